From an optimization exercise on the open Yosys and OpenROAD flow, aimed at a short achievable clock period and few clock cycles; shortcuts taken in it are not production practice.
Where RTL was checked, it was by simulation tests only, not by an equivalence proof against the original.
Runs are listed by start time; runs that overlapped did not see each other's results, and the first one shown may already differ from the original design.
The series may have gaps, and a smaller design here may also do less where the tests do not look.
Function not checked in runs 4, 7 to 10 and 12: the RTL went through the layout flow alone.
Power figures rest on the tool's default switching activity, not on a simulated workload.

File: design/flow/design.v
`timescale 1ps/1ps
module adder(input  wire [31:0] a,b,
             output wire [31:0] y);
    assign y = a+b;  
endmodule
module sl2(input  wire [31:0] a,
           output wire [31:0] y);
    assign y = {a[29:0], 2'b00};   
endmodule
module sl16(input  wire [15:0] a,
           output wire [31:0] y);
    assign y = {a, 16'b00};   
endmodule
module signext(input  wire [15:0] inst,
              output wire [31:0] imm);
    assign imm = {{16{inst[15]}}, inst[15:0]};  
endmodule
module equal(input wire [31:0] a, b,
             output wire equal);
    assign equal = (a == b);
endmodule
module flopr #(parameter WIDTH=8)
              (input  wire             clk, reset,
               input  wire [WIDTH-1:0] d,
               output reg [WIDTH-1:0] q);
    reg [WIDTH-1:0] mem;
    always @(posedge clk or posedge reset) begin  
        if(reset) mem <= 0;
        else      mem <= d;
    end
    assign q = mem;
endmodule
module cflopr #(parameter WIDTH=8)
              (input  wire             clk, reset, clr,
               input  wire [WIDTH-1:0] d,
               output reg [WIDTH-1:0] q);
    reg [WIDTH-1:0] mem;
    always @(posedge clk or posedge reset) begin  
        if(reset)    mem <= 0;
        else if(clr) mem <= 0;
        else         mem <= d;
    end
    assign q = mem;
endmodule
module eflopr #(parameter WIDTH=8)
              (input  wire             clk, reset, en,
               input  wire [WIDTH-1:0] d,
               output reg [WIDTH-1:0] q);
    reg [WIDTH-1:0] mem;
    always @(posedge clk or posedge reset) begin  
        if(reset)        mem <= 0;
        else if(en)      mem <= d;
    end
    assign q = mem;
endmodule
module ecflopr #(parameter WIDTH=8)
              (input  wire             clk, reset, en, clr,
               input  wire [WIDTH-1:0] d,
               output reg [WIDTH-1:0] q);
    reg [WIDTH-1:0] mem;
    always @(posedge clk or posedge reset) begin  
        if(reset)        mem <= 0;
        else if(clr)     mem <= 0;
        else if(en)      mem <= d;
    end
    assign q = mem;
endmodule
module mux2 #(parameter WIDTH=8)
             (input  wire [WIDTH-1:0] d0,d1,
              input  wire             s,
              output wire [WIDTH-1:0] y);
    assign y = s ? d1 : d0;   
endmodule
module mux3 #(parameter WIDTH=8)
             (input  wire [WIDTH-1:0] d0,d1, d2,
              input  wire [1:0]       s,
              output wire [WIDTH-1:0] y);
    assign y = s[1] ? d2 : s[0] ? d1 : d0;   
endmodule
`timescale 1ps/1ps
module ALU (input [31:0] InA, InB, input [3:0] ALUControl, output reg [31:0] out, output zero);
  wire less, greater, equal;
  wire [31:0] BB;
  wire [31:0] S;
  wire        cout;
  assign BB = (ALUControl[3]) ? ~InB : InB;
  assign {cout, S} = ALUControl[3] + InA + BB;   
  assign equal = (InA == InB) ? 1'b1 : 1'b0;
  assign less = (InA < InB && equal == 0) ? 1'b1 : 1'b0;
  assign greater = (InA > InB && equal == 0) ? 1'b1 : 1'b0;
  always @ * begin
    case (ALUControl[2:0]) 
      3'b000 : out <= InA & BB;          
      3'b001 : out <= InA | BB;          
      3'b010 : out <= S;                 
      3'b011 : out <= {31'b0, S[31]};    
      3'b100 : out <= InA ^ BB;          
      3'b101 : out <= ~(InA ^ BB);       
      default: out <= 32'h00000000;      
    endcase
  end 
  assign zero = (out == 0);
 endmodule
`timescale 1ps/1ps
module regfile(input  wire         CLK,
               input  wire         RST,
               input  wire         WE3,
               input  wire  [4:0]  A1, A2, A3,
               input  wire  [31:0] WD3,
               output wire  [31:0] RD1,RD2);
    reg [31:0] rf [31:0];
    integer i;
    assign RD1 = (A1 != 0) ? rf[A1] : 32'b0;
    assign RD2 = (A2 != 0) ? rf[A2] : 32'b0;
    always @(negedge CLK or posedge RST)begin
        if(RST) begin
            for(i = 1; i < 32; i = i + 1)begin
                rf[i] <= 32'b0;
            end
        end else begin
            if(WE3) rf[A3] <= WD3;
        end
    end
endmodule
`timescale 1ps/1ps
module multserial(input wire CLK,
                  input wire RST,
                  input wire MST,
                  input wire MSGN,
                  input wire [31:0] SRCA,
                  input wire [31:0] SRCB,
                  output wire [63:0] PROD,
                  output wire PRODV);
    reg [2:0] state;  
    reg msgn;  
  	reg [31:0] A, B;
  	reg [7:0] count;
    reg [63:0] P, T;  
  	reg [31:0] temp_b;  
    reg prodv;
  	assign PRODV = prodv;
  	assign PROD = P;
  	always @(posedge CLK or posedge RST) begin
      	if(RST) begin
          temp_b <= 0;
          msgn <= 0;
          P <= 0;
          T <= 0;
          prodv <= 1;
          A <= 0;
          B <= 0;
          state <= 3;
      	end else begin
          case (state)
              0: begin  
                  P <= 64'b0;
                  prodv <= 1'b0;
                  count <= 0;
                  if(B < A)begin
                      temp_b <= B;
                      T[31:0] <= A;
                      T[63:32] <= 32'b0;
                      if(msgn) begin
                        if(A[31] == 1'b1) begin
                          T[63:32] <= 32'b11111111111111111111111111111111;
                        end else begin
                          T[63:32] <= 32'b0;
                        end
                      end
                  end else begin
                      temp_b <= A;
                      T[31:0] <= B;
                      T[63:32] <= 32'b0;
                      if(msgn) begin
                        if(B[31] == 1'b1) begin
                          T[63:32] <= 32'b11111111111111111111111111111111;
                        end else begin
                          T[63:32] <= 32'b0;
                        end
                      end
                  end
                  state <= 1;
              end
              1: begin  
                    if(temp_b[0] == 1'b1) begin
                        if(count == 31 && msgn) begin  
                              P <= P - T;
                        end else begin
                          P <= P + T;
                        end
                    end else begin  
                          P <= P;
                    end
                    if(temp_b == 0) begin  
                          state <= 2;
                    end else begin  
                          temp_b <= temp_b>>1;  
                          T <= T<<1;  
                          count <= count + 1;
                          state <= 1;
                    end
              end
              2: begin  
                  prodv <= 1'b1;
                  if (MST) begin  
                      state <= 0; 
                      prodv <= 1'b0;
                      msgn <= MSGN;
                      A <= SRCA;
                      B <= SRCB;
                  end else begin  
                      state <= 3;
                  end
              end
              3: begin  
                  if(MST) begin  
                      state <= 0;
                      prodv <= 1'b0;
                      msgn <= MSGN;
                      A <= SRCA;
                      B <= SRCB;
                  end else begin 
                      state <= 3;
                  end
              end
              default: begin
                  if(MST) begin  
                      state <= 0;
                      prodv <= 1'b0;
                      msgn <= MSGN;
                      A <= SRCA;
                      B <= SRCB;
                  end else begin 
                      state <= 3;
                  end
              end
        endcase
      end
    end
endmodule
`timescale 1ps/1ps
module hazard(input regwriteW, regwriteM, memtoregM,
              input [4:0] writeregW, writeregM, writeregE,
              input regwriteE, memtoregE, branchD,
              input [4:0] rsE, rtE, rsD, rtD,
              input jalD, jalE, jalM, mdD, multstartE, prodv, 
              output [1:0] forwardAE, forwardBE,
              output forwardAD, forwardBD, stallD, stallF, flushE);
    wire lwstall, branchstall, jalstall, multstall;
    reg [1:0] forwardAE_temp, forwardBE_temp;
    assign forwardAE = forwardAE_temp;
    assign forwardBE = forwardBE_temp;
    always @ * begin
        if((rsE != 0) & (rsE == writeregM) & regwriteM)
            forwardAE_temp = 2'b10;
        else if ((rsE != 0) & (rsE == writeregW) & regwriteW)
            forwardAE_temp = 2'b01;
        else
            forwardAE_temp = 2'b00;
        if((rtE != 0) & (rtE == writeregM) & regwriteM)
            forwardBE_temp = 2'b10;
        else if ((rtE != 0) & (rtE == writeregW) & regwriteW)
            forwardBE_temp = 2'b01;
        else
            forwardBE_temp = 2'b00; 
    end
    assign forwardAD = (rsD != 0) & (rsD == writeregM) & regwriteM;
    assign forwardBD = (rtD != 0) & (rtD == writeregM) & regwriteM;
    assign lwstall = ((rsD == rtE) | (rtD == rtE)) & memtoregE;
    assign branchstall = (branchD & regwriteE & (writeregE == rsD | writeregE == rtD)) |
                         (branchD & memtoregM & (writeregM == rsD | writeregM == rtD));
    assign jalstall = jalE | jalM;
    assign multstall = mdD & (multstartE | ~prodv);  
    assign flushE = lwstall | branchstall | jalstall | multstall;
    assign stallD = flushE;
    assign stallF = stallD;
endmodule
`timescale 1ps/1ps
module controller(input         clk, rst,
                  input   [5:0] opD, fnD,
                  input         equalD, flushE,
                  output        regwriteW, memtoregW, jalW,
                  output        regwriteM, memtoregM, jalM, memwriteM, aluormultM, lohiM,
                  output        regwriteE, memtoregE, jalE, 
                  output        aluormultE, jalD, 
                  output        multstartE, multsignE,
                  output  [3:0] alucontrolE,
                  output  [1:0] alusrcE, regdstE,
                  output        branchD, jumpD, pcsrcD);
    wire       regwriteD, memwriteD, memtoregD, multstartD, multsignD, aluormultD, lohiD;
    wire [1:0] alusrcD, regdstD;
    wire       bneD;
    wire [2:0] aluopD;
    wire [3:0] alucontrolD;
    wire       lohiE, memwriteE;
    maindec md(opD, regwriteD, memwriteD, branchD, memtoregD, alusrcD, regdstD, jumpD, jalD, bneD, aluopD);
    aludec ad(fnD, aluopD, alucontrolD, multstartD, multsignD, aluormultD, lohiD);
    assign pcsrcD = branchD & (bneD ^ equalD);
    cflopr #(16) regE(clk, rst, flushE,
                    {multstartD, multsignD, regwriteD, 
                    memtoregD, memwriteD, alucontrolD, 
                    alusrcD, regdstD, jalD, aluormultD, lohiD},
                    {multstartE, multsignE, regwriteE, 
                    memtoregE, memwriteE, alucontrolE, 
                    alusrcE, regdstE, jalE, aluormultE, lohiE});
    flopr #(6) regM(clk, rst,
                   {regwriteE, memtoregE, memwriteE, jalE, aluormultE, lohiE},
                   {regwriteM, memtoregM, memwriteM, jalM, aluormultM, lohiM});
    flopr #(3) regW(clk, rst,
                   {regwriteM, memtoregM, jalM},
                   {regwriteW, memtoregW, jalW});
endmodule
module maindec(input  [5:0] op,
               output       regwrite, memwrite,
               output       branch, memtoreg,
               output [1:0] alusrc, regdst,
               output       jump, jal, bne,
               output [2:0] aluop);
    reg [13:0] controls;
    assign {regwrite, regdst, alusrc, branch, memwrite, memtoreg, jump, jal, bne, aluop} = controls;
    always @(op) begin
        case(op)
            6'b000000: controls <= 14'b10100000000010;  
            6'b100011: controls <= 14'b10001001000000;  
            6'b101011: controls <= 14'b00001010000000;  
            6'b000100: controls <= 14'b00000100000001;  
            6'b001000: controls <= 14'b10001000000000;  
            6'b000010: controls <= 14'b00000000100000;  
            6'b001101: controls <= 14'b10001000000011;  
            6'b000101: controls <= 14'b00000100001001;  
            6'b000011: controls <= 14'b11000000110000;  
            6'b001100: controls <= 14'b10001000000100;  
            6'b001110: controls <= 14'b10001000000101;  
            6'b001010: controls <= 14'b10001000000111;  
            6'b001111: controls <= 14'b10010000000000;  
            default:   controls <= 14'b00000000000000;  
        endcase
    end
endmodule
module aludec(input     [5:0]   funct,
              input     [2:0]   aluop,
              output    [3:0]   alucontrol,
              output            multstart,
              output            multsign,
              output            aluormult,
              output            lohi);
    reg [3:0] internal_ctrl;
    reg       int_multstart, int_multsign, int_aluormult, int_lohi;
    always @(funct or aluop) begin
        case(aluop)
            3'b000: begin internal_ctrl <= 3'b010; int_multstart <= 0; int_multsign <= 0; int_aluormult <= 0; int_lohi <= 0; end  
            3'b001: begin internal_ctrl <= 3'b110; int_multstart <= 0; int_multsign <= 0; int_aluormult <= 0; int_lohi <= 0; end  
            3'b010: case(funct)
                        6'b100000: begin internal_ctrl <= 4'b0010; int_multstart <= 0; int_multsign <= 0; int_aluormult <= 0; int_lohi <= 0; end  
                        6'b100010: begin internal_ctrl <= 4'b1010; int_multstart <= 0; int_multsign <= 0; int_aluormult <= 0; int_lohi <= 0; end  
                        6'b100100: begin internal_ctrl <= 4'b0000; int_multstart <= 0; int_multsign <= 0; int_aluormult <= 0; int_lohi <= 0; end  
                        6'b100101: begin internal_ctrl <= 4'b0001; int_multstart <= 0; int_multsign <= 0; int_aluormult <= 0; int_lohi <= 0; end  
                        6'b100110: begin internal_ctrl <= 4'b0100; int_multstart <= 0; int_multsign <= 0; int_aluormult <= 0; int_lohi <= 0; end  
                        6'b101000: begin internal_ctrl <= 4'b0101; int_multstart <= 0; int_multsign <= 0; int_aluormult <= 0; int_lohi <= 0; end  
                        6'b101010: begin internal_ctrl <= 4'b1011; int_multstart <= 0; int_multsign <= 0; int_aluormult <= 0; int_lohi <= 0; end  
                        6'b011000: begin internal_ctrl <= 4'b0000; int_multstart <= 1; int_multsign <= 1; int_aluormult <= 0; int_lohi <= 0; end  
                        6'b011001: begin internal_ctrl <= 4'b0000; int_multstart <= 1; int_multsign <= 0; int_aluormult <= 0; int_lohi <= 0; end  
                        6'b010010: begin internal_ctrl <= 4'b0000; int_multstart <= 0; int_multsign <= 0; int_aluormult <= 1; int_lohi <= 0; end 
                        6'b010000: begin internal_ctrl <= 4'b0000; int_multstart <= 0; int_multsign <= 0; int_aluormult <= 1; int_lohi <= 1; end 
                        default:   begin internal_ctrl <= 4'b0000; int_multstart <= 0; int_multsign <= 0; int_aluormult <= 0; int_lohi <= 0; end  
                    endcase
            3'b011: begin internal_ctrl <= 4'b0001; int_multstart <= 0; int_multsign <= 0; int_aluormult <= 0; int_lohi <= 0; end  
            3'b100: begin internal_ctrl <= 4'b0000; int_multstart <= 0; int_multsign <= 0; int_aluormult <= 0; int_lohi <= 0; end  
            3'b101: begin internal_ctrl <= 4'b0100; int_multstart <= 0; int_multsign <= 0; int_aluormult <= 0; int_lohi <= 0; end  
            3'b111: begin internal_ctrl <= 4'b1011; int_multstart <= 0; int_multsign <= 0; int_aluormult <= 0; int_lohi <= 0; end  
            default: begin internal_ctrl <= 4'b0000; int_multstart <= 0; int_multsign <= 0; int_aluormult <= 0; int_lohi <= 0; end  
        endcase
    end
    assign alucontrol = internal_ctrl;
    assign multstart = int_multstart;
    assign multsign = int_multsign; 
    assign aluormult = int_aluormult; 
    assign lohi = int_lohi;
endmodule
`timescale 1ps/1ps
module datapath(input        clk, rst,
                input  [31:0]instrF,
                input        regwriteW, memtoregW, jalW,
                input        regwriteM, memtoregM, jalM, memwriteM, aluormultM, lohiM,
                input        regwriteE, memtoregE, jalE, 
                input        multstartE, multsignE, aluormultE,
                input  [3:0] alucontrolE,
                input  [1:0] alusrcE, regdstE,
                input        branchD, jumpD, pcsrcD, jalD,
                input  [31:0]readdataM,
                output [31:0]alumultoutM, writedataM, pcF,
                output       flushE, equalD,
                output [5:0] opD, fnD);
    wire forwardAD, forwardBD;
    wire stallF, stallD, flushD, prodVE, mdD;
    wire [1:0] forwardAE, forwardBE;
    wire [4:0] rsD, rtD, rdD, rsE, rtE, rdE, writeregE, writeregM, writeregW;
    wire [31:0] wd3;
    wire [31:0] pcnextF, pcplus4F, pcplus4D, pcplus4E, pcplus4M, pcplus4W, 
                pctempD, pcbranchD, instrD,
                signimmD, signimmE, signimmshD, 
                luiD, luiE, srcAD, srcAE, srcBD, srcBE, writedataE,
                rfread1E, rfread2E, eq1, eq2,
                aluoutE, aluoutM, alumultoutW,
                readdataW, resultW, prodM1;
    wire [63:0] prodE, prodM;
    mux2 #(32) pcbrmux(pcplus4F, pcbranchD, pcsrcD, pctempD);
    mux2 #(32) pcjmux(pctempD, {pcplus4D[31:28], instrD[25:0], 2'b00}, jumpD, pcnextF);
    eflopr #(32) pcreg(clk, rst, ~stallF, pcnextF, pcF);
    adder pcplus4_1(pcF, 32'h4, pcplus4F);
    assign opD = instrD[31:26];
    assign fnD = instrD[5:0];
    assign rsD = instrD[25:21];
    assign rtD = instrD[20:16];
    assign rdD = instrD[15:11];
    assign flushD = (jumpD | pcsrcD) & ~stallD;  
    assign mdD = (opD == 6'b000000) & ((fnD == 6'b011000) | (fnD == 6'b011001) | (fnD == 6'b010010) | (fnD == 6'b010000));
    eflopr #(32) RD1(clk, rst, ~stallD, instrF, instrD);
    ecflopr #(32) RD2(clk, rst, ~stallD, flushD, pcplus4F, pcplus4D);
    mux2 #(32) jalmux(resultW, pcplus4W, jalW, wd3);
    signext se(instrD[15:0], signimmD);
    sl2 signimmsh(signimmD, signimmshD);
    sl16 lui(instrD[15:0], luiD);
    adder pcplus4_2(signimmshD, pcplus4D, pcbranchD);
    mux2 #(32) FADmux(srcAD, alumultoutM, forwardAD, eq1);
    mux2 #(32) FBDmux(srcBD, alumultoutM, forwardBD, eq2);
    equal eq(eq1, eq2, equalD);
    regfile rf(clk, rst, regwriteW, rsD, rtD, writeregW, wd3, srcAD, srcBD);
    cflopr #(32) RE1(clk, rst, flushE, srcAD, rfread1E);
    cflopr #(32) RE2(clk, rst, flushE, srcBD, rfread2E);
    cflopr #(5)  RE3(clk, rst, flushE, rsD, rsE);
    cflopr #(5)  RE4(clk, rst, flushE, rtD, rtE);
    cflopr #(5)  RE5(clk, rst, flushE, rdD, rdE);
    cflopr #(32) RE6(clk, rst, flushE, signimmD, signimmE);
    cflopr #(32) RE7(clk, rst, flushE, luiD, luiE);
    cflopr #(32) RE8(clk, rst, flushE, pcplus4D, pcplus4E);
    mux3 #(5)  regdstmux(rtE, rdE, 5'd31, regdstE, writeregE);
    mux3 #(32) forwardAEmux(rfread1E, resultW, alumultoutM, forwardAE, srcAE);
    mux3 #(32) forwardBEmux(rfread2E, resultW, alumultoutM, forwardBE, writedataE);
    mux3 #(32) alusrcmux(writedataE, signimmE, luiE, alusrcE, srcBE);
    ALU alu(srcAE, srcBE, alucontrolE, aluoutE, zeroE);
    multserial mult(clk, rst, multstartE, multsignE, srcAE, srcBE, prodE, prodVE );
    flopr #(64) RM1(clk, rst, prodE, prodM);
    flopr #(32) RM2(clk, rst, aluoutE, aluoutM);
    flopr #(32) RM3(clk, rst, writedataE, writedataM);
    flopr #(5) RM4(clk, rst, writeregE, writeregM);
    flopr #(32) RM5(clk, rst, pcplus4E, pcplus4M);
    mux2 #(32) multmux(prodM[31:0], prodM[63:32], lohiM, prodM1);  
    mux2 #(32) alumultmux(aluoutM, prodM1, aluormultM, alumultoutM);
    flopr #(32) RW1(clk, rst, readdataM, readdataW);
    flopr #(32) RW2(clk, rst, alumultoutM, alumultoutW);
    flopr #(5)  RW3(clk, rst, writeregM, writeregW);
    flopr #(32)  RW4(clk, rst, pcplus4M, pcplus4W);
    mux2 #(32) memtoregmux(alumultoutW, readdataW, memtoregW, resultW);
    hazard h(regwriteW, regwriteM, memtoregM,
             writeregW, writeregM, writeregE,
             regwriteE, memtoregE, branchD,
             rsE, rtE, rsD, rtD,
             jalD, jalE, jalM, mdD, multstartE, prodVE, 
             forwardAE, forwardBE,
             forwardAD, forwardBD, stallD, stallF, flushE);
endmodule
`timescale 1ps/1ps
module mips(input         clk, rst,
            input  [31:0] instrF, readdataM,
            output [31:0] pcF,
            output        memwriteM,
            output [31:0] alumultoutM, writedataM);
    wire [5:0] opD, fnD;
    wire equalD, flushE, regwriteW, memtoregW, jalW,
         regwriteM, memtoregM, jalM, lohiM,
         regwriteE, memtoregE, jalE, multstartE, multsignE,
         branchD, jumpD, pcsrcD;
    wire [1:0] alusrcE, regdstE;
    wire [3:0] alucontrolE;
    controller c(clk, rst, opD, fnD, equalD, flushE,
                  regwriteW, memtoregW, jalW,
                  regwriteM, memtoregM, jalM, memwriteM, aluormultM, lohiM,
                  regwriteE, memtoregE, jalE, 
                  aluormultE, jalD, 
                  multstartE, multsignE,
                  alucontrolE, alusrcE, regdstE,
                  branchD, jumpD, pcsrcD);
    datapath dp(clk, rst, instrF,
                regwriteW, memtoregW, jalW,
                regwriteM, memtoregM, jalM, memwriteM, aluormultM, lohiM,
                regwriteE, memtoregE, jalE, multstartE, multsignE, aluormultE,
                alucontrolE, alusrcE, regdstE,
                branchD, jumpD, pcsrcD, jalD,
                readdataM, alumultoutM, writedataM,
                pcF, flushE, equalD,
                opD, fnD);
endmodule
File: design/flow/run.sh
#!/bin/bash
# synth_recipe.tcl (not shown) runs the flow's synth.tcl, then flattens the netlist and writes it again
# the make line also repeats each setting of config.mk as NAME=value (left out here)
make -C /OpenROAD-flow-scripts/flow DESIGN_CONFIG=/design/flow/config.mk WORK_HOME=/design/flow/orfs CLKGATE_MAP_FILE= SYNTH_SCRIPT=/design/flow/synth_recipe.tcl finish
File: design/flow/config.mk
export PLATFORM = sky130hd
export DESIGN_NAME = mips
export DESIGN_NICKNAME = mips
export VERILOG_FILES = /design/flow/design.v
export SDC_FILE = /design/flow/constraint.sdc
export NUM_CORES = 8
export LEC_CHECK = 0
export CAP_MARGIN = 20
export CORE_MARGIN = 2
export CORE_UTILIZATION = 40
export PLACE_DENSITY = 0.6
export SLEW_MARGIN = 20
File: design/flow/constraint.sdc
create_clock -name core_clock -period 11.0 [get_ports {clk}]
set_input_delay 2.2000 -clock core_clock [delete_from_list [all_inputs] [get_ports {clk}]]
set_output_delay 2.2000 -clock core_clock [all_outputs]
set_load 0.01 [all_outputs]
==> results of run 1 <==
[stage by stage]
step / utilization / setup slack, ns / cells / hold slack, ns
floorplan: - / -20.06 / 9932 / 0.3312
global placement: 0.4281 / 0.3642 / 12580 / 0.3334
detailed placement: 0.4282 / 0.3746 / 12580 / 0.3346
CTS: 0.4584 / 0.4418 / 12930 / 0.3018
global route: 0.4590 / -0.001252 / 12940 / 0.3087
finish: 0.4597 / 0.2802 / 13010 / 0.3036
[cells in the mapped netlist (all sizes together), types with 48 or more instances]
cell type	n	area, um2
nand2	1680	6309
o21ai	1489	7456
dfrtn	992	24820
dfrtp	733	18340
clkbuf	697	2618
a22oi	565	4242
and3	503	3157
a21oi	345	1727
nor2	311	1182
nand3	310	1551
inv	199	747.0
ha	195	2440
nand4	165	1032
xnor2	158	1384
xor2	156	1366
a2111oi	136	1241
buf	121	643.1
and2	112	700.7
mux2i	90	904.6
a21o	72	540.5
nand3b	69	521.8
nor3	67	335.3
nor4	60	415.4
a211oi	51	382.9
a22o	48	420.4
[state kept, by name, indices dropped and copies added, names as in the netlist, 64 cells and up]
name        count
dp.rf.rf      992
dp.RM1.mem     64
dp.mult.T      64
dp.mult.P      64
[timing repair]
| action | in CTS | in global routing |
|---|---|---|
| resized for setup | 0 | 1 |
| setup endpoints to repair | 0 | 3 |
| buffers inserted | 0 | 0 |
[worst register-to-register path, stage by stage (launching register included)]
cell	delay (ns)
sky130_fd_sc_hd__dfrtn_1	0.35
sky130_fd_sc_hd__and3_1	0.15
sky130_fd_sc_hd__a2111oi_0	0.47
sky130_fd_sc_hd__nand3_1	0.14
sky130_fd_sc_hd__or4_1	0.78
sky130_fd_sc_hd__o21ai_0	0.32
sky130_fd_sc_hd__xor2_1	0.12
sky130_fd_sc_hd__nor4_1	0.52
sky130_fd_sc_hd__buf_4	0.20
sky130_fd_sc_hd__nand4_1	0.19
sky130_fd_sc_hd__nor4_4	0.56
sky130_fd_sc_hd__buf_4	0.24
sky130_fd_sc_hd__mux2i_2	0.39
sky130_fd_sc_hd__nand2_2	0.32
sky130_fd_sc_hd__o311ai_0	0.41
[cells by family after synthesis]
| group | after synthesis | share of synthesized area |
|---|---|---|
| DFF | 1736 | 0.4852 |
| muxes | 137 | 0.01604 |
| xor gates and xnor gates | 314 | 0.03068 |
| adders and majority gates | 198 | 0.02789 |
| buffers and inverters | 1018 | 0.04476 |
| and+or+nand+nor | 3500 | 0.1877 |
| AOI/OAI and AO/OA | 3029 | 0.2077 |
[worst max-delay path by stage]
stage | from | to | slack, ns | depth (start not counted)
final | dp.rf.rf[29][27]$_DFFE_NP0P_ | dp.pcreg.mem[30]$_DFFE_PP0N_ | 0.28 | 14
after detailed placement | dp.rf.rf[29][27]$_DFFE_NP0P_ | dp.pcreg.mem[30]$_DFFE_PP0N_ | 0.37 | 14
after floorplan | rst | dp.rf.rf[10][0]$_DFFE_NP0P_ | -20.06 | 1
after global routing | dp.rf.rf[29][27]$_DFFE_NP0P_ | dp.pcreg.mem[30]$_DFFE_PP0N_ | -0.001 | 14
after CTS | dp.rf.rf[29][27]$_DFFE_NP0P_ | dp.pcreg.mem[30]$_DFFE_PP0N_ | 0.44 | 14
after global placement | dp.rf.rf[29][27]$_DFFE_NP0P_ | dp.pcreg.mem[30]$_DFFE_PP0N_ | 0.36 | 14
[power breakdown]
group          total, mW  leakage [nW]  switching [mW]  internal [mW]
clock network       6.87          3.29            2.92           3.95
logic               3.36          19.3            2.23           1.13
registers           7.51          23.7           0.543           6.97
total               17.7          46.3            5.70           12.0
[area by class of cell]
type / count / area share
Antenna cell: 70 / 0.001712
Clock inverter: 75 / 0.01069
Clock buffer: 278 / 0.05500
Tap cell: 2975 / 0.03639
Multi-Input combinational cell: 7178 / 0.4201
Sequential cell: 1736 / 0.4252
Timing Repair Buffer: 494 / 0.04346
Inverter: 200 / 0.007387
[layer usage]
layer | vias up | GRT usage | part of all wire | wire [um]
li1 | 35360 | - | - | -
met1 | 41740 | 0.4814 | 0.38 | 162900
met2 | 6915 | 0.5073 | 0.40 | 172300
met3 | 2123 | 0.1491 | 0.14 | 62870
met4 | 26 | 0.2393 | 0.082 | 35800
met5 | - | 0 | 0.00042 | 182
==> notes.md, run 1 <==
- The number of detailed-route iterations in the first pass is 9.
- The final global-route overflow total is 0.
- The max capacitance violation total is 0.
- The boundary pin count is about 160.
- The total wire length after detailed routing is between 400 and 500 mm.
- The largest net degree at the start of global routing is 170.
- The worst setup path is of the reg2reg kind.
- The initialized floorplan defines 173 standard-cell rows.
- The average via count per standard cell is 6.625.
- The half-perimeter wire length after detailed placement is 276.9 mm.
- The number of buffers between clock root and the deepest sink is 3.
- The synthesis warning total is 31.
- The number of buffer cells added on primary ports is between 150 and 200.
- The synthesized design contains 8 enable-type register cells.
- The worst stage delay on the critical path is between 0.7 and 0.8 ns.
- The area of all sequential standard cells is between 40,000 and 50,000 um2.
- The hold path endpoint is dp.RW4.mem[18]$_DFF_PP0_.
- The kind of cell with the highest combined delay along the critical path is simple AND/OR/NAND/NOR gates.
- The synthesized area is 89,630 um2.
- The setup clock skew after layout is 0.1731 ns.
- The count of distinct cell types in the synthesized netlist is roughly 100.
- The floorplan step defined a die boundary enclosing about 230,000 um2.
- After clock tree synthesis, the clock-pin slew on the worst setup and hold paths is 0.06 ns.
- Detailed routing inserted a total of 86,160 vias.
- In the final layout, the multi-input gates occupy between 40,000 and 50,000 um2.
- The required time at the worst-slack endpoint is around 12 ns.
- The total number of nets in the final design is 10,070.
- The global placer's final weighted congestion is 0.9935.
- After filler insertion, the fill cell instance count of the layout stands at 21,370.
- The later pin in the worst-skew pair is clocked with a latency of roughly 0.9 ns.
- The clock root buffer is sky130_fd_sc_hd__clkbuf_16.
- The initial antenna violation count came to 70.
- The data arrival time of the worst path is 11.46 ns.
- Dividing total power by cell area gives a power density of 173.5 nW/um2.
- The endpoint of the worst register-to-register path is dp.pcreg.mem[30]$_DFFE_PP0N_.
- The worst hold path begins at dp.RM5.mem[18]$_DFF_PP0_.
- Together, buffers and inverters on the worst path number 2.
- Power comes to 17.74 mW.
- For this run, the total global-route usage over all layers was measured as 0.3708.
- TritonCTS built the clock tree.
- The top cell types in the final layout, fill and taps aside, are 1,655 x sky130_fd_sc_hd__nand2_1, 1,449 x sky130_fd_sc_hd__o21ai_0, 992 x sky130_fd_sc_hd__dfrtn_1.
- After the first detailed-routing iteration, the DRC count stood at 14,970.
- The initial core utilization is 0.4028.
- The number of clock sinks is between 1,500 and 2,000.
- The summed negative setup slack over all endpoints is 0 ns.
- The largest fanout on the critical path is 16.
- For the pin with the worst max-slew slack, the measured transition is roughly 1.4 ns.
- The number of CTS-inserted buffers is 191.
- The final setup violation count is 0.
- The flow ran to the end and the layout has no timing, DRC or antenna violations.
- After synthesis, the mean cell area works out to roughly 9 um2.
- The depth of the worst register-to-register path is 14.
- The number of pins exceeding their max-slew limit in the final report is 0.
- The DRC violation count after routing is 0.
- In this run the static leakage power is between 40 and 50 nW.
- The library cell used most frequently in the layout, excluding fill and tap cells, is sky130_fd_sc_hd__nand2_1.
- The quantity of hold-fixing buffers added after cts is 0.
- The dominant synthesized flop cell is sky130_fd_sc_hd__dfrtn_1.
- Dividing the detail-routed wire length by the instance count gives 33.37 um.
- VDD sags by at most around 0.00016 V.
- The worst hold path was traced through 0 stages.
- The start of the worst register-to-register path is dp.rf.rf[29][27]$_DFFE_NP0P_.
- The floorplan step defined a core boundary enclosing about 220,000 um2.
- The worst relative slew slack is 0.06995.
- The worst min-delay path class is reg2reg.
- The first global-routing pass estimated 609.6 mm of wire.
- The area growth from synthesis to layout is 14.14%.
- For this run, the register share of the synthesized area comes to 0.4852.
- The async set-reset flop share out of synthesis is 0.9954.
- Counting flops and latches in the post-synthesis netlist gives 1,736.
- The width of the chip is 477.4 um.
- The signal on the critical path passes through and3_1, a2111oi_0, nand3_1, or4_1, o21ai_0, xor2_1, nor4_1, buf_4, nand4_1, nor4_4, buf_4, mux2i_2, nand2_2, o311ai_0.
- The most numerous cell on the critical path is sky130_fd_sc_hd__buf_4.
- The design area is roughly 100,000 um2.
- The number of antenna-violating nets in the routed design is 0.
- The number of hold violations in the final report came to 0.
- The maximum level of the CTS H-tree is 4.
- The minimum setup slack among reg-to-reg paths is 0.28 ns.
- The launching element type of the critical path is a register.
- In this run the vertical extent of the chip is 477.4 um.
- Of the cells placed in the final design, the portion with a size suffix greater than 1 is 0.09106.
- Synthesis produced about 10,000 cells.
- The via count of the first global-routing pass is 80,660.
- The number of nets handed over by synthesis was ~10,000.
- In this run the cell area measured after placement is 95,290 um2.
- The largest individual stage delay along the critical path comes from the cell sky130_fd_sc_hd__or4_1.
- The worst setup path is captured at a register.
Testbench counts, summed over its fixed seeds: cycles 148,713.
## Run 2: large edit since run 1, in outline
design/flow/design.v: 493 -> 3582 lines; modules unchanged: 0
  alu: new, 16 lines
  regfile: edited, 20 -> 32 lines
  multpipe: new, 3228 lines, shown in part
  decoder: new, 71 lines
  mips: edited, 30 -> 227 lines
  removed: adder, sl2, sl16, signext, equal, flopr, cflopr, eflopr, ecflopr, mux2, mux3, ALU, multserial, hazard, controller, maindec, aludec, datapath
==> module alu as of run 2 <==
module alu(input  [31:0] a, b,
           input         s_and, s_or, s_xor, s_xnor, s_lo, s_hi, s_link,
           input  [31:0] lo, hi,
           output [31:0] sum, dif,
           output [31:0] oth);
    assign sum = a + b;
    assign dif = a - b;
    wire [31:0] x = a ^ b;
    assign oth = ({32{s_and}}  & (a & b))
               | ({32{s_or}}   & (a | b))
               | ({32{s_xor}}  & x)
               | ({32{s_xnor}} & ~x)
               | ({32{s_lo}}   & lo)
               | ({32{s_hi}}   & hi)
               | ({32{s_link}} & b);
endmodule
==> module regfile as of run 2 <==
module regfile(input         clk, rst,
               input         we,
               input  [4:0]  wa,
               input  [31:0] wd,
               input  [31:1] sel1, sel2,    
               output [31:0] rd1, rd2);
    reg [31:0] rf [1:31];
    reg [31:1] valid;
    integer i;
    wire [31:1] g1 = sel1 & valid;
    wire [31:1] g2 = sel2 & valid;
    reg  [31:0] r1, r2;
    always @* begin
        r1 = 32'b0;
        r2 = 32'b0;
        for (i = 1; i < 32; i = i + 1) begin
            r1 = r1 | ({32{g1[i]}} & rf[i]);
            r2 = r2 | ({32{g2[i]}} & rf[i]);
        end
    end
    assign rd1 = r1;
    assign rd2 = r2;
    always @(posedge clk) begin
        for (i = 1; i < 32; i = i + 1)
            if (we && wa == i) rf[i] <= wd;
    end
    always @(posedge clk or posedge rst) begin
        if (rst) valid <= 31'b0;
        else for (i = 1; i < 32; i = i + 1)
            if (we && wa == i) valid[i] <= 1'b1;
    end
endmodule
==> module multpipe as of run 2, first 77 of 3228 lines <==
module multpipe(input         clk, rst,
                input         start, sgn,
                input  [31:0] a, b,
                output [31:0] hi, lo,
                output        busy1, busy2);
    reg        v1, v2, v3;
    reg        hlv;             
    reg [31:0] hir, lor;
    assign hi = hir & {32{hlv}};
    assign lo = lor & {32{hlv}};
    wire [32:0] a1 = {sgn & a[31], a};
    wire [32:0] b1 = {sgn & b[31], b};
    reg [63:0] ra2, rb2;
    assign busy1 = v1;
    assign busy2 = v2;
    reg [31:0] lo3, rah3, rbh3;
    reg        c3;
    wire bn0, bo0, bt0;
    wire [33:0] pp0;
    wire ppi1;
    wire bn1, bo1, bt1;
    wire [33:0] pp1;
    wire ppi2;
    wire bn2, bo2, bt2;
    wire [33:0] pp2;
    wire ppi3;
    wire bn3, bo3, bt3;
    wire [33:0] pp3;
    wire ppi4;
    wire bn4, bo4, bt4;
    wire [33:0] pp4;
    wire ppi5;
    wire bn5, bo5, bt5;
    wire [33:0] pp5;
    wire ppi6;
    wire bn6, bo6, bt6;
    wire [33:0] pp6;
    wire ppi7;
    wire bn7, bo7, bt7;
    wire [33:0] pp7;
    wire ppi8;
    wire bn8, bo8, bt8;
    wire [33:0] pp8;
    wire ppi9;
    wire bn9, bo9, bt9;
    wire [33:0] pp9;
    wire ppi10;
    wire bn10, bo10, bt10;
    wire [33:0] pp10;
    wire ppi11;
    wire bn11, bo11, bt11;
    wire [33:0] pp11;
    wire ppi12;
    wire bn12, bo12, bt12;
    wire [33:0] pp12;
    wire ppi13;
    wire bn13, bo13, bt13;
    wire [33:0] pp13;
    wire ppi14;
    wire bn14, bo14, bt14;
    wire [33:0] pp14;
    wire ppi15;
    wire bn15, bo15, bt15;
    wire [33:0] pp15;
    wire ppi16;
    wire bn16, bo16, bt16;
    wire [33:0] pp16;
    wire s17, c18;
    wire s19, c20;
    wire s21, c22;
    wire s23, c24;
    wire s25, c26;
    wire s27, c28;
    wire s29, c30;
    wire s31, c32;
    wire s33, c34;
    wire s35, c36;
==> module decoder as of run 2 <==
module decoder(input  [31:0] instr,
               output        regwr,       
               output  [4:0] dest,
               output        usesrs, usesrt,
               output        breg,        
               output        bimm,        
               output        blui,        
               output        blink,       
               output        isload, isstore,
               output        s_add, s_sub, s_and, s_or, s_xor, s_xnor, s_slt, s_lo, s_hi, s_link,
               output        isbeq, isbne, isjump,
               output        ismult, msigned, ismf);
    wire [5:0] op = instr[31:26];
    wire [5:0] fn = instr[5:0];
    wire [4:0] rt = instr[20:16];
    wire [4:0] rd = instr[15:11];
    wire rtype = (op == 6'b000000);
    wire r_add  = rtype & (fn == 6'b100000);
    wire r_sub  = rtype & (fn == 6'b100010);
    wire r_and  = rtype & (fn == 6'b100100);
    wire r_or   = rtype & (fn == 6'b100101);
    wire r_xor  = rtype & (fn == 6'b100110);
    wire r_xnor = rtype & (fn == 6'b101000);
    wire r_slt  = rtype & (fn == 6'b101010);
    wire r_mult = rtype & (fn == 6'b011000);
    wire r_multu= rtype & (fn == 6'b011001);
    wire r_mflo = rtype & (fn == 6'b010010);
    wire r_mfhi = rtype & (fn == 6'b010000);
    wire i_addi = (op == 6'b001000);
    wire i_andi = (op == 6'b001100);
    wire i_ori  = (op == 6'b001101);
    wire i_xori = (op == 6'b001110);
    wire i_slti = (op == 6'b001010);
    wire i_lui  = (op == 6'b001111);
    wire i_lw   = (op == 6'b100011);
    wire i_sw   = (op == 6'b101011);
    wire i_beq  = (op == 6'b000100);
    wire i_bne  = (op == 6'b000101);
    wire i_j    = (op == 6'b000010);
    wire i_jal  = (op == 6'b000011);
    wire r_alu = r_add | r_sub | r_and | r_or | r_xor | r_xnor | r_slt;
    wire i_alu = i_addi | i_andi | i_ori | i_xori | i_slti | i_lui;
    wire wr_rd = r_alu | r_mflo | r_mfhi;
    wire wr_rt = i_alu | i_lw;
    assign dest  = i_jal ? 5'd31 : (wr_rd ? rd : rt);
    assign regwr = i_jal | ((wr_rd | wr_rt) & (dest != 5'd0));
    assign usesrs = r_alu | r_mult | r_multu | i_alu | i_lw | i_sw | i_beq | i_bne;
    assign usesrt = r_alu | r_mult | r_multu | i_sw | i_beq | i_bne;
    assign breg  = r_alu | r_mult | r_multu | i_beq | i_bne;
    assign bimm  = i_addi | i_andi | i_ori | i_xori | i_slti | i_lw | i_sw;
    assign blui  = i_lui;
    assign blink = i_jal;
    assign isload  = i_lw;
    assign isstore = i_sw;
    assign s_sub  = r_sub;
    assign s_add  = r_add | i_addi | i_lui | i_lw | i_sw;
    assign s_link = i_jal;
    assign s_and  = r_and | i_andi;
    assign s_or   = r_or  | i_ori;
    assign s_xor  = r_xor | i_xori;
    assign s_xnor = r_xnor;
    assign s_slt  = r_slt | i_slti;
    assign s_lo   = r_mflo;
    assign s_hi   = r_mfhi;
    assign isbeq  = i_beq;
    assign isbne  = i_bne;
    assign isjump = i_j | i_jal;
    assign ismult = r_mult | r_multu;
    assign msigned = r_mult;
    assign ismf   = r_mflo | r_mfhi;
endmodule
==> module mips as of run 2 <==
module mips(input         clk, rst,
            input  [31:0] instrF, readdataM,
            output [31:0] pcF,
            output        memwriteM,
            output [31:0] alumultoutM, writedataM);
    reg  [31:0] pc, pcp4;
    wire [31:0] pcp4F = pcp4;
    wire [31:0] pcp8F = pcp4 + 32'd4;
    assign pcF = pc;
    wire [4:0]  rsF = instrF[25:21];
    wire [4:0]  rtF = instrF[20:16];
    wire [31:1] rsohF, rtohF;
    genvar g;
    generate for (g = 1; g < 32; g = g + 1) begin : ohdec
        assign rsohF[g] = (rsF == g);
        assign rtohF[g] = (rtF == g);
    end endgenerate
    wire        regwrF, usesrsF, usesrtF, bregF, bimmF, bluiF, blinkF, isloadF, isstoreF;
    wire        s_addF, s_subF, s_andF, s_orF, s_xorF, s_xnorF, s_sltF, s_loF, s_hiF, s_linkF;
    wire        isbeqF, isbneF, isjumpF, ismultF, msignedF, ismfF;
    wire [4:0]  destF;
    decoder dec(instrF, regwrF, destF, usesrsF, usesrtF, bregF, bimmF, bluiF, blinkF,
                isloadF, isstoreF,
                s_addF, s_subF, s_andF, s_orF, s_xorF, s_xnorF, s_sltF, s_loF, s_hiF, s_linkF,
                isbeqF, isbneF, isjumpF, ismultF, msignedF, ismfF);
    reg  [31:0] instrD, pcp4D, pcp8D;
    reg  [31:1] rsohD, rtohD;
    reg         validD;        
    reg         regwrDq, usesrsDq, usesrtDq, bregD, bimmD, bluiD, blinkD, isloadDq, isstoreDq;
    reg         s_addD, s_subD, s_andD, s_orD, s_xorD, s_xnorD, s_sltD, s_loD, s_hiD, s_linkD;
    reg         isbeqDq, isbneDq, isjumpDq, ismultDq, msignedD, ismfDq;
    reg  [4:0]  destD;
    wire [4:0]  rsD = instrD[25:21];
    wire [4:0]  rtD = instrD[20:16];
    wire        regwrD   = validD & regwrDq;
    wire        isloadD  = validD & isloadDq;
    wire        isstoreD = validD & isstoreDq;
    wire        isbeqD   = validD & isbeqDq;
    wire        isbneD   = validD & isbneDq;
    wire        isjumpD  = validD & isjumpDq;
    wire        ismultD  = validD & ismultDq;
    wire        ismfD    = validD & ismfDq;
    wire [31:0] signimmD   = {{16{instrD[15]}}, instrD[15:0]};
    wire [31:0] btargetD   = pcp4D + {signimmD[29:0], 2'b00};
    wire [31:0] btargetp4D = pcp8D + {signimmD[29:0], 2'b00};
    wire [31:0] jtargetD   = {pcp4D[31:28], instrD[25:0], 2'b00};
    wire [31:0] jtargetp4D = jtargetD + 32'd4;
    wire        isbrD      = isbeqD | isbneD;
    reg  [1:0]  bht [0:63];
    reg  [63:0] bhv;
    wire [5:0]  bidxF  = pcp4F[7:2];
    reg  [5:0]  bidxD;
    reg         bvD, btD;
    wire        statD  = instrD[15] | isbneDq;
    wire        predtD = isbrD & (bvD ? btD : statD);
    reg         regwrE, isloadE, ismultE;
    reg  [4:0]  destE;
    reg         regwrM, isloadM;
    reg  [4:0]  destM;
    reg  [31:0] resMi;         
    wire        mbusy1, mbusy2;
    reg         stallq;
    wire        stallD = stallq & validD;
    wire        rsmF    = (rsF == destD);
    wire        rtmF    = (rtF == destD);
    wire        lduseN  = isloadD & regwrD & ((usesrsF & rsmF) | (usesrtF & rtmF));
    wire        mfwaitN = ismfF & (ismultD | ismultE | mbusy1);
    wire        mdepN   = ismultF & regwrD & (rsmF | rtmF);
    wire        mfwaitS = ismfD & (ismultE | mbusy1);
    wire        stallnext = stallD ? mfwaitS : (lduseN | mfwaitN | mdepN);
    wire [31:0] mvalM = isloadM ? readdataM : resMi;
    wire [31:0] rfa, rfb;
    regfile rf(clk, rst, regwrM, destM, mvalM, rsohD, rtohD, rfa, rfb);
    wire [4:0]  rsN   = stallD ? rsD : rsF;
    wire [4:0]  rtN   = stallD ? rtD : rtF;
    wire        bregN = stallD ? bregD : bregF;
    wire        fAEn  = ~stallD & regwrD & rsmF;
    wire        fBEn  = ~stallD & regwrD & rtmF;
    wire        fAMn  = regwrE & (rsN == destE);
    wire        fBMn  = regwrE & (rtN == destE);
    reg         fAM, fBM;
    reg         a_add, a_sub, a_slt, a_oth, a_rv;
    reg         b_add, b_sub, b_slt, b_oth, b_nf;
    reg         s_add, s_sub, s_slt, s_oth, s_rv;
    always @(posedge clk) begin
        fAM <= fAMn; fBM <= fBMn;
        a_add <= fAEn & s_addD; a_sub <= fAEn & s_subD; a_slt <= fAEn & s_sltD;
        a_oth <= fAEn;          a_rv  <= ~fAEn;
        b_add <= fBEn & bregN & s_addD; b_sub <= fBEn & bregN & s_subD;
        b_slt <= fBEn & bregN & s_sltD; b_oth <= fBEn & bregN; b_nf <= ~(fBEn & bregN);
        s_add <= fBEn & s_addD; s_sub <= fBEn & s_subD; s_slt <= fBEn & s_sltD;
        s_oth <= fBEn;          s_rv  <= ~fBEn;
    end
    wire [31:0] rvA  = fAM ? mvalM : rfa;
    wire [31:0] rvB  = fBM ? mvalM : rfb;
    wire [31:0] immB = bimmD ? signimmD :
                       bluiD ? {instrD[15:0], 16'b0} : pcp4D;
    wire [31:0] sumE, difE, othE;
    wire [31:0] opAD = ({32{a_add}} & sumE) | ({32{a_sub}} & difE)
                     | ({32{a_slt}} & {31'b0, difE[31]}) | ({32{a_oth}} & othE)
                     | ({32{a_rv}} & rvA);
    wire [31:0] bnfD = bregD ? rvB : immB;
    wire [31:0] opBD = ({32{b_add}} & sumE) | ({32{b_sub}} & difE)
                     | ({32{b_slt}} & {31'b0, difE[31]}) | ({32{b_oth}} & othE)
                     | ({32{b_nf}} & bnfD);
    wire [31:0] sdD  = ({32{s_add}} & sumE) | ({32{s_sub}} & difE)
                     | ({32{s_slt}} & {31'b0, difE[31]}) | ({32{s_oth}} & othE)
                     | ({32{s_rv}} & rvB);
    reg  [31:0] opAE, opBE, sdE, altE, altp4E;
    reg         s_addE, s_subE, s_andE, s_orE, s_xorE, s_xnorE, s_sltE, s_loE, s_hiE, s_linkE;
    reg         isstoreE, isbeqE, isbneE, predtE, msignedE;
    wire [31:0] hi, lo;
    alu alu(opAE, opBE, s_andE, s_orE, s_xorE, s_xnorE, s_loE, s_hiE, s_linkE, lo, hi,
            sumE, difE, othE);
    wire [31:0] aluoutE = ({32{s_addE}} & sumE) | ({32{s_subE}} & difE)
                        | ({32{s_sltE}} & {31'b0, difE[31]}) | othE;
    reg  [31:0] cmpAE, cmpBE, mulAE, mulBE;
    reg  [5:0]  bidxE;
    wire eqE    = (cmpAE == cmpBE);
    wire takenE = (isbeqE & eqE) | (isbneE & ~eqE);
    wire mispE  = (isbeqE | isbneE) & (takenE ^ predtE);
    multpipe mul(clk, rst, ismultE, msignedE, mulAE, mulBE, hi, lo, mbusy1, mbusy2);
    reg         memwrM;
    reg  [31:0] resM, wdM;     
    assign alumultoutM = resM;
    assign writedataM  = wdM;
    assign memwriteM   = memwrM;
    wire redirD = (isjumpD | predtD) & ~stallD;
    wire [31:0] pcnext   = mispE  ? altE :
                           stallD ? pc :
                           redirD ? (isjumpDq ? jtargetD : btargetD) :
                           pcp4F;
    wire [31:0] pcp4next = mispE  ? altp4E :
                           stallD ? pcp4 :
                           redirD ? (isjumpDq ? jtargetp4D : btargetp4D) :
                           pcp8F;
    always @(posedge clk or posedge rst) begin
        if (rst) begin
            pc <= 32'b0;
            pcp4 <= 32'd4;
            validD <= 1'b0;
            stallq <= 1'b0;
        end else begin
            pc <= pcnext;
            pcp4 <= pcp4next;
            stallq <= stallnext;
            if (!stallD) validD <= ~mispE;
        end
    end
    always @(posedge clk) begin
        if (!stallD) begin
            instrD <= instrF;
            pcp4D  <= pcp4F;
            pcp8D  <= pcp8F;
            rsohD  <= rsohF;
            rtohD  <= rtohF;
            bidxD  <= bidxF;
            bvD    <= bhv[bidxF];
            btD    <= bht[bidxF][1];
            regwrDq <= regwrF; destD <= destF; usesrsDq <= usesrsF; usesrtDq <= usesrtF;
            bregD <= bregF; bimmD <= bimmF; bluiD <= bluiF; blinkD <= blinkF;
            isloadDq <= isloadF; isstoreDq <= isstoreF;
            s_addD <= s_addF; s_subD <= s_subF; s_andD <= s_andF; s_orD <= s_orF;
            s_xorD <= s_xorF; s_xnorD <= s_xnorF; s_sltD <= s_sltF; s_loD <= s_loF;
            s_hiD <= s_hiF; s_linkD <= s_linkF;
            isbeqDq <= isbeqF; isbneDq <= isbneF; isjumpDq <= isjumpF;
            ismultDq <= ismultF; msignedD <= msignedF; ismfDq <= ismfF;
        end
    end
    always @(posedge clk) begin
        opAE <= opAD; opBE <= opBD; sdE <= sdD;
        cmpAE <= opAD & {32{isbeqDq | isbneDq}};
        cmpBE <= opBD & {32{isbeqDq | isbneDq}};
        mulAE <= rvA & {32{ismultDq}};
        mulBE <= rvB & {32{ismultDq}};
        altE <= predtD ? pcp4F : btargetD;
        altp4E <= predtD ? pcp8F : btargetp4D;
        bidxE <= bidxD;
        destE <= destD;
        msignedE <= msignedD;
        predtE <= predtD;
        s_addE <= s_addD; s_subE <= s_subD; s_andE <= s_andD; s_orE <= s_orD;
        s_xorE <= s_xorD; s_xnorE <= s_xnorD; s_sltE <= s_sltD; s_loE <= s_loD; s_hiE <= s_hiD;
        s_linkE <= s_linkD;
        resM <= aluoutE & {32{isloadE | isstoreE}};
        resMi <= aluoutE;
        wdM <= sdE;
        destM <= destE;
    end
    reg         bupd, btaken;
    reg  [5:0]  bidxU;
    always @(posedge clk) begin
        btaken <= takenE;
        bidxU  <= bidxE;
    end
    integer k;
    always @(posedge clk) begin
        for (k = 0; k < 64; k = k + 1)
            if (bupd && bidxU == k) begin
                if (!bhv[k])                         bht[k] <= btaken ? 2'b10 : 2'b01;
                else if (btaken && bht[k] != 2'b11)  bht[k] <= bht[k] + 2'b01;
                else if (!btaken && bht[k] != 2'b00) bht[k] <= bht[k] - 2'b01;
            end
    end
    always @(posedge clk or posedge rst) begin
        if (rst) bhv <= 64'b0;
        else for (k = 0; k < 64; k = k + 1)
            if (bupd && bidxU == k) bhv[k] <= 1'b1;
    end
    always @(posedge clk or posedge rst) begin
        if (rst) begin
            regwrE <= 0; isloadE <= 0; ismultE <= 0; isstoreE <= 0; isbeqE <= 0; isbneE <= 0;
            memwrM <= 0; isloadM <= 0; regwrM <= 0; bupd <= 0;
        end else begin
            regwrE   <= regwrD & ~stallD;
            isloadE  <= isloadD & ~stallD;
            ismultE  <= ismultD & ~stallD;
            isstoreE <= isstoreD & ~stallD;
            isbeqE   <= isbeqD & ~stallD;
            isbneE   <= isbneD & ~stallD;
            memwrM   <= isstoreE;
            isloadM  <= isloadE;
            regwrM   <= regwrE;
            bupd     <= isbeqE | isbneE;
        end
    end
endmodule
removed: design/flow/run.sh
==> design/flow/flow/run.sh (new file) <==
#!/bin/bash
# Layout flow: the standard ORFS flow (standard.sh), with the standard synthesis
# unchanged and two changes to the steps after it:
#  - every input and output port gets a sky130_fd_sc_hd__buf_4 (buffer_ports would
#    otherwise pick a slow delay buffer);
#  - the clkdlybuf4s* delay buffers are left out of the cells the repair steps may add.
# Each step's full output goes to a log file of its own in this folder.
set -euo pipefail
bash standard.sh synth > synth.log 2>&1
export DONT_USE_CELLS="sky130_fd_sc_hd__clkdlybuf4s15_1 sky130_fd_sc_hd__clkdlybuf4s15_2 sky130_fd_sc_hd__clkdlybuf4s18_1 sky130_fd_sc_hd__clkdlybuf4s18_2 sky130_fd_sc_hd__clkdlybuf4s25_1 sky130_fd_sc_hd__clkdlybuf4s25_2 sky130_fd_sc_hd__clkdlybuf4s50_1 sky130_fd_sc_hd__clkdlybuf4s50_2"
export BUFFER_PORTS_ARGS="-buffer_cell sky130_fd_sc_hd__buf_4"
bash standard.sh floorplan > floorplan.log 2>&1
bash standard.sh place > place.log 2>&1
bash standard.sh cts > cts.log 2>&1
bash standard.sh route > route.log 2>&1
bash standard.sh finish > finish.log 2>&1
==> design/flow/standard.sh (new file) <==
#!/bin/bash
# synth_recipe.tcl (not shown) runs the flow's synth.tcl, then flattens the netlist and writes it again
# the make line also repeats each setting of config.mk as NAME=value (left out here)
make -C /OpenROAD-flow-scripts/flow DESIGN_CONFIG=/design/flow/config.mk WORK_HOME=/design/flow/orfs CLKGATE_MAP_FILE= SYNTH_SCRIPT=/design/flow/synth_recipe.tcl "${@:-finish}"
--- a/design/flow/config.mk
+++ b/design/flow/config.mk
@@ -6,7 +6,8 @@
 export NUM_CORES = 8
 export LEC_CHECK = 0
-export CAP_MARGIN = 20
+export CAP_MARGIN = 60
 export CORE_MARGIN = 2
 export CORE_UTILIZATION = 40
 export PLACE_DENSITY = 0.6
-export SLEW_MARGIN = 20
+export SETUP_SLACK_MARGIN = 5
+export SLEW_MARGIN = 60
==> run 2 against run 1 <==
Against the previous run:
- area after synthesis increased by 57%
- via count increased by 39%
- global-route usage decreased by 5.8 points
- utilization decreased by 0.61 points
- cell count increased by 42%
- first-iteration DRC count increased by 33%
- synthesized cell count increased by 41%
- sequential share of layout area increased by 0.24 points
- hold slack improved by 0.014 ns
- clock power increased by about 50%
- critical path type unchanged
- largest cell class unchanged
==> notes.md, run 2 <==
- The kind of end point of the critical path is a register.
- The count of cells in the finished layout, fillers not included, comes to 18,460.
- The synthesized design spends more area on one cell type than any other, namely sky130_fd_sc_hd__edfxtp_1.
- The worst register-to-register path begins at opAE[0]$_DFF_P_.
- The count of distinct cell types in the synthesized netlist is 96.
- In the global route stage, met3 resource usage came out at 0.1070.
- The first detailed-routing pass took 9 iterations.
- The worst register-to-register path has a depth of 14.
- The dominant synthesized flop cell is sky130_fd_sc_hd__edfxtp_1.
- The via count is 119,400.
- The number of buffer cells added on primary ports is 162.
- Synthesis handed over a netlist of ~14,000 instances.
- Of the post-synthesis cell area, the dominant cell type holds 0.2915.
- The global placer's final weighted congestion is 0.9722.
- The ratio of total power to cell area is between 150 and 200 nW/um2.
- In the post-synthesis netlist, the biggest area contributors are sky130_fd_sc_hd__edfxtp_1 29%, sky130_fd_sc_hd__dfxtp_1 16%, sky130_fd_sc_hd__fa_1 6.7%.
- The number of pins exceeding their max-slew limit in the final report was 0.
- Of all flip-flops after synthesis, the portion carrying an async set or reset was 0.06604.
- The data arrival time of the worst path is 4.99 ns.
- The final setup violation count is 0.
- The mean cell area of the mapped netlist is 10.04 um2.
- After clock tree synthesis, the clock-pin slew on the worst setup and hold paths is roughly 0.060 ns.
- The number of clock sinks is roughly 2,700.
- The startpoint of the tightest hold check path is mul.ra2[52]$_DFF_P_.
- In this run, post-CTS hold repair placed 0 buffers.
- Once detailed placement completed, the half-perimeter wirelength came to between 300 and 400 mm.
- The design draws 26.46 mW.
- In the layout the commonest cells are 1,362 x sky130_fd_sc_hd__edfxtp_1, 1,272 x sky130_fd_sc_hd__nand2_1, 1,109 x sky130_fd_sc_hd__a21oi_1.
- The via count of the first global-routing pass was 108,700.
- After detailed routing, the number of remaining DRC violations is 0.
- The count of standard-cell rows is 217.
- After synthesis the netlist holds a flip-flop and latch count of 2,650.
- STA puts the critical path data required time at about 12 ns.
- STA classifies the critical path startpoint as a register.
- The number of hold violations in the final report is 0.
- Among all cell types in the netlist, the one instantiated most often is sky130_fd_sc_hd__edfxtp_1.
- The total area inside the core boundary comes to between 300,000 and 400,000 um2.
- The die is 596.3 um wide.
- The all-layer global routing usage is 0.3132.
- The DRC marker count from the first detailed-route iteration is slightly below 20,000.
- The largest registers in the layout are rf.rf (992), bht (128).
- The most utilized layer in the global route result is met2.
- Derived from the worst setup path, the maximum achievable clock frequency is 0.2402 GHz.
- The sequential element share of the synthesized area is 0.4815.
- Once the clock tree was built, the resizer swapped 0 gates to a different size.
- At the pin with the least slew margin, the transition time is 0.6982 ns.
- The minimum setup slack among reg-to-reg paths is 6.84 ns.
- The number of setup buffers added after CTS is 0.
- The fraction of met2 tracks used by global routing is 0.4316.
- The run finished with no timing, DRC or antenna violations.
- Yosys printed 5 warnings.
- The largest net degree at the start of global routing is between 100 and 150.
- The register with the most flip-flops in the layout has 992 of them.
- The boundary pin count is about 160.
- The area of the die is 355,500 um2.
- The initial antenna violation count came to 41.
- The clock insertion delay at the later pin of the skew report is 1.00 ns.
- The final global-route overflow total is 0.
- The time the final worst path needs with I/O delays and setup is 4.163 ns.
- In the final layout, the share of cells above drive strength 1 is 0.1080.
- Summing every instance area after synthesis gives ~140,000 um2.
- The worst hold path passes through 0 cells.
- In the final design database the tool counted between 10,000 and 15,000 nets.
- The fill cell instance count of the final layout is 32,420.
- The count of nets left with antenna violations once routing finished came out at 0.
- The worst relative slew slack is 0.5345.
- The hold path endpoint is mul.rah3[20]$_DFF_P_.
- The initial utilization of the core area, before any placement, comes to 0.4018.
- The max capacitance violation total is 0.
- The clock passes through at most 4 buffers.
- The setup clock skew after layout is 0.1068 ns.
- In the finished design, the share of the clock period the worst path needs comes to 0.3785.
- After detailed routing, the number of vias per cell comes to 6.469.
- The worst register-to-register path ends at resM[30]$_DFF_P_.
- The most frequent standard cell in the layout excluding fill and tap cells is sky130_fd_sc_hd__edfxtp_1.
- The worst min-delay path class is reg2reg.
- The most flop-heavy register is rf.rf.
- The largest fanout on the critical path is 8.
- The chip height is 596.3 um.
- The peak supply drop is 0.0001335 V.
- The first global-routing pass estimated 809.3 mm of wire.
- The path type of the worst setup path is reg2reg.
- TritonCTS created 301 clock buffers.
- In this run the cell area measured after placement is 147,500 um2.
- The maximum level of the CTS H-tree is 5.
- Sorting the synthesized cells by how often they occur yields 1,362 x sky130_fd_sc_hd__edfxtp_1, 1,282 x sky130_fd_sc_hd__nand2_1, 1,140 x sky130_fd_sc_hd__a21oi_1, 1,113 x sky130_fd_sc_hd__dfxtp_1, 1,005 x sky130_fd_sc_hd__clkbuf_1.
- Setup total negative slack on the finished layout was measured at 0 ns.
- The area added between synthesis and finish is 12.88%.
- The number of placed instances, taps included, is around 18,000.
- The clock root buffer is sky130_fd_sc_hd__clkbuf_16.
- The met1 routing resource usage after global routing is 0.4261.
- The routed length per instance is 31.32 um.
- Setup repair after global routing left no endpoint under its margin.
- The design area is 158,400 um2.
- Once layout is complete, the utilization of the core stands at 0.4536.
- The count of flip-flops with a built-in enable after synthesis is 1,362.
- The total wire length after detailed routing is roughly 580 mm.
- The total leakage power is between 50 and 60 nW.
- The CTS tree is done.
- The total nets after synthesis is roughly 15,000.
-- run 2: how the worst max path moves through the flow --
stage	start	to	depth (start not counted)
floorplan	rst	bhv[0]$_DFFE_PP0P_	1
finish	opAE[0]$_DFF_P_	resM[30]$_DFF_P_	14
global placement	instrF[30]	stallq$_DFF_PP0_	12
global route	instrD[0]$_DFFE_PN_	pc[26]$_DFFE_PP0P_	14
CTS	opBE[2]$_DFF_P_	resM[31]$_DFF_P_	13
detailed placement	instrF[30]	stallq$_DFF_PP0_	12
-- run 2: area by class of cell --
class	count	area, um2	share of cell area
well taps	4599	5754	0.03633
flip-flops and latches	2650	67720	0.4276
repair buffers	561	5638	0.03560
diodes	44	110.1	0.0006952
multi-input cells	9308	66350	0.4190
inverters	750	2840	0.01793
clock inverters	132	1485	0.009377
clock buffers	419	8476	0.05351
-- run 2: stage by stage --
| step | hold slack [ns] | setup WS [ns] |
|---|---|---|
| floorplan | 0.3096 | 6.562 |
| global placement | 0.3100 | 6.462 |
| detailed placement | 0.3121 | 6.523 |
| CTS | 0.3187 | 6.827 |
| global route | 0.3240 | 6.669 |
| finish | 0.3174 | 6.837 |
-- run 2: per-layer routing --
| layer | part of all wire | vias up |
|---|---|---|
| li1 | - | 50170 |
| met1 | 0.39 | 57840 |
| met2 | 0.40 | 9410 |
| met3 | 0.15 | 1989 |
| met4 | 0.068 | 24 |
| met5 | 0.00040 | - |
-- run 2: worst max-delay path, stage by stage, from the launching register on --
cell and delay [ns]:
sky130_fd_sc_hd__dfxtp_1 0.33, sky130_fd_sc_hd__inv_1 0.06, sky130_fd_sc_hd__ha_1 0.21, sky130_fd_sc_hd__fa_1 0.53
sky130_fd_sc_hd__o21bai_1 0.27, sky130_fd_sc_hd__a31oi_1 0.16, sky130_fd_sc_hd__a32oi_1 0.31, sky130_fd_sc_hd__a21oi_1 0.15
sky130_fd_sc_hd__o31a_1 0.43, sky130_fd_sc_hd__o31ai_1 0.54, sky130_fd_sc_hd__a211o_1 0.22, sky130_fd_sc_hd__a21oi_1 0.15
sky130_fd_sc_hd__xnor2_1 0.21, sky130_fd_sc_hd__a221o_1 0.35, sky130_fd_sc_hd__nor2b_1 0.15
-- run 2: power breakdown --
group | internal (mW) | leakage, nW | switching, mW
Combinational | 1.59 | 30.1 | 2.90
Sequential | 11.0 | 24.3 | 0.618
Clock | 5.93 | 4.88 | 4.39
-- run 2: cells by family (layout without fill, tap and decap cells) --
group / count (synthesis) / in the layout / synth area share
AO/OA/AOI/OAI: 4306 / 4306 / 0.2065
other: 0 / 44 / 0
flip-flops: 2650 / 2650 / 0.4815
XOR/XNOR: 338 / 338 / 0.02115
buffers and inverters: 2021 / 1862 / 0.05417
multiplexers: 238 / 238 / 0.01895
adder cells (fa/ha/maj): 929 / 929 / 0.1047
AND/OR/NAND/NOR: 3497 / 3497 / 0.1130
Testbench counts for the RTL of run 2, summed over its fixed seeds: cycles 104,768.
==> run 3: changes to the inputs <==
--- a/design/flow/config.mk
+++ b/design/flow/config.mk
@@ -6,8 +6,8 @@
 export NUM_CORES = 8
 export LEC_CHECK = 0
-export CAP_MARGIN = 60
+export CAP_MARGIN = 70
 export CORE_MARGIN = 2
 export CORE_UTILIZATION = 40
 export PLACE_DENSITY = 0.6
 export SETUP_SLACK_MARGIN = 5
-export SLEW_MARGIN = 60
+export SLEW_MARGIN = 70
==> run 3 against run 2 <==
Against the previous run:
- via count is 0.58% higher
- wire length is 0.46% higher
- synthesized cell count is the same
- clock power hardly changed
- total power rose by 1.2%
- sequential power is essentially flat
- sequential share of layout area is 1.2 points lower
- clock skew decreased by 0.0016 ns
- utilization grew 1.4 points
- critical path type unchanged
- critical endpoint is now cmpBE[22]$_DFF_P_
- largest power group unchanged
==> notes.md, run 3 <==
- The setup clock skew after layout is approximately 0.11 ns.
- The path length in cells of the critical path is 14.
- The number of nets in the synthesized netlist is 14,790.
- Final hold analysis gives a worst-case slack of between 0.2 and 0.3 ns.
- For this run, the share of the core covered by cells in the final layout is 0.4675.
- The chip height is 596.3 um.
- Timing would allow up to 0.2364 GHz.
- The final cycle utilization of the critical path is 0.3845.
- Once detail routing completed, the nets flagged for antenna violations numbered 0.
- Once detailed placement completed, the half-perimeter wirelength came to 383.9 mm.
- The critical path ends at cmpBE[22]$_DFF_P_.
- Synthesis produced a netlist whose cell count is 13,980.
- The register bit count reported by yosys is between 2,000 and 3,000.
- The DRC marker count from the first detailed-route iteration is between 20,000 and 25,000.
- The tool flagged a number of max-cap violations equal to 0.
- The register with the most flip-flops in the layout has between 900 and 1,000 of them.
- The most used flip-flop cell after synthesis is sky130_fd_sc_hd__edfxtp_1.
- The global placer's final weighted congestion is 0.9722.
- For this run, the total global-route usage over all layers was measured as 0.3148.
- Yosys printed 5 warnings.
- In the final layout, the share of cells above drive strength 1 is 0.1322.
- The beginning of the critical path is opAE[0]$_DFF_P_.
- The clock tree synthesis step divided the H-tree into 5 levels.
- The most frequent standard cell in the layout excluding fill and tap cells is sky130_fd_sc_hd__edfxtp_1.
- The worst pin sits at a relative slew slack of 0.6386.
- Setup repair after global routing left no endpoint under its margin.
- OpenSTA, run right after detailed placement, puts the worst setup slack at 6.500 ns.
- STA classifies the critical path endpoint as a register.
- The ratio of total power to cell area is about 160 nW/um2.
- Leaving out fill and tap cells, the most frequent cells in the layout are 1,362 x sky130_fd_sc_hd__edfxtp_1, 1,269 x sky130_fd_sc_hd__nand2_1, 1,085 x sky130_fd_sc_hd__a21oi_1.
- In this run the tool buffered the top-level ports with 162 buffer cells.
- The number of buffers between clock root and the deepest sink is 4.
- In this run the register-to-register setup slack is 6.77 ns.
- The area of the die is between 300,000 and 400,000 um2.
- The peak supply drop is 0.0001339 V.
- After clock tree synthesis, the clock-pin slew on the worst setup and hold paths is 0.06 ns.
- Walking the worst path, the cells encountered are inv_1, ha_1, fa_1, o21bai_1, a31oi_1, a32oi_1, a21oi_1, o31a_1, o31ai_4, a21oi_1, o21ai_1, xnor2_1, a221o_1, nor2b_1.
- Grouping stages by cell kind, the critical path spends the most delay in compound AO/OA/AOI/OAI gates.
- The largest registers in the layout are rf.rf (992), bht (128).
- Dividing the detail-routed wire length by the instance count gives 31.16 um.
- The flow ran to the end and the layout has no timing, DRC or antenna violations.
- The mean cell area of the mapped netlist is 10.04 um2.
- The largest fanout on the critical path is 8.
- The start of the worst register-to-register path is opAE[0]$_DFF_P_.
- Of the post-synthesis cell area, the dominant cell type holds 0.2915.
- After synthesis, the netlist uses 96 different library cells.
- The transition time of the tightest slew-check pin is about 0.54 ns.
- The core area is 349,200 um2.
- Counting both buffers and inverters, the worst setup path holds a total of 1.
- The number of cells on the worst reg-to-reg path is 14.
- The number of pins exceeding their max-slew limit in the final report is 0.
- The most flop-heavy register is rf.rf.
- The die is 596.3 um wide.
- For the worst-skew pair, the clock arrives at the later sink with an insertion delay of 1.02 ns.
- The number of cells upsized or downsized after cts is 0.
- The synthesized area is 140,300 um2.
- After detailed routing, the number of vias per cell comes to roughly 6.4.
- The wire length of the first global-routing pass is 813.7 mm.
- After synthesis, the cell types taking the most area are sky130_fd_sc_hd__edfxtp_1 29%, sky130_fd_sc_hd__dfxtp_1 16%, sky130_fd_sc_hd__fa_1 6.7%.
- The total wire length after detailed routing is around 580 mm.
- The initial antenna violation count was 42.
- For this design the top-level I/O count stands at 163.
- The biggest area consumer among synthesized cells is sky130_fd_sc_hd__edfxtp_1.
- In the final timing run, aggregate negative setup slack is 0 ns.
- The initial core utilization is 0.4018.
- The endpoint of the worst register-to-register path is cmpBE[22]$_DFF_P_.
- The final setup violation count is 0.
- Among all cell types in the netlist, the one instantiated most often is sky130_fd_sc_hd__edfxtp_1.
- The time the final worst path needs with I/O delays and setup is 4.230 ns.
- Ranked by instance count, the synthesized netlist is headed by 1,362 x sky130_fd_sc_hd__edfxtp_1, 1,282 x sky130_fd_sc_hd__nand2_1, 1,140 x sky130_fd_sc_hd__a21oi_1, 1,113 x sky130_fd_sc_hd__dfxtp_1, 1,005 x sky130_fd_sc_hd__clkbuf_1.
- The largest net degree at the start of global routing is approximately 80.
- The area growth from synthesis to layout is 16.33%.
- The number of hold buffers added after CTS was 0.
- The data arrival time of the worst path is 5.04 ns.
- The number of hold violations in the final report is 0.
- Buffers added to address setup during post-CTS repair amount to 0.
- The worst stage delay on the critical path is 0.54 ns.
- The total number of nets in the final design is 14,560.
- The launching element type of the critical path is a register.
- The number of clock sinks is 2,650.
- Across all setup checks in the final design, the least slack found is 6.770 ns.
- Global routing finished with a remaining overflow of 0.
- The most numerous cell on the critical path is sky130_fd_sc_hd__a21oi_1.
- The via count of the first global-routing pass came to 109,800.
- The slowest cell on the critical path is sky130_fd_sc_hd__fa_1.
- The worst min-delay path class is reg2reg.
- The async set-reset flop share out of synthesis is 0.06604.
- The routed layout has approximately 120k vias.
- The count of flip-flops with a built-in enable after synthesis is 1,362.
- The required time at the worst-slack endpoint is 11.81 ns.
- The tree is rooted in a sky130_fd_sc_hd__clkbuf_16.
- The count of standard-cell rows is ~220.
- TritonCTS built the clock tree.
- The number of CTS-inserted buffers is 303.
- The number of detailed-route iterations in the first pass is 8.
- The share of the Yosys chip area taken by registers is 0.4815.
- In the routed design, unresolved DRC markers number 0.
- The total leakage power is 61.10 nW.
- The critical path is of the reg2reg type.
[run 3: changes by cell type in the layout (fill, tap and decap cells not counted), moves of 30 or more]
cell	change
sky130_fd_sc_hd__xnor2_2	+30
sky130_fd_sc_hd__buf_12	+57
sky130_fd_sc_hd__buf_8	+50
sky130_fd_sc_hd__buf_6	+36
sky130_fd_sc_hd__xnor2_1	-30
sky130_fd_sc_hd__buf_16	+46
sky130_fd_sc_hd__buf_4	-73
sky130_fd_sc_hd__buf_2	+30
[run 3: worst min path at each step]
stage,slack (ns),from,to,cells after the start
global route,0.30,mul.rb2[55]$_DFF_P_,mul.rbh3[23]$_DFF_P_,0
global placement,0.31,mul.rb2[34]$_DFF_P_,mul.rbh3[2]$_DFF_P_,0
CTS,0.28,mul.rb2[55]$_DFF_P_,mul.rbh3[23]$_DFF_P_,0
detailed placement,0.31,mul.ra2[42]$_DFF_P_,mul.rah3[10]$_DFF_P_,0
finish,0.29,mul.rb2[55]$_DFF_P_,mul.rbh3[23]$_DFF_P_,0
floorplan,0.31,bidxE[0]$_DFF_P_,bidxU[0]$_DFF_P_,0
[run 3: final cells by class]
cell class	instances	area (um2)
clock buffers	416	8592
well taps	4599	5754
clock inverters	140	1480
flip-flops and latches	2650	67760
multi-input cells	9308	67600
inverters	750	2924
diodes	45	112.6
fillers	32030	185900
repair buffers	734	8997
[run 3: through the flow]
step | cells | power [mW] | instance area, um2
CTS | 18550 | 26.56 | 161800
global placement | 17780 | 16.02 | 145500
global route | 18630 | 27.57 | 163200
floorplan | 13980 | 14.44 | 140300
detailed placement | 17990 | 16.27 | 151700
finish | 18640 | 26.79 | 163200
[run 3: report_power, final]
group	total [mW]	switching [mW]	internal [mW]
registers	11.6	0.614	11.0
logic	4.74	3.01	1.73
clock network	10.4	4.41	6.00
[run 3: kinds of logic after synthesis]
kind of cell | share of synthesized area
muxes | 0.01895
and+or+nand+nor | 0.1130
xor gates and xnor gates | 0.02115
AOI/OAI and AO/OA | 0.2065
buffers and inverters | 0.05417
DFF | 0.4815
adders and majority gates | 0.1047
[run 3: layer usage]
metal / wire length (um) / up-vias / GRT usage
met1: 221500 / 58020 / 0.4279
met2: 232200 / 9454 / 0.4351
met4: 40960 / 30 / 0.1826
met3: 85980 / 2078 / 0.1033
met5: 238 / - / 0
li1: - / 50540 / -
[run 3: worst register-to-register path, cell delays in order (launching register included)]
cell                       delay [ns]
sky130_fd_sc_hd__dfxtp_1         0.33
sky130_fd_sc_hd__inv_1           0.06
sky130_fd_sc_hd__ha_1            0.21
sky130_fd_sc_hd__fa_1            0.54
sky130_fd_sc_hd__o21bai_1        0.28
sky130_fd_sc_hd__a31oi_1         0.17
sky130_fd_sc_hd__a32oi_1         0.36
sky130_fd_sc_hd__a21oi_1         0.16
sky130_fd_sc_hd__o31a_1          0.45
sky130_fd_sc_hd__o31ai_4         0.35
sky130_fd_sc_hd__a21oi_1         0.15
sky130_fd_sc_hd__o21ai_1         0.34
sky130_fd_sc_hd__xnor2_1         0.18
sky130_fd_sc_hd__a221o_1         0.39
sky130_fd_sc_hd__nor2b_1         0.13
==> run 4: changes to the inputs <==
--- a/design/flow/design.v
+++ b/design/flow/design.v
@@ -7,5 +7,5 @@
            output [31:0] oth);
     assign sum = a + b;
-    assign dif = a - b;
+    assign dif = ~(~a + b);    
     wire [31:0] x = a ^ b;
     assign oth = ({32{s_and}}  & (a & b))
@@ -55,6 +55,6 @@
                 input  [31:0] a, b,
                 output [31:0] hi, lo,
-                output        busy1, busy2);
-    reg        v1, v2, v3;
+                output        busy1);
+    reg        v1, v2;
     reg        hlv;             
     reg [31:0] hir, lor;
@@ -65,7 +65,4 @@
     reg [63:0] ra2, rb2;
     assign busy1 = v1;
-    assign busy2 = v2;
-    reg [31:0] lo3, rah3, rbh3;
-    reg        c3;
     wire bn0, bo0, bt0;
     wire [33:0] pp0;
@@ -2800,6 +2797,7 @@
     wire [63:0] rowa = {s1069, s1067, s1065, s1063, s1061, s1059, s1057, s1055, s1053, s1051, s1049, s1047, s1045, s1043, s1041, s1039, s1037, s1035, s1033, s1031, s1029, s1027, s1025, s1023, s1021, s1019, s1017, s1015, s1013, s1011, s1009, s1007, s1005, s1003, s1001, s999, s997, s995, s993, s991, s989, s987, s985, s983, s981, s979, s977, s975, s973, s971, s969, s967, s965, s963, s961, s959, s957, s955, s953, s951, s949, s947, r1_1_0, r1_0_0};
     wire [63:0] rowb = {c1068, c1066, c1064, c1062, c1060, c1058, c1056, c1054, c1052, c1050, c1048, c1046, c1044, c1042, c1040, c1038, c1036, c1034, c1032, c1030, c1028, c1026, c1024, c1022, c1020, c1018, c1016, c1014, c1012, c1010, c1008, c1006, c1004, c1002, c1000, c998, c996, c994, c992, c990, c988, c986, c984, c982, c980, c978, c976, c974, c972, c970, c968, c966, c964, c962, c960, c958, c956, c954, c952, c950, c948, r1_2_2, 1'b0, r1_0_1};
-    wire [32:0] lsum = {1'b0, ra2[31:0]} + {1'b0, rb2[31:0]};
-    wire [31:0] hsum = rah3 + rbh3 + {31'b0, c3};
+    wire [32:0] lsum  = {1'b0, ra2[31:0]} + {1'b0, rb2[31:0]};
+    wire [31:0] hsum0 = ra2[63:32] + rb2[63:32];
+    wire [31:0] hsum1 = ra2[63:32] + rb2[63:32] + 32'd1;
     always @(posedge clk) begin
             r1_0_0 <= pp0[0];
@@ -3259,21 +3257,16 @@
             ra2 <= rowa;
             rb2 <= rowb;
-            lo3  <= lsum[31:0];
-            c3   <= lsum[32];
-            rah3 <= ra2[63:32];
-            rbh3 <= rb2[63:32];
-            if (v3) begin
-                hir <= hsum;
-                lor <= lo3;
+            if (v2) begin
+                hir <= lsum[32] ? hsum1 : hsum0;
+                lor <= lsum[31:0];
             end
     end
     always @(posedge clk or posedge rst) begin
         if (rst) begin
-            v1 <= 1'b0; v2 <= 1'b0; v3 <= 1'b0; hlv <= 1'b0;
+            v1 <= 1'b0; v2 <= 1'b0; hlv <= 1'b0;
         end else begin
             v1 <= start;
             v2 <= v1;
-            v3 <= v2;
-            if (v3) hlv <= 1'b1;
+            if (v2) hlv <= 1'b1;
         end
     end
@@ -3414,5 +3407,5 @@
     reg  [4:0]  destM;
     reg  [31:0] resMi;         
-    wire        mbusy1, mbusy2;
+    wire        mbusy1;
     reg         stallq;
     wire        stallD = stallq & validD;
@@ -3420,7 +3413,7 @@
     wire        rtmF    = (rtF == destD);
     wire        lduseN  = isloadD & regwrD & ((usesrsF & rsmF) | (usesrtF & rtmF));
-    wire        mfwaitN = ismfF & (ismultD | ismultE | mbusy1);
+    wire        mfwaitN = ismfF & (ismultD | ismultE);
     wire        mdepN   = ismultF & regwrD & (rsmF | rtmF);
-    wire        mfwaitS = ismfD & (ismultE | mbusy1);
+    wire        mfwaitS = ismfD & ismultE;
     wire        stallnext = stallD ? mfwaitS : (lduseN | mfwaitN | mdepN);
     wire [31:0] mvalM = isloadM ? readdataM : resMi;
@@ -3451,5 +3444,5 @@
     wire [31:0] immB = bimmD ? signimmD :
                        bluiD ? {instrD[15:0], 16'b0} : pcp4D;
-    wire [31:0] sumE, difE, othE;
+    wire [31:0] sumE, difE, othE, sum2E, dif2E, oth2E;
     wire [31:0] opAD = ({32{a_add}} & sumE) | ({32{a_sub}} & difE)
                      | ({32{a_slt}} & {31'b0, difE[31]}) | ({32{a_oth}} & othE)
@@ -3459,7 +3452,13 @@
                      | ({32{b_slt}} & {31'b0, difE[31]}) | ({32{b_oth}} & othE)
                      | ({32{b_nf}} & bnfD);
-    wire [31:0] sdD  = ({32{s_add}} & sumE) | ({32{s_sub}} & difE)
-                     | ({32{s_slt}} & {31'b0, difE[31]}) | ({32{s_oth}} & othE)
+    wire [31:0] sdD  = ({32{s_add}} & sum2E) | ({32{s_sub}} & dif2E)
+                     | ({32{s_slt}} & {31'b0, dif2E[31]}) | ({32{s_oth}} & oth2E)
                      | ({32{s_rv}} & rvB);
+    wire [31:0] cmpAD = ({32{a_add}} & sum2E) | ({32{a_sub}} & dif2E)
+                      | ({32{a_slt}} & {31'b0, dif2E[31]}) | ({32{a_oth}} & oth2E)
+                      | ({32{a_rv}} & rvA);
+    wire [31:0] cmpBD = ({32{b_add}} & sum2E) | ({32{b_sub}} & dif2E)
+                      | ({32{b_slt}} & {31'b0, dif2E[31]}) | ({32{b_oth}} & oth2E)
+                      | ({32{b_nf}} & bnfD);
     reg  [31:0] opAE, opBE, sdE, altE, altp4E;
     reg         s_addE, s_subE, s_andE, s_orE, s_xorE, s_xnorE, s_sltE, s_loE, s_hiE, s_linkE;
@@ -3468,6 +3467,9 @@
     alu alu(opAE, opBE, s_andE, s_orE, s_xorE, s_xnorE, s_loE, s_hiE, s_linkE, lo, hi,
             sumE, difE, othE);
-    wire [31:0] aluoutE = ({32{s_addE}} & sumE) | ({32{s_subE}} & difE)
-                        | ({32{s_sltE}} & {31'b0, difE[31]}) | othE;
+    reg  [31:0] opA2E, opB2E;
+    alu alu2(opA2E, opB2E, s_andE, s_orE, s_xorE, s_xnorE, s_loE, s_hiE, s_linkE, lo, hi,
+             sum2E, dif2E, oth2E);
+    wire [31:0] aluoutE = ({32{s_addE}} & sum2E) | ({32{s_subE}} & dif2E)
+                        | ({32{s_sltE}} & {31'b0, dif2E[31]}) | oth2E;
     reg  [31:0] cmpAE, cmpBE, mulAE, mulBE;
     reg  [5:0]  bidxE;
@@ -3475,5 +3477,7 @@
     wire takenE = (isbeqE & eqE) | (isbneE & ~eqE);
     wire mispE  = (isbeqE | isbneE) & (takenE ^ predtE);
-    multpipe mul(clk, rst, ismultE, msignedE, mulAE, mulBE, hi, lo, mbusy1, mbusy2);
+    reg         mispq;
+    reg  [31:0] altq, altp4q;
+    multpipe mul(clk, rst, ismultE, msignedE, mulAE, mulBE, hi, lo, mbusy1);
     reg         memwrM;
     reg  [31:0] resM, wdM;     
@@ -3482,9 +3486,9 @@
     assign memwriteM   = memwrM;
     wire redirD = (isjumpD | predtD) & ~stallD;
-    wire [31:0] pcnext   = mispE  ? altE :
+    wire [31:0] pcnext   = mispq  ? altq :
                            stallD ? pc :
                            redirD ? (isjumpDq ? jtargetD : btargetD) :
                            pcp4F;
-    wire [31:0] pcp4next = mispE  ? altp4E :
+    wire [31:0] pcp4next = mispq  ? altp4q :
                            stallD ? pcp4 :
                            redirD ? (isjumpDq ? jtargetp4D : btargetp4D) :
@@ -3496,9 +3500,11 @@
             validD <= 1'b0;
             stallq <= 1'b0;
+            mispq <= 1'b0;
         end else begin
             pc <= pcnext;
             pcp4 <= pcp4next;
             stallq <= stallnext;
-            if (!stallD) validD <= ~mispE;
+            mispq <= mispE;
+            if (!stallD) validD <= ~(mispE | mispq);
         end
     end
@@ -3525,9 +3531,13 @@
     always @(posedge clk) begin
         opAE <= opAD; opBE <= opBD; sdE <= sdD;
-        cmpAE <= opAD & {32{isbeqDq | isbneDq}};
-        cmpBE <= opBD & {32{isbeqDq | isbneDq}};
+        cmpAE <= cmpAD & {32{isbeqDq | isbneDq}};
+        cmpBE <= cmpBD & {32{isbeqDq | isbneDq}};
+        opA2E <= opAD & {32{regwrDq | isloadDq | isstoreDq}};
+        opB2E <= opBD & {32{regwrDq | isloadDq | isstoreDq}};
         mulAE <= rvA & {32{ismultDq}};
         mulBE <= rvB & {32{ismultDq}};
         altE <= predtD ? pcp4F : btargetD;
+        altq <= altE;
+        altp4q <= altp4E;
         altp4E <= predtD ? pcp8F : btargetp4D;
         bidxE <= bidxD;
--- a/design/flow/config.mk
+++ b/design/flow/config.mk
@@ -6,8 +6,8 @@
 export NUM_CORES = 8
 export LEC_CHECK = 0
-export CAP_MARGIN = 70
+export CAP_MARGIN = 60
 export CORE_MARGIN = 2
 export CORE_UTILIZATION = 40
 export PLACE_DENSITY = 0.6
 export SETUP_SLACK_MARGIN = 5
-export SLEW_MARGIN = 70
+export SLEW_MARGIN = 60
==> run 4 against run 3 <==
Against the previous run:
- worst setup slack worse by 0.093 ns
- utilization is 1.4 points lower
- wire length is 12% higher
- sequential power hardly changed
- non-clock buffer count is 134 lower
- via count is 9.7% higher
- area after synthesis is 6.6% higher
- critical endpoint is now cmpAE[30]$_DFF_P_
==> notes.md, run 4 <==
- The minimum setup slack among reg-to-reg paths is 6.68 ns.
- Broken down by cell family, the worst path's largest delay share belongs to compound AO/OA/AOI/OAI gates.
- The initial antenna violation count is 40.
- Across every metal layer, demand over resource in global routing totals 0.3301.
- Among all stages on the critical path, the largest delay is contributed by sky130_fd_sc_hd__o41ai_4.
- The synthesized design spends more area on one cell type than any other, namely sky130_fd_sc_hd__edfxtp_1.
- After the last flow step, the layout net total stands at 15,820.
- The flow ran to the end and the layout has no timing, DRC or antenna violations.
- The design area is 168,700 um2.
- The die is 615.4 um tall.
- The sequential element share of the synthesized area is 0.4557.
- The summed negative setup slack over all endpoints is 0 ns.
- The endpoint of the worst register-to-register path is cmpAE[30]$_DFF_P_.
- The number of CTS-inserted buffers is 302.
- The maximum level of the CTS H-tree is 5.
- Of the post-synthesis cell area, the dominant cell type holds 0.2735.
- For this run, global-route usage on met2 was measured as 0.4859.
- The clock insertion delay at the later pin of the skew report is 1.01 ns.
- The critical path in this run is classified as reg2reg.
- Hold is met by 0.3035 ns.
- In the layout the commonest cells are 1,403 x sky130_fd_sc_hd__nand2_1, 1,362 x sky130_fd_sc_hd__edfxtp_1, 1,220 x sky130_fd_sc_hd__a21oi_1.
- The required time at the worst-slack endpoint is around 12 ns.
- For the pin with the worst max-slew slack, the measured transition is 0.7549 ns.
- The floorplan step defined a core boundary enclosing 372,200 um2.
- Entering global routing, the biggest net connects 112 pins.
- After the first detailed-routing iteration, the DRC count stood at ~21,000.
- TritonCTS built the clock tree.
- Walking the worst path, the cells encountered are ha_1, fa_1, a21oi_1, o21bai_1, a211oi_1, o21ai_1, buf_4, a32o_1, o41ai_4, nor2_1, mux2i_1, a2111oi_0, o22ai_1.
- The area of the die is 378,700 um2.
- Of all nets on the critical path, the largest fanout is 8.
- The number of nets in the synthesized netlist is around 16,000.
- The first global-routing pass estimated 908.2 mm of wire.
- The count of flip-flops with a built-in enable after synthesis is 1,362.
- The worst hold path begins at altp4E[29]$_DFF_P_.
- The peak supply drop is 0.0001641 V.
- The depth of the worst register-to-register path is 13.
- For the final database, setup skew stands at 0.1039 ns.
- The number of antenna-violating nets in the routed design is 0.
- The timing-limited maximum frequency is 0.2313 GHz.
- During I/O placement, the number of pins put on the boundary was 163.
- The largest single stage delay on the critical path is 0.57 ns.
- The number of cells traversed by the worst hold path is 0.
- The register bit count reported by yosys is 2,679.
- The mean cell area of the mapped netlist is 9.728 um2.
- The number of pins exceeding their max-slew limit in the final report was 0.
- The launching element type of the critical path is a register.
- The share of post-route cells with drive strength above 1 is 0.1080.
- The largest registers in the layout are rf.rf (992), bht (128).
- The start of the worst register-to-register path is opB2E[0]$_DFF_P_.
- The number of hold violations in the final report is 0.
- The max capacitance violation total is 0.
- The count of distinct cell types in the synthesized netlist is ~110.
- The worst min-delay path class is reg2reg.
- The standard cell area after detailed placement is around 160,000 um2.
- The final cycle utilization of the critical path is 0.3930.
- The global placer's final weighted congestion is 1.002.
- Gates resized during post-CTS repair numbered 0.
- Detailed placement finished with a half-perimeter wire length of 418.9 mm.
- The DRC violation count after routing is 0.
- The most utilized layer in the global route result is met2.
- The most flop-heavy register is rf.rf.
- The number of setup buffers added after CTS is 0.
- The leading cell type by number of instances after synthesis is sky130_fd_sc_hd__nand2_1.
- The total wire length after detailed routing is 651.4 mm.
- The fraction of met3 tracks used by global routing is 0.1171.
- The count of standard-cell rows is 224.
- The via count of the first global-routing pass is 121,100.
- The kind of end point of the critical path is a register.
- In this run the cell area of the synthesized design comes to 149,500 um2.
- The final setup violation count is 0.
- The library cell used most frequently in the layout, excluding fill and tap cells, is sky130_fd_sc_hd__nand2_1.
- Counting along the longest clock path gives a buffer depth of 4.
- The via count is ~130k.
- The pre-antenna-repair detailed-routing pass consisted of 11 iterations.
- For this design, the CTS-stage hold fixing added 0 buffers.
- The dominant synthesized flop cell is sky130_fd_sc_hd__edfxtp_1.
- The count of buffering cells on the critical path with inverters included is 1.
- After detailed routing, the average wire length per cell comes to 32.29 um.
- Ranked by total cell area, the synthesized netlist is headed by sky130_fd_sc_hd__edfxtp_1 27%, sky130_fd_sc_hd__dfxtp_1 15%, sky130_fd_sc_hd__fa_1 6.3%.
- The worst hold path terminates at altp4q[29]$_DFF_P_.
- The register with the most flip-flops in the layout has approximately 990 of them.
- Counting instances in the post-synthesis netlist gives the leading cell types as 1,408 x sky130_fd_sc_hd__nand2_1, 1,362 x sky130_fd_sc_hd__edfxtp_1, 1,240 x sky130_fd_sc_hd__a21oi_1, 1,142 x sky130_fd_sc_hd__dfxtp_1, 1,127 x sky130_fd_sc_hd__clkbuf_1.
- The area added between synthesis and finish is 12.81%.
- In this run the tool buffered the top-level ports with 162 buffer cells.
- In the routed layout, each cell is associated on average with a via count of between 6 and 7.
- Dividing total power by cell area gives a power density of between 150 and 200 nW/um2.
- The met1 routing resource usage after global routing is 0.4076.
- The clock net in this run drives a total of 2,679 sinks.
- For this run, the number of Yosys warnings is 5.
- Summed over all cells, the static leakage comes to 64.12 nW.
- Setup repair after global routing left no endpoint under its margin.
- The data arrival time of the worst path is ~5.1 ns.
- The tree is rooted in a sky130_fd_sc_hd__clkbuf_16.
- Global routing finished with a remaining overflow of 0.
- The width of the chip is 615.4 um.
- Counting I/O delays and the setup requirement, the final critical path takes 4.323 ns.
- The clock-pin transition on the worst setup and hold timing paths is 0.06 ns.
- Synthesis produced a netlist whose cell count is 15,370.
- The initial utilization of the core area, before any placement, comes to 0.4018.
- The worst relative slew slack is 0.4968.
- The async set-reset flop share out of synthesis is 0.06532.
run 4: cell count changes after synthesis, sizes merged, moves of 70 or more:
cell	change
ha	+97
a21oi	+99
nand3	+70
a222oi	+71
nand2	+126
a22oi	+86
clkbuf	+121
and2	+81
inv	+196
run 4: report_power, final:
group	total (mW)	internal (mW)	switching [mW]
clock network	10.6	5.99	4.58
logic	5.84	2.00	3.84
registers	11.7	11.2	0.563
total	28.1	19.2	8.98
run 4: how the worst max path moves through the flow:
| stage | to | slack [ns] | start | cells past startpoint |
|---|---|---|---|---|
| after global placement | destD[0]$_DFFE_PN_ | 5.76 | instrF[30] | 10 |
| final | cmpAE[30]$_DFF_P_ | 6.68 | opB2E[0]$_DFF_P_ | 13 |
| after floorplan | destD[0]$_DFFE_PN_ | 6.43 | instrF[30] | 9 |
| after global routing | cmpAE[30]$_DFF_P_ | 6.53 | opB2E[0]$_DFF_P_ | 13 |
| after detailed placement | destD[0]$_DFFE_PN_ | 6.01 | instrF[30] | 10 |
| after CTS | mul.hir[31]$_DFFE_PP_ | 6.70 | mul.rb2[32]$_DFF_P_ | 12 |
run 4: through the flow:
step / util / setup WS [ns] / total power, mW / cells
6_report: 0.4532 / 6.677 / 28.13 / 20180
5_1_grt: 0.4531 / 6.527 / 28.93 / 20150
4_1_cts: 0.4510 / 6.703 / 27.88 / 20110
3_5_place_dp: 0.4237 / 6.008 / 17.45 / 19550
3_3_place_gp: 0.4167 / 5.760 / 17.31 / 19490
2_1_floorplan: - / 6.429 / 15.22 / 15370
run 4: kinds of logic (layout without fill, tap and decap cells):
| family | Yosys count | after routing | share of synthesized area |
|---|---|---|---|
| compound gates | 4757 | 4757 | 0.2157 |
| simple gates | 3935 | 3935 | 0.1215 |
| flops | 2679 | 2679 | 0.4557 |
| buf+inv | 2321 | 2109 | 0.05839 |
| fa+ha+maj | 1027 | 1027 | 0.1065 |
| xor+xnor | 391 | 391 | 0.02290 |
| mux | 261 | 261 | 0.01937 |
| other cells | 0 | 46 | 0 |
run 4: final cells by class:
| type | count | area (um2) |
|---|---|---|
| Clock inverter | 149 | 1685 |
| Timing Repair Buffer | 600 | 6031 |
| Fill cell | 34930 | 203500 |
| Multi-Input combinational cell | 10370 | 74190 |
| Sequential cell | 2679 | 68350 |
| Inverter | 953 | 3625 |
| Tap cell | 4972 | 6221 |
| Clock buffer | 407 | 8464 |
| Antenna cell | 46 | 115.1 |
run 4: routing by layer:
layer  routed length, um  vias up
met5                 647        -
met4               52800       38
met3               89830     2622
met2              272900    10080
met1              235300    63800
li1                    -    55210
run 4: worst reg2reg max path, cell delays in order (launching register included):
cell	delay (ns)
sky130_fd_sc_hd__dfxtp_1	0.33
sky130_fd_sc_hd__ha_1	0.26
sky130_fd_sc_hd__fa_1	0.53
sky130_fd_sc_hd__a21oi_1	0.21
sky130_fd_sc_hd__o21bai_1	0.14
sky130_fd_sc_hd__a211oi_1	0.50
sky130_fd_sc_hd__o21ai_1	0.17
sky130_fd_sc_hd__buf_4	0.20
sky130_fd_sc_hd__a32o_1	0.31
sky130_fd_sc_hd__o41ai_4	0.57
sky130_fd_sc_hd__nor2_1	0.19
sky130_fd_sc_hd__mux2i_1	0.15
sky130_fd_sc_hd__a2111oi_0	0.45
sky130_fd_sc_hd__o22ai_1	0.13
==> run 5: changes to the inputs <==
==> design/flow/design.v: back to that of run 2 <==
--- a/design/flow/config.mk
+++ b/design/flow/config.mk
@@ -8,6 +8,6 @@
 export CAP_MARGIN = 60
 export CORE_MARGIN = 2
-export CORE_UTILIZATION = 40
-export PLACE_DENSITY = 0.6
+export CORE_UTILIZATION = 55
+export PLACE_DENSITY = 0.75
 export SETUP_SLACK_MARGIN = 5
 export SLEW_MARGIN = 60
==> run 5 against run 4 <==
Against the previous run:
- largest cell class is now flip-flops and latches
- via count fell by 7.1%
- critical endpoint is now pc[28]$_DFFE_PP0P_
- highest routed layer unchanged
- global-route usage rose by 8.0 points
- wire length fell by 16%
- cell count fell by 15%
- sequential power barely moved
- total power fell by 6.7%
- still clean
- clock skew fell by 0.0023 ns
- first-iteration DRC count rose by 13%
==> notes.md, run 5 <==
- The number of antenna-violating nets in the routed design is 0.
- The most numerous cell on the critical path is sky130_fd_sc_hd__o22ai_1.
- In the synthesized netlist, the number of instances is between 10,000 and 15,000.
- STA puts the critical path data required time at between 10 and 15 ns.
- The detailed router finished its first iteration with 23,710 violations.
- In this run the cell area of the synthesized design comes to 140,300 um2.
- The most flop-heavy register is rf.rf.
- The register with the most flip-flops in the layout has 992 of them.
- The boundary pin count is 163.
- The fill cell instance count of the final layout is around 20,000.
- The setup clock skew after layout is a little over 0.1 ns.
- Gates resized during post-CTS repair numbered 0.
- Once layout is complete, the utilization of the core stands at 0.6165.
- In this run the post-CTS setup repair buffer count came out at 0.
- The number of buffers between clock root and the deepest sink is 4.
- The dominant synthesized flop cell is sky130_fd_sc_hd__edfxtp_1.
- In the final layout, the share of cells above drive strength 1 is 0.1043.
- Across all layers, the routed design uses 122,500 vias.
- The library cell used most frequently in the layout, excluding fill and tap cells, is sky130_fd_sc_hd__edfxtp_1.
- The number of different library cells used by synthesis comes to between 90 and 100.
- The largest registers in the layout are rf.rf (992), bht (128).
- The average via count per standard cell is 7.147.
- The final setup violation count is 0.
- The number of CTS-inserted buffers is 298.
- The largest fanout on the critical path is 10.
- The root buffer cell chosen for the clock tree is sky130_fd_sc_hd__clkbuf_16.
- The slowest cell on the critical path is sky130_fd_sc_hd__edfxtp_1.
- The path type of the worst setup path is reg2reg.
- Registers take 67,730 um2.
- At the worst endpoint, the arrival time is 5.15 ns.
- The number of buffer cells added on primary ports is 162.
- The max capacitance violation total is 0.
- The kind of cell adding the most delay to the critical path is compound AO/OA/AOI/OAI gates.
- After detailed routing, the average wire length per cell comes to between 30 and 40 um.
- The mean cell area of the mapped netlist is 10.04 um2.
- The total wire length after detailed routing is 547.1 mm.
- The sequential element share of the synthesized area is 0.4815.
- The leading cell type by number of instances after synthesis is sky130_fd_sc_hd__edfxtp_1.
- After clock tree synthesis, the clock-pin slew on the worst setup and hold paths is 0.06 ns.
- After clock tree synthesis, the flow added hold-fix buffers numbering 0.
- The run finished with no timing, DRC or antenna violations.
- The global placer's final weighted congestion is 1.001.
- Measured against its own limit, the worst slew margin works out to 0.4962.
- STA classifies the critical path endpoint as a register.
- From synthesis to final layout, the design area changed by 11.56%.
- The via count of the first global-routing pass came to 112,400.
- In this run the number of H-tree levels came out at 5.
- The biggest area consumer among synthesized cells is sky130_fd_sc_hd__edfxtp_1.
- The DRC violation count after routing is 0.
- The path class of the tightest hold or removal check is reg2reg.
- The number of hold violations in the final report is 0.
- The transition time of the tightest slew-check pin is 0.7557 ns.
- The final cycle utilization of the critical path is 0.3901.
- At the later pin of the worst-skew pair, clock insertion delay measures 1.01 ns.
- Summing all multi-input logic gate instances after layout gives 66,300 um2.
- Dividing total power by cell area gives a power density of 167.6 nW/um2.
- For this run, the detailed router's first-pass iteration total came to 13.
- The floorplan has 185 rows.
- Entering global routing, the biggest net connects between 100 and 150 pins.
- The number of pins exceeding their max-slew limit in the final report is 0.
- IR analysis of the VDD net gives a maximum drop of about 0.00019 V.
- The share of synthesized area in the top cell type comes to 0.2915.
- The initial antenna violation count is 36.
- The count of buffering cells on the critical path with inverters included is 0.
- The commonest cells after synthesis are 1,362 x sky130_fd_sc_hd__edfxtp_1, 1,282 x sky130_fd_sc_hd__nand2_1, 1,140 x sky130_fd_sc_hd__a21oi_1, 1,113 x sky130_fd_sc_hd__dfxtp_1, 1,005 x sky130_fd_sc_hd__clkbuf_1.
- After layout, the minimum clock period comes to 4.291 ns.
- Setup repair after global routing left no endpoint under its margin.
- The synthesized design contains 1,362 enable-type register cells.
- The worst stage delay on the critical path is between 0.6 and 0.7 ns.
- In the layout the commonest cells are 1,362 x sky130_fd_sc_hd__edfxtp_1, 1,272 x sky130_fd_sc_hd__nand2_1, 1,112 x sky130_fd_sc_hd__a21oi_1.
- The async set-reset flop share out of synthesis is 0.06604.
- The count of placed standard cells in the final layout, fillers left out is 17,130.
- The wire length of the first global-routing pass is 774.4 mm.
- After floorplanning, the core was sized to cover ~250,000 um2.
- The total nets after synthesis is 14,790.
- After synthesis the netlist holds a flip-flop and latch count of 2,650.
- The total leakage power is 59.04 nW.
- The final global-route overflow total is 0.
- For this configuration, the core starts out at a cell density of 0.5526.
- Traced cell by cell, the critical path runs through ha_1, nor2b_1, o2111a_1, nor4b_1, o22ai_1, o211ai_1, o22ai_1, o41ai_4, o21bai_1, a211oi_1, a31oi_1, o31a_1.
- The area of the die is 259,200 um2.
- After the last flow step, the layout net total stands at 14,340.
- Summed over all nets, the half-perimeter wirelength after detailed placement is 331.2 mm.
- The CTS tree is done.
- The clock drives 2,650 sinks.
- The floorplan step set the die width to 509.1 um.
- The chip height is 509.1 um.
- During synthesis, Yosys emitted a total of 5 warnings.
- Timing would allow up to 0.2330 GHz.
- Sorting the synthesized cells by area gives the leading types as sky130_fd_sc_hd__edfxtp_1 29%, sky130_fd_sc_hd__dfxtp_1 16%, sky130_fd_sc_hd__fa_1 6.7%.
- The launching element type of the critical path is a register.
- Once placement completed, the tool counted placed cells totaling 16,570.
- The summed negative setup slack over all endpoints is 0 ns.
- The all-layer global routing usage is 0.4096.
## run 5: kinds of logic (layout without fill, tap and decap cells)
group	after synthesis	after routing	synth area share
muxes	238	238	0.01895
other	0	25	0
AOI/OAI and AO/OA	4306	4306	0.2065
and+or+nand+nor	3497	3497	0.1130
buffers and inverters	2021	1785	0.05417
DFF	2650	2650	0.4815
adders and majority gates	929	929	0.1047
xor gates and xnor gates	338	338	0.02115
## run 5: cell type report
cell class,count,area share
Clock buffer,389,0.05366
Tap cell,3366,0.02690
Multi-Input combinational cell,9308,0.4236
Timing Repair Buffer,517,0.03611
Inverter,750,0.01814
Antenna cell,25,0.0003997
Clock inverter,129,0.008537
Sequential cell,2650,0.4327
## run 5: metrics by stage
| step | hold WS [ns] | total power [mW] | worst slack, ns | area (um2) |
|---|---|---|---|---|
| finish | 0.3011 | 26.24 | 6.709 | 156500 |
| global route | 0.3134 | 26.90 | 6.518 | 156500 |
| CTS | 0.3068 | 25.96 | 6.800 | 155600 |
| detailed placement | 0.3121 | 16.04 | 6.445 | 145900 |
| global placement | 0.3096 | 15.93 | 6.460 | 143600 |
| floorplan | 0.3096 | 14.44 | 6.562 | 140300 |
## run 5: power by group
part / leakage [nW] / total (mW) / internal [mW] / switching [mW]
Sequential: 24.3 / 11.6 / 11.0 / 0.582
Clock: 4.79 / 10.1 / 5.96 / 4.16
Combinational: 29.9 / 4.52 / 1.58 / 2.94
Total: 59.0 / 26.2 / 18.6 / 7.68
## run 5: final timing paths
path	end	from	slack (ns)	depth (start not counted)
worst min register to register	wdM[0]$_DFF_P_	sdE[0]$_DFF_P_	0.30	0
max in group asynchronous	bhv[34]$_DFFE_PP0P_	rst	8.75	5
min in group asynchronous	pcp4[24]$_DFFE_PP0P_	rst	1.29	3
worst max register to register	pc[28]$_DFFE_PP0P_	instrD[2]$_DFFE_PN_	6.71	12
worst min-delay path	wdM[0]$_DFF_P_	sdE[0]$_DFF_P_	0.30	0
worst max-delay path	pc[28]$_DFFE_PP0P_	instrD[2]$_DFFE_PN_	6.71	12
## run 5: per-layer routing
metal	wire [um]	global-route usage
met1	188200	0.5227
met2	213500	0.5540
met3	96660	0.1915
met4	48010	0.2629
met5	632	0.008148
Testbench counts for the RTL of run 5, summed over its fixed seeds: cycles 104,768.
==> run 6: changes to the inputs <==
--- a/design/flow/config.mk
+++ b/design/flow/config.mk
@@ -8,6 +8,6 @@
 export CAP_MARGIN = 60
 export CORE_MARGIN = 2
-export CORE_UTILIZATION = 55
-export PLACE_DENSITY = 0.75
+export CORE_UTILIZATION = 45
+export PLACE_DENSITY = 0.7
 export SETUP_SLACK_MARGIN = 5
 export SLEW_MARGIN = 60
==> run 6 against run 5 <==
Against the previous run:
- die area grew 22%
- critical path type unchanged
- wire length rose by 1.8%
- still clean
- clock skew increased by 0.0049 ns
- first-iteration DRC count down 3.8%
- count of clock-buffer cells in the layout fell by 8
- largest power group unchanged
- largest cell class unchanged
- hold slack improved by 0.0052 ns
==> notes.md, run 6 <==
- The Yosys step of the flow raised 5 warnings.
- The largest fanout on the critical path is 8.
- The leading cell type by number of instances after synthesis is sky130_fd_sc_hd__edfxtp_1.
- The dominant synthesized flop cell is sky130_fd_sc_hd__edfxtp_1.
- The largest net degree at the start of global routing is 115.
- Power comes to 26.17 mW.
- The DRC marker count from the first detailed-route iteration is 22,800.
- The routed design has 556.7 mm of wire.
- For this run, asynchronously set or reset flops after synthesis account for 0.06604.
- Clock skew on the completed layout was measured at 0.1065 ns.
- The time the final worst path needs with I/O delays and setup is 4.403 ns.
- The flow ran to the end and the layout has no timing, DRC or antenna violations.
- The worst setup path is of the reg2reg kind.
- The via count is 120,700.
- Of the cells placed in the final design, the portion with a size suffix greater than 1 is 0.1075.
- The max capacitance violation total is 0.
- Setup violations remaining at the end of the flow were counted as 0.
- The number of CTS-inserted buffers is ~290.
- The count of buffers added on input and output ports is 162.
- The endpoint of the worst register-to-register path is resM[28]$_DFF_P_.
- The data arrival time of the worst path is 5.23 ns.
- The required time at the worst-slack endpoint is approximately 12 ns.
- Ranked by instance count, the synthesized netlist is headed by 1,362 x sky130_fd_sc_hd__edfxtp_1, 1,282 x sky130_fd_sc_hd__nand2_1, 1,140 x sky130_fd_sc_hd__a21oi_1, 1,113 x sky130_fd_sc_hd__dfxtp_1, 1,005 x sky130_fd_sc_hd__clkbuf_1.
- The count of flip-flops with a built-in enable after synthesis is between 1,000 and 1,500.
- The initial antenna violation count is 44.
- The count of standard-cell rows is just over 200.
- STA classifies the critical path endpoint as a register.
- Detailed placement finished with a half-perimeter wire length of ~350 mm.
- The mapped netlist covers 140,300 um2.
- Global routing finished with a remaining overflow of 0.
- The core area is 311,100 um2.
- The chip height is around 560 um.
- In the global route stage, overall resource usage came out at 0.3400.
- At the later pin of the worst-skew pair, clock insertion delay measures 0.97 ns.
- The beginning of the critical path is opBE[0]$_DFF_P_.
- After detailed routing, the average wire length per cell comes to about 31 um.
- The average via count per standard cell is 6.729.
- The most flop-heavy register is rf.rf.
- Headroom to the max-slew limit came out at 0.4922.
- The timing-limited maximum frequency is 0.2271 GHz.
- The tightest min-delay check is of the reg2reg type.
- The standard cell area after detailed placement is 147,000 um2.
- The peak supply drop is 0.0001798 V.
- The minimum setup slack among reg-to-reg paths is 6.60 ns.
- The total number of nets in the final design is ~14,000.
- Adding up every negative setup slack in the final design gives 0 ns.
- The boundary pin count is 163.
- Buffers inserted to repair hold after CTS numbered 0.
- The total leakage power is about 60 nW.
- The number of hold violations in the final report was 0.
- The longest clock path from root to sink contains 4 buffers.
- The final cycle utilization of the critical path is 0.4002.
- The worst setup path is launched from a register.
- For this configuration, the core starts out at a cell density of 0.4510.
- Timing analysis after detailed placement gives a worst setup slack of 6.526 ns.
- Gates resized during post-CTS repair numbered 0.
- After clock tree synthesis, the clock-pin slew on the worst setup and hold paths is around 0.06 ns.
- At the pin with the least slew margin, the transition time is 0.7559 ns.
- In this run the critical register-to-register path is launched from opBE[0]$_DFF_P_.
- Of the synthesized area, sequential elements account for 0.4815.
- The number of detailed-route iterations in the first pass is 17.
- The share of Yosys cell area claimed by the top area cell type is 0.2915.
- The worst path meets setup with 6.597 ns of slack.
- The tightest hold margin is 0.3063 ns.
- After clock tree synthesis, the setup repair step added 0 buffers.
- Setup repair after global routing left no endpoint under its margin.
- In the layout the commonest cells are 1,362 x sky130_fd_sc_hd__edfxtp_1, 1,271 x sky130_fd_sc_hd__nand2_1, 1,112 x sky130_fd_sc_hd__a21oi_1.
- Routability-driven placement finished with a final weighted congestion of 0.9876.
- The width of the chip is 562.4 um.
- The DRC violation count after routing is 0.
- The ratio of total power to cell area is 166.1 nW/um2.
- The number of pins exceeding their max-slew limit in the final report is 0.
- The register with the most flip-flops in the layout has slightly below 1,000 of them.
- Counting flops and latches in the post-synthesis netlist gives between 2,000 and 3,000.
- The finished layout holds approximately 18,000 standard cells, fillers aside.
- The clock tree synthesis step divided the H-tree into 5 levels.
- The post-synthesis cell count is 13,980.
- Fill cells in the final layout number 27,170.
- The number of clock sinks is 2,650.
- The via count of the first global-routing pass is ~110k.
- The library cell used most frequently in the layout, excluding fill and tap cells, is sky130_fd_sc_hd__edfxtp_1.
- The die covers 316,300 um2.
- CTS placed an instance of sky130_fd_sc_hd__clkbuf_16 at the clock tree root.
- The wire length of the first global-routing pass is just under 800 mm.
- Counting tap cells, the placed design contains a total of 17,370 instances.
- By area the synthesized netlist is led by sky130_fd_sc_hd__edfxtp_1 29%, sky130_fd_sc_hd__dfxtp_1 16%, sky130_fd_sc_hd__fa_1 6.7%.
- The number of cells on the worst reg-to-reg path is 13.
- The largest registers in the layout are rf.rf (992), bht (128).
- The total nets after synthesis is 14,790.
- The mean cell area of the mapped netlist is 10.04 um2.
- The number of different library cells used by synthesis comes to 96.
- The critical path ends at resM[28]$_DFF_P_.
- Summed over all instances, the cell type with the most area after synthesis is sky130_fd_sc_hd__edfxtp_1.
- The number of antenna-violating nets in the routed design is 0.
- Summing all non-filler instances in the final layout gives an area of between 150,000 and 200,000 um2.
- TritonCTS built the clock tree.
- The fraction of the core area covered by cells at the end of the flow is 0.5064.
- Compared with the post-synthesis result, the final layout area differs by 12.29%.
==> run 6: cells by family after synthesis <==
| logic type | synth area share |
|---|---|
| adders and majority gates | 0.1047 |
| DFF | 0.4815 |
| muxes | 0.01895 |
| buffers and inverters | 0.05417 |
| and+or+nand+nor | 0.1130 |
| xor gates and xnor gates | 0.02115 |
| AOI/OAI and AO/OA | 0.2065 |
==> run 6: worst min path at each step <==
stage,start,endpoint,slack [ns],depth (start not counted)
after floorplan,bidxE[0]$_DFF_P_,bidxU[0]$_DFF_P_,0.31,0
after global placement,mul.rb2[45]$_DFF_P_,mul.rbh3[13]$_DFF_P_,0.31,0
after detailed placement,sdE[19]$_DFF_P_,wdM[19]$_DFF_P_,0.31,0
after CTS,mul.ra2[52]$_DFF_P_,mul.rah3[20]$_DFF_P_,0.31,0
after global routing,mul.rb2[52]$_DFF_P_,mul.rbh3[20]$_DFF_P_,0.32,0
final,mul.ra2[52]$_DFF_P_,mul.rah3[20]$_DFF_P_,0.31,0
==> run 6: layout make-up <==
cell class | instances | area [um2] | area share
antenna | 25 | 62.56 | 0.0003971
clock buffer | 381 | 8103 | 0.05143
clock inverter | 144 | 1499 | 0.009514
inverter | 750 | 2843 | 0.01804
multi-input combinational | 9308 | 66410 | 0.4215
sequential | 2650 | 67720 | 0.4298
tap | 4140 | 5180 | 0.03288
timing repair buffer | 546 | 5739 | 0.03643
==> run 6: report_power, final <==
| part | leakage, nW | switching [mW] | internal (mW) |
|---|---|---|---|
| Combinational | 30.0 | 2.94 | 1.60 |
| Sequential | 24.3 | 0.597 | 11.0 |
| Clock | 4.72 | 4.28 | 5.74 |
==> run 6: layer usage <==
metal | up-vias | share of wire | global-route usage
met5 | - | 0.00080 | 0.004669
met4 | 40 | 0.083 | 0.2220
met3 | 2669 | 0.17 | 0.1374
met2 | 10640 | 0.39 | 0.4637
met1 | 57320 | 0.36 | 0.4418
li1 | 50080 | - | -
==> run 6: worst max-delay path, cell delays in order (launching register included) <==
cell	delay [ns]
sky130_fd_sc_hd__dfxtp_1	0.34
sky130_fd_sc_hd__ha_1	0.29
sky130_fd_sc_hd__fa_1	0.57
sky130_fd_sc_hd__a21o_1	0.24
sky130_fd_sc_hd__nand4_1	0.12
sky130_fd_sc_hd__nand3_1	0.26
sky130_fd_sc_hd__a31o_2	0.36
sky130_fd_sc_hd__nor3_1	0.25
sky130_fd_sc_hd__o21ai_1	0.26
sky130_fd_sc_hd__a31oi_2	0.51
sky130_fd_sc_hd__o21ai_0	0.22
sky130_fd_sc_hd__xnor2_1	0.23
sky130_fd_sc_hd__a221o_1	0.45
sky130_fd_sc_hd__o21a_1	0.15
==> run 7: changes to the inputs <==
--- a/design/flow/design.v
+++ b/design/flow/design.v
@@ -3470,7 +3470,7 @@
     wire [31:0] aluoutE = ({32{s_addE}} & sumE) | ({32{s_subE}} & difE)
                         | ({32{s_sltE}} & {31'b0, difE[31]}) | othE;
-    reg  [31:0] cmpAE, cmpBE, mulAE, mulBE;
+    reg  [31:0] mulAE, mulBE;
     reg  [5:0]  bidxE;
-    wire eqE    = (cmpAE == cmpBE);
+    wire eqE    = (opAE == opBE);
     wire takenE = (isbeqE & eqE) | (isbneE & ~eqE);
     wire mispE  = (isbeqE | isbneE) & (takenE ^ predtE);
@@ -3525,6 +3525,4 @@
     always @(posedge clk) begin
         opAE <= opAD; opBE <= opBD; sdE <= sdD;
-        cmpAE <= opAD & {32{isbeqDq | isbneDq}};
-        cmpBE <= opBD & {32{isbeqDq | isbneDq}};
         mulAE <= rvA & {32{ismultDq}};
         mulBE <= rvB & {32{ismultDq}};
@@ -3538,5 +3536,5 @@
         s_xorE <= s_xorD; s_xnorE <= s_xnorD; s_sltE <= s_sltD; s_loE <= s_loD; s_hiE <= s_hiD;
         s_linkE <= s_linkD;
-        resM <= aluoutE & {32{isloadE | isstoreE}};
+        resM <= sumE;            
         resMi <= aluoutE;
         wdM <= sdE;
--- a/design/flow/config.mk
+++ b/design/flow/config.mk
@@ -8,6 +8,6 @@
 export CAP_MARGIN = 60
 export CORE_MARGIN = 2
-export CORE_UTILIZATION = 45
-export PLACE_DENSITY = 0.7
+export CORE_UTILIZATION = 40
+export PLACE_DENSITY = 0.6
 export SETUP_SLACK_MARGIN = 5
 export SLEW_MARGIN = 60
==> run 7 against run 6 <==
Against the previous run:
- clock power about the same
- via count down 2.0%
- non-clock buffer count up 24
- first-iteration DRC count down 7.3%
- sequential power about the same
- flip-flop and latch count down 64
- hold slack worse by 0.051 ns
- area after synthesis down 1.6%
- wire length up 3.9%
- critical path type unchanged
- highest routed layer unchanged
==> notes.md, run 7 <==
- The run finished with no timing, DRC or antenna violations.
- The width of the chip is 591.6 um.
- The first global-routing pass estimated 809.3 mm of wire.
- The time the final worst path needs with I/O delays and setup is 4.913 ns.
- The launching element type of the critical path is a register.
- Counting flops and latches in the post-synthesis netlist gives between 2,000 and 3,000.
- The all-layer global routing usage is 0.3197.
- The DRC violation count after routing is 0.
- For this run, the number of Yosys warnings is 5.
- After synthesis the cells add up to 138,100 um2.
- After routing, the total negative slack on setup checks comes to 0 ns.
- The transition time of the tightest slew-check pin is approximately 0.74 ns.
- The most used flip-flop cell after synthesis is sky130_fd_sc_hd__edfxtp_1.
- The share of Yosys cell area claimed by the top area cell type is 0.2962.
- After clock tree synthesis, the repair step resized 0 gates.
- The die covers ~350,000 um2.
- The via count of the first global-routing pass is about 110k.
- The number of pins exceeding their max-slew limit in the final report was 0.
- The number of buffer cells added on primary ports is 162.
- The longest clock path from root to sink contains 4 buffers.
- The path type of the worst setup path is reg2reg.
- The total wire length after detailed routing is 578.6 mm.
- In this run the tightest slew margin relative to its limit is 0.5031.
- For this block, the via count after detailed routing is approximately 120k.
- Setup violations remaining at the end of the flow were counted as 0.
- The biggest area consumer among synthesized cells is sky130_fd_sc_hd__edfxtp_1.
- The top cell types in the final layout, fill and taps aside, are 1,362 x sky130_fd_sc_hd__edfxtp_1, 1,233 x sky130_fd_sc_hd__nand2_1, 981 x sky130_fd_sc_hd__dfxtp_1.
- Along the worst path, the maximum fanout reaches 45.
- In this run the remaining antenna-violating nets after routing total 0.
- The part of the power in the clock network is 0.382.
- In the final layout, the registers with the most flip-flops are rf.rf (992), bht (128).
- Of the total power, registers draw 0.440.
- The count of standard-cell rows is 215.
- The core region is 343,300 um2.
- The leading cell type by number of instances after synthesis is sky130_fd_sc_hd__edfxtp_1.
- In the synthesized netlist the async set-or-reset flop fraction comes to 0.06767.
- The quantity of hold-fixing buffers added after cts is 0.
- In the finished design, the share of the clock period the worst path needs comes to 0.4466.
- Entering global routing, the biggest net connects about 110 pins.
- The amount of wire on met2 after detailed routing is 231.4 mm.
- The initial antenna violation count is 44.
- The share of total power dissipated in combinational logic is 0.179.
- Cell internal power was estimated by the tool at around 18 mW.
- The first TritonRoute pass finished after 10 iterations.
- The global placer's final weighted congestion is approximately 0.97.
- The top routing layer in use is met5.
- The post-placement worst setup slack is 6.189 ns.
- The clock root buffer is sky130_fd_sc_hd__clkbuf_16.
- On the final layout, the worst clock skew is 0.1341 ns.
- Wire segments on met3 add up to 85.09 mm in the final route.
- Data arrives at the worst endpoint at 5.72 ns.
- In the synthesized netlist, the cells that appear most often are 1,362 x sky130_fd_sc_hd__edfxtp_1, 1,241 x sky130_fd_sc_hd__nand2_1, 1,053 x sky130_fd_sc_hd__clkbuf_1, 1,049 x sky130_fd_sc_hd__dfxtp_1, 986 x sky130_fd_sc_hd__a21oi_1.
- Counting distinct cell types in the post-synthesis netlist gives 91.
- The peak supply drop is 0.0001420 V.
- For this run, the top clock speed supported by timing is between 0.2 and 0.25 GHz.
- The area added between synthesis and finish is 12.76%.
- The initial utilization of the core area, before any placement, comes to 0.4023.
- Counting every instance in the synthesized netlist gives 13,700.
- Setup repair after global routing left no endpoint under its margin.
- In this run the vertical extent of the chip is 591.6 um.
- When the netlist entered floorplanning its net count stood at 14,510.
- The number of hold violations in the final report came to 0.
- The sequential element share of the synthesized area is 0.4800.
- For this block, wires on met1 add up to 222.7 mm.
- Buffers inserted during clock tree synthesis total between 200 and 300.
- For this block, the initial DRC count from the detailed router was about 21,000.
- The later pin in the worst-skew pair is clocked with a latency of 1.00 ns.
- The boundary pin count is around 160.
- Once detailed placement completed, the half-perimeter wirelength came to ~370 mm.
- Of the total power, the share spent switching nets is 0.3039.
- The register with the most flip-flops in the layout has around 1,000 of them.
- TritonCTS built the clock tree.
- In this run the mean area of a mapped cell was approximately 10 um2.
- The final layout contains ~14,000 nets.
- The maximum level of the CTS H-tree is 5.
- Yosys attributes the largest share of cell area to sky130_fd_sc_hd__edfxtp_1 30%, sky130_fd_sc_hd__dfxtp_1 15%, sky130_fd_sc_hd__fa_1 6.8%.
- Using the TritonRoute via totals, the vias-per-cell ratio works out to 6.530.
- The analysis attributes to net switching a power of 8.007 mW.
- For this design the ratio of total power to cell area is 169.2 nW/um2.
- After layout, the worst setup slack is between 6 and 7 ns.
- The total leakage power is about 59 nW.
- The most frequent standard cell in the layout excluding fill and tap cells is sky130_fd_sc_hd__edfxtp_1.
- The final global-route overflow total is 0.
- The most flop-heavy register is rf.rf.
- The routed length per instance is 31.94 um.
- STA classifies the critical path endpoint as a register.
- In the final layout, the share of cells above drive strength 1 is 0.1103.
- The required time at the worst-slack endpoint is 11.81 ns.
- The number of setup buffers added after CTS is 0.
- Yosys mapped a number of flops with a built-in enable equal to between 1,000 and 1,500.
- The clock-pin transition on the worst setup and hold timing paths is 0.06 ns.
- The worst min-delay path class is reg2reg.
- The number of clock sinks is between 2,000 and 3,000.
- The max capacitance violation total is 0.
-- run 7: changes by cell type in the layout (fill, tap and decap cells not counted), sizes merged, moves of 41 or more --
cell and delta:
nor2b -54, a22oi +58, nand2b -79, dfxtp -64
a21oi -155, nand2 -41
-- run 7: worst paths after layout --
path                             startpoint                  endpoint  slack (ns)  depth (start not counted)
hold / removal               sdE[4]$_DFF_P_            wdM[4]$_DFF_P_        0.26                          0
max in group asynchronous               rst       bhv[43]$_DFFE_PP0P_        8.12                          7
min in group asynchronous               rst  rf.valid[15]$_DFFE_PP0P_        1.16                          2
hold reg to reg              sdE[4]$_DFF_P_            wdM[4]$_DFF_P_        0.26                          0
setup / recovery           opBE[14]$_DFF_P_      pcp4[24]$_DFFE_PP0P_        6.09                         13
setup reg to reg           opBE[14]$_DFF_P_      pcp4[24]$_DFFE_PP0P_        6.09                         13
-- run 7: power groups by stage --
| stage | Sequential, mW | Combinational [mW] | Clock, mW |
|---|---|---|---|
| global placement | 11.7 | 4.38 | 0 |
| finish | 11.6 | 4.71 | 10.1 |
| global route | 11.6 | 5.04 | 10.5 |
| detailed placement | 11.7 | 4.50 | 0 |
| floorplan | 11.4 | 2.82 | 0 |
| CTS | 11.5 | 4.53 | 10.1 |
-- run 7: cell type report --
type                            count  area, um2
Sequential cell                  2586      66450
Inverter                          761       2885
Antenna cell                       27      67.56
Clock buffer                      425       8496
Fill cell                       32020     187500
Tap cell                         4557       5702
Multi-Input combinational cell   9087      65400
Timing Repair Buffer              570       5550
Clock inverter                    106       1156
-- run 7: cells by family (layout without fill, tap and decap cells) --
kind of cell | after synthesis | count (layout) | synth area share
xor gates and xnor gates | 301 | 301 | 0.01909
adders and majority gates | 927 | 927 | 0.1062
and+or+nand+nor | 3311 | 3311 | 0.1083
DFF | 2586 | 2586 | 0.4800
buffers and inverters | 2028 | 1862 | 0.05524
other | 0 | 27 | 0
AOI/OAI and AO/OA | 4305 | 4305 | 0.2116
muxes | 243 | 243 | 0.01962
-- run 7: metal layers --
metal / vias to the layer above / global-route usage
met5: - / 0.003382
met4: 21 / 0.1792
met3: 1946 / 0.1090
met2: 9413 / 0.4435
met1: 57440 / 0.4333
li1: 49490 / -
-- run 7: worst max-delay path, stage by stage, from the launching register on --
cell	delay, ns
sky130_fd_sc_hd__dfxtp_1	0.36
sky130_fd_sc_hd__inv_1	0.07
sky130_fd_sc_hd__ha_1	0.42
sky130_fd_sc_hd__nor4_2	0.52
sky130_fd_sc_hd__nand3_1	0.21
sky130_fd_sc_hd__nor3_2	0.34
sky130_fd_sc_hd__nor3b_4	0.56
sky130_fd_sc_hd__mux2i_1	0.37
sky130_fd_sc_hd__a22o_4	0.50
sky130_fd_sc_hd__buf_4	0.53
sky130_fd_sc_hd__nor2_2	0.17
sky130_fd_sc_hd__nand2_1	0.32
sky130_fd_sc_hd__o221ai_1	0.19
sky130_fd_sc_hd__o21a_1	0.13
-- run 7: stage by stage --
stage / hold WS, ns / std cells / area (um2) / total power, mW / util
floorplan: 0.3096 / 13700 / 138100 / 14.22 / -
global placement: 0.3102 / 17480 / 143200 / 16.12 / 0.4173
detailed placement: 0.3121 / 17540 / 145300 / 16.23 / 0.4234
CTS: 0.2707 / 18070 / 155000 / 26.17 / 0.4515
global route: 0.2837 / 18100 / 155700 / 27.15 / 0.4535
finish: 0.2556 / 18120 / 155700 / 26.35 / 0.4536
==> run 8: changes to the inputs <==
--- a/design/flow/design.v
+++ b/design/flow/design.v
@@ -3470,7 +3470,7 @@
     wire [31:0] aluoutE = ({32{s_addE}} & sumE) | ({32{s_subE}} & difE)
                         | ({32{s_sltE}} & {31'b0, difE[31]}) | othE;
-    reg  [31:0] mulAE, mulBE;
+    reg  [31:0] cmpAE, cmpBE, mulAE, mulBE;
     reg  [5:0]  bidxE;
-    wire eqE    = (opAE == opBE);
+    wire eqE    = (cmpAE == cmpBE);
     wire takenE = (isbeqE & eqE) | (isbneE & ~eqE);
     wire mispE  = (isbeqE | isbneE) & (takenE ^ predtE);
@@ -3525,4 +3525,6 @@
     always @(posedge clk) begin
         opAE <= opAD; opBE <= opBD; sdE <= sdD;
+        cmpAE <= opAD & {32{isbeqDq | isbneDq}};
+        cmpBE <= opBD & {32{isbeqDq | isbneDq}};
         mulAE <= rvA & {32{ismultDq}};
         mulBE <= rvB & {32{ismultDq}};
==> run 8 against run 7 <==
Against the previous run:
- clock power is essentially flat
- worst setup slack gained 0.61 ns
- first-iteration DRC count grew 0.45%
- area after synthesis grew 1.9%
- largest power group unchanged
- combinational power grew 12%
- utilization grew 0.061 points
- non-clock buffer count grew 4
- critical path depth is the same
- critical endpoint is now cmpAE[30]$_DFF_P_
- synthesized cell count grew 1.8%
- still clean
- critical path type unchanged
- wire length grew 3.3%
- cell count grew 1.7%
==> notes.md, run 8 <==
- The area added between synthesis and finish is 12.90%.
- The design area is 158,800 um2.
- The share of post-route cells with drive strength above 1 is 0.1114.
- In this run, the number of DRC markers left after iteration 0 of detailed routing was 21,220.
- The initial antenna violation count is between 50 and 60.
- The most utilized layer in the global route result is met2.
- The post-synthesis cell count is 13,950.
- The area of the die is 356,500 um2.
- The peak supply drop is 0.0001266 V.
- The clock insertion delay at the later pin of the skew report is 0.94 ns.
- At the end of the flow the core is filled with cells to 0.4542.
- The path type of the worst setup path is reg2reg.
- The initial core utilization is 0.4023.
- Yosys printed 5 warnings.
- The top cell types in the final layout, fill and taps aside, are 1,362 x sky130_fd_sc_hd__edfxtp_1, 1,253 x sky130_fd_sc_hd__nand2_1, 1,114 x sky130_fd_sc_hd__a21oi_1.
- rf.rf holds more flip-flops than any other register.
- The average via count per standard cell is 6.541.
- Max-cap violations in this run came to 0.
- Among all flip-flop cells after synthesis, the most frequent one is sky130_fd_sc_hd__edfxtp_1.
- Global routing finished with a remaining overflow of 0.
- For this run, global-route usage on met2 was measured as 0.4414.
- The flow ran to the end and the layout has no timing, DRC or antenna violations.
- The tightest hold margin is 0.3114 ns.
- Synthesis instantiated 97 different standard cells from the library.
- Summed over all layers, the routed wires come to ~600 mm.
- The kind of end point of the critical path is a register.
- In this run the tightest slew margin relative to its limit is 0.5014.
- The number of buffer cells added on primary ports is about 160.
- The ratio of total power to cell area is 173.0 nW/um2.
- The width of the chip is 597.1 um.
- The flip-flop count of the largest register, all copies and words added is around 990.
- The number of placed instances, taps included, is 17,840.
- The standard cell area after detailed placement is 148,300 um2.
- Timing would allow up to 0.2325 GHz.
- 163 I/O pins were placed.
- The share of synthesized area in the top cell type comes to 0.2907.
- The smallest clock period supported by the final layout is computed as 4.301 ns.
- Post-CTS repair changed the size of 0 cells.
- TritonCTS built the clock tree.
- The minimum setup slack among reg-to-reg paths is 6.70 ns.
- The total number of nets in the final design is 14,380.
- For the pin with the worst max-slew slack, the measured transition is 0.7478 ns.
- The core area is 349,700 um2.
- The number of clock buffers added by TritonCTS is 300.
- After detailed routing, the number of remaining DRC violations is 0.
- The half-perimeter wire length after detailed placement is about 380 mm.
- The largest net degree at the start of global routing is 116.
- Total power for the finished layout comes to 27.49 mW.
- Along the worst path, the maximum fanout reaches 6.
- The maximum level of the CTS H-tree is 5.
- After detailed routing, the average wire length per cell comes to 32.42 um.
- The leading cell type by number of instances after synthesis is sky130_fd_sc_hd__edfxtp_1.
- The setup clock skew after layout is 0.08674 ns.
- The routed layout has 120,500 vias.
- The clock root buffer is sky130_fd_sc_hd__clkbuf_16.
- The async set-reset flop share out of synthesis is 0.06604.
- The commonest cells after synthesis are 1,362 x sky130_fd_sc_hd__edfxtp_1, 1,259 x sky130_fd_sc_hd__nand2_1, 1,121 x sky130_fd_sc_hd__a21oi_1, 1,113 x sky130_fd_sc_hd__dfxtp_1, 1,020 x sky130_fd_sc_hd__clkbuf_1.
- The first global-routing pass estimated 830.2 mm of wire.
- The final cycle utilization of the critical path is 0.3910.
- After synthesis the netlist holds a flip-flop and latch count of 2,650.
- In this run the remaining antenna-violating nets after routing total 0.
- The worst setup margin is 6.699 ns.
- In this run the worst hold path is classified as reg2reg.
- The library cell used most frequently in the layout, excluding fill and tap cells, is sky130_fd_sc_hd__edfxtp_1.
- The number of detailed-route iterations in the first pass is 9.
- By area the synthesized netlist is led by sky130_fd_sc_hd__edfxtp_1 29%, sky130_fd_sc_hd__dfxtp_1 16%, sky130_fd_sc_hd__fa_1 6.7%.
- The number of clock sinks is 2,650.
- In this run, synthesis inferred 1,362 flip-flops with an integrated enable.
- The via count of the first global-routing pass is 110,700.
- The clock-pin transition on the worst setup and hold timing paths is 0.06 ns.
- The number of setup buffers added after CTS is 0.
- The fraction of met3 tracks used by global routing is 0.1153.
- The finished layout holds 18,430 standard cells, fillers aside.
- In the global route stage, met1 resource usage came out at 0.4365.
- The total leakage power is 59.78 nW.
- A synthesized cell averages 10.09 um2.
- The synthesized area is 140,700 um2.
- Counting along the longest clock path gives a buffer depth of 4.
- The chip height is 597.1 um.
- The total nets after synthesis is roughly 15,000.
- Setup repair after global routing left no endpoint under its margin.
- Row generation in the floorplan step produced 217 rows.
- Of the synthesized area, sequential elements account for 0.4802.
- The quantity of hold-fixing buffers added after cts is 0.
- The number of hold violations in the final report is 0.
- The required time at the worst-slack endpoint is 11.79 ns.
- The biggest area consumer among synthesized cells is sky130_fd_sc_hd__edfxtp_1.
- The all-layer global routing usage is 0.3233.
- Setup total negative slack on the finished layout was measured at 0 ns.
- At the worst endpoint, the arrival time is 5.09 ns.
- The number of pins exceeding their max-slew limit in the final report is 0.
- The final setup violation count is 0.
- The largest registers in the layout are rf.rf (992), bht (128).
- OpenSTA, run right after detailed placement, puts the worst setup slack at roughly 6.3 ns.
- The global placer's final weighted congestion is slightly below 1.
- The worst setup path is launched from a register.
## run 8: cell types whose count changed after synthesis, sizes merged, moves of 20 or more
cell,before,now
mux2,11,40
xor2,107,135
o21ai,764,681
a21oi,987,1123
buf,213,240
nand2b,104,182
a22oi,489,431
clkbuf,1054,1020
nor2b,52,72
dfxtp,1049,1113
## run 8: cell type report
| type | instances | area [um2] |
|---|---|---|
| clock buffers | 403 | 8323 |
| flip-flops and latches | 2650 | 67740 |
| repair buffers | 574 | 5768 |
| clock inverters | 143 | 1434 |
| diodes | 22 | 55.05 |
| inverters | 758 | 2898 |
| well taps | 4599 | 5754 |
| fillers | 32470 | 190900 |
| multi-input cells | 9279 | 66880 |
## run 8: logic make-up (layout without fill, tap and decap cells)
kind of cell | Yosys count | after routing | share of synthesized area
muxes | 265 | 265 | 0.02108
DFF | 2650 | 2650 | 0.4802
adders and majority gates | 927 | 927 | 0.1043
AOI/OAI and AO/OA | 4349 | 4349 | 0.2099
and+or+nand+nor | 3402 | 3402 | 0.1096
xor gates and xnor gates | 336 | 336 | 0.02097
buffers and inverters | 2018 | 1878 | 0.05398
other | 0 | 22 | 0
## run 8: worst paths after layout
check | to | startpoint | cells after the start
setup / recovery | cmpAE[30]$_DFF_P_ | opAE[0]$_DFF_P_ | 13
max in group asynchronous | bhv[49]$_DFFE_PP0P_ | rst | 6
setup reg to reg | cmpAE[30]$_DFF_P_ | opAE[0]$_DFF_P_ | 13
hold reg to reg | bidxU[1]$_DFF_P_ | bidxE[1]$_DFF_P_ | 0
hold / removal | bidxU[1]$_DFF_P_ | bidxE[1]$_DFF_P_ | 0
min in group asynchronous | memwrM$_DFF_PP0_ | rst | 2
## run 8: layer usage
layer / part of all wire / vias up
li1: - / 50300
met1: 0.38 / 58600
met2: 0.39 / 9578
met3: 0.15 / 2021
met4: 0.072 / 46
met5: 0.00091 / -
## run 8: worst max-delay path, cell delays in order, from the launching register on
cell and delay [ns]:
sky130_fd_sc_hd__dfxtp_1 0.33, sky130_fd_sc_hd__inv_1 0.06, sky130_fd_sc_hd__ha_1 0.21, sky130_fd_sc_hd__fa_1 0.53, sky130_fd_sc_hd__o21ba_2 0.29, sky130_fd_sc_hd__o2111ai_1 0.37, sky130_fd_sc_hd__a311oi_4 0.23, sky130_fd_sc_hd__o41a_1 0.44
sky130_fd_sc_hd__a21oi_2 0.40, sky130_fd_sc_hd__o21ai_1 0.23, sky130_fd_sc_hd__o21ai_1 0.38, sky130_fd_sc_hd__o311ai_2 0.19, sky130_fd_sc_hd__a221o_1 0.34, sky130_fd_sc_hd__nor2b_1 0.13
## run 8: where the power goes
part           internal [mW]  leakage (nW)  total [mW]  switching (mW)
logic                   1.87          30.6        5.28            3.41
clock network           5.85          4.78        10.2            4.34
registers               11.2          24.4        12.0           0.829
==> run 9: changes to the inputs <==
--- a/design/flow/design.v
+++ b/design/flow/design.v
@@ -55,6 +55,6 @@
                 input  [31:0] a, b,
                 output [31:0] hi, lo,
-                output        busy1, busy2);
-    reg        v1, v2, v3;
+                output        busy1);
+    reg        v1, v2;
     reg        hlv;             
     reg [31:0] hir, lor;
@@ -65,7 +65,4 @@
     reg [63:0] ra2, rb2;
     assign busy1 = v1;
-    assign busy2 = v2;
-    reg [31:0] lo3, rah3, rbh3;
-    reg        c3;
     wire bn0, bo0, bt0;
     wire [33:0] pp0;
@@ -2800,6 +2797,7 @@
     wire [63:0] rowa = {s1069, s1067, s1065, s1063, s1061, s1059, s1057, s1055, s1053, s1051, s1049, s1047, s1045, s1043, s1041, s1039, s1037, s1035, s1033, s1031, s1029, s1027, s1025, s1023, s1021, s1019, s1017, s1015, s1013, s1011, s1009, s1007, s1005, s1003, s1001, s999, s997, s995, s993, s991, s989, s987, s985, s983, s981, s979, s977, s975, s973, s971, s969, s967, s965, s963, s961, s959, s957, s955, s953, s951, s949, s947, r1_1_0, r1_0_0};
     wire [63:0] rowb = {c1068, c1066, c1064, c1062, c1060, c1058, c1056, c1054, c1052, c1050, c1048, c1046, c1044, c1042, c1040, c1038, c1036, c1034, c1032, c1030, c1028, c1026, c1024, c1022, c1020, c1018, c1016, c1014, c1012, c1010, c1008, c1006, c1004, c1002, c1000, c998, c996, c994, c992, c990, c988, c986, c984, c982, c980, c978, c976, c974, c972, c970, c968, c966, c964, c962, c960, c958, c956, c954, c952, c950, c948, r1_2_2, 1'b0, r1_0_1};
-    wire [32:0] lsum = {1'b0, ra2[31:0]} + {1'b0, rb2[31:0]};
-    wire [31:0] hsum = rah3 + rbh3 + {31'b0, c3};
+    wire [32:0] lsum  = {1'b0, ra2[31:0]} + {1'b0, rb2[31:0]};
+    wire [31:0] hsum0 = ra2[63:32] + rb2[63:32];
+    wire [31:0] hsum1 = ra2[63:32] + rb2[63:32] + 32'd1;
     always @(posedge clk) begin
             r1_0_0 <= pp0[0];
@@ -3259,21 +3257,16 @@
             ra2 <= rowa;
             rb2 <= rowb;
-            lo3  <= lsum[31:0];
-            c3   <= lsum[32];
-            rah3 <= ra2[63:32];
-            rbh3 <= rb2[63:32];
-            if (v3) begin
-                hir <= hsum;
-                lor <= lo3;
+            if (v2) begin
+                hir <= lsum[32] ? hsum1 : hsum0;
+                lor <= lsum[31:0];
             end
     end
     always @(posedge clk or posedge rst) begin
         if (rst) begin
-            v1 <= 1'b0; v2 <= 1'b0; v3 <= 1'b0; hlv <= 1'b0;
+            v1 <= 1'b0; v2 <= 1'b0; hlv <= 1'b0;
         end else begin
             v1 <= start;
             v2 <= v1;
-            v3 <= v2;
-            if (v3) hlv <= 1'b1;
+            if (v2) hlv <= 1'b1;
         end
     end
@@ -3414,5 +3407,5 @@
     reg  [4:0]  destM;
     reg  [31:0] resMi;         
-    wire        mbusy1, mbusy2;
+    wire        mbusy1;
     reg         stallq;
     wire        stallD = stallq & validD;
@@ -3420,7 +3413,7 @@
     wire        rtmF    = (rtF == destD);
     wire        lduseN  = isloadD & regwrD & ((usesrsF & rsmF) | (usesrtF & rtmF));
-    wire        mfwaitN = ismfF & (ismultD | ismultE | mbusy1);
+    wire        mfwaitN = ismfF & (ismultD | ismultE);
     wire        mdepN   = ismultF & regwrD & (rsmF | rtmF);
-    wire        mfwaitS = ismfD & (ismultE | mbusy1);
+    wire        mfwaitS = ismfD & ismultE;
     wire        stallnext = stallD ? mfwaitS : (lduseN | mfwaitN | mdepN);
     wire [31:0] mvalM = isloadM ? readdataM : resMi;
@@ -3475,5 +3468,5 @@
     wire takenE = (isbeqE & eqE) | (isbneE & ~eqE);
     wire mispE  = (isbeqE | isbneE) & (takenE ^ predtE);
-    multpipe mul(clk, rst, ismultE, msignedE, mulAE, mulBE, hi, lo, mbusy1, mbusy2);
+    multpipe mul(clk, rst, ismultE, msignedE, mulAE, mulBE, hi, lo, mbusy1);
     reg         memwrM;
     reg  [31:0] resM, wdM;     
==> run 9 against run 8 <==
Against the previous run:
- still clean
- non-clock buffer count down 11
- flip-flop and latch count down 98
- first-iteration DRC count down 1.9%
- total power down 3.1%
- combinational power down 4.9%
- hold slack worse by 0.012 ns
- maximum frequency up 3.3%
- worst setup slack better by 0.14 ns
- sequential power down 4%
- design area down 0.17%
- via count up 0.65%
- clock power about the same
- critical path type unchanged
==> notes.md, run 9 <==
- Gates resized during post-CTS repair numbered 0.
- The chip height is 595.6 um.
- Derived from the worst setup path, the maximum achievable clock frequency is 0.2402 GHz.
- The first global-routing pass estimated 828.2 mm of wire.
- The maximum level of the CTS H-tree is 5.
- The number of detailed-route iterations in the first pass is 12.
- In the final layout, the registers with the most flip-flops are rf.rf (992), bht (128).
- After global routing the overflow that remains totals 0.
- The total nets after synthesis is 14,900.
- The detail route stage leaves a number of antenna-violating nets equal to 0.
- In this run the tightest slew margin relative to its limit is 0.5303.
- The total wire length after detailed routing is 593.9 mm.
- The initial antenna violation count came to 34.
- The time the final worst path needs with I/O delays and setup is 4.164 ns.
- The standard cell area after detailed placement is 147,700 um2.
- At the end of the flow, the number of nets in the layout was 14,470.
- The launching element type of the critical path is a register.
- The signal on the critical path passes through ha_1, fa_1, a211oi_1, o211ai_1, a21boi_2, nor2_1, a221oi_1, xnor2_1, and3_1, nand4_2, nor4_1, xnor2_1.
- For this block, the initial DRC count from the detailed router was between 20,000 and 25,000.
- From synthesis to final layout, the design area changed by 13.25%.
- The total leakage power is 59.63 nW.
- By count the netlist is led by 1,362 x sky130_fd_sc_hd__edfxtp_1, 1,273 x sky130_fd_sc_hd__nand2_1, 1,137 x sky130_fd_sc_hd__a21oi_1, 1,045 x sky130_fd_sc_hd__clkbuf_1, 1,016 x sky130_fd_sc_hd__dfxtp_1.
- Leaving out fill and tap cells, the most frequent cell in the layout is sky130_fd_sc_hd__edfxtp_1.
- Once the clock tree was built, the setup fixing pass inserted 0 buffers.
- The number of CTS-inserted buffers is 288.
- The via count of the first global-routing pass came to between 100k and 150k.
- The number of buffers between clock root and the deepest sink is 4.
- The async set-reset flop share out of synthesis is 0.06818.
- The cell count after synthesis came out at 14,080.
- In this run the mean area of a mapped cell was 9.941 um2.
- The worst min-delay path class is reg2reg.
- The number of pins exceeding their max-slew limit in the final report is 0.
- The register with the most flip-flops in the layout has 992 of them.
- The floorplan step defined a core boundary enclosing 348,900 um2.
- The most flop-heavy register is rf.rf.
- The CTS tree is done.
- The top cell types in the final layout, fill and taps aside, are 1,362 x sky130_fd_sc_hd__edfxtp_1, 1,263 x sky130_fd_sc_hd__nand2_1, 1,097 x sky130_fd_sc_hd__a21oi_1.
- Of the post-synthesis cell area, the dominant cell type holds 0.2921.
- The most numerous cell on the critical path is sky130_fd_sc_hd__xnor2_1.
- The number of hold violations in the final report is 0.
- The fraction of the core area covered by cells at the end of the flow is 0.4545.
- The synthesized area is ~140,000 um2.
- Buffers placed on the I/O ports in this run total 162.
- After legalization and detailed placement, the total HPWL measured about 370 mm.
- The worst setup path is of the reg2reg kind.
- 163 I/O pins were placed.
- Counting the fill cells in the layout gives between 30,000 and 40,000.
- The number of different library cells used by synthesis comes to 99.
- Setup total negative slack on the finished layout was measured at 0 ns.
- The worst stage delay on the critical path is 0.44 ns.
- The required time at the worst-slack endpoint is 11.67 ns.
- At the later pin of the worst-skew pair, clock insertion delay measures 0.95 ns.
- The via count is about 120k.
- For the worst setup path, the data arrival time is 4.84 ns.
- For the final database, setup skew stands at 0.07041 ns.
- The final cycle utilization of the critical path is 0.3785.
- Power spread over the standard cell area amounts to approximately 170 nW/um2.
- The run finished with no timing, DRC or antenna violations.
- Setup violations remaining at the end of the flow were counted as 0.
- The biggest area consumer among synthesized cells is sky130_fd_sc_hd__edfxtp_1.
- The dominant synthesized flop cell is sky130_fd_sc_hd__edfxtp_1.
- STA classifies the critical path endpoint as a register.
- The area of the die is 354,800 um2.
- The transition time of the tightest slew-check pin is 0.7046 ns.
- After detailed routing, the average wire length per cell comes to 32.06 um.
- The leading cell type by number of instances after synthesis is sky130_fd_sc_hd__edfxtp_1.
- The all-layer global routing usage is 0.3229.
- Clock tree synthesis found a total of 2,552 sinks.
- The register bit count reported by yosys is 2,552.
- In this run the worst path has a maximum fanout of 6.
- Entering global routing, the biggest net connects around 110 pins.
- The synthesis warning total is 5.
- The count of standard-cell rows is 217.
- For this run, design rule violations remaining after detail routing come to 0.
- Of the cells placed in the final design, the portion with a size suffix greater than 1 is 0.1113.
- The minimum setup slack among reg-to-reg paths is 6.84 ns.
- The peak supply drop is 0.0001531 V.
- In this run the horizontal extent of the chip is 595.6 um.
- The initial core utilization is 0.4013.
- The average via count per standard cell is 6.550.
- The global placer's final weighted congestion is 0.9708.
- In the post-synthesis netlist, the biggest area contributors are sky130_fd_sc_hd__edfxtp_1 29%, sky130_fd_sc_hd__dfxtp_1 15%, sky130_fd_sc_hd__fa_1 6.7%.
- The synthesized design contains about 1,400 enable-type register cells.
- CTS placed an instance of sky130_fd_sc_hd__clkbuf_16 at the clock tree root.
- The design area is 158,600 um2.
- After clock tree synthesis, the clock-pin slew on the worst setup and hold paths is 0.06 ns.
- Across the run, the number of max-cap violations was 0.
- Setup repair after global routing left no endpoint under its margin.
- The slowest cell on the critical path is sky130_fd_sc_hd__a221oi_1.
- For this run, the register share of the synthesized area comes to 0.4685.
- For this design, the CTS-stage hold fixing added 0 buffers.
[run 9: cell families (layout without fill, tap and decap cells)]
group	count (synthesis)	after routing	synth area share
AOI/OAI and AO/OA	4430	4430	0.2137
and+or+nand+nor	3532	3532	0.1161
DFF	2552	2552	0.4685
buffers and inverters	2035	1843	0.05477
adders and majority gates	928	928	0.1048
xor gates and xnor gates	364	364	0.02277
muxes	243	243	0.01938
other	0	33	0
[run 9: layout make-up]
type                            count  area [um2]  share of cell area
Multi-Input combinational cell   9497       68080              0.4293
Tap cell                         4599        5754             0.03629
Clock inverter                    126        1368            0.008624
Timing Repair Buffer              563        6223             0.03925
Clock buffer                      401        8444             0.05325
Antenna cell                       33       82.58           0.0005208
Sequential cell                  2552       65760              0.4147
Inverter                          753        2863             0.01805
[run 9: worst max-delay path: cells and delay by family (launching register included)]
family,cells,cell delay (ns)
AND/OR/NAND/NOR,4,1.15
XOR/XNOR,2,0.38
flip-flops,1,0.31
adder cells (fa/ha/maj),2,0.67
AO/OA/AOI/OAI,4,1.38
[run 9: final timing paths]
kind / start / end / cells past startpoint
max: mul.rb2[32]$_DFF_P_ / mul.hir[31]$_DFFE_PP_ / 12
min: sdE[21]$_DFF_P_ / wdM[21]$_DFF_P_ / 0
max reg2reg: mul.rb2[32]$_DFF_P_ / mul.hir[31]$_DFFE_PP_ / 12
min reg2reg: sdE[21]$_DFF_P_ / wdM[21]$_DFF_P_ / 0
max in group asynchronous: rst / bhv[20]$_DFFE_PP0P_ / 5
min in group asynchronous: rst / rf.valid[13]$_DFFE_PP0P_ / 3
[run 9: layer usage]
layer,part of all wire,global-route usage,wire length (um),vias to the layer above
li1,-,-,-,50700
met1,0.37,0.4319,222400,58890
met2,0.40,0.4528,239800,9677
met3,0.15,0.1076,88700,2045
met4,0.072,0.1879,42800,16
met5,0.00033,0.001082,197,-
[run 9: through the flow]
step	power [mW]	hold WS [ns]	cells	worst slack (ns)
final	26.64	0.2991	18520	6.836
after global routing	27.38	0.3054	18500	6.598
after CTS	26.40	0.2965	18460	6.802
after detailed placement	16.38	0.3121	17940	6.356
after global placement	16.28	0.3096	17860	6.396
after floorplan	14.39	0.3096	14080	6.576
[run 9: report_power, final]
| group | internal, mW | total (mW) | switching (mW) |
|---|---|---|---|
| Clock | 5.95 | 10.2 | 4.22 |
| Combinational | 1.75 | 5.02 | 3.27 |
| Sequential | 10.8 | 11.5 | 0.695 |
| Total | 18.5 | 26.6 | 8.18 |
==> run 10: changes to the inputs <==
--- a/design/flow/design.v
+++ b/design/flow/design.v
@@ -3352,5 +3352,6 @@
             output        memwriteM,
             output [31:0] alumultoutM, writedataM);
-    reg  [31:0] pc, pcp4;
+    reg  [31:0] pc, pcp4x;
+    wire [31:0] pcp4  = pcp4x ^ 32'd4;
     wire [31:0] pcp4F = pcp4;
     wire [31:0] pcp8F = pcp4 + 32'd4;
@@ -3463,9 +3464,11 @@
     wire [31:0] aluoutE = ({32{s_addE}} & sumE) | ({32{s_subE}} & difE)
                         | ({32{s_sltE}} & {31'b0, difE[31]}) | othE;
-    reg  [31:0] cmpAE, cmpBE, mulAE, mulBE;
+    reg  [31:0] mulAE, mulBE;
     reg  [5:0]  bidxE;
-    wire eqE    = (cmpAE == cmpBE);
+    wire eqE    = (opAE == opBE);
     wire takenE = (isbeqE & eqE) | (isbneE & ~eqE);
     wire mispE  = (isbeqE | isbneE) & (takenE ^ predtE);
+    reg         mispq;
+    reg  [31:0] altq, altp4q;
     multpipe mul(clk, rst, ismultE, msignedE, mulAE, mulBE, hi, lo, mbusy1);
     reg         memwrM;
@@ -3475,9 +3478,9 @@
     assign memwriteM   = memwrM;
     wire redirD = (isjumpD | predtD) & ~stallD;
-    wire [31:0] pcnext   = mispE  ? altE :
+    wire [31:0] pcnext   = mispq  ? altq :
                            stallD ? pc :
                            redirD ? (isjumpDq ? jtargetD : btargetD) :
                            pcp4F;
-    wire [31:0] pcp4next = mispE  ? altp4E :
+    wire [31:0] pcp4next = mispq  ? altp4q :
                            stallD ? pcp4 :
                            redirD ? (isjumpDq ? jtargetp4D : btargetp4D) :
@@ -3486,12 +3489,14 @@
         if (rst) begin
             pc <= 32'b0;
-            pcp4 <= 32'd4;
+            pcp4x <= 32'b0;
             validD <= 1'b0;
             stallq <= 1'b0;
+            mispq <= 1'b0;
         end else begin
             pc <= pcnext;
-            pcp4 <= pcp4next;
+            pcp4x <= pcp4next ^ 32'd4;
             stallq <= stallnext;
-            if (!stallD) validD <= ~mispE;
+            mispq <= mispE;
+            if (!stallD) validD <= ~(mispE | mispq);
         end
     end
@@ -3518,9 +3523,9 @@
     always @(posedge clk) begin
         opAE <= opAD; opBE <= opBD; sdE <= sdD;
-        cmpAE <= opAD & {32{isbeqDq | isbneDq}};
-        cmpBE <= opBD & {32{isbeqDq | isbneDq}};
         mulAE <= rvA & {32{ismultDq}};
         mulBE <= rvB & {32{ismultDq}};
         altE <= predtD ? pcp4F : btargetD;
+        altq <= altE;
+        altp4q <= altp4E;
         altp4E <= predtD ? pcp8F : btargetp4D;
         bidxE <= bidxD;
==> run 10 against run 9 <==
Against the previous run:
- sequential power about the same
- die area down 1.1%
- cell count down 1.6%
- total power down 0.86%
- wire length down 4.4%
- design area down 1.3%
- highest routed layer unchanged
==> notes.md, run 10 <==
- The DRC marker count from the first detailed-route iteration is 19,950.
- In the post-synthesis netlist, the biggest area contributors are sky130_fd_sc_hd__edfxtp_1 30%, sky130_fd_sc_hd__dfxtp_1 15%, sky130_fd_sc_hd__fa_1 6.8%.
- Setup repair after global routing left no endpoint under its margin.
- The number of hold buffers added after CTS was 0.
- The timing-limited maximum frequency is 0.2291 GHz.
- The sequential element share of the synthesized area is 0.4738.
- The average via count per standard cell is 6.483.
- STA classifies the critical path endpoint as a register.
- The clock-pin transition on the worst setup and hold timing paths is 0.07 ns.
- The width of the chip is 592.2 um.
- Once detail routing completed, the nets flagged for antenna violations numbered 0.
- The first global-routing pass estimated about 800 mm of wire.
- The die covers 350,700 um2.
- The post-synthesis cell count is between 10,000 and 15,000.
- Leaving out fill and tap cells, the most frequent cell in the layout is sky130_fd_sc_hd__edfxtp_1.
- The largest registers in the layout are rf.rf (992), bht (128).
- The worst min-delay path class is reg2reg.
- The worst relative slew slack is 0.5201.
- The critical path starts at opBE[0]$_DFF_P_.
- The worst hold path was traced through 0 stages.
- The total number of nets in the final design is 14,210.
- The register bit count reported by yosys is ~2,600.
- Once layout is complete, the cells apart from fillers number 18,230.
- The ratio of total power to cell area is 168.8 nW/um2.
- Of the cells placed in the final design, the portion with a size suffix greater than 1 is 0.1108.
- The chip height is slightly below 600 um.
- In this run, distinct cell masters in the synthesized netlist total between 90 and 100.
- Ranked by flip-flop count, first place goes to rf.rf.
- The area fraction in compound gates after synthesis is 0.2123.
- The timing endpoint of the critical path is opAE[30]$_DFF_P_.
- Along the worst path, the maximum fanout reaches 8.
- In the layout the commonest cells are 1,362 x sky130_fd_sc_hd__edfxtp_1, 1,262 x sky130_fd_sc_hd__nand2_1, 1,094 x sky130_fd_sc_hd__a21oi_1.
- The internal power of the cells is about 18 mW.
- Buffers placed on the I/O ports in this run total 162.
- The number of setup buffers added after CTS is 0.
- The via count of the first global-routing pass is 108,500.
- On the final layout, the worst clock skew is between 0.06 and 0.07 ns.
- The sequential group share of total power is 0.439.
- The total leakage power is 58.50 nW.
- The multiplexer share of the synthesized area is 0.02036.
- The data arrival time of the worst path is 5.14 ns.
- The most common cell in the synthesized netlist is sky130_fd_sc_hd__edfxtp_1.
- The run finished with no timing, DRC or antenna violations.
- The share of Yosys cell area claimed by the top area cell type is 0.2955.
- Of the total synthesized cell area, the portion taken by full adders, half adders and majority gates is 0.1060.
- After synthesis, the largest family of logic cells by area is compound AO/OA/AOI/OAI gates.
- When the netlist entered floorplanning its net count stood at 14,650.
- For the pin with the worst max-slew slack, the measured transition is between 0.7 and 0.8 ns.
- The number of CTS-inserted buffers is approximately 290.
- For this run, design rule violations remaining after detail routing come to 0.
- The summed negative setup slack over all endpoints is 0 ns.
- The path type of the worst setup path is reg2reg.
- In the synthesized netlist the async set-or-reset flop fraction comes to 0.06860.
- The worst register-to-register path ends at opAE[30]$_DFF_P_.
- The clock drives 2,551 sinks.
- Ranked by instance count, the synthesized netlist is headed by 1,362 x sky130_fd_sc_hd__edfxtp_1, 1,269 x sky130_fd_sc_hd__nand2_1, 1,132 x sky130_fd_sc_hd__a21oi_1, 1,047 x sky130_fd_sc_hd__clkbuf_1, 1,014 x sky130_fd_sc_hd__dfxtp_1.
- The worst register-to-register path begins at opBE[0]$_DFF_P_.
- The number of placed instances, taps included is 17,640.
- The share of total power dissipated in the clock network is 0.384.
- Of the total power, combinational logic draws 0.177.
- The number of cells upsized or downsized after cts is 0.
- The synthesized netlist occupies a cell area of 138,400 um2.
- The count of flip-flops with a built-in enable after synthesis is 1,362.
- The final setup violation count is 0.
- The first detailed-routing pass took 8 iterations.
- The initial antenna violation count came to 43.
- The largest net degree at the start of global routing is 115.
- The power spent charging and discharging nets is 8.068 mW.
- Dividing the final minimum period by the clock period gives 0.3968.
- The core area is 343,800 um2.
- The maximum level of the CTS H-tree is 5.
- The later pin in the worst-skew pair is clocked with a latency of 0.96 ns.
- The tightest hold margin is roughly 0.30 ns.
- The mean cell area of the mapped netlist is 10.00 um2.
- After floorplanning, the core was divided into ~220 placement rows.
- Across the run, the number of max-cap violations was 0.
- From synthesis to final layout, the design area changed by 13.07%.
- The flip-flop count of the largest register, all copies and words added is between 900 and 1,000.
- The number of hold violations in the final report is 0.
- The dominant synthesized flop cell is sky130_fd_sc_hd__edfxtp_1.
- The initial core utilization is 0.4026.
- In this run the count of I/O pins placed on the die edge is 163.
- STA puts the critical path data required time at 11.78 ns.
- The via count is 118,200.
- The switching share of total power is 0.3055.
- CTS placed an instance of sky130_fd_sc_hd__clkbuf_16 at the clock tree root.
- The number of pins exceeding their max-slew limit in the final report is 0.
- The depth of the worst register-to-register path is 13.
- The longest clock path from root to sink contains 4 buffers.
- The layout has 31,920 filler cells.
- After detailed routing, the average wire length per cell comes to 31.14 um.
- The total overflow left after global routing is 0.
- The all-layer global routing usage is 0.3135.
- The synthesis warning total is 5.
- The worst path needs 4.365 ns of the cycle, external delays included.
- Across all register-to-register paths, the minimum setup slack is 6.64 ns.
- Of the total synthesized cell area, the portion taken by AND, OR, NAND and NOR gates is 0.1110.
- The wire-length estimate of the detail-placed layout is 357.5 mm.
- The CTS tree is done.
- The global placer's final weighted congestion is 0.9640.
- Of all cell types, the one taking the most synthesized area is sky130_fd_sc_hd__edfxtp_1.
- The peak supply drop is between 0.0001 and 0.00015 V.
- The worst setup path is launched from a register.
- Summed over all layers, the routed wires come to 567.8 mm.
- The synthesized-area fraction occupied by xor and xnor cells is 0.02107.
==> run 10: cell count changes after synthesis, sizes merged, moves of 17 or more <==
cell	change
xnor2	+18
o211ai	-27
nor2b	-25
a221oi	+18
and2	-41
a222oi	+17
nor3	+21
xor2	-49
a31oi	-18
nor2	-17
o21ai	-17
a21o	-17
==> run 10: final cells by class <==
cell class | count | area, um2 | share of cell area
antenna | 44 | 110.1 | 0.0007037
inverter | 754 | 2856 | 0.01825
clock inverter | 148 | 1511 | 0.009659
sequential | 2551 | 65750 | 0.4202
tap | 4557 | 5702 | 0.03644
multi-input combinational | 9248 | 66560 | 0.4253
timing repair buffer | 550 | 5663 | 0.03619
clock buffer | 380 | 8332 | 0.05325
==> run 10: cell families (layout without fill, tap and decap cells) <==
logic type      after synthesis  count (layout)
other cells                   0              44
xor+xnor                    333             333
fa+ha+maj                   928             928
compound gates             4339            4339
simple gates               3394            3394
flops                      2551            2551
buf+inv                    2037            1832
mux                         254             254
==> run 10: per-layer routing <==
layer,wire length [um],global-route usage
met4,39080,0.1701
met3,83670,0.1071
met2,228800,0.4401
met5,264,0.001623
met1,215900,0.4224
==> run 10: per-stage QoR <==
stage | power, mW | setup WS [ns] | area, um2 | util
finish | 26.41 | 6.635 | 156500 | 0.4552
global route | 27.22 | 6.530 | 156400 | 0.4550
CTS | 26.25 | 6.702 | 155700 | 0.4528
detailed placement | 16.22 | 6.135 | 145800 | 0.4242
global placement | 16.08 | 6.059 | 143300 | 0.4168
floorplan | 14.24 | 6.315 | 138400 | -
==> run 10: worst min-delay path by stage <==
stage	from	end	slack (ns)
floorplan	altp4E[0]$_DFF_P_	altp4q[0]$_DFF_P_	0.31
global placement	altp4E[12]$_DFF_P_	altp4q[12]$_DFF_P_	0.31
detailed placement	sdE[27]$_DFF_P_	wdM[27]$_DFF_P_	0.31
CTS	altp4E[1]$_DFF_P_	altp4q[1]$_DFF_P_	0.30
global route	altE[23]$_DFF_P_	altq[23]$_DFF_P_	0.33
finish	altp4E[1]$_DFF_P_	altp4q[1]$_DFF_P_	0.30
==> run 10: power by group through the flow <==
stage	registers, mW	logic (mW)	clock network, mW
final	11.6	4.68	10.1
after global routing	11.6	5.02	10.6
after CTS	11.5	4.52	10.2
after detailed placement	11.7	4.48	0
after global placement	11.7	4.35	0
after floorplan	11.4	2.85	0
==> run 10: critical path, stage by stage (launching register included) <==
cell,delay [ns]
sky130_fd_sc_hd__dfxtp_1,0.38
sky130_fd_sc_hd__ha_1,0.28
sky130_fd_sc_hd__fa_1,0.51
sky130_fd_sc_hd__a21oi_1,0.17
sky130_fd_sc_hd__o21bai_1,0.33
sky130_fd_sc_hd__a21oi_1,0.19
sky130_fd_sc_hd__o311ai_1,0.55
sky130_fd_sc_hd__nand2_1,0.28
sky130_fd_sc_hd__o31a_1,0.34
sky130_fd_sc_hd__nand2_1,0.10
sky130_fd_sc_hd__a21oi_1,0.11
sky130_fd_sc_hd__o21ai_0,0.43
sky130_fd_sc_hd__mux2i_1,0.38
sky130_fd_sc_hd__o221ai_1,0.17
==> run 11: changes to the inputs <==
--- a/design/flow/design.v
+++ b/design/flow/design.v
@@ -55,6 +55,6 @@
                 input  [31:0] a, b,
                 output [31:0] hi, lo,
-                output        busy1);
-    reg        v1, v2;
+                output        busy1, busy2);
+    reg        v1, v2, v3;
     reg        hlv;             
     reg [31:0] hir, lor;
@@ -65,4 +65,7 @@
     reg [63:0] ra2, rb2;
     assign busy1 = v1;
+    assign busy2 = v2;
+    reg [31:0] lo3, rah3, rbh3;
+    reg        c3;
     wire bn0, bo0, bt0;
     wire [33:0] pp0;
@@ -2797,7 +2800,6 @@
     wire [63:0] rowa = {s1069, s1067, s1065, s1063, s1061, s1059, s1057, s1055, s1053, s1051, s1049, s1047, s1045, s1043, s1041, s1039, s1037, s1035, s1033, s1031, s1029, s1027, s1025, s1023, s1021, s1019, s1017, s1015, s1013, s1011, s1009, s1007, s1005, s1003, s1001, s999, s997, s995, s993, s991, s989, s987, s985, s983, s981, s979, s977, s975, s973, s971, s969, s967, s965, s963, s961, s959, s957, s955, s953, s951, s949, s947, r1_1_0, r1_0_0};
     wire [63:0] rowb = {c1068, c1066, c1064, c1062, c1060, c1058, c1056, c1054, c1052, c1050, c1048, c1046, c1044, c1042, c1040, c1038, c1036, c1034, c1032, c1030, c1028, c1026, c1024, c1022, c1020, c1018, c1016, c1014, c1012, c1010, c1008, c1006, c1004, c1002, c1000, c998, c996, c994, c992, c990, c988, c986, c984, c982, c980, c978, c976, c974, c972, c970, c968, c966, c964, c962, c960, c958, c956, c954, c952, c950, c948, r1_2_2, 1'b0, r1_0_1};
-    wire [32:0] lsum  = {1'b0, ra2[31:0]} + {1'b0, rb2[31:0]};
-    wire [31:0] hsum0 = ra2[63:32] + rb2[63:32];
-    wire [31:0] hsum1 = ra2[63:32] + rb2[63:32] + 32'd1;
+    wire [32:0] lsum = {1'b0, ra2[31:0]} + {1'b0, rb2[31:0]};
+    wire [31:0] hsum = rah3 + rbh3 + {31'b0, c3};
     always @(posedge clk) begin
             r1_0_0 <= pp0[0];
@@ -3257,16 +3259,21 @@
             ra2 <= rowa;
             rb2 <= rowb;
-            if (v2) begin
-                hir <= lsum[32] ? hsum1 : hsum0;
-                lor <= lsum[31:0];
+            lo3  <= lsum[31:0];
+            c3   <= lsum[32];
+            rah3 <= ra2[63:32];
+            rbh3 <= rb2[63:32];
+            if (v3) begin
+                hir <= hsum;
+                lor <= lo3;
             end
     end
     always @(posedge clk or posedge rst) begin
         if (rst) begin
-            v1 <= 1'b0; v2 <= 1'b0; hlv <= 1'b0;
+            v1 <= 1'b0; v2 <= 1'b0; v3 <= 1'b0; hlv <= 1'b0;
         end else begin
             v1 <= start;
             v2 <= v1;
-            if (v2) hlv <= 1'b1;
+            v3 <= v2;
+            if (v3) hlv <= 1'b1;
         end
     end
@@ -3352,6 +3359,5 @@
             output        memwriteM,
             output [31:0] alumultoutM, writedataM);
-    reg  [31:0] pc, pcp4x;
-    wire [31:0] pcp4  = pcp4x ^ 32'd4;
+    reg  [31:0] pc, pcp4;
     wire [31:0] pcp4F = pcp4;
     wire [31:0] pcp8F = pcp4 + 32'd4;
@@ -3408,5 +3414,5 @@
     reg  [4:0]  destM;
     reg  [31:0] resMi;         
-    wire        mbusy1;
+    wire        mbusy1, mbusy2;
     reg         stallq;
     wire        stallD = stallq & validD;
@@ -3414,7 +3420,7 @@
     wire        rtmF    = (rtF == destD);
     wire        lduseN  = isloadD & regwrD & ((usesrsF & rsmF) | (usesrtF & rtmF));
-    wire        mfwaitN = ismfF & (ismultD | ismultE);
+    wire        mfwaitN = ismfF & (ismultD | ismultE | mbusy1);
     wire        mdepN   = ismultF & regwrD & (rsmF | rtmF);
-    wire        mfwaitS = ismfD & ismultE;
+    wire        mfwaitS = ismfD & (ismultE | mbusy1);
     wire        stallnext = stallD ? mfwaitS : (lduseN | mfwaitN | mdepN);
     wire [31:0] mvalM = isloadM ? readdataM : resMi;
@@ -3471,5 +3477,5 @@
     reg         mispq;
     reg  [31:0] altq, altp4q;
-    multpipe mul(clk, rst, ismultE, msignedE, mulAE, mulBE, hi, lo, mbusy1);
+    multpipe mul(clk, rst, ismultE, msignedE, mulAE, mulBE, hi, lo, mbusy1, mbusy2);
     reg         memwrM;
     reg  [31:0] resM, wdM;     
@@ -3489,5 +3495,5 @@
         if (rst) begin
             pc <= 32'b0;
-            pcp4x <= 32'b0;
+            pcp4 <= 32'd4;
             validD <= 1'b0;
             stallq <= 1'b0;
@@ -3495,5 +3501,5 @@
         end else begin
             pc <= pcnext;
-            pcp4x <= pcp4next ^ 32'd4;
+            pcp4 <= pcp4next;
             stallq <= stallnext;
             mispq <= mispE;
==> run 11 against run 10 <==
Against the previous run:
- still clean
- via count grew 2.1%
- maximum frequency grew 7.1%
- global-route usage is 2.0 points higher
- worst setup slack gained 0.29 ns
- die area grew 1.1%
- sequential power up 3%
- wire length grew 8.1%
- design area is 1.0% higher
- non-clock buffer count up 30
- critical path type is now reg2out
- critical endpoint is now pcF[28]
- largest cell class is now flip-flops and latches
==> notes.md, run 11 <==
- The CTS tree is done.
- Clock-pin slew was measured on the worst setup and hold paths at roughly 0.070 ns.
- The number of detailed-route iterations in the first pass is 14.
- The ratio of total power to cell area is 173.3 nW/um2.
- The kind of end point of the critical path is a primary output.
- The clock insertion delay at the later pin of the skew report is 0.99 ns.
- The number of hold violations in the final report is 0.
- The tightest hold path in the finished design has a slack of 0.3130 ns.
- Counting distinct cell types in the post-synthesis netlist gives 110.
- The number of pins exceeding their max-slew limit in the final report is 0.
- The via count is about 120k.
- The internal power of the cells is 18.96 mW.
- The global placer's final weighted congestion is 1.048.
- The first global-routing pass estimated 846.8 mm of wire.
- The total wire length after detailed routing is 614.0 mm.
- After detailed routing, the number of vias per cell comes to 6.559.
- After synthesis, the mean cell area works out to 10.09 um2.
- Global routing finished with a remaining overflow of 0.
- In this run the power spent charging and discharging nets is 8.435 mW.
- The switching share of total power is 0.3079.
- The most flop-heavy register is rf.rf.
- The synthesis warning total is 5.
- Leaving out fill and tap cells, the most frequent cells in the layout are 1,362 x sky130_fd_sc_hd__edfxtp_1, 1,269 x sky130_fd_sc_hd__nand2_1, 1,125 x sky130_fd_sc_hd__a21oi_1.
- The area added between synthesis and finish is 13.01%.
- The H-tree was split into 5 levels.
- Setup slack closes at 6.925 ns.
- Broken down by cell family, the worst path's largest delay share belongs to flip-flops.
- The synthesized area is approximately 140,000 um2.
- In this run the core area contains approximately 220 standard-cell rows.
- Across the run, the number of max-cap violations was 0.
- The core area is between 300,000 and 400,000 um2.
- Of the cells placed in the final design, the portion with a size suffix greater than 1 is 0.1128.
- The count of placed standard cells in the final layout, fillers left out is ~18,000.
- Fill cells in the final layout number 32,410.
- The flow ran to the end and the layout has no timing, DRC or antenna violations.
- The detail route stage leaves a number of antenna-violating nets equal to 0.
- The commonest cells after synthesis are 1,362 x sky130_fd_sc_hd__edfxtp_1, 1,276 x sky130_fd_sc_hd__nand2_1, 1,146 x sky130_fd_sc_hd__a21oi_1, 1,111 x sky130_fd_sc_hd__dfxtp_1, 1,018 x sky130_fd_sc_hd__clkbuf_1.
- The post-placement worst setup slack is 6.594 ns.
- The peak supply drop is 0.0001317 V.
- In the final design database the tool counted around 14,000 nets.
- The floorplan step set the die width to 595.4 um.
- Hold repair after CTS inserted 0 buffers.
- The worst min-delay path class is reg2reg.
- The share of total power dissipated in combinational logic is 0.176.
- The largest registers in the layout are rf.rf (992), bht (128).
- The design area is roughly 160,000 um2.
- STA puts the critical path data required time at 8.80 ns.
- For the worst setup path, the data arrival time is 1.88 ns.
- The critical path goes through buf_4.
- The all-layer global routing usage is 0.3339.
- Power comes to 27.40 mW.
- The number of nets in the synthesized netlist is about 15,000.
- Dividing the detail-routed wire length by the instance count gives 33.36 um.
- The summed negative setup slack over all endpoints is 0 ns.
- Input and output buffers added on the ports amount to around 160.
- The slowest cell on the critical path is sky130_fd_sc_hd__dfrtp_1.
- On the worst path, the slowest cell contributes a delay of 0.70 ns.
- Of the total power, the clock network draws 0.386.
- Of the synthesized area, sequential elements account for 0.4829.
- In this run the cell area measured after placement is 147,000 um2.
- Measured along the y axis, the die boundary spans 595.4 um.
- The biggest area consumer among synthesized cells is sky130_fd_sc_hd__edfxtp_1.
- The timing-limited maximum frequency is 0.2454 GHz.
- The share of Yosys cell area claimed by the top area cell type is 0.2924.
- The total leakage power is 59.22 nW.
- The half-perimeter wire length after detailed placement is 395.4 mm.
- Synthesis inferred about 2,600 register bits.
- Setup violations remaining at the end of the flow were counted as 0.
- The time the final worst path needs with I/O delays and setup is 4.075 ns.
- Counting the buffers created by CTS gives approximately 300.
- Of all nets on the critical path, the largest fanout is 2.
- The number of setup buffers added after CTS is 0.
- The fraction of the core area covered by cells at the end of the flow is 0.4535.
- The largest net degree at the start of global routing is 111.
- The via count of the first global-routing pass is 109,300.
- The number of placed instances, taps included is 17,760.
- Measured against its own limit, the worst slew margin works out to 0.5038.
- The most frequent standard cell in the layout excluding fill and tap cells is sky130_fd_sc_hd__edfxtp_1.
- In this run, the number of DRC markers left after iteration 0 of detailed routing was between 20,000 and 25,000.
- After synthesis, the share of flip-flops with an asynchronous set or reset is 0.06644.
- Counting flops with a built-in enable in the synthesized netlist gives 1,362.
- Counting both buffers and inverters, the worst setup path holds a total of 1.
- Yosys instantiated no cell more often than sky130_fd_sc_hd__edfxtp_1.
- The transition time of the tightest slew-check pin is 0.7443 ns.
- Of the available clock period, the critical path in the final layout requires 0.3705.
- The launching element type of the critical path is a register.
- The DRC violation count after routing is 0.
- The area of the die is 354,500 um2.
- The initial antenna violation count is 80.
- Counting every sink on the clock net gives 2,649.
- The setup clock skew after layout is 0.09599 ns.
- The register with the most flip-flops in the layout has slightly below 1,000 of them.
- Yosys attributes the largest share of cell area to sky130_fd_sc_hd__edfxtp_1 29%, sky130_fd_sc_hd__dfxtp_1 16%, sky130_fd_sc_hd__fa_1 6.7%.
- The boundary pin count is between 150 and 200.
- The tree is rooted in a sky130_fd_sc_hd__clkbuf_16.
- The critical path in this run is classified as reg2out.
- The dominant synthesized flop cell is sky130_fd_sc_hd__edfxtp_1.
- The number of cells upsized or downsized after cts is 0.
- The number of buffers between clock root and the deepest sink is 4.
- Setup repair after global routing left no endpoint under its margin.
- The initial utilization of the core area, before any placement, comes to 0.4013.
- Of the total power, registers draw 0.438.
- The post-synthesis cell count is between 10,000 and 15,000.
-- run 11: kinds of logic (layout without fill, tap and decap cells) --
group	count (synthesis)	count (layout)	synth area share
flops	2649	2649	0.4829
simple gates	3403	3403	0.1101
fa+ha+maj	930	930	0.1051
buf+inv	2027	1896	0.05503
compound gates	4316	4316	0.2086
mux	243	243	0.01937
xor+xnor	301	301	0.01901
other cells	0	70	0
-- run 11: per-layer routing --
layer,up-vias,part of all wire,wire length [um],global-route usage
met5,-,0.00058,357,0.0009466
met2,10190,0.39,240800,0.4511
met4,44,0.084,51680,0.2306
met3,2350,0.15,94000,0.1278
li1,49960,-,-,-
met1,58200,0.37,227200,0.4365
-- run 11: power by group through the flow --
stage | sequential, mW | clock [mW] | combinational (mW)
2_1_floorplan | 11.7 | 0 | 2.89
3_3_place_gp | 12.2 | 0 | 4.50
3_5_place_dp | 12.2 | 0 | 4.59
4_1_cts | 12.0 | 10.6 | 4.62
5_1_grt | 12.0 | 11.0 | 5.12
6_report | 12.0 | 10.6 | 4.81
-- run 11: area by class of cell --
type / count / area (um2) / area share
flip-flops and latches: 2649 / 67730 / 0.4284
multi-input cells: 9193 / 65770 / 0.4160
clock buffers: 399 / 8418 / 0.05325
well taps: 4599 / 5754 / 0.03640
repair buffers: 580 / 5565 / 0.03520
inverters: 758 / 2894 / 0.01831
clock inverters: 159 / 1780 / 0.01126
diodes: 70 / 175.2 / 0.001108
-- run 11: final timing paths --
check / startpoint / to / slack [ns] / depth (start not counted)
max in group asynchronous: rst / mispq$_DFF_PP0_ / 8.32 / 4
min reg2reg: altE[27]$_DFF_P_ / altq[27]$_DFF_P_ / 0.31 / 0
max: pc[28]$_DFFE_PP0P_ / pcF[28] / 6.92 / 1
min in group asynchronous: rst / pc[21]$_DFFE_PP0P_ / 1.33 / 2
max reg2reg: pcp4[2]$_DFFE_PP1P_ / pcp4[30]$_DFFE_PP0P_ / 6.97 / 11
min: altE[27]$_DFF_P_ / altq[27]$_DFF_P_ / 0.31 / 0
Testbench counts for the RTL of run 11, summed over its fixed seeds: cycles 105,550.
==> run 12: changes to the inputs <==
--- a/design/flow/design.v
+++ b/design/flow/design.v
@@ -4,8 +4,7 @@
            input         s_and, s_or, s_xor, s_xnor, s_lo, s_hi, s_link,
            input  [31:0] lo, hi,
-           output [31:0] sum, dif,
+           output [31:0] sum,
            output [31:0] oth);
     assign sum = a + b;
-    assign dif = a - b;
     wire [31:0] x = a ^ b;
     assign oth = ({32{s_and}}  & (a & b))
@@ -3435,11 +3434,14 @@
     wire        fBMn  = regwrE & (rtN == destE);
     reg         fAM, fBM;
-    reg         a_add, a_sub, a_slt, a_oth, a_rv;
+    wire        invN  = stallD ? (s_subD | s_sltD) : (s_subF | s_sltF);
+    reg         a_add, a_sub, a_slt, a_oth, a_rv, a_addn, a_subn, a_sltn, a_othn, a_rvn;
     reg         b_add, b_sub, b_slt, b_oth, b_nf;
     reg         s_add, s_sub, s_slt, s_oth, s_rv;
     always @(posedge clk) begin
         fAM <= fAMn; fBM <= fBMn;
-        a_add <= fAEn & s_addD; a_sub <= fAEn & s_subD; a_slt <= fAEn & s_sltD;
-        a_oth <= fAEn;          a_rv  <= ~fAEn;
+        a_add  <= fAEn & s_addD & ~invN; a_sub  <= fAEn & s_subD & ~invN; a_slt  <= fAEn & s_sltD & ~invN;
+        a_oth  <= fAEn & ~invN;          a_rv   <= ~fAEn & ~invN;
+        a_addn <= fAEn & s_addD & invN;  a_subn <= fAEn & s_subD & invN;  a_sltn <= fAEn & s_sltD & invN;
+        a_othn <= fAEn & invN & ~(s_addD | s_subD | s_sltD); a_rvn <= ~fAEn & invN;
         b_add <= fBEn & bregN & s_addD; b_sub <= fBEn & bregN & s_subD;
         b_slt <= fBEn & bregN & s_sltD; b_oth <= fBEn & bregN; b_nf <= ~(fBEn & bregN);
@@ -3451,14 +3453,17 @@
     wire [31:0] immB = bimmD ? signimmD :
                        bluiD ? {instrD[15:0], 16'b0} : pcp4D;
-    wire [31:0] sumE, difE, othE;
-    wire [31:0] opAD = ({32{a_add}} & sumE) | ({32{a_sub}} & difE)
-                     | ({32{a_slt}} & {31'b0, difE[31]}) | ({32{a_oth}} & othE)
-                     | ({32{a_rv}} & rvA);
+    wire [31:0] sumE, othE;
+    wire [31:0] opAD = ({32{a_add}} & sumE) | ({32{a_sub}} & ~sumE)
+                     | ({32{a_slt}} & {31'b0, ~sumE[31]}) | ({32{a_oth}} & othE)
+                     | ({32{a_rv}} & rvA)
+                     | ({32{a_addn}} & ~sumE) | ({32{a_subn}} & sumE)
+                     | ({32{a_sltn}} & {31'b1111111111111111111111111111111, sumE[31]})
+                     | ({32{a_othn}} & ~othE) | ({32{a_rvn}} & ~rvA);
     wire [31:0] bnfD = bregD ? rvB : immB;
-    wire [31:0] opBD = ({32{b_add}} & sumE) | ({32{b_sub}} & difE)
-                     | ({32{b_slt}} & {31'b0, difE[31]}) | ({32{b_oth}} & othE)
+    wire [31:0] opBD = ({32{b_add}} & sumE) | ({32{b_sub}} & ~sumE)
+                     | ({32{b_slt}} & {31'b0, ~sumE[31]}) | ({32{b_oth}} & othE)
                      | ({32{b_nf}} & bnfD);
-    wire [31:0] sdD  = ({32{s_add}} & sumE) | ({32{s_sub}} & difE)
-                     | ({32{s_slt}} & {31'b0, difE[31]}) | ({32{s_oth}} & othE)
+    wire [31:0] sdD  = ({32{s_add}} & sumE) | ({32{s_sub}} & ~sumE)
+                     | ({32{s_slt}} & {31'b0, ~sumE[31]}) | ({32{s_oth}} & othE)
                      | ({32{s_rv}} & rvB);
     reg  [31:0] opAE, opBE, sdE, altE, altp4E;
@@ -3467,7 +3472,7 @@
     wire [31:0] hi, lo;
     alu alu(opAE, opBE, s_andE, s_orE, s_xorE, s_xnorE, s_loE, s_hiE, s_linkE, lo, hi,
-            sumE, difE, othE);
-    wire [31:0] aluoutE = ({32{s_addE}} & sumE) | ({32{s_subE}} & difE)
-                        | ({32{s_sltE}} & {31'b0, difE[31]}) | othE;
+            sumE, othE);
+    wire [31:0] aluoutE = ({32{s_addE}} & sumE) | ({32{s_subE}} & ~sumE)
+                        | ({32{s_sltE}} & {31'b0, ~sumE[31]}) | othE;
     reg  [31:0] mulAE, mulBE;
     reg  [5:0]  bidxE;
==> run 12 against run 11 <==
Against the previous run:
- still clean
- clock skew up 0.019 ns
- sequential share of layout area up 0.070 points
- total power down 2.1%
- count of clock-buffer cells in the layout up 11
- utilization up 0.30 points
- via count down 3.6%
- synthesized cell count down 0.82%
- non-clock buffer count down 14
- clock power about the same
- maximum frequency down 2.6%
- critical endpoint is now regwrDq$_DFFE_PN_
- largest cell class unchanged
- largest power group unchanged
==> notes.md, run 12 <==
- The H-tree generated during clock tree synthesis spans 5 levels.
- Yosys attributes the largest share of cell area to sky130_fd_sc_hd__edfxtp_1 29%, sky130_fd_sc_hd__dfxtp_1 16%, sky130_fd_sc_hd__fa_1 6.7%.
- The sequential element share of the synthesized area is 0.4851.
- The dominant synthesized flop cell is sky130_fd_sc_hd__edfxtp_1.
- During I/O placement, the number of pins put on the boundary was roughly 160.
- For this run, the total global-route usage over all layers was measured as 0.3039.
- STA classifies the critical path startpoint as a primary input.
- Wires add up to 557.3 mm.
- The summed negative setup slack over all endpoints is 0 ns.
- The width of the chip is ~590 um.
- The number of buffer cells added on primary ports is between 150 and 200.
- Dividing the detail-routed wire length by the instance count gives 30.63 um.
- IR analysis of the VDD net gives a maximum drop of around 0.00014 V.
- The quantity of hold-fixing buffers added after cts is 0.
- The initial core utilization is 0.4025.
- The number of placed instances, taps included is 17,590.
- The fraction of the core area covered by cells at the end of the flow is 0.4564.
- Once the clock tree was built, the resizer swapped 0 gates to a different size.
- On the final layout, the worst hold slack is 0.3028 ns.
- Counting the buffers created by CTS gives 296.
- At the pin with the least slew margin, the transition time is between 0.6 and 0.7 ns.
- The number of hold violations in the final report is 0.
- The die is 594.4 um tall.
- The area added between synthesis and finish is 13.40%.
- In the routed design, unresolved DRC markers number 0.
- Yosys printed 5 warnings.
- The average via count per standard cell is 6.398.
- The number of pins exceeding their max-slew limit in the final report was 0.
- Across the whole layout, storage elements account for between 60,000 and 70,000 um2.
- The flow ran to the end and the layout has no timing, DRC or antenna violations.
- The synthesized area is 139,400 um2.
- The number of detailed-route iterations in the first pass is 9.
- Summing all multi-input logic gate instances after layout gives 65,450 um2.
- Max-cap violations in this run came to 0.
- rf.rf holds more flip-flops than any other register.
- The leading cell type by number of instances after synthesis is sky130_fd_sc_hd__edfxtp_1.
- The die covers 353,400 um2.
- Counting instances in the post-synthesis netlist gives the leading cell types as 1,362 x sky130_fd_sc_hd__edfxtp_1, 1,193 x sky130_fd_sc_hd__nand2_1, 1,116 x sky130_fd_sc_hd__dfxtp_1, 1,092 x sky130_fd_sc_hd__a21oi_1, 1,061 x sky130_fd_sc_hd__clkbuf_1.
- After global routing the overflow that remains totals 0.
- The register with the most flip-flops in the layout has 992 of them.
- The tree built by TritonCTS fans out to 2,654 sinks.
- The biggest area consumer among synthesized cells is sky130_fd_sc_hd__edfxtp_1.
- In the final layout, the registers with the most flip-flops are rf.rf (992), bht (128).
- The number of buffers between clock root and the deepest sink is 4.
- The core area is 346,500 um2.
- The sequential group share of total power is 0.446.
- The data arrival time of the worst path is 4.84 ns.
- The share of Yosys cell area claimed by the top area cell type is 0.2933.
- Setup violations remaining at the end of the flow were counted as 0.
- The DRC marker count from the first detailed-route iteration is 19,590.
- The path class of the tightest hold or removal check is reg2reg.
- The initial antenna violation count is 43.
- The global placer's final weighted congestion is 0.9400.
- The internal power of the cells is 18.90 mW.
- The total number of nets in the final design is around 14,000.
- The count of flip-flops with a built-in enable after synthesis is 1,362.
- Data on the critical path is required at its endpoint by 11.65 ns.
- The half-perimeter wire length after detailed placement is 355.4 mm.
- The clock-pin transition on the worst setup and hold timing paths is around 0.060 ns.
- The most frequent standard cell in the layout excluding fill and tap cells is sky130_fd_sc_hd__edfxtp_1.
- The cell count after synthesis came out at between 10,000 and 15,000.
- The via count of the first global-routing pass was 106,700.
- Of the total power, the share spent switching nets is 0.2951.
- The count of nets left with antenna violations once routing finished came out at 0.
- The part of the power in the clock network is 0.383.
- TritonCTS built the clock tree.
- Headroom to the max-slew limit came out at 0.5435.
- Derived from the worst setup path, the maximum achievable clock frequency is 0.2390 GHz.
- The tree is rooted in a sky130_fd_sc_hd__clkbuf_16.
- The clock insertion delay at the later pin of the skew report is 0.97 ns.
- Of the available clock period, the critical path in the final layout requires 0.3804.
- Setup repair after global routing left no endpoint under its margin.
- The count of placed standard cells in the final layout, fillers left out is roughly 18,000.
- The ratio of total power to cell area is 169.5 nW/um2.
- The share of post-route cells with drive strength above 1 is 0.1122.
- The via count is 116,400.
- STA classifies the critical path endpoint as a register.
- Each instance of the synthesized netlist takes up on average 10.14 um2.
- The total nets after synthesis is 14,540.
- Counting flops and latches in the post-synthesis netlist gives 2,654.
- Of the total power, combinational logic draws 0.170.
- The first global-routing pass estimated 783.6 mm of wire.
- Row generation in the floorplan step produced 216 rows.
- In the layout the commonest cells are 1,362 x sky130_fd_sc_hd__edfxtp_1, 1,186 x sky130_fd_sc_hd__nand2_1, 1,062 x sky130_fd_sc_hd__a21oi_1.
- The count of distinct cell types in the synthesized netlist is 91.
- The largest fanout on the critical path is 9.
- Summed over all cells, the static leakage comes to 59.67 nW.
- The power spent charging and discharging nets is 7.910 mW.
- The setup clock skew after layout is 0.1151 ns.
- Subtracting the final worst setup slack from the clock period gives approximately 4.2 ns.
- The number of setup buffers added after CTS is 0.
- Counting flops with an async set or reset pin after synthesis yields a share of 0.06631.
- The critical path in this run is classified as in2reg.
- Counting the fill cells in the layout gives 31,890.
- Entering global routing, the biggest net connects 108 pins.
-- run 12: changes by cell type after synthesis, moves of 26 or more --
| cell | previous run | this run |
|---|---|---|
| sky130_fd_sc_hd__a21oi_1 | 1146 | 1092 |
| sky130_fd_sc_hd__a221o_1 | 67 | 37 |
| sky130_fd_sc_hd__a222oi_1 | 70 | 28 |
| sky130_fd_sc_hd__clkbuf_1 | 1018 | 1061 |
| sky130_fd_sc_hd__ha_1 | 278 | 247 |
| sky130_fd_sc_hd__mux2_2 | 9 | 36 |
| sky130_fd_sc_hd__mux2i_1 | 212 | 356 |
| sky130_fd_sc_hd__nand2_1 | 1276 | 1193 |
| sky130_fd_sc_hd__nand4b_1 | 1 | 34 |
| sky130_fd_sc_hd__nor2b_1 | 43 | 83 |
| sky130_fd_sc_hd__o21ai_0 | 688 | 657 |
| sky130_fd_sc_hd__xnor2_1 | 200 | 174 |
-- run 12: path summary, 6_finish.rpt --
path	slack (ns)	from	cells past startpoint	end
worst max-delay path	6.82	instrF[29]	11	regwrDq$_DFFE_PN_
worst min-delay path	0.30	sdE[13]$_DFF_P_	0	wdM[13]$_DFF_P_
worst max register to register	7.00	opBE[0]$_DFF_P_	12	opAE[30]$_DFF_P_
worst min register to register	0.30	sdE[13]$_DFF_P_	0	wdM[13]$_DFF_P_
max in group asynchronous	8.76	rst	4	bhv[37]$_DFFE_PP0P_
min in group asynchronous	1.27	rst	2	pc[29]$_DFFE_PP0P_
-- run 12: cell families after synthesis --
kind of cell	synth area share
fa+ha+maj	0.1023
flops	0.4851
simple gates	0.1110
buf+inv	0.05485
xor+xnor	0.01718
compound gates	0.1974
mux	0.03218
-- run 12: metrics by stage --
| stage | power, mW | setup slack, ns | cell area (um2) |
|---|---|---|---|
| floorplan | 14.58 | 6.346 | 139500 |
| global placement | 16.37 | 5.838 | 144300 |
| detailed placement | 16.51 | 5.933 | 147400 |
| CTS | 26.69 | 6.898 | 157300 |
| global route | 27.61 | 6.536 | 158100 |
| finish | 26.81 | 6.816 | 158100 |
-- run 12: cell type report --
class | count | area share
Timing Repair Buffer | 566 | 0.03932
Clock buffer | 410 | 0.05246
Clock inverter | 133 | 0.01040
Sequential cell | 2654 | 0.4291
Inverter | 750 | 0.01802
Antenna cell | 38 | 0.0006013
Multi-Input combinational cell | 9066 | 0.4139
Tap cell | 4578 | 0.03622
-- run 12: worst max-delay path, cell delays in order --
cell and delay (ns):
sky130_fd_sc_hd__buf_4 0.14, sky130_fd_sc_hd__nor4_1 0.42, sky130_fd_sc_hd__nor3b_1 0.40, sky130_fd_sc_hd__nand3b_1 0.23
sky130_fd_sc_hd__a221oi_1 0.34, sky130_fd_sc_hd__or2_2 0.33, sky130_fd_sc_hd__nor2_1 0.07, sky130_fd_sc_hd__a211oi_1 0.38
sky130_fd_sc_hd__a22oi_1 0.12, sky130_fd_sc_hd__nor2_1 0.14, sky130_fd_sc_hd__a31oi_1 0.05
-- run 12: power groups by stage --
stage / Combinational, mW / Clock, mW / Sequential, mW
after floorplan: 2.78 / 0 / 11.8
after global placement: 4.23 / 0 / 12.1
after detailed placement: 4.38 / 0 / 12.1
after CTS: 4.41 / 10.3 / 11.9
after global routing: 4.89 / 10.7 / 12.0
final: 4.57 / 10.3 / 12.0
-- run 12: routing by layer --
layer	up-vias	global-route usage	routed length, um
met2	8784	0.4291	226100
met5	-	0.002028	160
met3	1912	0.09171	77160
li1	49280	-	-
met4	20	0.1781	40560
met1	56420	0.4097	213400
==> run 13: changes to the inputs <==
--- a/design/flow/design.v
+++ b/design/flow/design.v
@@ -4,7 +4,8 @@
            input         s_and, s_or, s_xor, s_xnor, s_lo, s_hi, s_link,
            input  [31:0] lo, hi,
-           output [31:0] sum,
+           output [31:0] sum, dif,
            output [31:0] oth);
     assign sum = a + b;
+    assign dif = a - b;
     wire [31:0] x = a ^ b;
     assign oth = ({32{s_and}}  & (a & b))
@@ -54,6 +55,6 @@
                 input  [31:0] a, b,
                 output [31:0] hi, lo,
-                output        busy1, busy2);
-    reg        v1, v2, v3;
+                output        busy1);
+    reg        v1, v2;
     reg        hlv;             
     reg [31:0] hir, lor;
@@ -64,7 +65,4 @@
     reg [63:0] ra2, rb2;
     assign busy1 = v1;
-    assign busy2 = v2;
-    reg [31:0] lo3, rah3, rbh3;
-    reg        c3;
     wire bn0, bo0, bt0;
     wire [33:0] pp0;
@@ -2799,6 +2797,7 @@
     wire [63:0] rowa = {s1069, s1067, s1065, s1063, s1061, s1059, s1057, s1055, s1053, s1051, s1049, s1047, s1045, s1043, s1041, s1039, s1037, s1035, s1033, s1031, s1029, s1027, s1025, s1023, s1021, s1019, s1017, s1015, s1013, s1011, s1009, s1007, s1005, s1003, s1001, s999, s997, s995, s993, s991, s989, s987, s985, s983, s981, s979, s977, s975, s973, s971, s969, s967, s965, s963, s961, s959, s957, s955, s953, s951, s949, s947, r1_1_0, r1_0_0};
     wire [63:0] rowb = {c1068, c1066, c1064, c1062, c1060, c1058, c1056, c1054, c1052, c1050, c1048, c1046, c1044, c1042, c1040, c1038, c1036, c1034, c1032, c1030, c1028, c1026, c1024, c1022, c1020, c1018, c1016, c1014, c1012, c1010, c1008, c1006, c1004, c1002, c1000, c998, c996, c994, c992, c990, c988, c986, c984, c982, c980, c978, c976, c974, c972, c970, c968, c966, c964, c962, c960, c958, c956, c954, c952, c950, c948, r1_2_2, 1'b0, r1_0_1};
-    wire [32:0] lsum = {1'b0, ra2[31:0]} + {1'b0, rb2[31:0]};
-    wire [31:0] hsum = rah3 + rbh3 + {31'b0, c3};
+    wire [32:0] lsum  = {1'b0, ra2[31:0]} + {1'b0, rb2[31:0]};
+    wire [31:0] hsum0 = ra2[63:32] + rb2[63:32];
+    wire [31:0] hsum1 = ra2[63:32] + rb2[63:32] + 32'd1;
     always @(posedge clk) begin
             r1_0_0 <= pp0[0];
@@ -3258,21 +3257,16 @@
             ra2 <= rowa;
             rb2 <= rowb;
-            lo3  <= lsum[31:0];
-            c3   <= lsum[32];
-            rah3 <= ra2[63:32];
-            rbh3 <= rb2[63:32];
-            if (v3) begin
-                hir <= hsum;
-                lor <= lo3;
+            if (v2) begin
+                hir <= lsum[32] ? hsum1 : hsum0;
+                lor <= lsum[31:0];
             end
     end
     always @(posedge clk or posedge rst) begin
         if (rst) begin
-            v1 <= 1'b0; v2 <= 1'b0; v3 <= 1'b0; hlv <= 1'b0;
+            v1 <= 1'b0; v2 <= 1'b0; hlv <= 1'b0;
         end else begin
             v1 <= start;
             v2 <= v1;
-            v3 <= v2;
-            if (v3) hlv <= 1'b1;
+            if (v2) hlv <= 1'b1;
         end
     end
@@ -3358,5 +3352,6 @@
             output        memwriteM,
             output [31:0] alumultoutM, writedataM);
-    reg  [31:0] pc, pcp4;
+    reg  [31:0] pc, pcp4x;
+    wire [31:0] pcp4  = pcp4x ^ 32'd4;
     wire [31:0] pcp4F = pcp4;
     wire [31:0] pcp8F = pcp4 + 32'd4;
@@ -3407,5 +3402,10 @@
     reg         bvD, btD;
     wire        statD  = instrD[15] | isbneDq;
-    wire        predtD = isbrD & (bvD ? btD : statD);
+    reg         zaddq, zsubq;
+    wire [31:0] zc    = {opAE[30:0] | opBE[30:0], 1'b0};
+    wire        zsum  = &(~(opAE ^ opBE ^ zc));
+    wire        zeroD = zaddq ? zsum : (opAE == opBE);    
+    wire        resD  = zaddq | zsubq;
+    wire        predtD = isbrD & (resD ? (isbeqDq ? zeroD : ~zeroD) : (bvD ? btD : statD));
     reg         regwrE, isloadE, ismultE;
     reg  [4:0]  destE;
@@ -3413,5 +3413,5 @@
     reg  [4:0]  destM;
     reg  [31:0] resMi;         
-    wire        mbusy1, mbusy2;
+    wire        mbusy1;
     reg         stallq;
     wire        stallD = stallq & validD;
@@ -3419,7 +3419,7 @@
     wire        rtmF    = (rtF == destD);
     wire        lduseN  = isloadD & regwrD & ((usesrsF & rsmF) | (usesrtF & rtmF));
-    wire        mfwaitN = ismfF & (ismultD | ismultE | mbusy1);
+    wire        mfwaitN = ismfF & (ismultD | ismultE);
     wire        mdepN   = ismultF & regwrD & (rsmF | rtmF);
-    wire        mfwaitS = ismfD & (ismultE | mbusy1);
+    wire        mfwaitS = ismfD & ismultE;
     wire        stallnext = stallD ? mfwaitS : (lduseN | mfwaitN | mdepN);
     wire [31:0] mvalM = isloadM ? readdataM : resMi;
@@ -3434,14 +3434,13 @@
     wire        fBMn  = regwrE & (rtN == destE);
     reg         fAM, fBM;
-    wire        invN  = stallD ? (s_subD | s_sltD) : (s_subF | s_sltF);
-    reg         a_add, a_sub, a_slt, a_oth, a_rv, a_addn, a_subn, a_sltn, a_othn, a_rvn;
+    reg         a_add, a_sub, a_slt, a_oth, a_rv;
     reg         b_add, b_sub, b_slt, b_oth, b_nf;
     reg         s_add, s_sub, s_slt, s_oth, s_rv;
     always @(posedge clk) begin
         fAM <= fAMn; fBM <= fBMn;
-        a_add  <= fAEn & s_addD & ~invN; a_sub  <= fAEn & s_subD & ~invN; a_slt  <= fAEn & s_sltD & ~invN;
-        a_oth  <= fAEn & ~invN;          a_rv   <= ~fAEn & ~invN;
-        a_addn <= fAEn & s_addD & invN;  a_subn <= fAEn & s_subD & invN;  a_sltn <= fAEn & s_sltD & invN;
-        a_othn <= fAEn & invN & ~(s_addD | s_subD | s_sltD); a_rvn <= ~fAEn & invN;
+        a_add <= fAEn & s_addD; a_sub <= fAEn & s_subD; a_slt <= fAEn & s_sltD;
+        a_oth <= fAEn;          a_rv  <= ~fAEn;
+        zaddq <= fAEn & (rtF == 5'd0) & (isbeqF | isbneF) & s_addD & ~isloadDq;
+        zsubq <= fAEn & (rtF == 5'd0) & (isbeqF | isbneF) & s_subD;
         b_add <= fBEn & bregN & s_addD; b_sub <= fBEn & bregN & s_subD;
         b_slt <= fBEn & bregN & s_sltD; b_oth <= fBEn & bregN; b_nf <= ~(fBEn & bregN);
@@ -3453,17 +3452,14 @@
     wire [31:0] immB = bimmD ? signimmD :
                        bluiD ? {instrD[15:0], 16'b0} : pcp4D;
-    wire [31:0] sumE, othE;
-    wire [31:0] opAD = ({32{a_add}} & sumE) | ({32{a_sub}} & ~sumE)
-                     | ({32{a_slt}} & {31'b0, ~sumE[31]}) | ({32{a_oth}} & othE)
-                     | ({32{a_rv}} & rvA)
-                     | ({32{a_addn}} & ~sumE) | ({32{a_subn}} & sumE)
-                     | ({32{a_sltn}} & {31'b1111111111111111111111111111111, sumE[31]})
-                     | ({32{a_othn}} & ~othE) | ({32{a_rvn}} & ~rvA);
+    wire [31:0] sumE, difE, othE;
+    wire [31:0] opAD = ({32{a_add}} & sumE) | ({32{a_sub}} & difE)
+                     | ({32{a_slt}} & {31'b0, difE[31]}) | ({32{a_oth}} & othE)
+                     | ({32{a_rv}} & rvA);
     wire [31:0] bnfD = bregD ? rvB : immB;
-    wire [31:0] opBD = ({32{b_add}} & sumE) | ({32{b_sub}} & ~sumE)
-                     | ({32{b_slt}} & {31'b0, ~sumE[31]}) | ({32{b_oth}} & othE)
+    wire [31:0] opBD = ({32{b_add}} & sumE) | ({32{b_sub}} & difE)
+                     | ({32{b_slt}} & {31'b0, difE[31]}) | ({32{b_oth}} & othE)
                      | ({32{b_nf}} & bnfD);
-    wire [31:0] sdD  = ({32{s_add}} & sumE) | ({32{s_sub}} & ~sumE)
-                     | ({32{s_slt}} & {31'b0, ~sumE[31]}) | ({32{s_oth}} & othE)
+    wire [31:0] sdD  = ({32{s_add}} & sumE) | ({32{s_sub}} & difE)
+                     | ({32{s_slt}} & {31'b0, difE[31]}) | ({32{s_oth}} & othE)
                      | ({32{s_rv}} & rvB);
     reg  [31:0] opAE, opBE, sdE, altE, altp4E;
@@ -3472,7 +3468,7 @@
     wire [31:0] hi, lo;
     alu alu(opAE, opBE, s_andE, s_orE, s_xorE, s_xnorE, s_loE, s_hiE, s_linkE, lo, hi,
-            sumE, othE);
-    wire [31:0] aluoutE = ({32{s_addE}} & sumE) | ({32{s_subE}} & ~sumE)
-                        | ({32{s_sltE}} & {31'b0, ~sumE[31]}) | othE;
+            sumE, difE, othE);
+    wire [31:0] aluoutE = ({32{s_addE}} & sumE) | ({32{s_subE}} & difE)
+                        | ({32{s_sltE}} & {31'b0, difE[31]}) | othE;
     reg  [31:0] mulAE, mulBE;
     reg  [5:0]  bidxE;
@@ -3482,5 +3478,5 @@
     reg         mispq;
     reg  [31:0] altq, altp4q;
-    multpipe mul(clk, rst, ismultE, msignedE, mulAE, mulBE, hi, lo, mbusy1, mbusy2);
+    multpipe mul(clk, rst, ismultE, msignedE, mulAE, mulBE, hi, lo, mbusy1);
     reg         memwrM;
     reg  [31:0] resM, wdM;     
@@ -3500,5 +3496,5 @@
         if (rst) begin
             pc <= 32'b0;
-            pcp4 <= 32'd4;
+            pcp4x <= 32'b0;
             validD <= 1'b0;
             stallq <= 1'b0;
@@ -3506,5 +3502,5 @@
         end else begin
             pc <= pcnext;
-            pcp4 <= pcp4next;
+            pcp4x <= pcp4next ^ 32'd4;
             stallq <= stallnext;
             mispq <= mispE;
@@ -3558,5 +3554,5 @@
         bidxU  <= bidxE;
     end
-    integer k;
+    integer k, kv;
     always @(posedge clk) begin
         for (k = 0; k < 64; k = k + 1)
@@ -3569,6 +3565,6 @@
     always @(posedge clk or posedge rst) begin
         if (rst) bhv <= 64'b0;
-        else for (k = 0; k < 64; k = k + 1)
-            if (bupd && bidxU == k) bhv[k] <= 1'b1;
+        else for (kv = 0; kv < 64; kv = kv + 1)
+            if (bupd && bidxU == kv) bhv[kv] <= 1'b1;
     end
     always @(posedge clk or posedge rst) begin
==> run 13 against run 12 <==
Against the previous run:
- flip-flop and latch count is 101 lower
- combinational power grew 13%
- worst setup slack got worse by 0.52 ns
- critical path type is now reg2reg
- largest power group unchanged
- highest routed layer unchanged
==> notes.md, run 13 <==
- The run finished with no timing, DRC or antenna violations.
- The tightest hold margin is 0.3073 ns.
- The count of flip-flops with a built-in enable after synthesis is ~1,400.
- Leaving out fill and tap cells, the most frequent cell in the layout is sky130_fd_sc_hd__edfxtp_1.
- The share of synthesized area in the top cell type comes to 0.2934.
- The share of synthesized cell area in and, or, nand and nor gates is 0.1115.
- The launching element type of the critical path is a register.
- The worst min-delay path class is reg2reg.
- The H-tree generated during clock tree synthesis spans 5 levels.
- Counting the fill cells in the layout gives between 30,000 and 40,000.
- Of the cells placed in the final design, the portion with a size suffix greater than 1 is 0.1133.
- In the layout the commonest cells are 1,362 x sky130_fd_sc_hd__edfxtp_1, 1,155 x sky130_fd_sc_hd__nand2_1, 1,086 x sky130_fd_sc_hd__a21oi_1.
- The number of hold violations in the final report is 0.
- The final setup violation count is 0.
- In this run the tightest slew margin relative to its limit is 0.5096.
- Entering global routing, the biggest net connects 139 pins.
- The synthesized area is 139,400 um2.
- The worst hold path passes through 0 cells.
- The setup clock skew after layout is 0.08042 ns.
- The area growth from synthesis to layout is 13.06%.
- The largest registers in the layout are rf.rf (992), bht (128).
- The clock root buffer is sky130_fd_sc_hd__clkbuf_16.
- For the pin with the worst max-slew slack, the measured transition is approximately 0.74 ns.
- The number of setup buffers added after CTS is 0.
- The max capacitance violation total is 0.
- The multi-input gate area in the final layout is ~67,000 um2.
- The wire length of the first global-routing pass is ~820 mm.
- The initial utilization of the core area, before any placement, comes to 0.4024.
- Of the total synthesized cell area, the portion taken by XOR and XNOR cells is 0.02224.
- Measured along the y axis, the die boundary spans 594.4 um.
- The path type of the worst setup path is reg2reg.
- The total leakage power is a little under 60 nW.
- The async set-reset flop share out of synthesis is 0.06855.
- The die covers 353,300 um2.
- The area fraction in compound gates after synthesis is 0.2120.
- The floorplan has 216 rows.
- Once the clock tree was built, the resizer swapped 0 gates to a different size.
- The total nets after synthesis is roughly 15,000.
- The timing-limited maximum frequency is between 0.2 and 0.25 GHz.
- The routed layout has 119,700 vias.
- The final layout contains routed wiring with a total length of 583.2 mm.
- The via count of the first global-routing pass came to 109,800.
- In this run, distinct cell masters in the synthesized netlist total 95.
- In this run the deepest clock path goes through 4 buffers.
- By area the synthesized netlist is led by sky130_fd_sc_hd__edfxtp_1 29%, sky130_fd_sc_hd__dfxtp_1 15%, sky130_fd_sc_hd__fa_1 6.7%.
- Setup total negative slack on the finished layout was measured at 0 ns.
- The core area is 346,500 um2.
- The combinational family with the most area after synthesis is compound AO/OA/AOI/OAI gates.
- In the final layout, flip-flops and latches occupy 65,790 um2.
- The largest fanout on the critical path is 50.
- The worst-case IR drop observed on VDD is about 0.00015 V.
- The commonest cells after synthesis are 1,362 x sky130_fd_sc_hd__edfxtp_1, 1,160 x sky130_fd_sc_hd__nand2_1, 1,124 x sky130_fd_sc_hd__a21oi_1, 1,032 x sky130_fd_sc_hd__clkbuf_1, 1,016 x sky130_fd_sc_hd__dfxtp_1.
- In the final design database the tool counted 14,330 nets.
- The DRC violation count after routing is 0.
- At the later pin of the worst-skew pair, clock insertion delay measures 0.97 ns.
- Clock tree synthesis found a total of 2,553 sinks.
- The design area is 157,600 um2.
- The number of CTS-inserted buffers is 297.
- The DRC marker count from the first detailed-route iteration is roughly 20,000.
- TritonCTS built the clock tree.
- The flip-flop count of the largest register, all copies and words added is 992.
- Power comes to 26.89 mW.
- The number of buffer cells added on primary ports is 162.
- The congestion estimate from routability-driven global placement came to between 0.9 and 1.
- In this run the cell area measured after placement is 147,000 um2.
- The number of detailed-route iterations in the first pass is 10.
- STA puts the critical path data required time at 11.81 ns.
- The count of nets left with antenna violations once routing finished came out at 0.
- After synthesis, the mean cell area works out to approximately 10 um2.
- The most used flip-flop cell after synthesis is sky130_fd_sc_hd__edfxtp_1.
- The worst setup path is captured at a register.
- The quantity of hold-fixing buffers added after cts is 0.
- The initial antenna violation count is 55.
- The time the final worst path needs with I/O delays and setup is 4.701 ns.
- After clock tree synthesis, the clock-pin slew on the worst setup and hold paths is approximately 0.06 ns.
- The data arrival time of the worst path is approximately 5.5 ns.
- The biggest area consumer among synthesized cells is sky130_fd_sc_hd__edfxtp_1.
- The adder-cell area share of the yosys netlist is 0.1053.
- For this run, the number of Yosys warnings is 5.
- The number of pins exceeding their max-slew limit in the final report came to 0.
- Summed over all layers, the global routing overflow is 0.
- The most flop-heavy register is rf.rf.
- The half-perimeter wire length after detailed placement is 369.4 mm.
- For this design the ratio of total power to cell area is 170.6 nW/um2.
- In this run the count of I/O pins placed on the die edge is 163.
- The multiplexer share of the synthesized area is 0.02259.
- Measured along the x axis, the die boundary spans 594.4 um.
- The post-synthesis cell count is approximately 14,000.
- The register bit count reported by yosys is 2,553.
- Among all cell types in the netlist, the one instantiated most often is sky130_fd_sc_hd__edfxtp_1.
- The sequential element share of the synthesized area is 0.4707.
- For the worst flop-to-flop path, the logic depth is 13.
- Across every metal layer, demand over resource in global routing totals 0.3177.
- After detailed routing, the average wire length per cell comes to 31.75 um.
- Setup repair after global routing left no endpoint under its margin.
- The average via count per standard cell is 6.515.
- The final cycle utilization of the critical path is 0.4274.
[run 13: cell types whose count changed after synthesis, moves of 29 or more]
cell	previous run	this run
sky130_fd_sc_hd__nand2_1	1193	1160
sky130_fd_sc_hd__ha_1	247	280
sky130_fd_sc_hd__nand4b_1	34	5
sky130_fd_sc_hd__inv_1	738	770
sky130_fd_sc_hd__clkbuf_1	1061	1032
sky130_fd_sc_hd__mux2i_1	356	228
sky130_fd_sc_hd__a221o_1	37	77
sky130_fd_sc_hd__xnor2_1	174	234
sky130_fd_sc_hd__a21oi_1	1092	1124
sky130_fd_sc_hd__dfxtp_1	1116	1016
sky130_fd_sc_hd__nor3_1	153	195
[run 13: final cells by class]
class / count / area share
clock buffer: 391 / 0.05304
antenna: 45 / 0.0007144
multi-input combinational: 9310 / 0.4278
sequential: 2553 / 0.4174
tap: 4578 / 0.03634
clock inverter: 142 / 0.008510
timing repair buffer: 568 / 0.03738
inverter: 783 / 0.01888
[run 13: final timing paths]
path | startpoint | slack [ns] | to
max | opBE[14]$_DFF_P_ | 6.30 | pc[26]$_DFFE_PP0P_
min | altp4E[9]$_DFF_P_ | 0.31 | altp4q[9]$_DFF_P_
max reg2reg | opBE[14]$_DFF_P_ | 6.30 | pc[26]$_DFFE_PP0P_
min reg2reg | altp4E[9]$_DFF_P_ | 0.31 | altp4q[9]$_DFF_P_
max in group asynchronous | rst | 8.15 | mispq$_DFF_PP0_
min in group asynchronous | rst | 1.28 | rf.valid[2]$_DFFE_PP0P_
[run 13: layer usage]
layer	share of wire	vias up	global-route usage
met4	0.070	24	0.1813
met1	0.38	58140	0.4281
met2	0.40	9208	0.4417
met5	0.00030	-	0
met3	0.15	2017	0.1085
li1	-	50290	-
[run 13: worst max-delay path: stages (launching register included)]
cell and delay (ns):
sky130_fd_sc_hd__dfxtp_1 0.37, sky130_fd_sc_hd__inv_1 0.08, sky130_fd_sc_hd__ha_1 0.46, sky130_fd_sc_hd__or4_4 0.65, sky130_fd_sc_hd__or4b_1 0.58, sky130_fd_sc_hd__or4_4 0.50, sky130_fd_sc_hd__nor2_2 0.12, sky130_fd_sc_hd__o21ai_1 0.08
sky130_fd_sc_hd__a31o_4 0.31, sky130_fd_sc_hd__nand2_2 0.32, sky130_fd_sc_hd__buf_6 0.44, sky130_fd_sc_hd__nand2_1 0.22, sky130_fd_sc_hd__a221oi_1 0.35, sky130_fd_sc_hd__a221oi_2 0.09
[run 13: where the power goes]
group	switching (mW)	total (mW)	internal (mW)
registers	0.727	11.6	10.9
logic	3.29	5.17	1.88
clock network	4.27	10.1	5.81
total	8.29	26.9	18.6
[run 13: per-stage QoR]
step	worst slack (ns)	cells	utilization
after global placement	5.940	17700	0.4169
after global routing	6.160	18350	0.4548
after detailed placement	6.288	17760	0.4243
after CTS	6.341	18300	0.4523
after floorplan	6.357	13930	-
final	6.299	18370	0.4549
[run 13: cells by family after synthesis]
kind of cell | after synthesis
mux | 284
compound gates | 4356
flops | 2553
fa+ha+maj | 928
xor+xnor | 354
buf+inv | 2062
simple gates | 3388
Testbench counts for the RTL of run 13, summed over its fixed seeds: cycles 103,880.
==> run 14: changes to the inputs <==
==> design/flow/design.v: back to that of run 11 <==
==> design/flow/run.sh (new file) <==
#!/bin/bash
# synth_recipe.tcl (not shown) runs the flow's synth.tcl, then flattens the netlist and writes it again
# the make line also repeats each setting of config.mk as NAME=value (left out here)
make -C /OpenROAD-flow-scripts/flow DESIGN_CONFIG=/design/flow/config.mk WORK_HOME=/design/flow/orfs CLKGATE_MAP_FILE= SYNTH_SCRIPT=/design/flow/synth_recipe.tcl finish
removed: design/flow/flow/run.sh
removed: design/flow/standard.sh
==> run 14 against run 13 <==
Against the previous run:
- clock skew shrank 0.013 ns
- sequential power grew 3%
- sequential share of layout area grew 0.88 points
- utilization grew 0.10 points
- clock power grew 4%
- flip-flop and latch count grew 96
- critical path depth shrank 12
- die area grew 0.34%
- wire length grew 6.0%
- via count grew 0.49%
- still clean
- synthesized cell count shrank 0.40%
- largest power group unchanged
- design area grew 0.85%
==> notes.md, run 14 <==
- For this run, the post-layout net count is 14,320.
- IR analysis of the VDD net gives a maximum drop of 0.0001795 V.
- The combinational group share of total power is 0.182.
- The quantity of hold-fixing buffers added after cts is 0.
- The number of buffers between clock root and the deepest sink is 4.
- The min-delay analysis places its worst path in the category reg2reg.
- The count of nets left with antenna violations once routing finished came out at 0.
- The critical path goes through clkdlybuf4s50_1.
- The initial core utilization is 0.4013.
- The depth of the worst register-to-register path is 13.
- TritonCTS created a little over 300 clock buffers.
- The leading cell type by number of instances after synthesis is sky130_fd_sc_hd__edfxtp_1.
- The wire length of the first global-routing pass is roughly 850 mm.
- The biggest area consumer among synthesized cells is sky130_fd_sc_hd__edfxtp_1.
- The floorplan step defined a core boundary enclosing 348,600 um2.
- The multi-input gate area in the final layout is 66,020 um2.
- For the worst-skew pair, the clock arrives at the later sink with an insertion delay of between 0.9 and 1 ns.
- The run finished with no timing, DRC or antenna violations.
- The width of the chip is 595.4 um.
- The share of synthesized area in the top cell type comes to 0.2924.
- The area growth from synthesis to layout is 13.63%.
- In the post-synthesis netlist, the biggest area contributors are sky130_fd_sc_hd__edfxtp_1 29%, sky130_fd_sc_hd__dfxtp_1 16%, sky130_fd_sc_hd__fa_1 6.7%.
- The worst path meets setup with 6.472 ns of slack.
- In the synthesized netlist, the cells that appear most often are 1,362 x sky130_fd_sc_hd__edfxtp_1, 1,276 x sky130_fd_sc_hd__nand2_1, 1,146 x sky130_fd_sc_hd__a21oi_1, 1,111 x sky130_fd_sc_hd__dfxtp_1, 1,018 x sky130_fd_sc_hd__clkbuf_1.
- Across all hold checks on the routed design, the worst slack comes to 0.3049 ns.
- The global placer's final weighted congestion is ~1.0.
- The count of flip-flops with a built-in enable after synthesis is 1,362.
- In this run the count of I/O pins placed on the die edge is about 160.
- The standard cell area after detailed placement is 147,900 um2.
- The endpoint of the worst register-to-register path is resMi[30]$_DFF_P_.
- The register bit count reported by yosys is ~2,600.
- The worst stage delay on the critical path is 0.71 ns.
- Leaving out fill and tap cells, the most frequent cell in the layout is sky130_fd_sc_hd__edfxtp_1.
- The initial antenna violation count is 70.
- The finished cells cover 159,000 um2.
- Power spread over the standard cell area amounts to roughly 170 nW/um2.
- The mean cell area of the mapped netlist is 10.09 um2.
- During synthesis, Yosys emitted a total of 5 warnings.
- The post-synthesis cell count is 13,870.
- The time the final worst path needs with I/O delays and setup is 4.528 ns.
- The total wire length after detailed routing is 617.9 mm.
- Buffers placed on the I/O ports in this run total 162.
- The flip-flop count of the largest register, all copies and words added is 992.
- Across the run, the number of max-cap violations was 0.
- The number of hold violations in the final report came to 0.
- The die covers 354,500 um2.
- The setup clock skew after layout is roughly 0.067 ns.
- The via count of the first global-routing pass is between 100k and 150k.
- For this run, design rule violations remaining after detail routing come to 0.
- The library cells used most frequently in the layout, excluding fill and tap cells, are 1,362 x sky130_fd_sc_hd__edfxtp_1, 1,265 x sky130_fd_sc_hd__nand2_1, 1,135 x sky130_fd_sc_hd__a21oi_1.
- After synthesis, the share of flip-flops with an asynchronous set or reset is 0.06644.
- STA puts the critical path data required time at 8.80 ns.
- Of the available clock period, the critical path in the final layout requires 0.4116.
- The CTS tree is done.
- For this design, the slowest cell found on the critical path is sky130_fd_sc_hd__dfrtp_1.
- Setup repair after global routing left no endpoint under its margin.
- Entering global routing, the biggest net connects approximately 110 pins.
- The minimum setup slack among reg-to-reg paths is 6.95 ns.
- The dominant synthesized flop cell is sky130_fd_sc_hd__edfxtp_1.
- The largest fanout on the critical path is 2.
- After detailed routing, the number of vias per cell comes to 6.528.
- In this run, post-CTS repair resized a total of 0 instances.
- The final setup violation count is 0.
- The maximum level of the CTS H-tree is 5.
- The worst setup path is launched from a register.
- The synthesized area is 139,900 um2.
- In the final layout, the share of cells above drive strength 1 is 0.1041.
- In this run the tightest slew margin relative to its limit is 0.5194.
- Clock-pin slew was measured on the worst setup and hold paths at 0.06 ns.
- The number of detailed-route iterations in the first pass is 12.
- The half-perimeter wire length after detailed placement is 403.6 mm.
- The sequential element share of the synthesized area is 0.4829.
- The area of all sequential standard cells is 67,740 um2.
- Counting both buffers and inverters, the worst setup path holds a total of 1.
- The startpoint identified for the worst register-to-register timing path is opBE[0]$_DFF_P_.
- The power spent charging and discharging nets is 8.431 mW.
- The most critical setup path has its startpoint at pc[31]$_DFFE_PP0P_.
- The largest registers in the layout are rf.rf (992), bht (128).
- The switching share of total power is 0.3073.
- The timing-limited maximum frequency is 0.2209 GHz.
- After floorplanning, the core was divided into 217 placement rows.
- The number of pins exceeding their max-slew limit in the final report was 0.
- Synthesis instantiated 110 different standard cells from the library.
- At the pin with the least slew margin, the transition time is 0.7209 ns.
- The total leakage power is 59.31 nW.
- The summed negative setup slack over all endpoints is 0 ns.
- The part of the power in the clock network is 0.382.
- The total overflow left after global routing is 0.
- The kind of end point of the critical path is a primary output.
- The DRC marker count from the first detailed-route iteration is 20,670.
- When the netlist entered floorplanning its net count stood at between 10,000 and 15,000.
- The post-placement worst setup slack is 6.088 ns.
- The setup path with the least slack is of type reg2out.
- The routed length per instance is 33.54 um.
- The data arrival time of the worst path is 2.33 ns.
- The sequential group share of total power is 0.436.
- The most flop-heavy register is rf.rf.
- The path length in cells of the critical path is 1.
- The internal portion of the total power is 19.01 mW.
- The chip height is between 500 and 600 um.
- Following the worst setup path forward leads to its endpoint at pcF[31].
- The all-layer global routing usage is 0.3357.
- In this run the clock root is driven by a sky130_fd_sc_hd__clkbuf_16.
- The kind of cell adding the most delay to the critical path is flip-flops.
- The number of setup buffers added after CTS is 0.
- Clock tree synthesis found a total of 2,649 sinks.
- Counting the fill cells in the layout gives 32,410.
- For this block, the via count after detailed routing is 120,300.
-- run 14: metal layers --
layer  wire length, um  part of all wire  track usage  vias up
met4             52220             0.085       0.2333       32
li1                  -                 -            -    49950
met1            231800              0.38       0.4398    58490
met2            241100              0.39       0.4521     9631
met5               225           0.00036     0.001352        -
met3             92560              0.15       0.1286     2163
-- run 14: layout make-up --
class,count,area share
inverters,758,0.01811
flip-flops and latches,2649,0.4261
clock buffers,418,0.05446
repair buffers,599,0.03952
multi-input cells,9193,0.4153
diodes,66,0.001039
well taps,4599,0.03620
clock inverters,141,0.009202
-- run 14: metrics by stage --
stage          utilization  total power [mW]  instances
2_1_floorplan            -             14.62      13870
3_3_place_gp        0.4179             16.76      17710
3_5_place_dp        0.4243             16.89      17770
4_1_cts             0.4534             27.26      18330
5_1_grt             0.4558             28.20      18400
6_report            0.4559             27.44      18420
-- run 14: cell families after synthesis --
kind of cell | after synthesis | share of synthesized area
adders and majority gates | 930 | 0.1051
DFF | 2649 | 0.4829
xor gates and xnor gates | 301 | 0.01901
buffers and inverters | 2027 | 0.05503
muxes | 243 | 0.01937
AOI/OAI and AO/OA | 4316 | 0.2086
and+or+nand+nor | 3403 | 0.1101
-- run 14: how the worst min path moves through the flow --
stage | cells past startpoint | endpoint | startpoint
2_1_floorplan | 0 | altp4q[0]$_DFF_P_ | altp4E[0]$_DFF_P_
3_3_place_gp | 0 | altp4q[14]$_DFF_P_ | altp4E[14]$_DFF_P_
3_5_place_dp | 0 | altp4q[20]$_DFF_P_ | altp4E[20]$_DFF_P_
4_1_cts | 0 | mul.rbh3[26]$_DFF_P_ | mul.rb2[58]$_DFF_P_
5_1_grt | 0 | altp4q[9]$_DFF_P_ | altp4E[9]$_DFF_P_
6_report | 0 | mul.rbh3[5]$_DFF_P_ | mul.rb2[37]$_DFF_P_
-- run 14: power groups by stage --
stage / Clock [mW] / Combinational, mW / Sequential [mW]
after floorplan: 0 / 2.89 / 11.7
after global placement: 0 / 4.62 / 12.1
after detailed placement: 0 / 4.75 / 12.1
after CTS: 10.5 / 4.79 / 11.9
after global routing: 10.9 / 5.28 / 12.0
final: 10.5 / 4.99 / 12.0
Testbench counts for the RTL of run 14, summed over its fixed seeds: cycles 105,550.
==> run 15: changes to the inputs <==
--- a/design/flow/design.v
+++ b/design/flow/design.v
@@ -55,6 +55,6 @@
                 input  [31:0] a, b,
                 output [31:0] hi, lo,
-                output        busy1, busy2);
-    reg        v1, v2, v3;
+                output        busy1);
+    reg        v1, v2;
     reg        hlv;             
     reg [31:0] hir, lor;
@@ -65,7 +65,4 @@
     reg [63:0] ra2, rb2;
     assign busy1 = v1;
-    assign busy2 = v2;
-    reg [31:0] lo3, rah3, rbh3;
-    reg        c3;
     wire bn0, bo0, bt0;
     wire [33:0] pp0;
@@ -2800,6 +2797,7 @@
     wire [63:0] rowa = {s1069, s1067, s1065, s1063, s1061, s1059, s1057, s1055, s1053, s1051, s1049, s1047, s1045, s1043, s1041, s1039, s1037, s1035, s1033, s1031, s1029, s1027, s1025, s1023, s1021, s1019, s1017, s1015, s1013, s1011, s1009, s1007, s1005, s1003, s1001, s999, s997, s995, s993, s991, s989, s987, s985, s983, s981, s979, s977, s975, s973, s971, s969, s967, s965, s963, s961, s959, s957, s955, s953, s951, s949, s947, r1_1_0, r1_0_0};
     wire [63:0] rowb = {c1068, c1066, c1064, c1062, c1060, c1058, c1056, c1054, c1052, c1050, c1048, c1046, c1044, c1042, c1040, c1038, c1036, c1034, c1032, c1030, c1028, c1026, c1024, c1022, c1020, c1018, c1016, c1014, c1012, c1010, c1008, c1006, c1004, c1002, c1000, c998, c996, c994, c992, c990, c988, c986, c984, c982, c980, c978, c976, c974, c972, c970, c968, c966, c964, c962, c960, c958, c956, c954, c952, c950, c948, r1_2_2, 1'b0, r1_0_1};
-    wire [32:0] lsum = {1'b0, ra2[31:0]} + {1'b0, rb2[31:0]};
-    wire [31:0] hsum = rah3 + rbh3 + {31'b0, c3};
+    wire [32:0] lsum  = {1'b0, ra2[31:0]} + {1'b0, rb2[31:0]};
+    wire [31:0] hsum0 = ra2[63:32] + rb2[63:32];
+    wire [31:0] hsum1 = ra2[63:32] + rb2[63:32] + 32'd1;
     always @(posedge clk) begin
             r1_0_0 <= pp0[0];
@@ -3259,21 +3257,16 @@
             ra2 <= rowa;
             rb2 <= rowb;
-            lo3  <= lsum[31:0];
-            c3   <= lsum[32];
-            rah3 <= ra2[63:32];
-            rbh3 <= rb2[63:32];
-            if (v3) begin
-                hir <= hsum;
-                lor <= lo3;
+            if (v2) begin
+                hir <= lsum[32] ? hsum1 : hsum0;
+                lor <= lsum[31:0];
             end
     end
     always @(posedge clk or posedge rst) begin
         if (rst) begin
-            v1 <= 1'b0; v2 <= 1'b0; v3 <= 1'b0; hlv <= 1'b0;
+            v1 <= 1'b0; v2 <= 1'b0; hlv <= 1'b0;
         end else begin
             v1 <= start;
             v2 <= v1;
-            v3 <= v2;
-            if (v3) hlv <= 1'b1;
+            if (v2) hlv <= 1'b1;
         end
     end
@@ -3359,5 +3352,6 @@
             output        memwriteM,
             output [31:0] alumultoutM, writedataM);
-    reg  [31:0] pc, pcp4;
+    reg  [31:0] pc, pcp4x;
+    wire [31:0] pcp4  = pcp4x ^ 32'd4;
     wire [31:0] pcp4F = pcp4;
     wire [31:0] pcp8F = pcp4 + 32'd4;
@@ -3408,5 +3402,11 @@
     reg         bvD, btD;
     wire        statD  = instrD[15] | isbneDq;
+    reg         zaddq, zsubq;
+    wire [31:0] zc    = {opAE[30:0] | opBE[30:0], 1'b0};
+    wire        zsum  = &(~(opAE ^ opBE ^ zc));
+    wire        zeroD = zaddq ? zsum : (opAE == opBE);    
+    wire        resD  = zaddq | zsubq;
     wire        predtD = isbrD & (bvD ? btD : statD);
+    wire        mearlyD = isbrD & resD & ((isbeqDq ? zeroD : ~zeroD) ^ predtD) & ~stallD;
     reg         regwrE, isloadE, ismultE;
     reg  [4:0]  destE;
@@ -3414,5 +3414,5 @@
     reg  [4:0]  destM;
     reg  [31:0] resMi;         
-    wire        mbusy1, mbusy2;
+    wire        mbusy1;
     reg         stallq;
     wire        stallD = stallq & validD;
@@ -3420,7 +3420,7 @@
     wire        rtmF    = (rtF == destD);
     wire        lduseN  = isloadD & regwrD & ((usesrsF & rsmF) | (usesrtF & rtmF));
-    wire        mfwaitN = ismfF & (ismultD | ismultE | mbusy1);
+    wire        mfwaitN = ismfF & (ismultD | ismultE);
     wire        mdepN   = ismultF & regwrD & (rsmF | rtmF);
-    wire        mfwaitS = ismfD & (ismultE | mbusy1);
+    wire        mfwaitS = ismfD & ismultE;
     wire        stallnext = stallD ? mfwaitS : (lduseN | mfwaitN | mdepN);
     wire [31:0] mvalM = isloadM ? readdataM : resMi;
@@ -3442,4 +3442,6 @@
         a_add <= fAEn & s_addD; a_sub <= fAEn & s_subD; a_slt <= fAEn & s_sltD;
         a_oth <= fAEn;          a_rv  <= ~fAEn;
+        zaddq <= fAEn & (rtF == 5'd0) & (isbeqF | isbneF) & s_addD & ~isloadDq;
+        zsubq <= fAEn & (rtF == 5'd0) & (isbeqF | isbneF) & s_subD;
         b_add <= fBEn & bregN & s_addD; b_sub <= fBEn & bregN & s_subD;
         b_slt <= fBEn & bregN & s_sltD; b_oth <= fBEn & bregN; b_nf <= ~(fBEn & bregN);
@@ -3474,8 +3476,9 @@
     wire eqE    = (opAE == opBE);
     wire takenE = (isbeqE & eqE) | (isbneE & ~eqE);
-    wire mispE  = (isbeqE | isbneE) & (takenE ^ predtE);
+    reg         mearlyE, resE;
+    wire mispE  = (isbeqE | isbneE) & (takenE ^ predtE) & ~resE;
     reg         mispq;
     reg  [31:0] altq, altp4q;
-    multpipe mul(clk, rst, ismultE, msignedE, mulAE, mulBE, hi, lo, mbusy1, mbusy2);
+    multpipe mul(clk, rst, ismultE, msignedE, mulAE, mulBE, hi, lo, mbusy1);
     reg         memwrM;
     reg  [31:0] resM, wdM;     
@@ -3485,8 +3488,10 @@
     wire redirD = (isjumpD | predtD) & ~stallD;
     wire [31:0] pcnext   = mispq  ? altq :
+                           mearlyE ? altE :
                            stallD ? pc :
                            redirD ? (isjumpDq ? jtargetD : btargetD) :
                            pcp4F;
     wire [31:0] pcp4next = mispq  ? altp4q :
+                           mearlyE ? altp4E :
                            stallD ? pcp4 :
                            redirD ? (isjumpDq ? jtargetp4D : btargetp4D) :
@@ -3495,14 +3500,16 @@
         if (rst) begin
             pc <= 32'b0;
-            pcp4 <= 32'd4;
+            pcp4x <= 32'b0;
             validD <= 1'b0;
             stallq <= 1'b0;
             mispq <= 1'b0;
+            mearlyE <= 1'b0;
         end else begin
             pc <= pcnext;
-            pcp4 <= pcp4next;
+            pcp4x <= pcp4next ^ 32'd4;
             stallq <= stallnext;
             mispq <= mispE;
-            if (!stallD) validD <= ~(mispE | mispq);
+            mearlyE <= mearlyD;
+            if (!stallD) validD <= ~(mispE | mispq | mearlyE);
         end
     end
@@ -3539,4 +3546,5 @@
         msignedE <= msignedD;
         predtE <= predtD;
+        resE <= resD;
         s_addE <= s_addD; s_subE <= s_subD; s_andE <= s_andD; s_orE <= s_orD;
         s_xorE <= s_xorD; s_xnorE <= s_xnorD; s_sltE <= s_sltD; s_loE <= s_loD; s_hiE <= s_hiD;
@@ -3553,5 +3561,5 @@
         bidxU  <= bidxE;
     end
-    integer k;
+    integer k, kv;
     always @(posedge clk) begin
         for (k = 0; k < 64; k = k + 1)
@@ -3564,6 +3572,6 @@
     always @(posedge clk or posedge rst) begin
         if (rst) bhv <= 64'b0;
-        else for (k = 0; k < 64; k = k + 1)
-            if (bupd && bidxU == k) bhv[k] <= 1'b1;
+        else for (kv = 0; kv < 64; kv = kv + 1)
+            if (bupd && bidxU == kv) bhv[kv] <= 1'b1;
     end
     always @(posedge clk or posedge rst) begin
==> design/flow/flow/run.sh (new file) <==
#!/bin/bash
# Layout flow: the standard ORFS flow (standard.sh), with the standard synthesis
# unchanged and two changes to the steps after it:
#  - every input and output port gets a sky130_fd_sc_hd__buf_4 (buffer_ports would
#    otherwise pick a slow delay buffer);
#  - the clkdlybuf4s* delay buffers are left out of the cells the repair steps may add.
# Each step's full output goes to a log file of its own in this folder.
set -euo pipefail
bash standard.sh synth > synth.log 2>&1
export DONT_USE_CELLS="sky130_fd_sc_hd__clkdlybuf4s15_1 sky130_fd_sc_hd__clkdlybuf4s15_2 sky130_fd_sc_hd__clkdlybuf4s18_1 sky130_fd_sc_hd__clkdlybuf4s18_2 sky130_fd_sc_hd__clkdlybuf4s25_1 sky130_fd_sc_hd__clkdlybuf4s25_2 sky130_fd_sc_hd__clkdlybuf4s50_1 sky130_fd_sc_hd__clkdlybuf4s50_2"
export BUFFER_PORTS_ARGS="-buffer_cell sky130_fd_sc_hd__buf_4"
bash standard.sh floorplan > floorplan.log 2>&1
bash standard.sh place > place.log 2>&1
bash standard.sh cts > cts.log 2>&1
bash standard.sh route > route.log 2>&1
bash standard.sh finish > finish.log 2>&1
==> design/flow/standard.sh (new file) <==
#!/bin/bash
# synth_recipe.tcl (not shown) runs the flow's synth.tcl, then flattens the netlist and writes it again
# the make line also repeats each setting of config.mk as NAME=value (left out here)
make -C /OpenROAD-flow-scripts/flow DESIGN_CONFIG=/design/flow/config.mk WORK_HOME=/design/flow/orfs CLKGATE_MAP_FILE= SYNTH_SCRIPT=/design/flow/synth_recipe.tcl "${@:-finish}"
removed: design/flow/run.sh
==> run 15 against run 14 <==
Against the previous run:
- critical path type is now reg2reg
- register-to-register slack lost 0.21 ns
- die area about the same
- still clean on timing, DRC and antenna
- worst setup slack gained 0.27 ns
- largest power group unchanged
- total power decreased by 2.1%
- non-clock buffer count shrank 42
==> notes.md, run 15 <==
- The number of clock sinks is roughly 2,600.
- Across the VDD grid, the largest voltage drop is 0.0001313 V.
- The share of post-route cells with drive strength above 1 is 0.1104.
- The leading cell type by number of instances after synthesis is sky130_fd_sc_hd__edfxtp_1.
- The initial antenna violation count came to 30.
- The quantity of hold-fixing buffers added after cts is 0.
- The startpoint of the tightest hold check path is bidxE[3]$_DFF_P_.
- 163 I/O pins were placed.
- The all-layer global routing usage is 0.3193.
- Counting every instance in the synthesized netlist gives 14,090.
- The top cell types in the final layout, fill and taps aside, are 1,362 x sky130_fd_sc_hd__edfxtp_1, 1,281 x sky130_fd_sc_hd__nand2_1, 1,085 x sky130_fd_sc_hd__a21oi_1.
- In the finished design, the share of the clock period the worst path needs comes to 0.3870.
- The area of the die is around 350,000 um2.
- The share of the Yosys chip area taken by registers is 0.4692.
- After synthesis, the cell types taking the most area are sky130_fd_sc_hd__edfxtp_1 29%, sky130_fd_sc_hd__dfxtp_1 15%, sky130_fd_sc_hd__fa_1 6.7%.
- The worst min-delay path class is reg2reg.
- The global placer's final weighted congestion is 0.9852.
- STA classifies the critical path startpoint as a register.
- Across the run, the number of max-cap violations was 0.
- The summed negative setup slack over all endpoints is 0 ns.
- Port buffering added 162 buffers.
- The worst hold path passes through 0 cells.
- The transition time of the tightest slew-check pin is 0.7292 ns.
- The detailed router finished its first iteration with 20,330 violations.
- The total overflow left after global routing is 0.
- The async set-reset flop share out of synthesis is 0.06888.
- In this run the critical register-to-register path is launched from opBE[4]$_DFF_P_.
- Counting along the longest clock path gives a buffer depth of 4.
- In the synthesized netlist, the cells that appear most often are 1,362 x sky130_fd_sc_hd__edfxtp_1, 1,288 x sky130_fd_sc_hd__nand2_1, 1,128 x sky130_fd_sc_hd__a21oi_1, 1,035 x sky130_fd_sc_hd__clkbuf_1, 1,017 x sky130_fd_sc_hd__dfxtp_1.
- Measured along the x axis, the die boundary spans approximately 600 um.
- The total leakage power is approximately 60 nW.
- Dividing total power by cell area gives a power density of 169.9 nW/um2.
- Entering global routing, the biggest net connects roughly 120 pins.
- For this block, the routed nets add up to 588.8 mm of wire.
- The via count of the first global-routing pass is 110,800.
- The later pin in the worst-skew pair is clocked with a latency of 0.97 ns.
- After detailed routing, the number of remaining DRC violations is 0.
- The number of clock buffers added by TritonCTS is just under 300.
- Static timing analysis puts the maximum clock frequency at 0.2349 GHz.
- The half-perimeter wire length after detailed placement is 372.8 mm.
- The number of cells upsized or downsized after cts is 0.
- The detail route stage leaves a number of antenna-violating nets equal to 0.
- Yosys mapped a number of flops with a built-in enable equal to 1,362.
- The kind of end point of the critical path is a register.
- The area added between synthesis and finish is 13.01%.
- The largest registers in the layout are rf.rf (992), bht (128).
- The count of standard-cell rows is 217.
- Across all layers, the routed design uses approximately 120k vias.
- The tree is rooted in a sky130_fd_sc_hd__clkbuf_16.
- The synthesized design contains approximately 2,600 register bits.
- Of all nets on the critical path, the largest fanout is 12.
- The biggest area consumer among synthesized cells is sky130_fd_sc_hd__edfxtp_1.
- The synthesized area is 139,900 um2.
- For this run, the leading register cell type out of synthesis is sky130_fd_sc_hd__edfxtp_1.
- The register with the most flip-flops in the layout has 992 of them.
- The maximum level of the CTS H-tree is 5.
- Clock skew on the completed layout was measured at 0.06820 ns.
- The CTS tree is done.
- The flow ran to the end and the layout has no timing, DRC or antenna violations.
- The number of pins exceeding their max-slew limit in the final report was 0.
- Yosys printed 5 warnings.
- The routed length per instance is 31.77 um.
- The initial core utilization is 0.4011.
- The core area is 348,900 um2.
- In this run the mean area of a mapped cell was 9.931 um2.
- The time the final worst path needs with I/O delays and setup is 4.257 ns.
- The depth of the worst register-to-register path is 13.
- The required time at the worst-slack endpoint is 11.83 ns.
- More flip-flops sit in one register than any other, and that register is rf.rf.
- The share of Yosys cell area claimed by the top area cell type is 0.2923.
- The chip height is 595.5 um.
- The total number of nets in the final design is 14,490.
- Setup violations remaining at the end of the flow were counted as 0.
- The tightest hold margin is 0.3225 ns.
- By startpoint and endpoint, the worst setup path is classified as reg2reg.
- The count of distinct cell types in the synthesized netlist is around 100.
- In this run the post-CTS setup repair buffer count came out at 0.
- The endpoint of the worst register-to-register path is sdE[29]$_DFF_P_.
- The wire length of the first global-routing pass is ~820 mm.
- The library cell used most frequently in the layout, excluding fill and tap cells, is sky130_fd_sc_hd__edfxtp_1.
- Setup repair after global routing left no endpoint under its margin.
- The worst relative slew slack is 0.5139.
- Using the TritonRoute via totals, the vias-per-cell ratio works out to between 6 and 7.
- The number of detailed-route iterations in the first pass is 10.
- Counting every net in the synthesized netlist gives roughly 15,000.
- The minimum setup slack among reg-to-reg paths is 6.74 ns.
- For hold timing, the worst endpoint is bidxU[3]$_DFF_P_.
- STA puts the critical path data arrival time at 5.09 ns.
- The layout has 32,160 filler cells.
- The clock-pin transition on the worst setup and hold timing paths is 0.06 ns.
- The number of hold violations in the final report is 0.
## run 15: layout make-up
| type | count | area, um2 | share of cell area |
|---|---|---|---|
| Antenna cell | 16 | 40.04 | 0.0002532 |
| Clock buffer | 383 | 8217 | 0.05195 |
| Clock inverter | 154 | 1645 | 0.01040 |
| Inverter | 778 | 2943 | 0.01861 |
| Multi-Input combinational cell | 9488 | 67880 | 0.4292 |
| Sequential cell | 2555 | 65850 | 0.4164 |
| Tap cell | 4599 | 5754 | 0.03638 |
| Timing Repair Buffer | 557 | 5826 | 0.03684 |
## run 15: per-stage QoR
stage                     utilization  power (mW)  worst slack (ns)  cells  cell area (um2)
final                          0.4533       26.87             6.743  18530           158200
after global routing           0.4533       27.58             6.515  18520           158100
after CTS                      0.4514       26.66             6.686  18490           157500
after detailed placement       0.4232       16.59             6.504  17960           147600
after global placement         0.4156       16.46             6.524  17880           145000
after floorplan                     -       14.39             6.547  14090           139900
## run 15: critical path, cell delays in order, from the launching register on
cell,delay (ns)
sky130_fd_sc_hd__dfxtp_1,0.35
sky130_fd_sc_hd__inv_1,0.07
sky130_fd_sc_hd__ha_1,0.53
sky130_fd_sc_hd__nor3_1,0.23
sky130_fd_sc_hd__a211o_1,0.38
sky130_fd_sc_hd__o2111a_1,0.27
sky130_fd_sc_hd__a211oi_2,0.49
sky130_fd_sc_hd__o221a_1,0.26
sky130_fd_sc_hd__nand2_1,0.13
sky130_fd_sc_hd__a221oi_2,0.39
sky130_fd_sc_hd__clkdlybuf4s15_2,0.31
sky130_fd_sc_hd__nor3_1,0.05
sky130_fd_sc_hd__a311o_1,0.36
sky130_fd_sc_hd__a221o_1,0.32
## run 15: cells by family (layout without fill, tap and decap cells)
family | Yosys count | after routing | synth area share
compound gates | 4429 | 4429 | 0.2141
simple gates | 3541 | 3541 | 0.1157
flops | 2555 | 2555 | 0.4692
buf+inv | 2048 | 1872 | 0.05501
fa+ha+maj | 928 | 928 | 0.1049
xor+xnor | 360 | 360 | 0.02263
mux | 230 | 230 | 0.01844
other cells | 0 | 16 | 0
## run 15: metal layers
metal,global-route usage,part of all wire,up-vias
li1,-,-,50830
met1,0.4292,0.38,58680
met2,0.4476,0.40,9544
met3,0.1021,0.15,2070
met4,0.1881,0.074,18
met5,0.001217,0.00023,-
## run 15: power breakdown
group | internal [mW] | switching, mW | leakage (nW)
logic | 1.75 | 3.31 | 30.6
clock network | 5.88 | 4.32 | 4.82
registers | 10.8 | 0.777 | 23.6
total | 18.5 | 8.41 | 59.0
## run 15: how the worst max path moves through the flow
stage,start,to,slack [ns],depth (start not counted)
floorplan,rst,asynchronous set/reset pin,6.55,1
global placement,instrF[31],b_nf$_DFF_P_,6.52,10
detailed placement,instrF[31],b_nf$_DFF_P_,6.50,10
CTS,opBE[2]$_DFF_P_,opAE[29]$_DFF_P_,6.69,13
global route,mul.rb2[32]$_DFF_P_,mul.hir[31]$_DFFE_PP_,6.52,12
finish,opBE[4]$_DFF_P_,sdE[29]$_DFF_P_,6.74,13
Testbench counts for the RTL of run 15, summed over its fixed seeds: cycles 104,533.

-- what the ideal ports hide --
The results above use ideal ports. As a check the final layouts listed here were re-extracted and re-timed, cells and wires unchanged. Step 1, drivers: a clkbuf_16 drives clk and a buf_2 each remaining input, both assumed. Step 2 moves the port delays by t, midway between the first and last clock arrival at a register: inputs arrive t later, outputs are due t later. That takes back most of the time a late clock gives input paths. Slacks: ideal ports / drivers / drivers and shift; pairs: ideal ports / drivers.
| run | t (ns) | setup WS [ns] | worst setup path after step 2 |
|---|---|---|---|
| run 2 | 1.050 | 6.837 / 6.837 / 6.521 | input to register |
| run 3 | 1.058 | 6.770 / 6.770 / 6.050 | input to register |
| run 4 | 1.075 | 6.677 / 6.677 / 5.971 | input to register |
| run 5 | 1.065 | 6.709 / 6.709 / 6.357 | input to register |
| run 6 | 1.030 | 6.597 / 6.597 / 6.450 | input to register |
| run 7 | 1.046 | 6.087 / 6.087 / 6.076 | input to register |
| run 8 | 1.025 | 6.699 / 6.699 / 6.151 | input to register |
| run 9 | 1.028 | 6.836 / 6.836 / 6.334 | input to register |
| run 10 | 1.034 | 6.635 / 6.635 / 6.109 | input to register |
| run 11 | 1.048 | 6.925 / 6.821 / 6.434 | input to register |
| run 12 | 1.026 | 6.816 / 6.867 / 5.878 | input to register |
| run 13 | 1.038 | 6.299 / 6.299 / 6.269 | input to register |
| run 14 | 1.034 | 6.472 / 6.365 / 6.008 | input to register |
| run 15 | 1.048 | 6.743 / 6.743 / 6.381 | input to register |
After both steps setup and hold are still met in every run listed. For run 12, which loses most, drivers alone change the setup slack by +0.051 ns; drivers and shift together by -0.938 ns.
